Source: an optimization exercise on an open RTL-to-GDS flow (aim: small area, a short achievable clock period and few clock cycles). Production flows keep margins and buffers that such runs may drop. At most, simulation tests tie the RTL to the original design; equivalence was not proved. Order is by start time. A run may have started before the one above it ended, and the first run may already hold edits. Not every run is shown, and edits may drop behaviour that the tests do not exercise. For runs 2 and 3, only the layout was checked, not whether the RTL still works. No activity file was given, so power comes from the tool's default toggle rates.

[flow/run.sh]
#!/bin/bash
# synth_recipe.tcl (not shown) runs the flow's synth.tcl, then flattens the netlist and writes it again
# the make line also repeats each setting of config.mk as NAME=value (left out here)
make -C /OpenROAD-flow-scripts/flow DESIGN_CONFIG=/design/flow/config.mk WORK_HOME=/design/flow/orfs CLKGATE_MAP_FILE= SYNTH_SCRIPT=/design/flow/synth_recipe.tcl finish
[flow/config.mk]
export PLATFORM = sky130hd
export DESIGN_NAME = cpu
export DESIGN_NICKNAME = cpu
export VERILOG_FILES = /design/flow/design.v
export SDC_FILE = /design/flow/constraint.sdc
export NUM_CORES = 8
export LEC_CHECK = 0
export CAP_MARGIN = 20
export CORE_MARGIN = 2
export CORE_UTILIZATION = 40
export SETUP_SLACK_MARGIN = 5
export SLEW_MARGIN = 20
export TNS_END_PERCENT = 0
[flow/constraint.sdc]
create_clock -name core_clock -period 10.0 [get_ports {clk}]
set_input_delay 2.0000 -clock core_clock [delete_from_list [all_inputs] [get_ports {clk}]]
set_output_delay 2.0000 -clock core_clock [all_outputs]
set_load 0.01 [all_outputs]
[flow/design.v]
module regfile ( input [4:0] rs1,      
                 input [4:0] rs2,      
                 input [4:0] rd,       
                 input we,             
                 input [31:0] wdata,   
                 output [31:0] rv1,    
                 output [31:0] rv2,    
                 input clk              
            );
    reg [31:0] internalRegisters [0:31];
    reg [31:0] rv1_r, rv2_r;
    always @(posedge clk) begin
        if (we == 1'b1) begin
            if(rd == 5'd0)
                internalRegisters[rd] <= 32'd0;
            else
                internalRegisters[rd] <= wdata;
        end
    end
    always @(*) begin
        rv1_r = (rs1 == 5'd0) ? 32'd0 : internalRegisters[rs1];
        rv2_r = (rs2 == 5'd0) ? 32'd0 : internalRegisters[rs2];
    end
    assign rv1 = rv1_r;
    assign rv2 = rv2_r;
endmodule
module cpu (
    input clk, 
    input reset,
    output reg [31:0] iaddr,
    input [31:0] idata,
    output reg [31:0] daddr,
    input [31:0] drdata,
    output reg [31:0] dwdata,
    output reg [3:0] dwe
);
    parameter load= 7'b0000011,                                                     
    store= 7'b0100011,
    ALU= 7'b0110011,
    ALUI= 7'b0010011,
    LUI= 7'b0110111,
    AUIPC= 7'b0010111,
    JAL= 7'b1101111,
    JALR= 7'b1100111,
    BRANCH= 7'b1100011;
    reg [31:0] new_iaddr;
    reg [31:0] wdata;
    reg [6:0] opcode;
    reg [2:0] funct3;
    reg [4:0] rd, rs1, rs2;
    reg [0:0] we;
    reg [6:0] imm;
    reg [0:0] flag;
    wire [31:0] rv1, rv2;
    regfile rf(
        .clk(clk),
        .rs1(rs1),
        .rs2(rs2),
        .rd(rd),
        .we(we),
        .wdata(wdata),
        .rv1(rv1),
        .rv2(rv2)
    );
    always @(posedge clk) begin
        if (reset) begin
            iaddr <= 0;
        end else begin 
            if(flag==1) begin
                iaddr <= new_iaddr;
            end
            else begin
                iaddr <= iaddr + 32'd4;
            end
        end
    end
            always @(*) begin
                opcode=idata[6:0];
                rd=idata[11:7];
                funct3=idata[14:12];
                rs1=idata[19:15];
                rs2=idata[24:20];
                imm=idata[31:25];
                if(reset) begin
                    daddr = 0;
                    dwdata = 0;
                    dwe = 0;
                    we=0;
                    new_iaddr=0;
                    flag= 1'b0;
                    wdata=0;
                end else begin
                        case(opcode)
                            load: begin
                                new_iaddr=iaddr;
                                flag= 1'b0;
                                dwdata = 0;
                                dwe = 0;
                                daddr= rv1+{{20{imm[6]}}, imm, rs2};
                                we =1;
                                wdata=0;
                                case(funct3)
                                    3'b000: begin
                                        case(daddr[1:0])
                                            2'b00: wdata= {{24{drdata[7]}}, drdata[7:0]} ;
                                            2'b01: wdata= {{24{drdata[15]}}, drdata[15:8]} ;
                                            2'b10: wdata=  {{24{drdata[23]}}, drdata[23:16]} ;
                                            2'b11: wdata= {{24{drdata[31]}}, drdata[31:24]} ;
                                            default: begin
                                                wdata = 32'b0;
                                                dwdata=0;
                                                dwe = 4'b0;
                                                we =0;
                                                end
                                        endcase
                                    end
                                    3'b001: begin
                                        case(daddr[1:0])
                                            2'b00: wdata= {{16{drdata[15]}}, drdata[15:0]} ;
                                            2'b10: wdata= {{16{drdata[31]}}, drdata[31:16]} ;
                                            default: begin
                                                wdata = 0;
                                                dwe = 4'b0;
                                                we =0;
                                                end
                                        endcase
                                    end
                                    3'b010:wdata=drdata ;
                                    3'b100: begin
                                         case(daddr[1:0])
                                            2'b00: wdata= {24'b0,drdata[7:0]};
                                            2'b01: wdata= {24'b0,drdata[15:8]} ;
                                            2'b10: wdata= {24'b0,drdata[23:16]} ;
                                            2'b11: wdata= {24'b0,drdata[31:24]} ;
                                            default: begin
                                                wdata = 0;
                                                dwe = 0;
                                                we =0;
                                            end
                                        endcase
                                    end
                                    3'b101: begin
                                        case(daddr[1:0])
                                            2'b00: wdata= {16'b0, drdata[15:0]} ;
                                            2'b10: wdata= {16'b0, drdata[31:16]} ;
                                            default: begin
                                                wdata = 0;
                                                dwe = 0;
                                                we =0;
                                                end
                                        endcase
                                    end
                                    default: begin
                                            dwe =0;
                                            we =0;
                                            wdata =0;
                                    end
                                endcase
                            end
                            store: begin
                                new_iaddr=iaddr;
                                flag= 1'b0;
                                daddr= rv1+{{20{imm[6]}}, imm, rd};
                                we = 0;
                                wdata = 0;
                                dwdata=0;
                                case(funct3)
                                    3'b000: begin
                                    dwdata={4{rv2[7:0]}};
                                    case(daddr[1:0])
                                            2'b00: dwe= 4'b0001 ;
                                            2'b01: dwe= 4'b0010 ;
                                            2'b10: dwe= 4'b0100 ;
                                            2'b11: dwe= 4'b1000 ;
                                            default: begin
                                                dwdata = 0;
                                                dwe = 0;
                                                we =0;
                                            end
                                        endcase
                                    end
                                    3'b001: begin
                                        dwdata={2{rv2[15:0]}};
                                        case(daddr[1:0])
                                                2'b00: dwe= 4'b0011 ;
                                                2'b10: dwe= 4'b1100 ;
                                                default: begin
                                                    dwdata = 0;
                                                    dwe = 0;
                                                    we =0;
                                                end
                                            endcase
                                    end
                                    3'b010: begin
                                        dwdata=rv2;
                                        case(daddr[1:0])
                                                2'b00: dwe= 4'b1111 ;
                                                default: begin
                                                    dwdata = 0;
                                                    dwe = 0;
                                                    we =0;
                                                end
                                            endcase
                                    end
                                    default: begin
                                        dwdata = 0;
                                        dwe = 0;
                                        we =0;
                                    end
                                endcase                        
                            end
                            ALU: begin
                                new_iaddr=iaddr;
                                flag= 1'b0;
                                daddr = 0;
                                dwdata = 0;
                                dwe = 0;
                                we=1;
                                case(funct3)
                                3'b000:begin
                                    case(imm)
                                        7'b0000000: wdata= rv1+rv2;
                                        7'b0100000: wdata= rv1-rv2;
                                        default: begin
                                            wdata = 32'b0;                                   
                                            dwe = 0;
                                            we =0;
                                        end
                                    endcase
                                end 
                                3'b001: wdata= rv1<<rv2[4:0];
                                3'b010: begin
                                    if($signed(rv1)<$signed(rv2)) wdata=32'd1;
                                    else wdata=0;
                                end
                                3'b011: begin
                                    if($unsigned(rv1)<$unsigned(rv2)) wdata=32'd1;
                                    else wdata=0;
                                end
                                3'b100: wdata= rv1^rv2;
                                3'b101:begin
                                    case(imm)
                                        7'b0000000: wdata= rv1>>rv2[4:0];
                                        7'b0100000: wdata= $signed(rv1)>>>rv2[4:0];
                                        default: begin
                                            wdata = 0;
                                            dwe = 0;
                                            we =0;
                                        end
                                    endcase
                                end
                                3'b110: wdata= rv1 | rv2;
                                3'b111: wdata= rv1 & rv2;
                                default: begin
                                        wdata = 0;
                                        dwe = 0;
                                        we =0;         
                                end
                                endcase
                            end
                            ALUI: begin
                                daddr = 0;
                                dwdata = 0;
                                dwe = 0;
                                we= 1;
                                new_iaddr=iaddr;
                                flag= 1'b0;
                                case(funct3)
                                    3'b000: wdata= rv1+{{20{idata[31]}}, idata[31:20]};  
                                    3'b001: wdata= rv1<<rs2;
                                    3'b010: begin
                                        if($signed(rv1)<$signed({{20{idata[31]}}, idata[31:20]})) wdata=32'd1;
                                        else wdata=0;
                                    end
                                    3'b011: begin
                                        if($unsigned(rv1)<$unsigned({{20{idata[31]}}, idata[31:20]})) wdata=32'd1;
                                        else wdata=0;
                                    end
                                    3'b100: wdata= rv1^{{20{idata[31]}}, idata[31:20]};
                                    3'b101:begin
                                        case(imm[6:1])
                                            6'b000000: wdata= rv1>>rs2;
                                            6'b010000: wdata= $signed(rv1)>>>rs2;
                                            default: begin
                                                wdata = 0;
                                                dwe = 0;
                                                we =0;
                                            end
                                        endcase
                                    end
                                    3'b110: wdata= rv1 | {{20{idata[31]}}, idata[31:20]};
                                    3'b111: wdata= rv1 & {{20{idata[31]}}, idata[31:20]};
                                    default: begin
                                        wdata = 0;
                                        dwe = 0;
                                        we =0;
                                    end
                                endcase
                            end
                            LUI: begin
                                dwdata = 0;
                                dwe = 0;
                                daddr= 0;
                                we =1;
                                wdata= {idata[31:12], 12'b0};
                                new_iaddr=iaddr;
                                flag= 1'b0;
                            end
                            AUIPC: begin
                                dwdata = 0;
                                dwe = 0;
                                daddr= 0;
                                we =1;
                                wdata= iaddr+{idata[31:12], 12'b0};
                                new_iaddr=iaddr;
                                flag= 1'b0;
                            end
                            JAL: begin
                                dwdata = 0;
                                dwe = 0;
                                daddr= 0;
                                we =1;
                                wdata= iaddr+32'd4;
                                new_iaddr=iaddr+{{12{imm[6]}}, rs1, funct3, rs2[0], imm[5:0], rs2[4:1], 1'b0};
                                flag= 1'b1;
                            end
                            JALR: begin
                                case(funct3)
                                    3'b000: begin
                                        dwdata = 0;
                                        dwe = 0;
                                        daddr= 0;
                                        we =1;
                                        wdata= iaddr+32'd4;
                                        new_iaddr = (rv1+ {{20{imm[6]}}, imm, rs2}) & 32'b11111111111111111111111111111110;
                                        flag= 1'b1;
                                    end
                                    default: begin
                                        dwdata = 0;
                                        dwe = 0;
                                        daddr= 0;
                                        we =0;
                                        wdata= 0;
                                        new_iaddr = iaddr+32'd4;
                                        flag= 1'b0;
                                    end
                                endcase
                            end
                            BRANCH: begin
                                dwdata = 0;
                                dwe = 0;
                                daddr= 0;
                                we =0;
                                wdata=0;
                                flag= 1'b1;
                                case(funct3)
                                    3'b000: begin
                                        if(rv1==rv2) new_iaddr=iaddr+ {{20{imm[6]}}, rd[0], imm[5:0], rd[4:1], 1'b0};
                                        else new_iaddr= iaddr+32'd4;
                                    end
                                    3'b001: begin
                                        if(rv1!=rv2) new_iaddr=iaddr+ {{20{imm[6]}}, rd[0], imm[5:0], rd[4:1], 1'b0};
                                        else new_iaddr= iaddr+32'd4;
                                    end
                                    3'b100: begin
                                        if($signed(rv1)<$signed(rv2)) new_iaddr=iaddr+ {{20{imm[6]}}, rd[0], imm[5:0], rd[4:1], 1'b0};
                                        else new_iaddr= iaddr+32'd4;
                                    end
                                    3'b101: begin
                                        if($signed(rv1)>=$signed(rv2)) new_iaddr=iaddr+ {{20{imm[6]}}, rd[0], imm[5:0], rd[4:1], 1'b0};
                                        else new_iaddr= iaddr+32'd4;
                                    end
                                    3'b110: begin
                                        if($unsigned(rv1)<$unsigned(rv2)) new_iaddr=iaddr+ {{20{imm[6]}}, rd[0], imm[5:0], rd[4:1], 1'b0};
                                        else new_iaddr= iaddr+32'd4;
                                    end
                                    3'b111:  begin
                                        if($unsigned(rv1)>=$unsigned(rv2)) new_iaddr=iaddr+ {{20{imm[6]}}, rd[0], imm[5:0], rd[4:1], 1'b0};
                                        else new_iaddr= iaddr+32'd4;
                                    end
                                    default: new_iaddr= iaddr+32'd4;
                                endcase
                            end
                            default: begin
                                dwdata = 0;
                                dwe = 0;
                                daddr= 0;
                                we =0;
                                wdata=0;
                                flag= 1'b0;
                                new_iaddr= iaddr;
                            end
                        endcase
                end
            end
endmodule
==> results of run 1 <==
## critical path, stage by stage
cell             delay [ns]
buf_8                  0.37
inv_2                  0.37
nand2_4                0.49
buf_4                  0.39
o22ai_1                0.18
o311ai_0               1.01
o21ai_0                0.24
buf_4                  0.25
a22oi_1                0.16
a21oi_1                0.12
clkdlybuf4s50_1        0.53
## per-layer routing
layer	track usage, %	part of all wire [%]	vias to the layer above
met4	32.9	8.8	16
li1	-	-	28300
met5	0	0.026	-
met2	67.4	43	5544
met1	56.6	37	36300
met3	12.2	12	1311
## final timing paths
| path | from | endpoint | slack (ns) |
|---|---|---|---|
| worst max register to register | rf.internalRegisters[3][0] | rf.internalRegisters[13][19] | 3.24 |
| worst max-delay path | idata[21] | dwdata[31] | 1.69 |
| worst min-delay path | iaddr[1] | iaddr[1] | 0.65 |
| worst min register to register | iaddr[1] | iaddr[1] | 0.65 |
## placed cells by master, fill, tap and decap left out, drive strengths merged, types with 133 or more instances in the layout
master,synthesis,final
a21oi,535,535
a22oi,133,133
buf,217,722
edfxtp,1024,1024
ha,255,255
inv,175,183
mux2i,378,378
mux4,361,361
nand2,540,540
nand3,177,177
nor2,516,516
nor3,138,138
o21ai,404,404
o221ai,172,172
## layout make-up
cell class                 instances  area share, %
antenna                           12         0.0334
clock inverter                    80           1.10
inverter                         179          0.768
clock buffer                     126           3.15
sequential                      1055           34.9
multi-input combinational       5122           47.0
tap                             2480           3.45
timing repair buffer             879           9.60
## sequential cells by signal (all words and copies together), names as in the netlist
register and flops:
rf.internalRegisters 1024, iaddr 31
## through the flow
step	hold slack [ns]	util, %	total power, W
after floorplan	0.572	-	0.00612
after global placement	0.630	44.4	0.00723
after detailed placement	0.624	44.4	0.00721
after CTS	0.629	48.1	0.0117
after global routing	0.715	48.4	0.0121
final	0.650	48.5	0.0119
## cell families after synthesis
group / count (synthesis)
adders and majority gates: 262
buffers and inverters: 733
DFF: 1055
xor gates and xnor gates: 160
AOI/OAI and AO/OA: 2130
muxes: 822
other: 1
and+or+nand+nor: 1744
## power by group through the flow
stage	logic, W	registers, W	clock network, W
3_3_place_gp	0.00235	0.00488	0
3_5_place_dp	0.00233	0.00488	0
2_1_floorplan	0.00124	0.00488	0
4_1_cts	0.00251	0.00479	0.00441
6_report	0.00267	0.00479	0.00440
5_1_grt	0.00270	0.00479	0.00458
## what timing repair did
action	CTS	global route
pin swaps	95	66
gates cloned	23	1
setup endpoints to repair	2147	2147
hold buffers	0	0
resized for setup	368	85
setup buffers	111	32
==> impl_metrics.toml, run 1 <==
[drt]
drc = 0
wl_per_cell_microns = 44.8
drtIter0Drc = 10700
drt-vias-per-instance = 7.20
vias = 71500
ant_nets = 0
dr.pass1.iters = 6
finalWirelength_mm = 445

[setup_path]
arrival_ns = 6.31
crit_required_ns = 8.00
path_class = "input port to output pin"
cp_max_fo = 45
worst_setup_path_start_kind = "input port"
rr_worst_depth = 18
crit_path_end_kind = "output pin"

[yosys]
synth.area.top_cells = "edfxtp_1, mux4_2, mux2i_1"
synth_compound_area_share_pct = 19.2
avgSynthCellArea_sq_um = 10.8
ys_ff_latch = 1055
yosys_warnings = 2
synth_cell_types = 110
synthTopCellsByCount = "edfxtp_1, nand2_1, a21oi_1"
synth.most_common_cell = "edfxtp_1"
synth-simple-area-share_pct = 10.8
synth_top_family_by_area = "compound AO/OA/AOI/OAI gates"
synth_top_area_share_pct = 41.1
synth_edf_count = 1024
syn-cell-area_sq_mm = 0.0748
synth_top_area_cell = "edfxtp_1"
synth_ff_type = "edfxtp_1"
synthAdderAreaFrac_pct = 4.45
synthesis.nets = 7235
ys_seq_area_share_pct = 41.9
synthArstFlopShare_pct = 0
syn_inst = 6907
synth_xor_area_share_pct = 1.87
synthMuxAreaShare_pct = 17.3

[global_routing]
first_global_vias = 67800
grtUsageTotal_pct = 45.2
gr-total-overflow = 0
antenna_found_initial = 28
grt_max_degree = 75
grt_pass1_wl_mm = 595

[sta]
grt_setup_unrepaired = "yes"
relSlewSlack_pct = 7.17
setup_violations = 0
max_clock_freq_mhz = 120
min_period_over_period_pct = 83.1
worst_pin_slew_ns = 1.39
hold_viol_final = 0
layout_min_cycle_time_ns = 8.31
fin_skew_ns = 0.0790
worst_slack_ns = 1.69
maxSlewViolCount = 0
setup_tns_ns = 0

[run_status]
outcome = "finished clean"

[min_path]
holdPathStages = 2
hp-class = "flop to flop"

[power_and_ir_drop]
power.share.clock_pct = 37.1
leakage_nw = 33.7
power_switching_w = 0.00371
seqPwrFrac_pct = 40.4
p_sw_share_pct = 31.3
internal-power_w = 0.00815
ir_drop_v = 0.000181
powerDensity_mw_per_mm2 = 132
combPwrFrac_pct = 22.5

[place]
port_buffers = 164
place_congestion = 1.10
preCtsSetupSlack_ns = 0.0732
dp_hpwl_mm = 319
placedCellCount = 9546
dpl_cell_area_sq_mm = 0.0825

[die]
die_height_microns = 436
start_util_pct = 40.3
die-area_sq_mm = 0.190
row_count = 158
die_w_microns = 436
core_area_sq_mm = 0.186
ios = 166

[cts]
ctsLongestPathBuffers = 3
cts_buffers = 111
htreeDepth = 3
clkTransAtPathRegs_ns = 0.07
clock_sinks = 1055
insertion_delay_ns = 0.81
cts_root_buffer = "clkbuf_16"
cts_tree = "done"

[finish]
instances_no_fill = 9933
final_nets = 7676
fillCellCount = 16800
ff_latch_area_sq_mm = 0.0314
area_growth_syn_to_layout_pct = 20.2
drive_gt1_share_pct = 23.5
multi_input_area_sq_mm = 0.0423
postLayoutCellArea_sq_mm = 0.0900

[flow_run]
cap_violations = 0
Testbench counts, summed over its fixed seeds: cycles 81,405.
==> run 2: changes to the inputs <==
==> flow/design.v (replaced) <==
module cpu (
    input clk,
    input reset,
    output reg [31:0] iaddr,
    input [31:0] idata,
    output reg [31:0] daddr,
    input [31:0] drdata,
    output reg [31:0] dwdata,
    output reg [3:0] dwe
);
    reg [31:0] pc;
    reg [31:0] rf [1:31];
    reg        xv;           
    reg [31:0] xa, xb;       
    reg [11:0] ximm;         
    reg [31:0] xtgt;         
    reg [31:0] xlink;        
    reg [4:0]  xrd;
    reg        xwen;         
    reg [2:0]  xf3;
    reg        xalt;         
    reg        xload, xstore, xbr, xjalr, xjal, xpred;
    wire [12:0] alo = {1'b0, xa[11:0]} + {1'b0, ximm};
    wire [19:0] ahi_p = xa[31:12] + 20'd1;
    wire [19:0] ahi_m = xa[31:12] - 20'd1;
    wire [19:0] ahi = (alo[12] == ximm[11]) ? xa[31:12] : (alo[12] ? ahi_p : ahi_m);
    wire [31:0] addr = {ahi, alo[11:0]};
    wire [31:0] sum = xalt ? (xa - xb) : (xa + xb);
    wire        lts = $signed(xa) < $signed(xb);
    wire        ltu = xa < xb;
    wire [4:0]  sh = xb[4:0];
    wire [31:0] sra = $signed(xa) >>> sh;
    reg  [31:0] alu;
    always @(*) begin
        case (xf3)
            3'b000: alu = sum;
            3'b001: alu = xa << sh;
            3'b010: alu = {31'd0, lts};
            3'b011: alu = {31'd0, ltu};
            3'b100: alu = xa ^ xb;
            3'b101: alu = xalt ? sra : (xa >> sh);
            3'b110: alu = xa | xb;
            default: alu = xa & xb;
        endcase
    end
    reg [31:0] ld;
    always @(*) begin
        case (xf3[1:0])
            2'b00: begin
                case (addr[1:0])
                    2'b00: ld[7:0] = drdata[7:0];
                    2'b01: ld[7:0] = drdata[15:8];
                    2'b10: ld[7:0] = drdata[23:16];
                    default: ld[7:0] = drdata[31:24];
                endcase
                ld[31:8] = {24{ld[7] & ~xf3[2]}};
            end
            2'b01: begin
                ld[15:0] = addr[1] ? drdata[31:16] : drdata[15:0];
                ld[31:16] = {16{ld[15] & ~xf3[2]}};
            end
            default: ld = drdata;
        endcase
    end
    wire [31:0] xres = xload ? ld : ((xjal | xjalr) ? xlink : alu);
    wire        xwe = xv & xwen & ~(xload & (xf3[1:0] == 2'b01) & addr[0]);
    reg cond;
    always @(*) begin
        case (xf3)
            3'b000: cond = (xa == xb);
            3'b001: cond = (xa != xb);
            3'b100: cond = lts;
            3'b101: cond = ~lts;
            3'b110: cond = ltu;
            3'b111: cond = ~ltu;
            default: cond = 1'b0;
        endcase
    end
    wire        taken = xbr & cond;
    wire        redir = xv & (xjalr | (xbr & (taken != xpred)));
    wire [31:0] rtgt = xjalr ? {addr[31:1], 1'b0} : (taken ? xtgt : xlink);
    always @(*) begin
        daddr = addr;
        dwdata = xb;
        dwe = 4'd0;
        if (xv & xstore & ~reset) begin
            case (xf3[1:0])
                2'b00: dwe = 4'b0001 << addr[1:0];
                2'b01: dwe = addr[0] ? 4'b0000 : (addr[1] ? 4'b1100 : 4'b0011);
                2'b10: dwe = (addr[1:0] == 2'b00) ? 4'b1111 : 4'b0000;
                default: dwe = 4'b0000;
            endcase
        end
    end
    always @(posedge clk) begin
        if (xwe) rf[xrd] <= xres;
    end
    always @(*) iaddr = pc;
    wire [6:0] op  = idata[6:0];
    wire [4:0] rd  = idata[11:7];
    wire [2:0] f3  = idata[14:12];
    wire [4:0] rs1 = idata[19:15];
    wire [4:0] rs2 = idata[24:20];
    wire [6:0] f7  = idata[31:25];
    wire is_load  = (op == 7'b0000011) & (f3 != 3'b011) & (f3[2:1] != 2'b11);
    wire is_store = (op == 7'b0100011) & ~f3[2] & (f3[1:0] != 2'b11);
    wire is_alu   = (op == 7'b0110011) &
                    ~(((f3 == 3'b000) | (f3 == 3'b101)) & ((f7 != 7'b0000000) & (f7 != 7'b0100000)));
    wire is_alui  = (op == 7'b0010011) &
                    ~((f3 == 3'b101) & (idata[31:26] != 6'b000000) & (idata[31:26] != 6'b010000));
    wire is_lui   = (op == 7'b0110111);
    wire is_auipc = (op == 7'b0010111);
    wire is_jal   = (op == 7'b1101111);
    wire is_jalr  = (op == 7'b1100111) & (f3 == 3'b000);
    wire is_br    = (op == 7'b1100011);
    wire [31:0] imm_i = {{20{idata[31]}}, idata[31:20]};
    wire [31:0] imm_u = {idata[31:12], 12'd0};
    wire [31:0] imm_b = {{20{idata[31]}}, idata[7], idata[30:25], idata[11:8], 1'b0};
    wire [31:0] imm_j = {{12{idata[31]}}, idata[19:12], idata[20], idata[30:21], 1'b0};
    wire [31:0] ftgt  = pc + (is_jal ? imm_j : imm_b);
    wire [31:0] flink = pc + 32'd4;
    wire        fpred = is_jal | (is_br & idata[31]);
    wire [31:0] r1 = (rs1 == 5'd0) ? 32'd0 : ((xwe & (xrd == rs1)) ? xres : rf[rs1]);
    wire [31:0] r2 = (rs2 == 5'd0) ? 32'd0 : ((xwe & (xrd == rs2)) ? xres : rf[rs2]);
    always @(posedge clk) begin
        if (reset) begin
            pc <= 32'd0;
            xv <= 1'b0;
        end else begin
            pc <= redir ? rtgt : (fpred ? ftgt : flink);
            xv <= ~redir;
        end
        xa <= is_lui ? 32'd0 : (is_auipc ? pc : r1);
        xb <= is_store ? (f3[1] ? r2 : (f3[0] ? {2{r2[15:0]}} : {4{r2[7:0]}})) :
              is_alui ? imm_i :
              (is_lui | is_auipc) ? imm_u : r2;
        ximm <= is_store ? {idata[31:25], idata[11:7]} : idata[31:20];
        xtgt <= ftgt;
        xlink <= flink;
        xrd <= rd;
        xwen <= (rd != 5'd0) & (is_load | is_alu | is_alui | is_lui | is_auipc | is_jal | is_jalr);
        xf3 <= (is_lui | is_auipc) ? 3'b000 : f3;
        xalt <= (is_alu | (is_alui & (f3 == 3'b101))) & idata[30];
        xload <= is_load;
        xstore <= is_store;
        xbr <= is_br;
        xjalr <= is_jalr;
        xjal <= is_jal;
        xpred <= fpred;
    end
endmodule
==> impl_metrics.toml, run 2 <==
[die]
ios = 166
core_area_sq_mm = 0.170
start_util_pct = 40.4
die-area_sq_mm = 0.175
die_w_microns = 418
row_count = 151
die_height_microns = 418

[global_routing]
grtUsageMet2_pct = 50.9
grt_max_degree = 103
busiest_layer = "met2"
gr-total-overflow = 0
grtUsageTotal_pct = 32.4
use_met1_pct = 41.0
first_global_vias = 49500
globalRouteMet3Util_pct = 5.97
grt_pass1_wl_mm = 397
antenna_found_initial = 16

[setup_path]
crit_path_end_kind = "output pin"
r2r_slack_ns = 3.70
cp_max_fo = 15
worstReg2RegStart = "xa[23]"
startpoint = "xa[4]"
reg2reg_to = "pc[2]"
crit_required_ns = 8.00
path_class = "flop to output pin"
worst_setup_path_start_kind = "flop"
rr_worst_depth = 15
arrival_ns = 5.02

[cts]
ctsLongestPathBuffers = 3
cts_tree = "done"
cts_buffers = 120
clock_sinks = 1180
clkTransAtPathRegs_ns = 0.07
cts_root_buffer = "clkbuf_16"
postCtsHoldBufs = 0
htreeDepth = 3
insertion_delay_ns = 0.78

[sta]
setup_violations = 0
setup_tns_ns = 0
min_period_over_period_pct = 70.2
worst_pin_slew_ns = 1.25
relSlewSlack_pct = 15.9
max_clock_freq_mhz = 142
maxSlewViolCount = 0
hold_viol_final = 0
worst_slack_ns = 2.98
layout_min_cycle_time_ns = 7.02
grt_setup_unrepaired = "yes"
fin_skew_ns = 0.0602

[yosys]
synth_edf_count = 992
syn-cell-area_sq_mm = 0.0686
yosys_warnings = 1
syn_inst = 5176
synth_top_area_cell = "edfxtp_1"
synth_top_area_share_pct = 43.4
ys_ff_latch = 1180
synthesis.nets = 5405
avgSynthCellArea_sq_um = 13.2
synthArstFlopShare_pct = 0
synth.most_common_cell = "edfxtp_1"
synth_cell_types = 94
synth.area.top_cells = "edfxtp_1, mux4_2, dfxtp_1"
synth_ff_type = "edfxtp_1"
synthTopCellsByCount = "edfxtp_1, mux4_2, nor2_1"
ys_seq_area_share_pct = 48.9

[flow_run]
cap_violations = 0

[drt]
ant_nets = 0
drtIter0Drc = 7479
vias = 51400
drc = 0
wl_per_cell_microns = 37.9
finalWirelength_mm = 287
dr.pass1.iters = 8
drt-vias-per-instance = 6.78

[min_path]
min_from = "pc[0]"
hp-class = "flop to flop"
holdPathEnd = "xlink[0]"
holdPathStages = 0

[finish]
final_nets = 5491
max_flop_register = "rf"
final_cell_mix = "edfxtp_1, mux4_2, nor2_1"
largest_register_ffs = 992
area_growth_syn_to_layout_pct = 13.1
layout_commonest_cell = "edfxtp_1"
drive_gt1_share_pct = 23.6

[power_and_ir_drop]
report.power.total_w = 0.0142
ir_drop_v = 0.000146
leakage_nw = 26.5
powerDensity_mw_per_mm2 = 183

[place]
preCtsSetupSlack_ns = 2.77
dp_hpwl_mm = 196
place_congestion = 1.06
port_buffers = 165

[run_status]
outcome = "finished clean"
-- run 2: final cells by class --
class | instances | area, sq um
Clock buffer | 150 | 3240
Antenna cell | 6 | 15.0
Tap cell | 2218 | 2780
Fill cell | 15100 | 92300
Inverter | 136 | 518
Timing Repair Buffer | 375 | 3270
Clock inverter | 75 | 831
Sequential cell | 1180 | 33600
Multi-Input combinational cell | 3449 | 33400
-- run 2: logic make-up after synthesis --
kind of cell               Yosys count  share of synthesized area [%]
DFF                               1180                           48.9
and+or+nand+nor                   1112                           7.36
buffers and inverters              547                           3.35
muxes                              884                           24.7
adders and majority gates          163                           3.03
AOI/OAI and AO/OA                 1177                           11.1
xor gates and xnor gates           113                           1.44
-- run 2: worst max-delay path by stage --
stage	to	slack [ns]
after floorplan	daddr[31]	3.65
after global placement	pc[29]	2.78
after detailed placement	pc[29]	2.77
after CTS	daddr[31]	2.99
after global routing	daddr[31]	2.81
final	daddr[30]	2.98
-- run 2: metrics by stage --
step                hold slack, ns  instances  instance area, sq um  utilization (%)
floorplan                    0.364       5176                 68600                -
global placement             0.436       7340                 73100             43.0
detailed placement           0.438       7340                 73100             43.0
CTS                          0.447       7581                 77500             45.6
global route                 0.453       7586                 77600             45.7
finish                       0.466       7589                 77600             45.7
-- run 2: worst max-delay path: stages, from the launching register on --
cell and delay, ns:
dfxtp_1 0.30, buf_4 0.20, ha_1 0.36, o21a_1 0.12, o31a_1 0.14, o41ai_4 0.28, o21ai_2 0.13, o41ai_4 0.39
buf_6 0.18, buf_4 0.11, ha_1 0.27, o21ai_2 0.20, a21oi_4 0.06, o311a_1 0.35, nor2_2 0.17, a31oi_2 0.12
a21o_1 0.20, a21o_1 0.18, xnor2_1 0.12, mux2i_1 0.21, buf_2 0.19
-- run 2: power by group --
group | internal (W) | switching, W | leakage, nW
registers | 0.00561 | 0.000108 | 10.6
clock network | 0.00268 | 0.00198 | 1.99
logic | 0.00131 | 0.00247 | 13.9
total | 0.00961 | 0.00456 | 26.5
-- run 2: what timing repair did --
action / CTS / global route
resized for setup: 58 / 12
pin swaps: 17 / 15
endpoints found under the setup margin: 472 / 580
cloned: 1 / 0
buffers inserted: 15 / 2
-- run 2: metal layers --
metal	up-vias	share of wire, %
met4	6	8.0
met3	829	9.3
met5	-	0.014
met2	3214	46
met1	26600	37
li1	20800	-
==> run 3: changes to the inputs <==
==> flow/design.v (replaced) <==
module cpu (
    input clk,
    input reset,
    output reg [31:0] iaddr,
    input [31:0] idata,
    output reg [31:0] daddr,
    input [31:0] drdata,
    output reg [31:0] dwdata,
    output reg [3:0] dwe
);
    reg [31:0] pc;
    reg [31:0] rf [1:31];
    reg        xv;
    reg [31:0] xa, xb;
    reg [11:0] ximm;
    reg [31:0] xtgt;         
    reg [31:0] xlink;        
    reg [4:0]  xrd;
    reg        xfw1, xfw2;   
    reg        xstl;         
    reg        xwen;
    reg [2:0]  xf3;
    reg        xalt, xload, xstore, xbr, xjalr, xjal, xut, xpred;
    reg [31:0] mres;         
    reg [31:0] mdw;
    reg [3:0]  mdwe;
    reg [4:0]  mrd;
    reg        mwe, mload;
    reg [2:0]  mf3;
    reg [31:0] ld;
    always @(*) begin
        case (mf3[1:0])
            2'b00: begin
                case (mres[1:0])
                    2'b00: ld[7:0] = drdata[7:0];
                    2'b01: ld[7:0] = drdata[15:8];
                    2'b10: ld[7:0] = drdata[23:16];
                    default: ld[7:0] = drdata[31:24];
                endcase
                ld[31:8] = {24{ld[7] & ~mf3[2]}};
            end
            2'b01: begin
                ld[15:0] = mres[1] ? drdata[31:16] : drdata[15:0];
                ld[31:16] = {16{ld[15] & ~mf3[2]}};
            end
            default: ld = drdata;
        endcase
    end
    wire [31:0] mwdata = mload ? ld : mres;
    always @(*) begin
        daddr = mres;
        dwdata = mdw;
        dwe = mdwe & {4{~reset}};
    end
    always @(posedge clk) begin
        if (mwe) rf[mrd] <= mwdata;
    end
    wire stall = xv & xstl;
    wire [31:0] a = xfw1 ? mres : xa;
    wire [31:0] b = xfw2 ? mres : xb;
    wire [31:0] addr = a + {{20{ximm[11]}}, ximm};
    wire [31:0] sum = xalt ? (a - b) : (a + b);
    reg [31:0] lt_t, eq_t;
    reg [15:0] lt1, eq1;
    reg [7:0]  lt2, eq2;
    reg [3:0]  lt3, eq3;
    reg [1:0]  lt4, eq4;
    integer k;
    always @(*) begin
        lt_t = ~a & b;
        eq_t = ~(a ^ b);
        for (k = 0; k < 16; k = k + 1) begin
            lt1[k] = lt_t[2*k+1] | (eq_t[2*k+1] & lt_t[2*k]);
            eq1[k] = eq_t[2*k+1] & eq_t[2*k];
        end
        for (k = 0; k < 8; k = k + 1) begin
            lt2[k] = lt1[2*k+1] | (eq1[2*k+1] & lt1[2*k]);
            eq2[k] = eq1[2*k+1] & eq1[2*k];
        end
        for (k = 0; k < 4; k = k + 1) begin
            lt3[k] = lt2[2*k+1] | (eq2[2*k+1] & lt2[2*k]);
            eq3[k] = eq2[2*k+1] & eq2[2*k];
        end
        for (k = 0; k < 2; k = k + 1) begin
            lt4[k] = lt3[2*k+1] | (eq3[2*k+1] & lt3[2*k]);
            eq4[k] = eq3[2*k+1] & eq3[2*k];
        end
    end
    wire ltu = lt4[1] | (eq4[1] & lt4[0]);
    wire eq  = eq4[1] & eq4[0];
    wire lts = ltu ^ a[31] ^ b[31];
    wire [4:0]  sh = b[4:0];
    wire [31:0] sra = $signed(a) >>> sh;
    reg  [31:0] alu;
    always @(*) begin
        case (xf3)
            3'b000: alu = sum;
            3'b001: alu = a << sh;
            3'b010: alu = {31'd0, lts};
            3'b011: alu = {31'd0, ltu};
            3'b100: alu = a ^ b;
            3'b101: alu = xalt ? sra : (a >> sh);
            3'b110: alu = a | b;
            default: alu = a & b;
        endcase
    end
    wire        cmp   = xf3[2] ? (xf3[1] ? ltu : lts) : eq;
    wire        cond  = (cmp ^ xf3[0]) & (xf3[2:1] != 2'b01);
    wire        xgo   = xv & ~xstl;
    wire        redir = xgo & ((xjalr & ~xpred) | (xbr & (cond ^ xpred)));
    wire [31:0] rtgt  = xjalr ? {addr[31:1], 1'b0} : (xpred ? xlink : xtgt);
    reg [3:0] sdwe;
    always @(*) begin
        case (xf3[1:0])
            2'b00: sdwe = 4'b0001 << addr[1:0];
            2'b01: sdwe = addr[0] ? 4'b0000 : (addr[1] ? 4'b1100 : 4'b0011);
            2'b10: sdwe = (addr[1:0] == 2'b00) ? 4'b1111 : 4'b0000;
            default: sdwe = 4'b0000;
        endcase
    end
    wire xwe = xgo & xwen & ~(xload & (xf3[1:0] == 2'b01) & addr[0]);
    always @(posedge clk) begin
        if (reset) begin
            mwe <= 1'b0;
            mdwe <= 4'd0;
        end else begin
            mwe <= xwe;
            mdwe <= (xgo & xstore) ? sdwe : 4'd0;
        end
        mres <= (xload | xstore) ? addr : ((xjal | xjalr) ? xlink : (xut ? xtgt : alu));
        mdw <= xf3[1] ? b : (xf3[0] ? {2{b[15:0]}} : {4{b[7:0]}});
        mrd <= xrd;
        mload <= xload;
        mf3 <= xf3;
    end
    always @(*) iaddr = pc;
    wire [6:0] op  = idata[6:0];
    wire [4:0] rd  = idata[11:7];
    wire [2:0] f3  = idata[14:12];
    wire [4:0] rs1 = idata[19:15];
    wire [4:0] rs2 = idata[24:20];
    wire [6:0] f7  = idata[31:25];
    wire is_load  = (op == 7'b0000011) & (f3 != 3'b011) & (f3[2:1] != 2'b11);
    wire is_store = (op == 7'b0100011) & ~f3[2] & (f3[1:0] != 2'b11);
    wire is_alu   = (op == 7'b0110011) &
                    ~(((f3 == 3'b000) | (f3 == 3'b101)) & ((f7 != 7'b0000000) & (f7 != 7'b0100000)));
    wire is_alui  = (op == 7'b0010011) &
                    ~((f3 == 3'b101) & (idata[31:26] != 6'b000000) & (idata[31:26] != 6'b010000));
    wire is_lui   = (op == 7'b0110111);
    wire is_auipc = (op == 7'b0010111);
    wire is_jal   = (op == 7'b1101111);
    wire is_jalr  = (op == 7'b1100111) & (f3 == 3'b000);
    wire is_br    = (op == 7'b1100011);
    wire use1 = is_load | is_store | is_alu | is_alui | is_jalr | is_br;
    wire use2 = is_store | is_alu | is_br;
    wire wen  = (rd != 5'd0) & (is_load | is_alu | is_alui | is_lui | is_auipc | is_jal | is_jalr);
    wire [31:0] imm_i = {{20{idata[31]}}, idata[31:20]};
    wire [20:0] imm_jb = is_jal ? {idata[31], idata[19:12], idata[20], idata[30:21], 1'b0}
                                : {{9{idata[31]}}, idata[7], idata[30:25], idata[11:8], 1'b0};
    wire [21:0] tlo    = {1'b0, pc[20:0]} + {1'b0, imm_jb};
    wire [10:0] pch_p  = pc[31:21] + 11'd1;
    wire [10:0] pch_m  = pc[31:21] - 11'd1;
    wire [10:0] thi    = (tlo[21] == idata[31]) ? pc[31:21] : (tlo[21] ? pch_p : pch_m);
    wire [31:0] ftgt   = {thi, tlo[20:0]};
    wire [31:0] flink  = pc + 32'd4;
    wire [19:0] ahi    = pc[31:12] + idata[31:12];
    wire [31:0] fut    = is_lui ? {idata[31:12], 12'd0} : {ahi, pc[11:0]};
    wire        x1busy = (xv & xwen & (xrd == 5'd1)) | (mwe & (mrd == 5'd1));
    wire        xut_w  = xv & xwen & xut;
    wire        jx     = xut_w & (xrd == rs1);
    wire        j0     = (rs1 == 5'd0);
    wire        jr1    = (rs1 == 5'd1) & (idata[31:20] == 12'd0) & ~x1busy;
    wire        jf     = j0 | jx | jr1;
    wire [12:0] jlo    = {1'b0, xtgt[11:0]} + {1'b0, idata[31:20]};
    wire [19:0] xth_p  = xtgt[31:12] + 20'd1;
    wire [19:0] xth_m  = xtgt[31:12] - 20'd1;
    wire [19:0] jhi    = (jlo[12] == idata[31]) ? xtgt[31:12] : (jlo[12] ? xth_p : xth_m);
    wire [31:0] jtgt   = j0 ? {imm_i[31:1], 1'b0} : (jx ? {jhi, jlo[11:1], 1'b0} : {rf[1][31:1], 1'b0});
    wire        fjmp  = is_jal | (is_br & idata[31]) | (is_jalr & jf);
    wire [31:0] fnext = is_jalr ? jtgt : ftgt;
    wire [31:0] r1 = (rs1 == 5'd0) ? 32'd0 : ((mwe & (mrd == rs1)) ? mwdata : rf[rs1]);
    wire [31:0] r2 = (rs2 == 5'd0) ? 32'd0 : ((mwe & (mrd == rs2)) ? mwdata : rf[rs2]);
    wire        xnw = xv & xwen;
    wire        fw1 = xnw & use1 & (xrd == rs1);
    wire        fw2 = xnw & use2 & (xrd == rs2);
    wire [31:0] pc_f = stall ? pc : (fjmp ? fnext : flink);
    always @(posedge clk) begin
        if (reset) begin
            pc <= 32'd0;
            xv <= 1'b0;
        end else begin
            pc <= redir ? rtgt : pc_f;
            if (~stall) xv <= ~redir;
        end
        if (stall) begin
            if (mwe & (mrd == xrd_rs1)) xa <= mwdata;
            if (mwe & (mrd == xrd_rs2)) xb <= mwdata;
            xfw1 <= 1'b0;
            xfw2 <= 1'b0;
            xstl <= 1'b0;
        end else begin
            xa <= r1;
            xb <= is_alui ? imm_i : r2;
            xfw1 <= fw1;
            xfw2 <= fw2;
            xstl <= (fw1 | fw2) & xload;
            ximm <= is_store ? {idata[31:25], idata[11:7]} : idata[31:20];
            xtgt <= (is_lui | is_auipc) ? fut : ftgt;
            xlink <= flink;
            xrd <= rd;
            xrd_rs1 <= use1 ? rs1 : 5'd0;
            xrd_rs2 <= use2 ? rs2 : 5'd0;
            xwen <= wen;
            xf3 <= f3;
            xalt <= (is_alu | (is_alui & (f3 == 3'b101))) & idata[30];
            xload <= is_load;
            xstore <= is_store;
            xbr <= is_br;
            xjalr <= is_jalr;
            xjal <= is_jal;
            xut <= is_lui | is_auipc;
            xpred <= fjmp;
        end
    end
    reg [4:0] xrd_rs1, xrd_rs2;
endmodule
==> impl_metrics.toml, run 3 <==
[yosys]
synth-simple-area-share_pct = 7.50
synth_xor_area_share_pct = 2.35
synth_top_area_share_pct = 46.2
synth_compound_area_share_pct = 13.4
syn-cell-area_sq_mm = 0.0753
avgSynthCellArea_sq_um = 12.3
syn_inst = 6118
synth_edf_count = 1159
synth.most_common_cell = "edfxtp_1"
synth.area.top_cells = "edfxtp_1, mux4_2, mux2i_1"
yosys_warnings = 1
ys_seq_area_share_pct = 49.2
synth_top_area_cell = "edfxtp_1"
synthMuxAreaShare_pct = 20.3
synth_cell_types = 95
synthesis.nets = 6429
ys_ff_latch = 1273
synthArstFlopShare_pct = 0
synthTopCellsByCount = "edfxtp_1, mux2i_1, nor2_1"
synthAdderAreaFrac_pct = 4.14
synth_ff_type = "edfxtp_1"
synth_top_family_by_area = "multiplexers"

[finish]
largest_register_ffs = 992
layout_commonest_cell = "edfxtp_1"
max_flop_register = "rf"
final_cell_mix = "edfxtp_1, mux2i_1, a21oi_1"
drive_gt1_share_pct = 16.7
instances_no_fill = 8834
final_core_utilization_pct = 45.7
postLayoutCellArea_sq_mm = 0.0856
area_growth_syn_to_layout_pct = 13.6
final_nets = 6534

[setup_path]
reg2reg_to = "pc[19]"
path_class = "input port to flop"
cp_slowest_cell = "or4_1"
rr_worst_depth = 14
path_buf_inv = 22
startpoint = "idata[4]"
r2r_slack_ns = 3.82
critPathMaxStageDelay_ns = 0.52
worst_setup_path_start_kind = "input port"
crit_path_frequent_cell = "buf_4"
crit_path_end_kind = "flop"
crit_required_ns = 10.66
worstReg2RegStart = "mres[29]"
arrival_ns = 6.87
cp_max_fo = 26
path_delay_family = "buffers and inverters"

[sta]
max_clock_freq_mhz = 161
fin_skew_ns = 0.0474
min_period_over_period_pct = 62.1
whs_ns = 0.470
maxSlewViolCount = 0
setup_tns_ns = 0
layout_min_cycle_time_ns = 6.21
setup_violations = 0
worst_pin_slew_ns = 1.26
grt_setup_unrepaired = "yes"
relSlewSlack_pct = 15.3
hold_viol_final = 0

[drt]
wl_met2_mm = 145
wl_met3_mm = 29.1
top_layer = "met5"
vias = 58100
drtIter0Drc = 7577
drc = 0
finalWirelength_mm = 317
drt-vias-per-instance = 6.57
wl_per_cell_microns = 35.9
ant_nets = 0
met1_length_mm = 119
dr.pass1.iters = 6

[min_path]
hp-class = "flop to flop"
holdPathStages = 0
holdPathEnd = "mrd[3]"
min_from = "xrd[3]"

[die]
die-area_sq_mm = 0.192
die_height_microns = 438
ios = 166
die_w_microns = 438
start_util_pct = 40.2
core_area_sq_mm = 0.187
row_count = 159

[power_and_ir_drop]
ir_drop_v = 0.000131
leakage_nw = 30.1
powerDensity_mw_per_mm2 = 175

[cts]
insertion_delay_ns = 0.84
clock_sinks = 1273
cts_root_buffer = "clkbuf_16"
clkTransAtPathRegs_ns = 0.07
cts_tree = "done"
cts_buffers = 141
ctsLongestPathBuffers = 3
postCtsHoldBufs = 0
htreeDepth = 4

[global_routing]
grt_pass1_wl_mm = 439
grt_max_degree = 145
first_global_vias = 55900
grtUsageTotal_pct = 32.3
antenna_found_initial = 13
gr-total-overflow = 0

[place]
port_buffers = 165
dp_hpwl_mm = 218
place_congestion = 1.04
placedCellCount = 8523
dpl_cell_area_sq_mm = 0.0803

[flow_run]
cap_violations = 0

[run_status]
outcome = "finished clean"
==> run 3: cell count changes in the layout (fill, tap and decap cells not counted), moves of 70 or more <==
cell	delta
mux4_2	-200
edfxtp_1	+167
mux2i_1	+284
a221oi_1	+91
a21oi_1	+114
nor2_1	+74
ha_1	+84
o22ai_1	+70
==> run 3: worst max path at each step <==
stage | to | slack, ns | cells after the start
final | pc[5] | 3.79 | 28
after global routing | pc[28] | 3.71 | 21
after CTS | pc[31] | 3.99 | 26
after detailed placement | pc[31] | 1.74 | 25
after global placement | pc[31] | 1.77 | 25
after floorplan | pc[31] | 3.35 | 25
==> run 3: metrics by stage <==
| step | power (W) | setup slack [ns] |
|---|---|---|
| floorplan | 0.00829 | 3.35 |
| global placement | 0.00969 | 1.77 |
| detailed placement | 0.00968 | 1.74 |
| CTS | 0.0149 | 3.99 |
| global route | 0.0154 | 3.71 |
| finish | 0.0149 | 3.79 |
==> run 3: report_power, final <==
| part | total (W) | internal [W] | switching [W] |
|---|---|---|---|
| combinational | 0.00335 | 0.00114 | 0.00221 |
| sequential | 0.00636 | 0.00614 | 0.000217 |
| clock | 0.00523 | 0.00293 | 0.00231 |
==> run 3: kinds of logic after synthesis <==
| kind of cell | after synthesis |
|---|---|
| adders and majority gates | 245 |
| AOI/OAI and AO/OA | 1579 |
| muxes | 963 |
| DFF | 1273 |
| buffers and inverters | 612 |
| xor gates and xnor gates | 202 |
| and+or+nand+nor | 1244 |
==> run 3: what timing repair did <==
| action | CTS | global route |
|---|---|---|
| pin swaps | 16 | 17 |
| endpoints found under the setup margin | 363 | 549 |
| resized for setup | 48 | 16 |
| buffers inserted | 40 | 6 |
| gates cloned | 3 | 1 |
==> run 3: per-layer routing <==
| layer | track usage (%) | vias to the layer above |
|---|---|---|
| met1 | 40.8 | 29600 |
| met3 | 6.83 | 817 |
| met2 | 50.5 | 3298 |
| met4 | 20.9 | 14 |
| met5 | 0 | - |
| li1 | - | 24300 |
==> run 3: cell type report <==
type	instances	area [sq um]
multi-input cells	4233	36500
flip-flops and latches	1273	37100
clock buffers	180	3720
well taps	2495	3120
diodes	5	12.5
fillers	16900	102000
inverters	180	691
repair buffers	394	3610
clock inverters	74	820
==> run 4: changes to the inputs <==
==> flow/design.v (replaced) <==
module pfx_add #(parameter W = 32) (
    input  [W-1:0] a,
    input  [W-1:0] b,
    input          ci,
    output [W-1:0] s,
    output         co
);
    reg [W-1:0] g, p, gg, pp;
    integer i, l;
    always @(*) begin
        g = a & b;
        p = a ^ b;
        g[0] = g[0] | (p[0] & ci);
        gg = g;
        pp = p;
        for (l = 0; (1 << l) < W; l = l + 1)
            for (i = 0; i < W; i = i + 1)
                if ((i >> l) & 1) begin
                    gg[i] = gg[i] | (pp[i] & gg[((i >> l) << l) - 1]);
                    pp[i] = pp[i] & pp[((i >> l) << l) - 1];
                end
    end
    assign s  = p ^ {gg[W-2:0], ci};
    assign co = gg[W-1];
endmodule
module imm_add #(parameter W = 12) (
    input  [31:0]  x,
    input  [W-1:0] imm,
    output [31:0]  s
);
    wire [W-1:0] lo;
    wire         c;
    pfx_add #(W) u_lo (.a(x[W-1:0]), .b(imm), .ci(1'b0), .s(lo), .co(c));
    wire [31-W:0] hp = x[31:W] + 1'b1;
    wire [31-W:0] hm = x[31:W] - 1'b1;
    assign s = {(c == imm[W-1]) ? x[31:W] : (c ? hp : hm), lo};
endmodule
module cpu (
    input clk,
    input reset,
    output reg [31:0] iaddr,
    input [31:0] idata,
    output reg [31:0] daddr,
    input [31:0] drdata,
    output reg [31:0] dwdata,
    output reg [3:0] dwe
);
    reg [31:1] pc_r;         
    wire [31:0] pc = {pc_r, 1'b0};
    reg [31:0] rf [1:31];
    reg        xv;
    reg [31:0] xa, xb;       
    reg [11:0] ximm;
    reg [31:1] xtgt_r;       
    wire [31:0] xtgt = {xtgt_r, 1'b0};
    reg [4:0]  xrd;
    reg        xwen;
    reg [2:0]  xf3;
    reg        xsub, xsra, xload, xstore, xbr, xjalr, xpred;
    reg        s_add, s_sll, s_slt, s_sltu, s_xor, s_sr, s_or, s_and, s_link, s_tgt;
    reg [31:0] mres;         
    reg [31:0] mdw;
    reg [3:0]  mdwe;
    reg [4:0]  mrd;
    reg        mwe, mload;
    reg [2:0]  mf3;
    reg [31:0] ld;
    always @(*) begin
        case (mf3[1:0])
            2'b00: begin
                case (mres[1:0])
                    2'b00: ld[7:0] = drdata[7:0];
                    2'b01: ld[7:0] = drdata[15:8];
                    2'b10: ld[7:0] = drdata[23:16];
                    default: ld[7:0] = drdata[31:24];
                endcase
                ld[31:8] = {24{ld[7] & ~mf3[2]}};
            end
            2'b01: begin
                ld[15:0] = mres[1] ? drdata[31:16] : drdata[15:0];
                ld[31:16] = {16{ld[15] & ~mf3[2]}};
            end
            default: ld = drdata;
        endcase
    end
    wire [31:0] mwdata = mload ? ld : mres;
    always @(*) begin
        daddr = mres;
        dwdata = mdw;
        dwe = mdwe & {4{~reset}};
    end
    always @(posedge clk) begin
        if (mwe) rf[mrd] <= mwdata;
    end
    wire [31:0] a = xa;
    wire [31:0] b = xb;
    wire [31:0] addr;
    imm_add #(12) u_addr (.x(a), .imm(ximm), .s(addr));
    wire [31:0] sum;
    pfx_add #(32) u_sum (.a(a), .b(b), .ci(xsub), .s(sum), .co());
    reg [31:0] lt_t, eq_t;
    reg [15:0] lt1, eq1;
    reg [7:0]  lt2, eq2;
    reg [3:0]  lt3, eq3;
    reg [1:0]  lt4, eq4;
    integer k;
    always @(*) begin
        lt_t = ~a & b;
        eq_t = ~(a ^ b);
        for (k = 0; k < 16; k = k + 1) begin
            lt1[k] = lt_t[2*k+1] | (eq_t[2*k+1] & lt_t[2*k]);
            eq1[k] = eq_t[2*k+1] & eq_t[2*k];
        end
        for (k = 0; k < 8; k = k + 1) begin
            lt2[k] = lt1[2*k+1] | (eq1[2*k+1] & lt1[2*k]);
            eq2[k] = eq1[2*k+1] & eq1[2*k];
        end
        for (k = 0; k < 4; k = k + 1) begin
            lt3[k] = lt2[2*k+1] | (eq2[2*k+1] & lt2[2*k]);
            eq3[k] = eq2[2*k+1] & eq2[2*k];
        end
        for (k = 0; k < 2; k = k + 1) begin
            lt4[k] = lt3[2*k+1] | (eq3[2*k+1] & lt3[2*k]);
            eq4[k] = eq3[2*k+1] & eq3[2*k];
        end
    end
    wire ltu = lt4[1] | (eq4[1] & lt4[0]);
    wire eq  = eq4[1] & eq4[0];
    wire lts = ltu ^ a[31] ^ b[31];
    reg  [31:0] a_rev, sh_out_rev;
    integer m;
    always @(*) for (m = 0; m < 32; m = m + 1) a_rev[m] = a[31-m];
    wire [31:0] sh_in   = s_sll ? a_rev : a;
    wire        sh_fill = xsra & a[31];
    wire [31:0] sh_out  = $signed({sh_fill, sh_in}) >>> b[4:0];
    always @(*) for (m = 0; m < 32; m = m + 1) sh_out_rev[m] = sh_out[31-m];
    wire [31:0] xres = ({32{s_add}}  & sum)
                     | ({32{s_sll}}  & sh_out_rev)
                     | ({32{s_sr}}   & sh_out)
                     | ({32{s_xor}}  & (a ^ b))
                     | ({32{s_or}}   & (a | b))
                     | ({32{s_and}}  & (a & b))
                     | ({32{s_link}} & b)
                     | ({32{s_tgt}}  & xtgt)
                     | {31'd0, (s_slt & lts) | (s_sltu & ltu)};
    wire        cmp   = xf3[2] ? (xf3[1] ? ltu : lts) : eq;
    wire        cond  = (cmp ^ xf3[0]) & (xf3[2:1] != 2'b01);
    wire        redir = xv & ((xjalr & ~xpred) | (xbr & (cond ^ xpred)));
    wire [31:0] rtgt  = xjalr ? {addr[31:1], 1'b0} : xtgt;
    reg [3:0] sdwe;
    always @(*) begin
        case (xf3[1:0])
            2'b00: sdwe = 4'b0001 << addr[1:0];
            2'b01: sdwe = addr[0] ? 4'b0000 : (addr[1] ? 4'b1100 : 4'b0011);
            2'b10: sdwe = (addr[1:0] == 2'b00) ? 4'b1111 : 4'b0000;
            default: sdwe = 4'b0000;
        endcase
    end
    wire xwe = xv & xwen & ~(xload & (xf3[1:0] == 2'b01) & addr[0]);
    always @(posedge clk) begin
        if (reset) begin
            mwe <= 1'b0;
            mdwe <= 4'd0;
        end else begin
            mwe <= xwe;
            mdwe <= (xv & xstore) ? sdwe : 4'd0;
        end
        mres <= (xload | xstore) ? addr : xres;
        mdw <= xf3[1] ? b : (xf3[0] ? {2{b[15:0]}} : {4{b[7:0]}});
        mrd <= xrd;
        mload <= xload;
        mf3 <= xf3;
    end
    always @(*) iaddr = pc;
    wire [6:0] op  = idata[6:0];
    wire [4:0] rd  = idata[11:7];
    wire [2:0] f3  = idata[14:12];
    wire [4:0] rs1 = idata[19:15];
    wire [4:0] rs2 = idata[24:20];
    wire [6:0] f7  = idata[31:25];
    wire is_load  = (op == 7'b0000011) & (f3 != 3'b011) & (f3[2:1] != 2'b11);
    wire is_store = (op == 7'b0100011) & ~f3[2] & (f3[1:0] != 2'b11);
    wire alu_ok   = ~(((f3 == 3'b000) | (f3 == 3'b101)) & ((f7 != 7'b0000000) & (f7 != 7'b0100000)));
    wire is_alu   = (op == 7'b0110011) & alu_ok;
    wire alui_ok  = ~((f3 == 3'b101) & (idata[31:26] != 6'b000000) & (idata[31:26] != 6'b010000));
    wire is_alui  = (op == 7'b0010011) & alui_ok;
    wire is_lui   = (op == 7'b0110111);
    wire is_auipc = (op == 7'b0010111);
    wire is_jal   = (op == 7'b1101111);
    wire is_jalr  = (op == 7'b1100111) & (f3 == 3'b000);
    wire is_br    = (op == 7'b1100011);
    wire is_op    = is_alu | is_alui;
    wire is_sub   = is_alu & (f3 == 3'b000) & idata[30];
    wire use1 = is_load | is_store | is_op | is_jalr | is_br;
    wire use2 = is_store | is_alu | is_br;
    wire wen  = (rd != 5'd0) & (is_load | is_op | is_lui | is_auipc | is_jal | is_jalr);
    wire [31:0] imm_i = {{20{idata[31]}}, idata[31:20]};
    wire        sgn   = idata[31];
    wire [31:0] tgt_b, tgt_j;
    imm_add #(13) u_tb (.x(pc), .imm({sgn, idata[7], idata[30:25], idata[11:8], 1'b0}), .s(tgt_b));
    imm_add #(21) u_tj (.x(pc), .imm({sgn, idata[19:12], idata[20], idata[30:21], 1'b0}), .s(tgt_j));
    wire [31:0] flink = pc + 32'd4;
    wire [19:0] ahi;
    pfx_add #(20) u_ahi (.a(pc[31:12]), .b(idata[31:12]), .ci(1'b0), .s(ahi), .co());
    wire [31:0] fut   = is_lui ? {idata[31:12], 12'd0} : {ahi, pc[11:0]};
    wire        x1busy = (xv & xwen & (xrd == 5'd1)) | (mwe & (mrd == 5'd1));
    wire        jx     = xv & xwen & s_tgt & (xrd == rs1);
    wire        j0     = (rs1 == 5'd0);
    wire        jr1    = (rs1 == 5'd1) & (idata[31:20] == 12'd0) & ~x1busy;
    wire        jf     = j0 | jx | jr1;
    wire [31:0] jsum;
    imm_add #(12) u_jsum (.x(xtgt), .imm(idata[31:20]), .s(jsum));
    wire [31:0] jtgt   = j0 ? {imm_i[31:1], 1'b0} : (jx ? {jsum[31:1], 1'b0} : {rf[1][31:1], 1'b0});
    reg  [31:0] rf1, rf2;
    integer n;
    always @(*) begin
        rf1 = 32'd0;
        rf2 = 32'd0;
        for (n = 1; n < 32; n = n + 1) begin
            rf1 = rf1 | (rf[n] & {32{rs1 == n}});
            rf2 = rf2 | (rf[n] & {32{rs2 == n}});
        end
    end
    wire        mb1 = mwe & (mrd == rs1);
    wire        mb2 = mwe & (mrd == rs2);
    wire [31:0] r1  = mb1 ? mwdata : rf1;
    wire [31:0] r2  = mb2 ? mwdata : rf2;
    wire        xnw  = xv & xwen;
    wire        fw1  = xnw & (xrd == rs1);
    wire        fw2  = xnw & (xrd == rs2);
    wire        fstall = xload & ((fw1 & use1) | (fw2 & use2));
    wire        fjmp  = is_jal | (is_br & sgn) | (is_jalr & jf);
    wire [31:0] fnext = is_jalr ? jtgt : (is_jal ? tgt_j : tgt_b);
    wire [31:0] pc_f  = fstall ? pc : (fjmp ? fnext : flink);
    wire [31:0] opa = fw1 ? xres : r1;
    wire [31:0] opb = fw2 ? xres : r2;
    always @(posedge clk) begin
        if (reset) begin
            pc_r <= 31'd0;
            xv <= 1'b0;
        end else begin
            pc_r <= redir ? rtgt[31:1] : pc_f[31:1];
            xv <= ~redir & ~fstall;
        end
        xa <= opa;
        xb <= is_alui ? imm_i : ((is_jal | is_jalr) ? flink : (is_sub ? ~opb : opb));
        ximm <= is_store ? {idata[31:25], idata[11:7]} : idata[31:20];
        xtgt_r <= (is_lui | is_auipc) ? fut[31:1] : (sgn ? flink[31:1] : tgt_b[31:1]);
        xrd <= rd;
        xwen <= wen;
        xf3 <= f3;
        xsub <= is_sub;
        xsra <= idata[30] & (f3 == 3'b101);
        xload <= is_load;
        xstore <= is_store;
        xbr <= is_br;
        xjalr <= is_jalr;
        xpred <= fjmp;
        s_add  <= is_op & (f3 == 3'b000);
        s_sll  <= is_op & (f3 == 3'b001);
        s_slt  <= is_op & (f3 == 3'b010);
        s_sltu <= is_op & (f3 == 3'b011);
        s_xor  <= is_op & (f3 == 3'b100);
        s_sr   <= is_op & (f3 == 3'b101);
        s_or   <= is_op & (f3 == 3'b110);
        s_and  <= is_op & (f3 == 3'b111);
        s_link <= is_jal | is_jalr;
        s_tgt  <= is_lui | is_auipc;
    end
endmodule
==> flow/flow/run.sh (new file) <==
#!/bin/bash
# Layout flow: the standard ORFS flow (standard.sh) with these changes:
#  - synthesis keeps adders as plain logic for ABC (no full/half-adder cell
#    extraction), so ABC can restructure carry logic for delay;
#  - port buffers are buf_4 cells instead of the default delay-type buffer;
set -euo pipefail
bash standard.sh \
    ADDER_MAP_FILE= \
    "BUFFER_PORTS_ARGS=-buffer_cell sky130_fd_sc_hd__buf_4" \
    SETUP_SLACK_MARGIN=5.7 \
    TNS_END_PERCENT=100 \
    finish > orfs_make.log 2>&1
==> flow/standard.sh (new file) <==
#!/bin/bash
# synth_recipe.tcl (not shown) runs the flow's synth.tcl, then flattens the netlist and writes it again
# the make line also repeats each setting of config.mk as NAME=value (left out here)
make -C /OpenROAD-flow-scripts/flow DESIGN_CONFIG=/design/flow/config.mk WORK_HOME=/design/flow/orfs CLKGATE_MAP_FILE= SYNTH_SCRIPT=/design/flow/synth_recipe.tcl "${@:-finish}"
removed: flow/run.sh
==> impl_metrics.toml, run 4 <==
[run_status]
outcome = "finished clean"

[power_and_ir_drop]
seqPwrFrac_pct = 44.7
powerDensity_mw_per_mm2 = 172
ir_drop_v = 0.000202
power.share.clock_pct = 39.1
p_sw_share_pct = 29.7
leakage_nw = 26.2
power_switching_w = 0.00394
combPwrFrac_pct = 16.2
internal-power_w = 0.00931

[min_path]
holdPathStages = 0
min_from = "xrd[1]"
holdPathEnd = "mrd[1]"
hp-class = "flop to flop"

[yosys]
synthTopCellsByCount = "edfxtp_1, a22oi_1, nor2_1"
synth_top_area_share_pct = 45.7
synth_top_area_cell = "edfxtp_1"
synth_cell_types = 90
synth.most_common_cell = "edfxtp_1"
yosys_warnings = 6
synth_ff_type = "edfxtp_1"
synth_xor_area_share_pct = 4.21
ys_seq_area_share_pct = 53.2
synthMuxAreaShare_pct = 3.87
synthesis.nets = 6156
synthAdderAreaFrac_pct = 0.972
synth.area.top_cells = "edfxtp_1, a22oi_1, dfxtp_1"
ys_ff_latch = 1235
synthArstFlopShare_pct = 0
synth_top_family_by_area = "compound AO/OA/AOI/OAI gates"
synth-simple-area-share_pct = 11.3
syn-cell-area_sq_mm = 0.0651
synth_compound_area_share_pct = 22.7
synth_edf_count = 992
syn_inst = 6090
avgSynthCellArea_sq_um = 10.7

[place]
preCtsSetupSlack_ns = 3.76
dpl_cell_area_sq_mm = 0.0697
port_buffers = 164
place_congestion = 1.03
placedCellCount = 8071
dp_hpwl_mm = 215

[cts]
cts_tree = "done"
postCtsHoldBufs = 0
clkTransAtPathRegs_ns = 0.06
cts_root_buffer = "clkbuf_16"
insertion_delay_ns = 0.83
cts_buffers = 134
ctsLongestPathBuffers = 3
htreeDepth = 4
clock_sinks = 1235

[drt]
drt-vias-per-instance = 7.61
dr.pass1.iters = 17
drtIter0Drc = 15600
wl_per_cell_microns = 42.1
ant_nets = 0
finalWirelength_mm = 357
drc = 0
vias = 64500

[sta]
maxSlewViolCount = 0
grt_setup_unrepaired = "yes"
worst_pin_slew_ns = 1.15
hold_viol_final = 0
layout_min_cycle_time_ns = 4.58
max_clock_freq_mhz = 218
worst_slack_ns = 5.42
setup_tns_ns = 0
fin_skew_ns = 0.0526
relSlewSlack_pct = 23.5
setup_violations = 0
min_period_over_period_pct = 45.8

[setup_path]
crit_cells = 14
cp_cell_sequence = "buf_12 > or2_4 > buf_4 > nor2_4 > buf_6 > a221oi_1 > nand3_1 > nor4_4 > a21oi_2 > nand2_1 > o21ai_0 > a211oi_1 > o41ai_1 > o221ai_1"
crit_path_end_kind = "flop"
path_buf_inv = 3
cp_slowest_cell = "nor4_4"
arrival_ns = 5.30
worstReg2RegStart = "xb[13]"
cp_max_fo = 32
r2r_slack_ns = 5.61
startpoint = "idata[23]"
path_delay_family = "compound AO/OA/AOI/OAI gates"
path_class = "input port to flop"
worst_setup_path_start_kind = "input port"
rr_worst_depth = 13
critPathMaxStageDelay_ns = 0.70
reg2reg_to = "pc_r[19]"
crit_required_ns = 10.72

[global_routing]
gr-total-overflow = 0
globalRouteMet3Util_pct = 18.9
grtUsageMet2_pct = 57.0
use_met1_pct = 49.2
first_global_vias = 57900
antenna_found_initial = 24
grt_max_degree = 54
grtUsageTotal_pct = 40.8
busiest_layer = "met2"
grt_pass1_wl_mm = 476

[die]
die-area_sq_mm = 0.166
die_w_microns = 408
start_util_pct = 40.1
die_height_microns = 408
ios = 166
row_count = 148
core_area_sq_mm = 0.162

[finish]
layout_commonest_cell = "edfxtp_1"
final_cell_mix = "edfxtp_1, a22oi_1, nand2_1"
drive_gt1_share_pct = 19.5
largest_register_ffs = 992
instances_no_fill = 8478
final_nets = 6245
postLayoutCellArea_sq_mm = 0.0770
area_growth_syn_to_layout_pct = 18.2
max_flop_register = "rf"
fillCellCount = 14800

[flow_run]
cap_violations = 0
==> run 4: changes by cell type after synthesis, moves of 141 or more <==
cell / before / now
a22oi_1: 35 / 703
mux4_2: 444 / 39
mux2i_1: 480 / 109
ha_1: 238 / 0
edfxtp_1: 1159 / 992
a21oi_1: 454 / 309
clkbuf_1: 324 / 465
==> run 4: worst max-delay path by stage <==
stage	to	slack [ns]
after floorplan	pc_r[19]	5.31
after global placement	xb[26]	3.34
after detailed placement	xb[26]	3.76
after CTS	xb[26]	5.55
after global routing	xb[26]	5.49
final	xb[26]	5.42
==> run 4: what timing repair did <==
action	in CTS	in global routing
hold endpoints to repair	0	0
gates resized for setup	167	192
pin swaps	47	64
buffers inserted	74	68
setup endpoints to repair	108	93
gates cloned	1	3
==> run 4: per-stage QoR <==
step,hold WS (ns),util (%),power [W]
3_3_place_gp,0.459,42.9,0.00790
5_1_grt,0.475,47.4,0.0135
3_5_place_dp,0.451,43.0,0.00791
2_1_floorplan,0.329,-,0.00710
4_1_cts,0.470,46.6,0.0130
6_report,0.467,47.5,0.0132
==> run 4: final cells by class <==
type | instances | area [sq um] | share of cell area [%]
Antenna cell | 18 | 45.0 | 0.0585
Clock buffer | 157 | 3540 | 4.60
Clock inverter | 85 | 952 | 1.24
Inverter | 73 | 288 | 0.374
Multi-Input combinational cell | 4225 | 30400 | 39.4
Sequential cell | 1235 | 34700 | 45.0
Tap cell | 2175 | 2720 | 3.53
Timing Repair Buffer | 510 | 4410 | 5.73
==> run 4: cells by family (layout without fill, tap and decap cells) <==
logic type	count (synthesis)	count (layout)
other cells	1	19
fa+ha+maj	62	62
xor+xnor	313	313
mux	197	197
flops	1235	1235
buf+inv	631	825
compound gates	2072	2072
simple gates	1579	1580
==> run 4: worst register-to-register path, delay by kind of cell (launching register included) <==
family	cells	cell delay [ns]
AOI/OAI and AO/OA	5	1.08
xor gates and xnor gates	1	0.29
buffers and inverters	1	0.20
DFF	1	0.82
and+or+nand+nor	6	1.88
==> run 4: power by group through the flow <==
stage          Combinational, W  Clock (W)  Sequential, W
2_1_floorplan           0.00130          0        0.00580
3_3_place_gp            0.00190          0        0.00600
3_5_place_dp            0.00191          0        0.00600
4_1_cts                 0.00197    0.00515        0.00590
5_1_grt                 0.00220    0.00536        0.00591
6_report                0.00214    0.00518        0.00592
==> run 4: per-layer routing <==
layer	vias up	part of all wire [%]
met5	-	0.15
met4	32	10
met3	2308	17
met2	7184	39
met1	30800	33
li1	24200	-
Testbench counts for the RTL of run 4, summed over its fixed seeds: cycles 86,738.
==> run 5: changes to the inputs <==
--- a/flow/design.v
+++ b/flow/design.v
@@ -57,5 +57,7 @@
     reg        xwen;
     reg [2:0]  xf3;
-    reg        xsub, xsra, xload, xstore, xbr, xjalr, xpred;
+    reg        xsub, xsra, xload, xstore;
+    reg        xb_eq, xb_lt, xb_ltu, xb_inv, xb_never;
+    reg        xj_unres;     
     reg        s_add, s_sll, s_slt, s_sltu, s_xor, s_sr, s_or, s_and, s_link, s_tgt;
     reg [31:0] mres;         
@@ -144,8 +146,7 @@
                      | ({32{s_tgt}}  & xtgt)
                      | {31'd0, (s_slt & lts) | (s_sltu & ltu)};
-    wire        cmp   = xf3[2] ? (xf3[1] ? ltu : lts) : eq;
-    wire        cond  = (cmp ^ xf3[0]) & (xf3[2:1] != 2'b01);
-    wire        redir = xv & ((xjalr & ~xpred) | (xbr & (cond ^ xpred)));
-    wire [31:0] rtgt  = xjalr ? {addr[31:1], 1'b0} : xtgt;
+    wire        redir = xv & (xj_unres | xb_never | (xb_eq & (eq ^ xb_inv))
+                              | (xb_lt & (lts ^ xb_inv)) | (xb_ltu & (ltu ^ xb_inv)));
+    wire [31:0] rtgt  = xj_unres ? {addr[31:1], 1'b0} : xtgt;
     reg [3:0] sdwe;
     always @(*) begin
@@ -230,5 +231,20 @@
     wire        fw2  = xnw & (xrd == rs2);
     wire        fstall = xload & ((fw1 & use1) | (fw2 & use2));
-    wire        fjmp  = is_jal | (is_br & sgn) | (is_jalr & jf);
+    reg  [31:0] zt;
+    integer q;
+    always @(*) for (q = 0; q < 32; q = q + 1)
+        zt[q] = (xa[q] ^ xb[q]) ^ ((q == 0) ? 1'b0 : (xa[q-1] | xb[q-1]));
+    wire        z_x   = ~|zt;
+    wire        s_x   = sum[31];
+    wire        xadd  = xnw & s_add & ~xsub;
+    wire        lp1   = xadd & fw1 & (rs2 == 5'd0);     
+    wire        lp2   = xadd & fw2 & (rs1 == 5'd0);     
+    wire        l_eq  = z_x;
+    wire        l_lts = lp1 ? s_x : (~s_x & ~z_x);
+    wire        l_ltu = lp2 & ~z_x;
+    wire        l_cmp = f3[2] ? (f3[1] ? l_ltu : l_lts) : l_eq;
+    wire        l_tk  = (l_cmp ^ f3[0]) & (f3[2:1] != 2'b01);
+    wire        bpred = (lp1 | lp2) ? l_tk : sgn;
+    wire        fjmp  = is_jal | (is_br & bpred) | (is_jalr & jf);
     wire [31:0] fnext = is_jalr ? jtgt : (is_jal ? tgt_j : tgt_b);
     wire [31:0] pc_f  = fstall ? pc : (fjmp ? fnext : flink);
@@ -246,5 +262,5 @@
         xb <= is_alui ? imm_i : ((is_jal | is_jalr) ? flink : (is_sub ? ~opb : opb));
         ximm <= is_store ? {idata[31:25], idata[11:7]} : idata[31:20];
-        xtgt_r <= (is_lui | is_auipc) ? fut[31:1] : (sgn ? flink[31:1] : tgt_b[31:1]);
+        xtgt_r <= (is_lui | is_auipc) ? fut[31:1] : (bpred ? flink[31:1] : tgt_b[31:1]);
         xrd <= rd;
         xwen <= wen;
@@ -254,7 +270,10 @@
         xload <= is_load;
         xstore <= is_store;
-        xbr <= is_br;
-        xjalr <= is_jalr;
-        xpred <= fjmp;
+        xb_eq  <= is_br & (f3[2:1] == 2'b00);
+        xb_lt  <= is_br & (f3[2:1] == 2'b10);
+        xb_ltu <= is_br & (f3[2:1] == 2'b11);
+        xb_inv <= bpred ^ f3[0];
+        xb_never <= is_br & (f3[2:1] == 2'b01) & bpred;
+        xj_unres <= is_jalr & ~jf;
         s_add  <= is_op & (f3 == 3'b000);
         s_sll  <= is_op & (f3 == 3'b001);
--- a/flow/flow/run.sh
+++ b/flow/flow/run.sh
@@ -4,9 +4,11 @@
 #    extraction), so ABC can restructure carry logic for delay;
 #  - port buffers are buf_4 cells instead of the default delay-type buffer;
+#  - timing repair works on all endpoints and aims past the clock period;
 set -euo pipefail
 bash standard.sh \
     ADDER_MAP_FILE= \
     "BUFFER_PORTS_ARGS=-buffer_cell sky130_fd_sc_hd__buf_4" \
-    SETUP_SLACK_MARGIN=5.7 \
+    SETUP_SLACK_MARGIN=5.5 \
     TNS_END_PERCENT=100 \
+    "CTS_ARGS=-sink_clustering_enable -repair_clock_nets -dont_use_dummy_load -buf_list sky130_fd_sc_hd__clkbuf_8 -sink_clustering_size 50" \
     finish > orfs_make.log 2>&1
==> impl_metrics.toml, run 5 <==
[drt]
finalWirelength_mm = 373
dr.pass1.iters = 14
vias = 65300
drt-vias-per-instance = 7.75
drc = 0
ant_nets = 0
drtIter0Drc = 16200
wl_per_cell_microns = 44.2

[finish]
postLayoutCellArea_sq_mm = 0.0765
drive_gt1_share_pct = 21.0
fillCellCount = 14900
layout_commonest_cell = "edfxtp_1"
instances_no_fill = 8426
largest_register_ffs = 992
max_flop_register = "rf"
final_nets = 6295
area_growth_syn_to_layout_pct = 17.2
final_cell_mix = "edfxtp_1, a22oi_1, buf_4"

[power_and_ir_drop]
ir_drop_v = 0.000146
powerDensity_mw_per_mm2 = 167
leakage_nw = 25.8

[setup_path]
path_buf_inv = 2
path_delay_family = "simple AND/OR/NAND/NOR gates"
path_class = "input port to flop"
startpoint = "idata[19]"
cp_cell_sequence = "buf_4 > xor2_1 > nor4_1 > nand3_4 > buf_4 > o22ai_1 > mux2i_1"
arrival_ns = 5.42
worst_setup_path_start_kind = "input port"
crit_required_ns = 10.75
crit_path_end_kind = "flop"
critPathMaxStageDelay_ns = 0.83
crit_path_frequent_cell = "buf_4"
cp_slowest_cell = "nand3_4"
worstReg2RegStart = "xa[1]"
cp_max_fo = 38

[cts]
htreeDepth = 4
cts_tree = "done"
clkTransAtPathRegs_ns = 0.05
ctsLongestPathBuffers = 3
cts_root_buffer = "clkbuf_8"
insertion_delay_ns = 1.03
clock_sinks = 1238
cts_buffers = 203

[yosys]
synthTopCellsByCount = "edfxtp_1, a22oi_1, nor2_1"
synth_ff_type = "edfxtp_1"
synth_top_area_cell = "edfxtp_1"
yosys_warnings = 6
synth.most_common_cell = "edfxtp_1"
synthArstFlopShare_pct = 0
syn-cell-area_sq_mm = 0.0653
syn_inst = 6047
avgSynthCellArea_sq_um = 10.8
synth_edf_count = 992
synth.area.top_cells = "edfxtp_1, dfxtp_1, a22oi_1"
ys_seq_area_share_pct = 53.2
synthesis.nets = 6113
ys_ff_latch = 1238
synth_top_area_share_pct = 45.6
synth_cell_types = 88

[place]
place_congestion = 1.06
placedCellCount = 8063
dp_hpwl_mm = 220
dpl_cell_area_sq_mm = 0.0701
preCtsSetupSlack_ns = 3.68
port_buffers = 164

[die]
core_area_sq_mm = 0.162
row_count = 148
die_height_microns = 408
die-area_sq_mm = 0.166
start_util_pct = 40.2
die_w_microns = 408
ios = 166

[sta]
maxSlewViolCount = 0
worst_pin_slew_ns = 1.30
grt_setup_unrepaired = "yes"
setup_tns_ns = 0
min_period_over_period_pct = 46.7
layout_min_cycle_time_ns = 4.67
whs_ns = 0.455
setup_violations = 0
worst_slack_ns = 5.33
fin_skew_ns = 0.127
max_clock_freq_mhz = 214
hold_viol_final = 0
relSlewSlack_pct = 13.5

[global_routing]
grt_pass1_wl_mm = 492
grt_max_degree = 60
antenna_found_initial = 33
grtUsageTotal_pct = 42.3
gr-total-overflow = 0
first_global_vias = 58700

[min_path]
min_from = "xb[7]"
hp-class = "flop to flop"

[flow_run]
cap_violations = 0

[run_status]
outcome = "finished clean"
## run 5: cell types whose count changed in the layout (fill, tap and decap cells not counted), moves of 22 or more
cell,change
a211oi_2,+22
dfxtp_1,-22
a22o_1,+103
o22ai_1,+31
clkbuf_8,+200
a22oi_1,-205
nand4_1,+26
nand2_1,-73
a221oi_1,+101
clkbuf_16,-128
clkinv_2,-28
## run 5: logic make-up (layout without fill, tap and decap cells)
kind of cell | count (synthesis) | in the layout | synth area share [%]
AO/OA/AOI/OAI | 2061 | 2061 | 22.8
AND/OR/NAND/NOR | 1518 | 1520 | 11.0
flip-flops | 1238 | 1238 | 53.2
buffers and inverters | 631 | 809 | 3.74
XOR/XNOR | 345 | 345 | 4.64
multiplexers | 196 | 196 | 3.77
adder cells (fa/ha/maj) | 57 | 57 | 0.874
other | 1 | 25 | 0.00574
## run 5: per-layer routing
layer	track usage (%)	vias up	part of all wire, %
met5	0.0287	-	0.11
met4	32.4	34	11
met3	19.9	2383	17
met2	58.6	7584	39
met1	50.6	31100	33
li1	-	24100	-
## run 5: final cells by class
class | instances | area, sq um | area share (%)
tap | 2175 | 2720 | 3.56
clock buffer | 203 | 2790 | 3.65
inverter | 71 | 279 | 0.365
multi-input combinational | 4180 | 30900 | 40.4
sequential | 1238 | 34800 | 45.5
antenna | 24 | 60.1 | 0.0785
timing repair inverter | 1 | 5.00 | 0.00654
timing repair buffer | 534 | 4920 | 6.43
## run 5: where the power goes
group	internal [W]	switching [W]	total (W)
clock	0.00177	0.00197	0.00374
sequential	0.00570	0.000341	0.00604
combinational	0.00108	0.00194	0.00302
## run 5: through the flow
stage                     total power [W]  utilization (%)
final                              0.0128             47.1
after global routing               0.0130             47.1
after CTS                          0.0124             45.8
after detailed placement          0.00863             43.2
after global placement            0.00863             43.2
after floorplan                   0.00754                -
## run 5: timing repair
action / in CTS / in global routing
setup buffers: 44 / 69
gates cloned: 9 / 14
endpoints found under the hold margin: 0 / 0
gates resized for setup: 195 / 259
endpoints found under the setup margin: 122 / 114
pin swaps: 25 / 79
hold buffers: 0 / 0
## run 5: path summary, 6_finish.rpt
kind / to / slack (ns) / depth (start not counted)
worst max-delay path: xa[4] / 5.33 / 7
worst min-delay path: mdw[7] / 0.45 / 0
worst max register to register: pc_r[13] / 5.41 / 13
worst min register to register: mdw[7] / 0.45 / 0
Testbench counts for the RTL of run 5, summed over its fixed seeds: cycles 85,301.
==> run 6: changes to the inputs <==
--- a/flow/design.v
+++ b/flow/design.v
@@ -27,10 +27,11 @@
     input  [31:0]  x,
     input  [W-1:0] imm,
-    output [31:0]  s
+    output [31:0]  s,
+    output [31-W:0] hp       
 );
     wire [W-1:0] lo;
     wire         c;
     pfx_add #(W) u_lo (.a(x[W-1:0]), .b(imm), .ci(1'b0), .s(lo), .co(c));
-    wire [31-W:0] hp = x[31:W] + 1'b1;
+    assign hp = x[31:W] + 1'b1;
     wire [31-W:0] hm = x[31:W] - 1'b1;
     assign s = {(c == imm[W-1]) ? x[31:W] : (c ? hp : hm), lo};
@@ -59,4 +60,7 @@
     reg        xsub, xsra, xload, xstore;
     reg        xb_eq, xb_lt, xb_ltu, xb_inv, xb_never;
+    reg        xbf, xbp;     
+    reg [3:0]  xbi;          
+    reg [15:0] bht;
     reg        xj_unres;     
     reg        s_add, s_sll, s_slt, s_sltu, s_xor, s_sr, s_or, s_and, s_link, s_tgt;
@@ -98,5 +102,5 @@
     wire [31:0] b = xb;
     wire [31:0] addr;
-    imm_add #(12) u_addr (.x(a), .imm(ximm), .s(addr));
+    imm_add #(12) u_addr (.x(a), .imm(ximm), .s(addr), .hp());
     wire [31:0] sum;
     pfx_add #(32) u_sum (.a(a), .b(b), .ci(xsub), .s(sum), .co());
@@ -149,4 +153,8 @@
                               | (xb_lt & (lts ^ xb_inv)) | (xb_ltu & (ltu ^ xb_inv)));
     wire [31:0] rtgt  = xj_unres ? {addr[31:1], 1'b0} : xtgt;
+    always @(posedge clk) begin
+        if (reset) bht <= 0;
+        else if (xv & xbf) bht[xbi] <= xbp ^ redir;
+    end
     reg [3:0] sdwe;
     always @(*) begin
@@ -199,7 +207,9 @@
     wire        sgn   = idata[31];
     wire [31:0] tgt_b, tgt_j;
-    imm_add #(13) u_tb (.x(pc), .imm({sgn, idata[7], idata[30:25], idata[11:8], 1'b0}), .s(tgt_b));
-    imm_add #(21) u_tj (.x(pc), .imm({sgn, idata[19:12], idata[20], idata[30:21], 1'b0}), .s(tgt_j));
-    wire [31:0] flink = pc + 32'd4;
+    wire [31:13] pch1;
+    imm_add #(13) u_tb (.x(pc), .imm({sgn, idata[7], idata[30:25], idata[11:8], 1'b0}), .s(tgt_b), .hp(pch1));
+    imm_add #(21) u_tj (.x(pc), .imm({sgn, idata[19:12], idata[20], idata[30:21], 1'b0}), .s(tgt_j), .hp());
+    wire [11:0] fl_lo = {1'b0, pc[12:2]} + 12'd1;
+    wire [31:0] flink = {fl_lo[11] ? pch1 : pc[31:13], fl_lo[10:0], 2'b00};
     wire [19:0] ahi;
     pfx_add #(20) u_ahi (.a(pc[31:12]), .b(idata[31:12]), .ci(1'b0), .s(ahi), .co());
@@ -211,6 +221,5 @@
     wire        jf     = j0 | jx | jr1;
     wire [31:0] jsum;
-    imm_add #(12) u_jsum (.x(xtgt), .imm(idata[31:20]), .s(jsum));
-    wire [31:0] jtgt   = j0 ? {imm_i[31:1], 1'b0} : (jx ? {jsum[31:1], 1'b0} : {rf[1][31:1], 1'b0});
+    imm_add #(12) u_jsum (.x(xtgt), .imm(idata[31:20]), .s(jsum), .hp());
     reg  [31:0] rf1, rf2;
     integer n;
@@ -245,8 +254,16 @@
     wire        l_cmp = f3[2] ? (f3[1] ? l_ltu : l_lts) : l_eq;
     wire        l_tk  = (l_cmp ^ f3[0]) & (f3[2:1] != 2'b01);
-    wire        bpred = (lp1 | lp2) ? l_tk : sgn;
+    wire        bpred = (lp1 | lp2) ? l_tk : (sgn | bht[pc[5:2]]);
     wire        fjmp  = is_jal | (is_br & bpred) | (is_jalr & jf);
-    wire [31:0] fnext = is_jalr ? jtgt : (is_jal ? tgt_j : tgt_b);
-    wire [31:0] pc_f  = fstall ? pc : (fjmp ? fnext : flink);
+    wire        ps_st = fstall;
+    wire        ps_j  = ~fstall & is_jal;
+    wire        ps_b  = ~fstall & is_br & bpred;
+    wire        ps_r0 = ~fstall & is_jalr & j0;
+    wire        ps_rx = ~fstall & is_jalr & ~j0 & jx;
+    wire        ps_r1 = ~fstall & is_jalr & ~j0 & ~jx & jr1;
+    wire        ps_l  = ~fstall & ~fjmp;
+    wire [31:0] pc_f  = ({32{ps_st}} & pc) | ({32{ps_j}} & tgt_j) | ({32{ps_b}} & tgt_b)
+                      | ({32{ps_r0}} & imm_i) | ({32{ps_rx}} & jsum) | ({32{ps_r1}} & rf[1])
+                      | ({32{ps_l}} & flink);
     wire [31:0] opa = fw1 ? xres : r1;
     wire [31:0] opb = fw2 ? xres : r2;
@@ -274,4 +291,7 @@
         xb_ltu <= is_br & (f3[2:1] == 2'b11);
         xb_inv <= bpred ^ f3[0];
+        xbf <= is_br & ~sgn;
+        xbp <= bpred;
+        xbi <= pc[5:2];
         xb_never <= is_br & (f3[2:1] == 2'b01) & bpred;
         xj_unres <= is_jalr & ~jf;
--- a/flow/flow/run.sh
+++ b/flow/flow/run.sh
@@ -9,5 +9,5 @@
     ADDER_MAP_FILE= \
     "BUFFER_PORTS_ARGS=-buffer_cell sky130_fd_sc_hd__buf_4" \
-    SETUP_SLACK_MARGIN=5.5 \
+    SETUP_SLACK_MARGIN=5.7 \
     TNS_END_PERCENT=100 \
     "CTS_ARGS=-sink_clustering_enable -repair_clock_nets -dont_use_dummy_load -buf_list sky130_fd_sc_hd__clkbuf_8 -sink_clustering_size 50" \
==> impl_metrics.toml, run 6 <==
[yosys]
syn_inst = 6153
synth_edf_count = 992
synth_top_area_cell = "edfxtp_1"
synth_ff_type = "edfxtp_1"
synth.area.top_cells = "edfxtp_1, dfxtp_1, a22oi_1"
synthesis.nets = 6219
synthMuxAreaShare_pct = 4.12
ys_ff_latch = 1260
avgSynthCellArea_sq_um = 10.7
synth_top_family_by_area = "compound AO/OA/AOI/OAI gates"
synth_compound_area_share_pct = 21.7
synthAdderAreaFrac_pct = 0.719
synth_cell_types = 102
synth.most_common_cell = "edfxtp_1"
synth-simple-area-share_pct = 11.9
syn-cell-area_sq_mm = 0.0661
synthTopCellsByCount = "edfxtp_1, a22oi_1, nor2_1"
ys_seq_area_share_pct = 53.2
synth_xor_area_share_pct = 4.61
yosys_warnings = 6
synthArstFlopShare_pct = 0
synth_top_area_share_pct = 45.1

[setup_path]
worst_setup_path_start_kind = "input port"
critPathMaxStageDelay_ns = 0.61
crit_required_ns = 10.76
cp_slowest_cell = "a222oi_1"
cp_max_fo = 5
crit_path_end_kind = "flop"
cp_cell_sequence = "buf_16 > o211ai_1 > a222oi_1 > o21ai_2 > o221ai_1 > nand4_1 > buf_6 > a31o_4 > a222oi_1 > buf_4 > o22ai_4 > a311oi_2 > buf_4 > o21a_1 > nor3_1 > xnor2_1 > a21oi_1"
path_class = "input port to flop"
arrival_ns = 5.22

[die]
die-area_sq_mm = 0.169
row_count = 149
die_w_microns = 410
ios = 166
die_height_microns = 410
core_area_sq_mm = 0.165
start_util_pct = 40.2

[cts]
cts_buffers = 205
postCtsHoldBufs = 0
clock_sinks = 1260
ctsLongestPathBuffers = 3
clkTransAtPathRegs_ns = 0.06
insertion_delay_ns = 1.05
htreeDepth = 4
cts_root_buffer = "clkbuf_8"
cts_tree = "done"

[power_and_ir_drop]
leakage_nw = 26.3
ir_drop_v = 0.000155
powerDensity_mw_per_mm2 = 165

[sta]
relSlewSlack_pct = 13.7
layout_min_cycle_time_ns = 4.46
min_period_over_period_pct = 44.6
maxSlewViolCount = 0
hold_viol_final = 0
max_clock_freq_mhz = 224
setup_tns_ns = 0
setup_violations = 0
grt_setup_unrepaired = "yes"
worst_slack_ns = 5.54
fin_skew_ns = 0.168
worst_pin_slew_ns = 1.28

[global_routing]
grt_pass1_wl_mm = 497
grt_max_degree = 60
first_global_vias = 59400
gr-total-overflow = 0
antenna_found_initial = 38
grtUsageTotal_pct = 42.6

[finish]
largest_register_ffs = 992
final_cell_mix = "edfxtp_1, a22oi_1, buf_4"
max_flop_register = "rf"
area_growth_syn_to_layout_pct = 17.7
drive_gt1_share_pct = 21.0
layout_commonest_cell = "edfxtp_1"
final_nets = 6481
instances_no_fill = 8632

[min_path]
hp-class = "flop to flop"

[run_status]
outcome = "finished clean"

[place]
dp_hpwl_mm = 225
port_buffers = 164
placedCellCount = 8203
place_congestion = 1.04
preCtsSetupSlack_ns = 3.50

[drt]
drt-vias-per-instance = 7.62
drc = 0
wl_per_cell_microns = 43.8
ant_nets = 0
vias = 65800
dr.pass1.iters = 17
finalWirelength_mm = 378
drtIter0Drc = 15500

[flow_run]
cap_violations = 0
-- run 6: cell count changes in the layout (fill, tap and decap cells not counted), moves of 17 or more --
cell and delta:
a22oi_1 +208, a22o_1 -100, nand2_1 +84, a221oi_1 -83, buf_4 +48, xor2_1 -40
xnor2_1 +38, nor3_1 +36, o22ai_1 -33, a21oi_1 -23, dfxtp_1 +22, a211oi_2 -21
o21ai_0 +17
-- run 6: path summary, 6_finish.rpt --
path / slack [ns] / to / from / depth (start not counted)
worst max-delay path: 5.54 / xtgt_r[30] / idata[13] / 17
worst min-delay path: 0.44 / mf3[2] / xf3[2] / 0
worst max register to register: 5.56 / pc_r[31] / xa[1] / 13
worst min register to register: 0.44 / mf3[2] / xf3[2] / 0
-- run 6: area by class of cell --
class	instances	area (sq um)
clock buffer	205	2820
tap	2189	2740
fill	15100	86800
timing repair inverter	1	7.51
sequential	1260	35200
multi-input combinational	4267	31000
timing repair buffer	592	5510
inverter	88	353
antenna	30	75.1
-- run 6: worst max-delay path: cells and delay by family --
kind | cells | cell delay (ns)
compound gates | 10 | 2.25
xor+xnor | 1 | 0.16
simple gates | 2 | 0.18
buf+inv | 4 | 0.62
-- run 6: logic make-up (layout without fill, tap and decap cells) --
kind of cell | count (synthesis) | after routing
compound gates | 1994 | 1997
xor+xnor | 346 | 346
fa+ha+maj | 47 | 47
buf+inv | 633 | 886
flops | 1260 | 1260
mux | 215 | 215
other cells | 1 | 31
simple gates | 1657 | 1661
-- run 6: power breakdown --
| group | internal [W] | switching [W] | total, W |
|---|---|---|---|
| Combinational | 0.00104 | 0.00189 | 0.00293 |
| Clock | 0.00179 | 0.00199 | 0.00378 |
| Sequential | 0.00578 | 0.000354 | 0.00613 |
-- run 6: metrics by stage --
stage / total power (W) / hold slack (ns) / area (sq um) / utilization [%]
3_3_place_gp: 0.00873 / 0.471 / 71000 / 43.1
6_report: 0.0128 / 0.437 / 77800 / 47.2
5_1_grt: 0.0131 / 0.401 / 77700 / 47.2
4_1_cts: 0.0126 / 0.412 / 76200 / 46.3
3_5_place_dp: 0.00872 / 0.474 / 71000 / 43.1
2_1_floorplan: 0.00764 / 0.310 / 66900 / -
-- run 6: repair_timing --
action                                  in CTS  in global routing
gates resized for setup                    275                168
setup buffers                               97                 74
pin swaps                                   60                 37
endpoints found under the setup margin     146                117
gates cloned                                14                  9
-- run 6: routing by layer --
metal	part of all wire [%]	vias to the layer above	wire, microns	GRT usage (%)
met4	9.8	42	37200	30.9
met3	17	2226	64500	19.2
li1	-	24600	-	-
met1	33	31500	125000	51.1
met2	40	7414	151000	60.1
met5	0.12	-	463	0.259
Testbench counts for the RTL of run 6, summed over its fixed seeds: cycles 83,982.
==> run 7: changes to the inputs <==
--- a/flow/design.v
+++ b/flow/design.v
@@ -52,7 +52,5 @@
     reg        xv;
     reg [31:0] xa, xb;       
-    reg [11:0] ximm;
-    reg [31:1] xtgt_r;       
-    wire [31:0] xtgt = {xtgt_r, 1'b0};
+    reg [31:0] xtgt;         
     reg [4:0]  xrd;
     reg        xwen;
@@ -64,5 +62,5 @@
     reg [15:0] bht;
     reg        xj_unres;     
-    reg        s_add, s_sll, s_slt, s_sltu, s_xor, s_sr, s_or, s_and, s_link, s_tgt;
+    reg        s_add, s_sll, s_slt, s_sltu, s_xor, s_sr, s_or, s_and, s_tgt;
     reg [31:0] mres;         
     reg [31:0] mdw;
@@ -101,6 +99,4 @@
     wire [31:0] a = xa;
     wire [31:0] b = xb;
-    wire [31:0] addr;
-    imm_add #(12) u_addr (.x(a), .imm(ximm), .s(addr), .hp());
     wire [31:0] sum;
     pfx_add #(32) u_sum (.a(a), .b(b), .ci(xsub), .s(sum), .co());
@@ -147,9 +143,9 @@
                      | ({32{s_or}}   & (a | b))
                      | ({32{s_and}}  & (a & b))
-                     | ({32{s_link}} & b)
                      | ({32{s_tgt}}  & xtgt)
                      | {31'd0, (s_slt & lts) | (s_sltu & ltu)};
     wire        redir = xv & (xj_unres | xb_never | (xb_eq & (eq ^ xb_inv))
                               | (xb_lt & (lts ^ xb_inv)) | (xb_ltu & (ltu ^ xb_inv)));
+    wire [31:0] addr  = sum;        
     wire [31:0] rtgt  = xj_unres ? {addr[31:1], 1'b0} : xtgt;
     always @(posedge clk) begin
@@ -175,6 +171,6 @@
             mdwe <= (xv & xstore) ? sdwe : 4'd0;
         end
-        mres <= (xload | xstore) ? addr : xres;
-        mdw <= xf3[1] ? b : (xf3[0] ? {2{b[15:0]}} : {4{b[7:0]}});
+        mres <= xres;
+        mdw <= xf3[1] ? xtgt : (xf3[0] ? {2{xtgt[15:0]}} : {4{xtgt[7:0]}});
         mrd <= xrd;
         mload <= xload;
@@ -246,5 +242,5 @@
     wire        z_x   = ~|zt;
     wire        s_x   = sum[31];
-    wire        xadd  = xnw & s_add & ~xsub;
+    wire        xadd  = xnw & s_add & ~xsub & ~xload;
     wire        lp1   = xadd & fw1 & (rs2 == 5'd0);     
     wire        lp2   = xadd & fw2 & (rs1 == 5'd0);     
@@ -277,7 +273,8 @@
         end
         xa <= opa;
-        xb <= is_alui ? imm_i : ((is_jal | is_jalr) ? flink : (is_sub ? ~opb : opb));
-        ximm <= is_store ? {idata[31:25], idata[11:7]} : idata[31:20];
-        xtgt_r <= (is_lui | is_auipc) ? fut[31:1] : (bpred ? flink[31:1] : tgt_b[31:1]);
+        xb <= (is_alui | is_load | is_jalr) ? imm_i :
+              (is_store ? {{20{idata[31]}}, idata[31:25], idata[11:7]} : (is_sub ? ~opb : opb));
+        xtgt <= is_store ? opb : ((is_lui | is_auipc) ? fut :
+                ((is_jal | is_jalr | bpred) ? flink : tgt_b));
         xrd <= rd;
         xwen <= wen;
@@ -296,5 +293,5 @@
         xb_never <= is_br & (f3[2:1] == 2'b01) & bpred;
         xj_unres <= is_jalr & ~jf;
-        s_add  <= is_op & (f3 == 3'b000);
+        s_add  <= (is_op & (f3 == 3'b000)) | is_load | is_store;
         s_sll  <= is_op & (f3 == 3'b001);
         s_slt  <= is_op & (f3 == 3'b010);
@@ -304,6 +301,5 @@
         s_or   <= is_op & (f3 == 3'b110);
         s_and  <= is_op & (f3 == 3'b111);
-        s_link <= is_jal | is_jalr;
-        s_tgt  <= is_lui | is_auipc;
+        s_tgt  <= is_lui | is_auipc | is_jal | is_jalr;
     end
 endmodule
--- a/flow/flow/run.sh
+++ b/flow/flow/run.sh
@@ -5,4 +5,6 @@
 #  - port buffers are buf_4 cells instead of the default delay-type buffer;
 #  - timing repair works on all endpoints and aims past the clock period;
+#  - slew and capacitance repair keep a wider margin, so antenna diodes
+#    added after repair do not push a net over its limit;
 set -euo pipefail
 bash standard.sh \
@@ -11,4 +13,6 @@
     SETUP_SLACK_MARGIN=5.7 \
     TNS_END_PERCENT=100 \
+    CAP_MARGIN=35 \
+    SLEW_MARGIN=35 \
     "CTS_ARGS=-sink_clustering_enable -repair_clock_nets -dont_use_dummy_load -buf_list sky130_fd_sc_hd__clkbuf_8 -sink_clustering_size 50" \
     finish > orfs_make.log 2>&1
==> impl_metrics.toml, run 7 <==
[yosys]
ys_seq_area_share_pct = 53.8
synthesis.nets = 6084
synth.area.top_cells = "edfxtp_1, a22oi_1, dfxtp_1"
syn_inst = 6018
yosys_warnings = 6
synth.most_common_cell = "edfxtp_1"
synth_ff_type = "edfxtp_1"
synthArstFlopShare_pct = 0
synth_top_area_share_pct = 45.9
syn-cell-area_sq_mm = 0.0649
synth_top_area_cell = "edfxtp_1"
avgSynthCellArea_sq_um = 10.8
ys_ff_latch = 1248
synthTopCellsByCount = "edfxtp_1, a22oi_1, nand2_1"
synth_edf_count = 992
synth_cell_types = 96

[finish]
max_flop_register = "rf"
instances_no_fill = 8448
fillCellCount = 14600
multi_input_area_sq_mm = 0.0305
final_cell_mix = "edfxtp_1, a22oi_1, buf_4"
area_growth_syn_to_layout_pct = 18.8
postLayoutCellArea_sq_mm = 0.0771
layout_commonest_cell = "edfxtp_1"
final_nets = 6337
largest_register_ffs = 992
ff_latch_area_sq_mm = 0.0350
drive_gt1_share_pct = 21.5

[setup_path]
crit_required_ns = 10.76
arrival_ns = 5.31
cp_max_fo = 20
crit_path_end_kind = "flop"
worst_setup_path_start_kind = "input port"
path_class = "input port to flop"

[flow_run]
cap_violations = 0

[global_routing]
grt_pass1_wl_mm = 483
grtUsageTotal_pct = 42.4
gr-total-overflow = 0
grt_max_degree = 51
antenna_found_initial = 26
first_global_vias = 58600

[cts]
htreeDepth = 4
clkTransAtPathRegs_ns = 0.06
clock_sinks = 1248
ctsLongestPathBuffers = 3
insertion_delay_ns = 1.02
postCtsHoldBufs = 0
cts_buffers = 207
cts_root_buffer = "clkbuf_8"
cts_tree = "done"

[place]
dp_hpwl_mm = 219
dpl_cell_area_sq_mm = 0.0700
port_buffers = 164
preCtsSetupSlack_ns = 3.73
place_congestion = 1.02
placedCellCount = 8034

[drt]
dr.pass1.iters = 13
ant_nets = 0
vias = 64100
drt-vias-per-instance = 7.59
drtIter0Drc = 14600
finalWirelength_mm = 364
drc = 0
wl_per_cell_microns = 43.1

[die]
row_count = 147
die_height_microns = 407
ios = 166
die_w_microns = 407
core_area_sq_mm = 0.161
start_util_pct = 40.4
die-area_sq_mm = 0.165

[sta]
setup_tns_ns = 0
hold_viol_final = 0
fin_skew_ns = 0.158
maxSlewViolCount = 0
relSlewSlack_pct = 26.3
layout_min_cycle_time_ns = 4.56
max_clock_freq_mhz = 219
worst_slack_ns = 5.44
min_period_over_period_pct = 45.6
worst_pin_slew_ns = 1.11
setup_violations = 0
grt_setup_unrepaired = "yes"

[power_and_ir_drop]
ir_drop_v = 0.000163
powerDensity_mw_per_mm2 = 163
report.power.total_w = 0.0126
leakage_nw = 26.1

[min_path]
hp-class = "flop to flop"

[run_status]
outcome = "finished clean"
## run 7: worst max-delay path, stage by stage
cell,delay (ns)
buf_12,0.12
buf_4,0.14
buf_4,0.13
nor2_1,0.08
nand2_1,0.27
nor2_4,0.83
buf_4,0.61
a221oi_1,0.17
nand4_1,0.15
o22ai_1,0.28
a21oi_2,0.53
## run 7: power breakdown
part	internal, W	leakage (nW)	switching, W
clock	0.00180	1.49	0.00197
sequential	0.00583	11.2	0.000287
combinational	0.000902	13.4	0.00178
total	0.00854	26.1	0.00403
## run 7: worst paths after layout
kind	end	slack (ns)	start	cells past startpoint
worst min register to register	bht[14]	0.48	bht[14]	2
worst max register to register	pc_r[13]	5.58	xb[3]	15
worst min-delay path	bht[14]	0.48	bht[14]	2
worst max-delay path	xa[2]	5.44	idata[19]	11
## run 7: kinds of logic after synthesis
family | share of synthesized area, %
AO/OA/AOI/OAI | 22.2
AND/OR/NAND/NOR | 11.7
flip-flops | 53.8
buffers and inverters | 3.80
XOR/XNOR | 3.97
multiplexers | 3.92
adder cells (fa/ha/maj) | 0.609
other | 0.00578
## run 7: final cells by class
cell class,instances,share of cell area [%]
well taps,2160,3.51
repair buffers,579,7.26
diodes,19,0.0617
flip-flops and latches,1248,45.3
multi-input cells,4130,39.6
clock buffers,207,3.70
inverters,105,0.531
## run 7: repair_timing
item | CTS | global route
buffers inserted | 102 | 63
setup endpoints to repair | 136 | 129
resized for setup | 244 | 222
cloned | 11 | 5
pin swaps | 69 | 95
## run 7: per-stage QoR
step,util [%],hold slack [ns]
after floorplan,-,0.310
after global placement,43.4,0.458
after detailed placement,43.5,0.458
after CTS,46.7,0.453
after global routing,47.9,0.437
final,48.0,0.477
## run 7: metal layers
| layer | wire (microns) | share of wire (%) | GRT usage, % | vias to the layer above |
|---|---|---|---|---|
| met4 | 39400 | 11 | 34.2 | 45 |
| met3 | 62400 | 17 | 19.6 | 2301 |
| li1 | - | - | - | 24100 |
| met5 | 606 | 0.17 | 1.64 | - |
| met1 | 116000 | 32 | 49.4 | 30500 |
| met2 | 146000 | 40 | 59.6 | 7148 |
Testbench counts for the RTL of run 7, summed over its fixed seeds: cycles 83,982.
==> run 8: changes to the inputs <==
--- a/flow/design.v
+++ b/flow/design.v
@@ -52,5 +52,7 @@
     reg        xv;
     reg [31:0] xa, xb;       
-    reg [31:0] xtgt;         
+    reg [11:0] ximm;
+    reg [31:1] xtgt_r;       
+    wire [31:0] xtgt = {xtgt_r, 1'b0};
     reg [4:0]  xrd;
     reg        xwen;
@@ -62,5 +64,5 @@
     reg [15:0] bht;
     reg        xj_unres;     
-    reg        s_add, s_sll, s_slt, s_sltu, s_xor, s_sr, s_or, s_and, s_tgt;
+    reg        s_add, s_sll, s_slt, s_sltu, s_xor, s_sr, s_or, s_and, s_link, s_tgt;
     reg [31:0] mres;         
     reg [31:0] mdw;
@@ -99,4 +101,6 @@
     wire [31:0] a = xa;
     wire [31:0] b = xb;
+    wire [31:0] addr;
+    imm_add #(12) u_addr (.x(a), .imm(ximm), .s(addr), .hp());
     wire [31:0] sum;
     pfx_add #(32) u_sum (.a(a), .b(b), .ci(xsub), .s(sum), .co());
@@ -143,9 +147,9 @@
                      | ({32{s_or}}   & (a | b))
                      | ({32{s_and}}  & (a & b))
+                     | ({32{s_link}} & b)
                      | ({32{s_tgt}}  & xtgt)
                      | {31'd0, (s_slt & lts) | (s_sltu & ltu)};
     wire        redir = xv & (xj_unres | xb_never | (xb_eq & (eq ^ xb_inv))
                               | (xb_lt & (lts ^ xb_inv)) | (xb_ltu & (ltu ^ xb_inv)));
-    wire [31:0] addr  = sum;        
     wire [31:0] rtgt  = xj_unres ? {addr[31:1], 1'b0} : xtgt;
     always @(posedge clk) begin
@@ -171,6 +175,6 @@
             mdwe <= (xv & xstore) ? sdwe : 4'd0;
         end
-        mres <= xres;
-        mdw <= xf3[1] ? xtgt : (xf3[0] ? {2{xtgt[15:0]}} : {4{xtgt[7:0]}});
+        mres <= (xload | xstore) ? addr : xres;
+        mdw <= xf3[1] ? b : (xf3[0] ? {2{b[15:0]}} : {4{b[7:0]}});
         mrd <= xrd;
         mload <= xload;
@@ -207,5 +211,5 @@
     imm_add #(21) u_tj (.x(pc), .imm({sgn, idata[19:12], idata[20], idata[30:21], 1'b0}), .s(tgt_j), .hp());
     wire [11:0] fl_lo = {1'b0, pc[12:2]} + 12'd1;
-    wire [31:0] flink = {fl_lo[11] ? pch1 : pc[31:13], fl_lo[10:0], 2'b00};
+    wire [31:0] flink = {fl_lo[11] ? pch1 : pc[31:13], fl_lo[10:0], pc[1:0]};
     wire [19:0] ahi;
     pfx_add #(20) u_ahi (.a(pc[31:12]), .b(idata[31:12]), .ci(1'b0), .s(ahi), .co());
@@ -242,5 +246,5 @@
     wire        z_x   = ~|zt;
     wire        s_x   = sum[31];
-    wire        xadd  = xnw & s_add & ~xsub & ~xload;
+    wire        xadd  = xnw & s_add & ~xsub;
     wire        lp1   = xadd & fw1 & (rs2 == 5'd0);     
     wire        lp2   = xadd & fw2 & (rs1 == 5'd0);     
@@ -273,8 +277,7 @@
         end
         xa <= opa;
-        xb <= (is_alui | is_load | is_jalr) ? imm_i :
-              (is_store ? {{20{idata[31]}}, idata[31:25], idata[11:7]} : (is_sub ? ~opb : opb));
-        xtgt <= is_store ? opb : ((is_lui | is_auipc) ? fut :
-                ((is_jal | is_jalr | bpred) ? flink : tgt_b));
+        xb <= is_alui ? imm_i : ((is_jal | is_jalr) ? flink : (is_sub ? ~opb : opb));
+        ximm <= is_store ? {idata[31:25], idata[11:7]} : idata[31:20];
+        xtgt_r <= (is_lui | is_auipc) ? fut[31:1] : (bpred ? flink[31:1] : tgt_b[31:1]);
         xrd <= rd;
         xwen <= wen;
@@ -293,5 +296,5 @@
         xb_never <= is_br & (f3[2:1] == 2'b01) & bpred;
         xj_unres <= is_jalr & ~jf;
-        s_add  <= (is_op & (f3 == 3'b000)) | is_load | is_store;
+        s_add  <= is_op & (f3 == 3'b000);
         s_sll  <= is_op & (f3 == 3'b001);
         s_slt  <= is_op & (f3 == 3'b010);
@@ -301,5 +304,6 @@
         s_or   <= is_op & (f3 == 3'b110);
         s_and  <= is_op & (f3 == 3'b111);
-        s_tgt  <= is_lui | is_auipc | is_jal | is_jalr;
+        s_link <= is_jal | is_jalr;
+        s_tgt  <= is_lui | is_auipc;
     end
 endmodule
--- a/flow/flow/run.sh
+++ b/flow/flow/run.sh
@@ -5,6 +5,4 @@
 #  - port buffers are buf_4 cells instead of the default delay-type buffer;
 #  - timing repair works on all endpoints and aims past the clock period;
-#  - slew and capacitance repair keep a wider margin, so antenna diodes
-#    added after repair do not push a net over its limit;
 set -euo pipefail
 bash standard.sh \
@@ -13,6 +11,4 @@
     SETUP_SLACK_MARGIN=5.7 \
     TNS_END_PERCENT=100 \
-    CAP_MARGIN=35 \
-    SLEW_MARGIN=35 \
     "CTS_ARGS=-sink_clustering_enable -repair_clock_nets -dont_use_dummy_load -buf_list sky130_fd_sc_hd__clkbuf_8 -sink_clustering_size 50" \
     finish > orfs_make.log 2>&1
==> impl_metrics.toml, run 8 <==
[run_status]
outcome = "finished clean"

[sta]
worst_pin_slew_ns = 1.24
max_clock_freq_mhz = 220
setup_violations = 0
hold_viol_final = 0
worst_slack_ns = 5.45
setup_tns_ns = 0
grt_setup_unrepaired = "yes"
min_period_over_period_pct = 45.5
fin_skew_ns = 0.152
maxSlewViolCount = 0
relSlewSlack_pct = 17.1
layout_min_cycle_time_ns = 4.55

[place]
port_buffers = 164
dpl_cell_area_sq_mm = 0.0709
place_congestion = 1.04
dp_hpwl_mm = 223
preCtsSetupSlack_ns = 3.70

[finish]
layout_commonest_cell = "edfxtp_1"
postLayoutCellArea_sq_mm = 0.0784
final_cell_mix = "edfxtp_1, a22oi_1, nand2_1"
largest_register_ffs = 992
final_nets = 6549
final_core_utilization_pct = 47.6
max_flop_register = "rf"
area_growth_syn_to_layout_pct = 18.3
drive_gt1_share_pct = 21.5

[drt]
wl_met2_mm = 147
met1_length_mm = 123
finalWirelength_mm = 376
drt-vias-per-instance = 7.58
wl_met3_mm = 66.7
drc = 0
drtIter0Drc = 16100
top_layer = "met5"
ant_nets = 0
dr.pass1.iters = 17
vias = 65800
wl_per_cell_microns = 43.4

[setup_path]
path_class = "input port to flop"
rr_worst_depth = 19
cp_max_fo = 7
crit_required_ns = 10.81
arrival_ns = 5.36
worst_setup_path_start_kind = "input port"
crit_path_end_kind = "flop"

[global_routing]
gr-total-overflow = 0
first_global_vias = 59800
grt_pass1_wl_mm = 496
grt_max_degree = 59
antenna_found_initial = 26
grtUsageTotal_pct = 42.5

[die]
die-area_sq_mm = 0.169
ios = 166
die_height_microns = 411
core_area_sq_mm = 0.165
row_count = 149
die_w_microns = 411
start_util_pct = 40.2

[cts]
cts_buffers = 206
cts_tree = "done"
cts_root_buffer = "clkbuf_8"
clock_sinks = 1260
ctsLongestPathBuffers = 3
clkTransAtPathRegs_ns = 0.05
insertion_delay_ns = 1.03
htreeDepth = 4
postCtsHoldBufs = 0

[yosys]
syn-cell-area_sq_mm = 0.0662
ys_seq_area_share_pct = 53.1
yosys_warnings = 6
avgSynthCellArea_sq_um = 10.6
synth_top_area_cell = "edfxtp_1"
synth_top_area_share_pct = 45.0
synthTopCellsByCount = "edfxtp_1, a22oi_1, nand2_1"
ys_ff_latch = 1260
synth.area.top_cells = "edfxtp_1, dfxtp_1, a22oi_1"
syn_inst = 6220
synth_cell_types = 94
synthesis.nets = 6286
synth_ff_type = "edfxtp_1"
synthArstFlopShare_pct = 0
synth.most_common_cell = "edfxtp_1"
synth_edf_count = 992

[min_path]
hp-class = "flop to flop"
holdPathStages = 0

[power_and_ir_drop]
leakage_nw = 27.0
powerDensity_mw_per_mm2 = 167
ir_drop_v = 0.000160

[flow_run]
cap_violations = 0
[run 8: cell count changes after synthesis, sizes merged, moves of 18 or more]
cell	previous run	this run
nand2	450	526
o21ai	234	269
nor2	433	466
o22ai	84	55
inv	105	81
a21oi	256	279
xnor2	194	217
o221ai	11	29
[run 8: critical path, stage by stage]
cell	delay [ns]
buf_16	0.12
buf_6	0.11
a22oi_2	0.06
o21ai_2	0.22
a22oi_2	0.09
o31ai_2	0.37
a221o_1	0.36
maj3_2	0.37
o2111ai_4	0.24
buf_4	0.24
a211oi_2	0.27
o2bb2a_4	0.21
nor2_2	0.09
a41oi_2	0.04
mux2_4	0.30
a221oi_2	0.23
[run 8: layout make-up]
| class | count | area, sq um |
|---|---|---|
| Multi-Input combinational cell | 4331 | 31500 |
| Sequential cell | 1260 | 35200 |
| Tap cell | 2189 | 2740 |
| Timing Repair Buffer | 598 | 5700 |
| Inverter | 86 | 369 |
| Clock buffer | 206 | 2840 |
| Antenna cell | 14 | 35.0 |
| Fill cell | 15000 | 86200 |
[run 8: routing by layer]
metal / GRT usage (%) / vias to the layer above
met3: 20.5 / 2273
met4: 32.2 / 34
met5: 0.509 / -
met1: 50.6 / 31200
met2: 58.7 / 7509
li1: - / 24700
[run 8: repair_timing]
action	in CTS	in global routing
resized for setup	272	294
buffers inserted	118	83
cloned	17	7
pin swaps	90	111
endpoints found under the setup margin	154	138
endpoints found under the hold margin	0	0
[run 8: logic make-up after synthesis]
group | Yosys count | share of synthesized area, %
mux | 220 | 4.17
buf+inv | 637 | 3.68
other cells | 1 | 0.00566
xor+xnor | 328 | 4.34
flops | 1260 | 53.1
fa+ha+maj | 54 | 0.827
compound gates | 2010 | 21.8
simple gates | 1710 | 12.1
[run 8: final timing paths]
kind / from / endpoint / slack (ns)
worst min-delay path: xf3[2] / mf3[2] / 0.38
worst max register to register: xa[0] / xtgt_r[31] / 5.63
worst min register to register: xf3[2] / mf3[2] / 0.38
worst max-delay path: idata[22] / pc_r[29] / 5.45
[run 8: report_power, final]
part           switching (W)  total [W]  internal, W  leakage [nW]
combinational        0.00199    0.00313      0.00115          13.8
clock                0.00199    0.00378      0.00180          1.48
sequential          0.000409    0.00619      0.00578          11.7
total                0.00438     0.0131      0.00872          27.0
[run 8: stage by stage]
step | instances | power (W) | hold slack (ns)
after floorplan | 6220 | 0.00773 | 0.310
after global placement | 8237 | 0.00883 | 0.381
after detailed placement | 8238 | 0.00884 | 0.360
after CTS | 8579 | 0.0127 | 0.374
after global routing | 8671 | 0.0133 | 0.386
final | 8684 | 0.0131 | 0.382
Testbench counts for the RTL of run 8, summed over its fixed seeds: cycles 83,982.
==> run 9: changes to the inputs <==
--- a/flow/design.v
+++ b/flow/design.v
@@ -52,7 +52,5 @@
     reg        xv;
     reg [31:0] xa, xb;       
-    reg [11:0] ximm;
-    reg [31:1] xtgt_r;       
-    wire [31:0] xtgt = {xtgt_r, 1'b0};
+    reg [31:0] xtgt;         
     reg [4:0]  xrd;
     reg        xwen;
@@ -64,5 +62,5 @@
     reg [15:0] bht;
     reg        xj_unres;     
-    reg        s_add, s_sll, s_slt, s_sltu, s_xor, s_sr, s_or, s_and, s_link, s_tgt;
+    reg        s_add, s_sll, s_slt, s_sltu, s_xor, s_sr, s_or, s_and, s_tgt;
     reg [31:0] mres;         
     reg [31:0] mdw;
@@ -101,6 +99,4 @@
     wire [31:0] a = xa;
     wire [31:0] b = xb;
-    wire [31:0] addr;
-    imm_add #(12) u_addr (.x(a), .imm(ximm), .s(addr), .hp());
     wire [31:0] sum;
     pfx_add #(32) u_sum (.a(a), .b(b), .ci(xsub), .s(sum), .co());
@@ -147,9 +143,9 @@
                      | ({32{s_or}}   & (a | b))
                      | ({32{s_and}}  & (a & b))
-                     | ({32{s_link}} & b)
                      | ({32{s_tgt}}  & xtgt)
                      | {31'd0, (s_slt & lts) | (s_sltu & ltu)};
     wire        redir = xv & (xj_unres | xb_never | (xb_eq & (eq ^ xb_inv))
                               | (xb_lt & (lts ^ xb_inv)) | (xb_ltu & (ltu ^ xb_inv)));
+    wire [31:0] addr  = sum;        
     wire [31:0] rtgt  = xj_unres ? {addr[31:1], 1'b0} : xtgt;
     always @(posedge clk) begin
@@ -175,6 +171,6 @@
             mdwe <= (xv & xstore) ? sdwe : 4'd0;
         end
-        mres <= (xload | xstore) ? addr : xres;
-        mdw <= xf3[1] ? b : (xf3[0] ? {2{b[15:0]}} : {4{b[7:0]}});
+        mres <= xres;
+        mdw <= xf3[1] ? xtgt : (xf3[0] ? {2{xtgt[15:0]}} : {4{xtgt[7:0]}});
         mrd <= xrd;
         mload <= xload;
@@ -246,5 +242,5 @@
     wire        z_x   = ~|zt;
     wire        s_x   = sum[31];
-    wire        xadd  = xnw & s_add & ~xsub;
+    wire        xadd  = xnw & s_add & ~xsub & ~xload;
     wire        lp1   = xadd & fw1 & (rs2 == 5'd0);     
     wire        lp2   = xadd & fw2 & (rs1 == 5'd0);     
@@ -277,7 +273,8 @@
         end
         xa <= opa;
-        xb <= is_alui ? imm_i : ((is_jal | is_jalr) ? flink : (is_sub ? ~opb : opb));
-        ximm <= is_store ? {idata[31:25], idata[11:7]} : idata[31:20];
-        xtgt_r <= (is_lui | is_auipc) ? fut[31:1] : (bpred ? flink[31:1] : tgt_b[31:1]);
+        xb <= (is_alui | is_load | is_jalr) ? imm_i :
+              (is_store ? {{20{idata[31]}}, idata[31:25], idata[11:7]} : (is_sub ? ~opb : opb));
+        xtgt <= is_store ? opb : ((is_lui | is_auipc) ? fut :
+                ((is_jal | is_jalr | bpred) ? flink : tgt_b));
         xrd <= rd;
         xwen <= wen;
@@ -296,5 +293,5 @@
         xb_never <= is_br & (f3[2:1] == 2'b01) & bpred;
         xj_unres <= is_jalr & ~jf;
-        s_add  <= is_op & (f3 == 3'b000);
+        s_add  <= (is_op & (f3 == 3'b000)) | is_load | is_store;
         s_sll  <= is_op & (f3 == 3'b001);
         s_slt  <= is_op & (f3 == 3'b010);
@@ -304,6 +301,5 @@
         s_or   <= is_op & (f3 == 3'b110);
         s_and  <= is_op & (f3 == 3'b111);
-        s_link <= is_jal | is_jalr;
-        s_tgt  <= is_lui | is_auipc;
+        s_tgt  <= is_lui | is_auipc | is_jal | is_jalr;
     end
 endmodule
--- a/flow/flow/run.sh
+++ b/flow/flow/run.sh
@@ -5,4 +5,6 @@
 #  - port buffers are buf_4 cells instead of the default delay-type buffer;
 #  - timing repair works on all endpoints and aims past the clock period;
+#  - slew and capacitance repair keep a wider margin, so antenna diodes
+#    added after repair do not push a net over its limit;
 set -euo pipefail
 bash standard.sh \
@@ -11,4 +13,6 @@
     SETUP_SLACK_MARGIN=5.7 \
     TNS_END_PERCENT=100 \
+    CAP_MARGIN=35 \
+    SLEW_MARGIN=35 \
     "CTS_ARGS=-sink_clustering_enable -repair_clock_nets -dont_use_dummy_load -buf_list sky130_fd_sc_hd__clkbuf_8 -sink_clustering_size 50" \
     finish > orfs_make.log 2>&1
==> impl_metrics.toml, run 9 <==
[min_path]
hp-class = "flop to flop"
holdPathStages = 0

[setup_path]
critPathMaxStageDelay_ns = 0.66
cp_slowest_cell = "dfxtp_1"
path_delay_family = "compound AO/OA/AOI/OAI gates"
cp_cell_sequence = "xnor2_1 > or4_4 > a21oi_1 > o21ai_0 > a31oi_1 > nor3_4 > a2111oi_4 > nor4b_4 > buf_4 > nor3_4 > buf_12 > buf_12 > mux2i_2 > nor3_1 > a21oi_1 > mux2i_1"
startpoint = "xa[23]"
path_buf_inv = 3
endpoint = "xtgt[11]"
arrival_ns = 5.48
crit_cells = 16
reg2reg_to = "xtgt[11]"
path_class = "flop to flop"
rr_worst_depth = 16
worstReg2RegStart = "xa[23]"
crit_path_end_kind = "flop"
worst_setup_path_start_kind = "flop"
crit_required_ns = 10.78
cp_max_fo = 10
r2r_slack_ns = 5.30

[yosys]
ys_seq_area_share_pct = 54.0
synth_top_area_cell = "edfxtp_1"
avgSynthCellArea_sq_um = 11.0
yosys_warnings = 6
ys_ff_latch = 1248
synthTopCellsByCount = "edfxtp_1, a22oi_1, nor2_1"
synthesis.nets = 5928
syn_inst = 5862
synth_top_area_share_pct = 46.1
synth.most_common_cell = "edfxtp_1"
synth_cell_types = 109
synthArstFlopShare_pct = 0
synth_ff_type = "edfxtp_1"
synth.area.top_cells = "edfxtp_1, dfxtp_1, a22oi_1"
syn-cell-area_sq_mm = 0.0647
synth_edf_count = 992

[cts]
clkTransAtPathRegs_ns = 0.06
clock_sinks = 1248
cts_root_buffer = "clkbuf_8"
insertion_delay_ns = 0.98
htreeDepth = 4
ctsLongestPathBuffers = 3
cts_buffers = 203
postCtsHoldBufs = 0
cts_tree = "done"

[sta]
max_clock_freq_mhz = 213
fin_skew_ns = 0.115
grt_setup_unrepaired = "yes"
maxSlewViolCount = 0
worst_pin_slew_ns = 1.09
setup_tns_ns = 0
hold_viol_final = 0
layout_min_cycle_time_ns = 4.70
relSlewSlack_pct = 26.9
min_period_over_period_pct = 47.0
setup_violations = 0
whs_ns = 0.463

[global_routing]
grt_pass1_wl_mm = 478
first_global_vias = 57500
grtUsageTotal_pct = 42.1
gr-total-overflow = 0
antenna_found_initial = 27
grt_max_degree = 61

[die]
die_w_microns = 406
core_area_sq_mm = 0.161
die-area_sq_mm = 0.165
die_height_microns = 406
ios = 166
start_util_pct = 40.3
row_count = 147

[finish]
final_nets = 6206
area_growth_syn_to_layout_pct = 18.6
layout_commonest_cell = "edfxtp_1"
final_cell_mix = "edfxtp_1, a22oi_1, buf_4"
max_flop_register = "rf"
postLayoutCellArea_sq_mm = 0.0767
final_core_utilization_pct = 47.8
drive_gt1_share_pct = 23.0
largest_register_ffs = 992
fillCellCount = 14400

[drt]
wl_per_cell_microns = 43.5
drtIter0Drc = 15100
drt-vias-per-instance = 7.65
finalWirelength_mm = 362
drc = 0
ant_nets = 0
vias = 63600
dr.pass1.iters = 13

[power_and_ir_drop]
power_switching_w = 0.00406
combPwrFrac_pct = 21.5
report.power.total_w = 0.0126
ir_drop_v = 0.000150
seqPwrFrac_pct = 48.7
leakage_nw = 25.6
powerDensity_mw_per_mm2 = 164
p_sw_share_pct = 32.3
power.share.clock_pct = 29.8
internal-power_w = 0.00851

[flow_run]
cap_violations = 0

[place]
port_buffers = 164
dpl_cell_area_sq_mm = 0.0696
dp_hpwl_mm = 213
place_congestion = 1.05

[run_status]
outcome = "finished clean"
[run 9: cell count changes in the layout (fill, tap and decap cells not counted), moves of 39 or more]
cell      change
a221oi_1    +102
a22oi_1     -174
a22o_1       +85
a21oi_1      -39
nand2_1     -233
o21ai_0      -52
[run 9: layout make-up]
type	count	area, sq um	area share (%)
Multi-Input combinational cell	3997	30400	39.6
Tap cell	2160	2700	3.52
Clock buffer	203	2790	3.64
Timing Repair Buffer	586	5410	7.05
Inverter	104	413	0.538
Sequential cell	1248	35000	45.6
Antenna cell	15	37.5	0.0489
[run 9: per-layer routing]
metal	GRT usage [%]	wire, microns	up-vias
met5	2.32	804	-
met4	32.5	38600	42
met3	21.7	65000	2284
met2	58.2	142000	7225
met1	48.7	115000	30300
li1	-	-	23700
[run 9: worst min path at each step]
stage,startpoint,end,slack (ns)
after global routing,xf3[2],mf3[2],0.47
after CTS,xrd[0],mrd[0],0.46
after global placement,xrd[1],mrd[1],0.40
after detailed placement,xrd[1],mrd[1],0.39
after floorplan,xf3[2],mf3[2],0.31
final,xrd[1],mrd[1],0.46
[run 9: metrics by stage]
step	worst slack [ns]	std cells
after global routing	5.25	8303
after CTS	5.43	8230
after global placement	3.14	7888
final	5.30	8313
after detailed placement	3.19	7892
after floorplan	4.97	5862
[run 9: kinds of logic (layout without fill, tap and decap cells)]
| kind of cell | count (synthesis) | in the layout | synth area share [%] |
|---|---|---|---|
| xor gates and xnor gates | 301 | 301 | 4.09 |
| muxes | 215 | 215 | 4.12 |
| buffers and inverters | 628 | 893 | 3.94 |
| other | 1 | 16 | 0.00580 |
| DFF | 1248 | 1248 | 54.0 |
| and+or+nand+nor | 1451 | 1456 | 10.9 |
| adders and majority gates | 42 | 42 | 0.650 |
| AOI/OAI and AO/OA | 1976 | 1982 | 22.4 |
[run 9: power groups by stage]
| stage | sequential, W | combinational, W | clock (W) |
|---|---|---|---|
| floorplan | 0.00602 | 0.00145 | 0 |
| global placement | 0.00619 | 0.00230 | 0 |
| detailed placement | 0.00619 | 0.00230 | 0 |
| CTS | 0.00610 | 0.00247 | 0.00370 |
| global route | 0.00612 | 0.00276 | 0.00390 |
| finish | 0.00612 | 0.00270 | 0.00374 |
[run 9: timing repair]
action	CTS	global route
cloned	16	4
pin swaps	88	63
buffers inserted	119	59
setup endpoints to repair	137	137
gates resized for setup	320	193
Testbench counts for the RTL of run 9, summed over its fixed seeds: cycles 83,982.
==> run 10: changes to the inputs <==
--- a/flow/design.v
+++ b/flow/design.v
@@ -250,5 +250,6 @@
     wire        l_cmp = f3[2] ? (f3[1] ? l_ltu : l_lts) : l_eq;
     wire        l_tk  = (l_cmp ^ f3[0]) & (f3[2:1] != 2'b01);
-    wire        bpred = (lp1 | lp2) ? l_tk : (sgn | bht[pc[5:2]]);
+    wire        bpred_h = sgn | bht[pc[5:2]];
+    wire        bpred = (lp1 | lp2) ? l_tk : bpred_h;
     wire        fjmp  = is_jal | (is_br & bpred) | (is_jalr & jf);
     wire        ps_st = fstall;
@@ -276,5 +277,5 @@
               (is_store ? {{20{idata[31]}}, idata[31:25], idata[11:7]} : (is_sub ? ~opb : opb));
         xtgt <= is_store ? opb : ((is_lui | is_auipc) ? fut :
-                ((is_jal | is_jalr | bpred) ? flink : tgt_b));
+                ((is_jal | is_jalr | bpred_h) ? flink : tgt_b));
         xrd <= rd;
         xwen <= wen;
==> impl_metrics.toml, run 10 <==
[finish]
final_cell_mix = "edfxtp_1, a22oi_1, buf_4"
final_nets = 6174
max_flop_register = "rf"
drive_gt1_share_pct = 21.1
layout_commonest_cell = "edfxtp_1"
fillCellCount = 14200
area_growth_syn_to_layout_pct = 17.4
largest_register_ffs = 992

[yosys]
syn-cell-area_sq_mm = 0.0640
synth_top_area_cell = "edfxtp_1"
synth.area.top_cells = "edfxtp_1, dfxtp_1, a22oi_1"
syn_inst = 5865
synth.most_common_cell = "edfxtp_1"
synth_cell_types = 90
synth_top_area_share_pct = 46.5
synth_ff_type = "edfxtp_1"
avgSynthCellArea_sq_um = 10.9
synthTopCellsByCount = "edfxtp_1, a22oi_1, nor2_1"
ys_seq_area_share_pct = 54.5
synthesis.nets = 5931
ys_ff_latch = 1248
synthArstFlopShare_pct = 0
synth_edf_count = 992
yosys_warnings = 6

[sta]
setup_tns_ns = 0
setup_violations = 0
maxSlewViolCount = 0
worst_pin_slew_ns = 1.11
grt_setup_unrepaired = "yes"
fin_skew_ns = 0.126
hold_viol_final = 0
max_clock_freq_mhz = 220
min_period_over_period_pct = 45.5
layout_min_cycle_time_ns = 4.55
relSlewSlack_pct = 25.7

[global_routing]
grt_pass1_wl_mm = 474
grt_max_degree = 58
first_global_vias = 57100
grtUsageTotal_pct = 41.9
antenna_found_initial = 30
gr-total-overflow = 0

[power_and_ir_drop]
internal-power_w = 0.00871
combPwrFrac_pct = 23.7
power.share.clock_pct = 28.7
leakage_nw = 25.2
seqPwrFrac_pct = 47.6
ir_drop_v = 0.000164
report.power.total_w = 0.0131
power_switching_w = 0.00440
powerDensity_mw_per_mm2 = 174
p_sw_share_pct = 33.5

[drt]
drtIter0Drc = 15100
vias = 63000
dr.pass1.iters = 19
drt-vias-per-instance = 7.69
finalWirelength_mm = 356
wl_per_cell_microns = 43.4
drc = 0
ant_nets = 0

[setup_path]
path_class = "input port to flop"
cp_max_fo = 25
arrival_ns = 5.32
critPathMaxStageDelay_ns = 0.73
cp_cell_sequence = "buf_4 > nand3b_1 > nor2_4 > buf_4 > a22oi_1 > nand4_1 > nor2_1 > nand4_1 > o22ai_1 > a21oi_1"
path_buf_inv = 2
worst_setup_path_start_kind = "input port"
path_delay_family = "simple AND/OR/NAND/NOR gates"
crit_required_ns = 10.77
cp_slowest_cell = "buf_4"
crit_path_end_kind = "flop"

[die]
start_util_pct = 40.3
ios = 166
core_area_sq_mm = 0.159
row_count = 146
die_height_microns = 404
die-area_sq_mm = 0.163
die_w_microns = 404

[place]
dp_hpwl_mm = 215
port_buffers = 164
place_congestion = 1.03

[cts]
clock_sinks = 1248
cts_root_buffer = "clkbuf_8"
cts_tree = "done"
ctsLongestPathBuffers = 3
postCtsHoldBufs = 0
htreeDepth = 4
insertion_delay_ns = 1.02
clkTransAtPathRegs_ns = 0.06
cts_buffers = 206

[flow_run]
cap_violations = 0

[run_status]
outcome = "finished clean"

[min_path]
hp-class = "flop to flop"
## run 10: changes by cell type after synthesis, sizes merged, moves of 19 or more
cell   delta
nand2    +84
a22oi    +24
mux2i    -22
o22ai    -20
nand3    -19
## run 10: cells by family after synthesis
| logic type | share of synthesized area (%) |
|---|---|
| buf+inv | 3.65 |
| other cells | 0.00586 |
| flops | 54.5 |
| simple gates | 11.4 |
| fa+ha+maj | 0.834 |
| compound gates | 22.1 |
| mux | 3.36 |
| xor+xnor | 4.06 |
## run 10: final timing paths
path | end | from | cells past startpoint | slack [ns]
max | xa[27] | idata[16] | 10 | 5.45
min | bht[10] | bht[10] | 2 | 0.49
max reg2reg | pc_r[13] | xb[0] | 18 | 5.50
min reg2reg | bht[10] | bht[10] | 2 | 0.49
## run 10: worst reg2reg max path: stages, from the launching register on
cell,delay (ns)
dfxtp_4,0.36
buf_12,0.14
maj3_2,0.31
maj3_2,0.35
o221ai_4,0.24
a211oi_4,0.12
o211a_1,0.28
o211a_1,0.25
o31ai_2,0.50
a211o_1,0.26
buf_6,0.11
a31oi_4,0.07
o31a_4,0.40
inv_8,0.07
a21oi_4,0.05
buf_8,0.16
buf_12,0.14
a2111oi_4,0.38
a221oi_2,0.13
## run 10: timing repair
item	4_1_cts	5_1_grt
cloned	3	2
endpoints found under the setup margin	141	121
gates resized for setup	208	168
pin swaps	59	72
setup buffers	100	54
## run 10: metal layers
layer  vias to the layer above  global-route usage [%]  routed length [microns]
met4                        31                    31.2                    38500
li1                      23600                       -                        -
met5                         -                    1.43                      764
met1                     29700                    49.5                   116000
met3                      2441                    20.3                    61100
met2                      7251                    58.3                   139000
## run 10: final cells by class
| type | instances | area (sq um) | share of cell area (%) |
|---|---|---|---|
| Sequential cell | 1248 | 35000 | 46.5 |
| Multi-Input combinational cell | 4010 | 29400 | 39.1 |
| Timing Repair Buffer | 548 | 4930 | 6.56 |
| Clock buffer | 206 | 2840 | 3.77 |
| Tap cell | 2072 | 2590 | 3.45 |
| Inverter | 94 | 380 | 0.506 |
| Antenna cell | 23 | 57.6 | 0.0766 |
## run 10: per-stage QoR
step	utilization (%)	setup slack (ns)	instance area, sq um	std cells	hold WS, ns
after global placement	43.3	3.49	68800	7802	0.471
after CTS	46.4	5.57	73700	8118	0.495
after detailed placement	43.4	3.84	69000	7809	0.467
after global routing	47.3	5.46	75100	8184	0.508
final	47.3	5.45	75100	8201	0.493
after floorplan	-	5.37	64800	5865	0.310
## run 10: power groups by stage
stage / clock network [W] / registers, W / logic (W)
after detailed placement: 0 / 0.00631 / 0.00275
after global routing: 0.00394 / 0.00624 / 0.00319
final: 0.00376 / 0.00624 / 0.00310
after CTS: 0.00373 / 0.00621 / 0.00287
after floorplan: 0 / 0.00608 / 0.00173
after global placement: 0 / 0.00631 / 0.00274
Testbench counts for the RTL of run 10, summed over its fixed seeds: cycles 83,982.
==> run 11: changes to the inputs <==
--- a/flow/design.v
+++ b/flow/design.v
@@ -52,5 +52,7 @@
     reg        xv;
     reg [31:0] xa, xb;       
-    reg [31:0] xtgt;         
+    reg [11:0] ximm;
+    reg [31:1] xtgt_r;       
+    wire [31:0] xtgt = {xtgt_r, 1'b0};
     reg [4:0]  xrd;
     reg        xwen;
@@ -62,5 +64,5 @@
     reg [15:0] bht;
     reg        xj_unres;     
-    reg        s_add, s_sll, s_slt, s_sltu, s_xor, s_sr, s_or, s_and, s_tgt;
+    reg        s_add, s_sll, s_slt, s_sltu, s_xor, s_sr, s_or, s_and, s_link, s_tgt;
     reg [31:0] mres;         
     reg [31:0] mdw;
@@ -99,4 +101,6 @@
     wire [31:0] a = xa;
     wire [31:0] b = xb;
+    wire [31:0] addr;
+    imm_add #(12) u_addr (.x(a), .imm(ximm), .s(addr), .hp());
     wire [31:0] sum;
     pfx_add #(32) u_sum (.a(a), .b(b), .ci(xsub), .s(sum), .co());
@@ -143,9 +147,9 @@
                      | ({32{s_or}}   & (a | b))
                      | ({32{s_and}}  & (a & b))
+                     | ({32{s_link}} & b)
                      | ({32{s_tgt}}  & xtgt)
                      | {31'd0, (s_slt & lts) | (s_sltu & ltu)};
     wire        redir = xv & (xj_unres | xb_never | (xb_eq & (eq ^ xb_inv))
                               | (xb_lt & (lts ^ xb_inv)) | (xb_ltu & (ltu ^ xb_inv)));
-    wire [31:0] addr  = sum;        
     wire [31:0] rtgt  = xj_unres ? {addr[31:1], 1'b0} : xtgt;
     always @(posedge clk) begin
@@ -171,6 +175,6 @@
             mdwe <= (xv & xstore) ? sdwe : 4'd0;
         end
-        mres <= xres;
-        mdw <= xf3[1] ? xtgt : (xf3[0] ? {2{xtgt[15:0]}} : {4{xtgt[7:0]}});
+        mres <= (xload | xstore) ? addr : xres;
+        mdw <= xf3[1] ? b : (xf3[0] ? {2{b[15:0]}} : {4{b[7:0]}});
         mrd <= xrd;
         mload <= xload;
@@ -242,5 +246,5 @@
     wire        z_x   = ~|zt;
     wire        s_x   = sum[31];
-    wire        xadd  = xnw & s_add & ~xsub & ~xload;
+    wire        xadd  = xnw & s_add & ~xsub;
     wire        lp1   = xadd & fw1 & (rs2 == 5'd0);     
     wire        lp2   = xadd & fw2 & (rs1 == 5'd0);     
@@ -274,8 +278,7 @@
         end
         xa <= opa;
-        xb <= (is_alui | is_load | is_jalr) ? imm_i :
-              (is_store ? {{20{idata[31]}}, idata[31:25], idata[11:7]} : (is_sub ? ~opb : opb));
-        xtgt <= is_store ? opb : ((is_lui | is_auipc) ? fut :
-                ((is_jal | is_jalr | bpred_h) ? flink : tgt_b));
+        xb <= is_alui ? imm_i : ((is_jal | is_jalr) ? flink : (is_sub ? ~opb : opb));
+        ximm <= is_store ? {idata[31:25], idata[11:7]} : idata[31:20];
+        xtgt_r <= (is_lui | is_auipc) ? fut[31:1] : (bpred_h ? flink[31:1] : tgt_b[31:1]);
         xrd <= rd;
         xwen <= wen;
@@ -294,5 +297,5 @@
         xb_never <= is_br & (f3[2:1] == 2'b01) & bpred;
         xj_unres <= is_jalr & ~jf;
-        s_add  <= (is_op & (f3 == 3'b000)) | is_load | is_store;
+        s_add  <= is_op & (f3 == 3'b000);
         s_sll  <= is_op & (f3 == 3'b001);
         s_slt  <= is_op & (f3 == 3'b010);
@@ -302,5 +305,6 @@
         s_or   <= is_op & (f3 == 3'b110);
         s_and  <= is_op & (f3 == 3'b111);
-        s_tgt  <= is_lui | is_auipc | is_jal | is_jalr;
+        s_link <= is_jal | is_jalr;
+        s_tgt  <= is_lui | is_auipc;
     end
 endmodule
--- a/flow/flow/run.sh
+++ b/flow/flow/run.sh
@@ -5,6 +5,4 @@
 #  - port buffers are buf_4 cells instead of the default delay-type buffer;
 #  - timing repair works on all endpoints and aims past the clock period;
-#  - slew and capacitance repair keep a wider margin, so antenna diodes
-#    added after repair do not push a net over its limit;
 set -euo pipefail
 bash standard.sh \
@@ -13,6 +11,4 @@
     SETUP_SLACK_MARGIN=5.7 \
     TNS_END_PERCENT=100 \
-    CAP_MARGIN=35 \
-    SLEW_MARGIN=35 \
     "CTS_ARGS=-sink_clustering_enable -repair_clock_nets -dont_use_dummy_load -buf_list sky130_fd_sc_hd__clkbuf_8 -sink_clustering_size 50" \
     finish > orfs_make.log 2>&1
==> impl_metrics.toml, run 11 <==
[sta]
min_period_over_period_pct = 46.1
worst_pin_slew_ns = 1.21
layout_min_cycle_time_ns = 4.61
setup_tns_ns = 0
worst_slack_ns = 5.39
relSlewSlack_pct = 18.2
hold_viol_final = 0
fin_skew_ns = 0.146
maxSlewViolCount = 0
grt_setup_unrepaired = "yes"
setup_violations = 0
max_clock_freq_mhz = 217

[die]
row_count = 149
start_util_pct = 40.3
die-area_sq_mm = 0.169
die_height_microns = 411
die_w_microns = 411
ios = 166
core_area_sq_mm = 0.165

[setup_path]
critPathMaxStageDelay_ns = 0.77
path_class = "input port to flop"
crit_required_ns = 10.86
worst_setup_path_start_kind = "input port"
crit_cells = 11
r2r_slack_ns = 5.60
reg2reg_to = "pc_r[26]"
crit_path_frequent_cell = "nand3_1"
rr_worst_depth = 14
path_buf_inv = 2
cp_slowest_cell = "buf_4"
cp_cell_sequence = "buf_6 > nand3_1 > nor2_4 > buf_4 > a22o_1 > a221oi_1 > nand3_1 > nor2_1 > nand4_1 > o22ai_1 > mux2i_1"
arrival_ns = 5.46
path_delay_family = "simple AND/OR/NAND/NOR gates"
worstReg2RegStart = "xa[0]"
cp_max_fo = 23
crit_path_end_kind = "flop"

[min_path]
min_from = "xrd[0]"
holdPathStages = 0
holdPathEnd = "mrd[0]"
hp-class = "flop to flop"

[global_routing]
grt_max_degree = 60
grtUsageTotal_pct = 41.5
antenna_found_initial = 38
gr-total-overflow = 0
grt_pass1_wl_mm = 488
first_global_vias = 59500

[finish]
final_cell_mix = "edfxtp_1, a22oi_1, buf_4"
layout_commonest_cell = "edfxtp_1"
drive_gt1_share_pct = 22.3
area_growth_syn_to_layout_pct = 17.6
largest_register_ffs = 992
final_nets = 6404
instances_no_fill = 8552
max_flop_register = "rf"
postLayoutCellArea_sq_mm = 0.0781

[drt]
drc = 0
drtIter0Drc = 16700
dr.pass1.iters = 30
ant_nets = 0
vias = 66200
drt-vias-per-instance = 7.74
finalWirelength_mm = 370
wl_per_cell_microns = 43.3

[place]
place_congestion = 1.05
placedCellCount = 8134
preCtsSetupSlack_ns = 3.65
dpl_cell_area_sq_mm = 0.0712
port_buffers = 164
dp_hpwl_mm = 218

[cts]
cts_tree = "done"
ctsLongestPathBuffers = 3
clkTransAtPathRegs_ns = 0.06
cts_buffers = 201
insertion_delay_ns = 1.02
postCtsHoldBufs = 0
htreeDepth = 4
clock_sinks = 1260
cts_root_buffer = "clkbuf_8"

[run_status]
outcome = "finished clean"

[yosys]
synth.area.top_cells = "edfxtp_1, dfxtp_1, a22oi_1"
syn-cell-area_sq_mm = 0.0664
synth.most_common_cell = "edfxtp_1"
avgSynthCellArea_sq_um = 10.9
synth_cell_types = 107
ys_ff_latch = 1260
synth_top_area_cell = "edfxtp_1"
yosys_warnings = 6
synthArstFlopShare_pct = 0
synth_edf_count = 992
ys_seq_area_share_pct = 52.9
synth_ff_type = "edfxtp_1"
synthesis.nets = 6179
synth_top_area_share_pct = 44.9
synthTopCellsByCount = "edfxtp_1, nor2_1, a22oi_1"
syn_inst = 6113

[power_and_ir_drop]
leakage_nw = 26.3
report.power.total_w = 0.0129
ir_drop_v = 0.000157
powerDensity_mw_per_mm2 = 166

[flow_run]
cap_violations = 0
-- run 11: where the power goes --
group / switching (W) / internal [W]
clock network: 0.00196 / 0.00175
logic: 0.00194 / 0.00109
registers: 0.000375 / 0.00581
total: 0.00428 / 0.00865
-- run 11: cell families (layout without fill, tap and decap cells) --
| logic type | after synthesis | count (layout) | share of synthesized area (%) |
|---|---|---|---|
| AND/OR/NAND/NOR | 1609 | 1614 | 11.7 |
| adder cells (fa/ha/maj) | 56 | 56 | 0.859 |
| multiplexers | 217 | 217 | 4.10 |
| flip-flops | 1260 | 1260 | 52.9 |
| XOR/XNOR | 333 | 333 | 4.47 |
| buffers and inverters | 634 | 851 | 3.88 |
| AO/OA/AOI/OAI | 2003 | 2004 | 22.1 |
| other | 1 | 28 | 0.00565 |
-- run 11: worst max-delay path by stage --
stage / startpoint / to / slack, ns
6_report: idata[15] / xa[1] / 5.39
5_1_grt: idata[21] / xb[15] / 5.49
4_1_cts: idata[18] / xa[21] / 5.59
3_5_place_dp: idata[16] / pc_r[2] / 3.65
3_3_place_gp: idata[23] / pc_r[18] / 3.61
2_1_floorplan: idata[15] / pc_r[18] / 5.29
-- run 11: per-layer routing --
layer	vias to the layer above	GRT usage [%]	routed length, microns
met5	-	0.509	205
met4	20	32.5	41100
met3	2659	21.0	68100
met2	7827	56.9	142000
met1	31100	48.7	118000
li1	24500	-	-
-- run 11: repair_timing --
action,CTS,global route
buffers inserted,67,101
gates cloned,11,10
setup endpoints to repair,130,114
pin swaps,48,94
gates resized for setup,256,232
-- run 11: layout make-up --
class | instances | area (sq um)
antenna | 27 | 67.6
clock buffer | 201 | 2770
fill | 14900 | 86900
inverter | 79 | 309
multi-input combinational | 4225 | 31700
sequential | 1260 | 35200
tap | 2189 | 2740
timing repair buffer | 570 | 5260
timing repair inverter | 1 | 5.00
-- run 11: metrics by stage --
| step | hold WS (ns) | utilization, % |
|---|---|---|
| 2_1_floorplan | 0.310 | - |
| 3_3_place_gp | 0.429 | 43.1 |
| 3_5_place_dp | 0.431 | 43.1 |
| 4_1_cts | 0.451 | 46.0 |
| 5_1_grt | 0.455 | 47.3 |
| 6_report | 0.455 | 47.3 |
Testbench counts for the RTL of run 11, summed over its fixed seeds: cycles 83,982.
==> run 12: changes to the inputs <==
==> flow/design.v: back to that of run 10 <==
--- a/flow/flow/run.sh
+++ b/flow/flow/run.sh
@@ -5,4 +5,6 @@
 #  - port buffers are buf_4 cells instead of the default delay-type buffer;
 #  - timing repair works on all endpoints and aims past the clock period;
+#  - slew and capacitance repair keep a wider margin, so antenna diodes
+#    added after repair do not push a net over its limit;
 set -euo pipefail
 bash standard.sh \
@@ -11,4 +13,6 @@
     SETUP_SLACK_MARGIN=5.7 \
     TNS_END_PERCENT=100 \
-    "CTS_ARGS=-sink_clustering_enable -repair_clock_nets -dont_use_dummy_load -buf_list sky130_fd_sc_hd__clkbuf_8 -sink_clustering_size 50" \
+    CAP_MARGIN=35 \
+    SLEW_MARGIN=35 \
+    "CTS_ARGS=-sink_clustering_enable -repair_clock_nets -dont_use_dummy_load -buf_list sky130_fd_sc_hd__clkbuf_16 -sink_clustering_size 20 -sink_clustering_max_diameter 80" \
     finish > orfs_make.log 2>&1
==> impl_metrics.toml, run 12 <==
[finish]
max_flop_register = "rf"
drive_gt1_share_pct = 21.4
fillCellCount = 14200
postLayoutCellArea_sq_mm = 0.0758
final_nets = 6120
final_cell_mix = "edfxtp_1, a22oi_1, buf_4"
final_core_utilization_pct = 47.7
largest_register_ffs = 992
layout_commonest_cell = "edfxtp_1"
area_growth_syn_to_layout_pct = 18.4

[drt]
drt-vias-per-instance = 7.74
finalWirelength_mm = 358
vias = 63100
drc = 0
drtIter0Drc = 15400
dr.pass1.iters = 19
wl_per_cell_microns = 43.9
ant_nets = 0

[global_routing]
busiest_layer = "met2"
use_met1_pct = 49.1
grt_pass1_wl_mm = 473
globalRouteMet3Util_pct = 20.1
first_global_vias = 56600
antenna_found_initial = 33
grt_max_degree = 58
grtUsageMet2_pct = 58.7
gr-total-overflow = 0
grtUsageTotal_pct = 41.8

[setup_path]
crit_required_ns = 10.61
path_class = "input port to flop"
crit_path_end_kind = "flop"
r2r_slack_ns = 5.50
cp_max_fo = 18
worst_setup_path_start_kind = "input port"
arrival_ns = 5.21

[cts]
cts_root_buffer = "clkbuf_16"
insertion_delay_ns = 0.78
clock_sinks = 1248
cts_buffers = 84
ctsLongestPathBuffers = 3
clkTransAtPathRegs_ns = 0.08
cts_tree = "done"
htreeDepth = 3

[yosys]
yosys_warnings = 6
synth_top_area_cell = "edfxtp_1"
synth.area.top_cells = "edfxtp_1, dfxtp_1, a22oi_1"
ys_ff_latch = 1248
synth_cell_types = 90
synthTopCellsByCount = "edfxtp_1, a22oi_1, nor2_1"
synth.most_common_cell = "edfxtp_1"
synthesis.nets = 5931
syn_inst = 5865
syn-cell-area_sq_mm = 0.0640
ys_seq_area_share_pct = 54.5
synthArstFlopShare_pct = 0
synth_edf_count = 992
avgSynthCellArea_sq_um = 10.9
synth_top_area_share_pct = 46.5
synth_ff_type = "edfxtp_1"

[sta]
fin_skew_ns = 0.123
setup_tns_ns = 0
min_period_over_period_pct = 46.0
grt_setup_unrepaired = "yes"
hold_viol_final = 0
relSlewSlack_pct = 25.8
max_clock_freq_mhz = 217
maxSlewViolCount = 0
whs_ns = 0.492
layout_min_cycle_time_ns = 4.60
worst_pin_slew_ns = 1.11
setup_violations = 0

[place]
place_congestion = 1.03
dpl_cell_area_sq_mm = 0.0690
port_buffers = 164
dp_hpwl_mm = 215

[power_and_ir_drop]
combPwrFrac_pct = 25.1
ir_drop_v = 0.000147
seqPwrFrac_pct = 49.1
p_sw_share_pct = 33.6
leakage_nw = 25.3
power_switching_w = 0.00426
internal-power_w = 0.00843
power.share.clock_pct = 25.8
powerDensity_mw_per_mm2 = 168

[die]
die_height_microns = 404
ios = 166
row_count = 146
core_area_sq_mm = 0.159
start_util_pct = 40.3
die-area_sq_mm = 0.163
die_w_microns = 404

[min_path]
hp-class = "flop to flop"

[flow_run]
cap_violations = 0

[run_status]
outcome = "finished clean"
## run 12: cell count changes after synthesis, sizes merged, moves of 32 or more
cell	before	now
xnor2	224	192
nand2	324	382
nor2	495	457
nand3	188	153
a22oi	485	549
a21oi	305	266
buf	147	87
## run 12: what timing repair did
item                                    4_1_cts  5_1_grt
endpoints found under the setup margin      152      127
hold buffers                                  0        0
pin swaps                                    94       80
resized for setup                           321      214
hold endpoints to repair                      0        0
buffers inserted                            146       72
cloned                                        7        4
## run 12: worst max-delay path, stage by stage
cell,delay (ns)
buf_6,0.16
nand3b_1,0.47
nor2_4,0.04
buf_4,0.28
buf_4,0.37
a22o_1,0.30
a221oi_1,0.33
nand4_1,0.18
nor3_2,0.52
o21ai_0,0.33
o21a_1,0.18
## run 12: final timing paths
check,startpoint,end,cells past startpoint
max,idata[15],xa[22],11
min reg2reg,bht[10],bht[10],2
max reg2reg,xb[0],pc_r[13],17
min,bht[10],bht[10],2
## run 12: final cells by class
type	instances	area, sq um	area share, %
multi-input combinational	4010	29800	39.3
tap	2072	2590	3.42
inverter	94	383	0.505
antenna	19	47.5	0.0627
clock buffer	84	2100	2.77
sequential	1248	35000	46.2
timing repair buffer	616	5890	7.77
## run 12: kinds of logic after synthesis
family | synth area share, %
XOR/XNOR | 4.06
AND/OR/NAND/NOR | 11.4
buffers and inverters | 3.65
AO/OA/AOI/OAI | 22.1
multiplexers | 3.36
other | 0.00586
adder cells (fa/ha/maj) | 0.834
flip-flops | 54.5
## run 12: metrics by stage
step,power (W),cells,setup slack [ns]
floorplan,0.00781,5865,5.37
global placement,0.00905,7802,3.49
detailed placement,0.00906,7809,3.84
CTS,0.0124,8046,5.60
global route,0.0129,8128,5.44
finish,0.0127,8143,5.40
## run 12: layer usage
layer | vias to the layer above | wire, microns | part of all wire [%]
li1 | 23500 | - | -
met1 | 30100 | 116000 | 32
met2 | 7134 | 141000 | 39
met3 | 2353 | 61900 | 17
met4 | 40 | 38000 | 11
met5 | - | 822 | 0.23
## run 12: power groups by stage
stage	clock, W	combinational, W	sequential [W]
6_report	0.00328	0.00319	0.00623
3_5_place_dp	0	0.00275	0.00631
3_3_place_gp	0	0.00274	0.00631
2_1_floorplan	0	0.00173	0.00608
4_1_cts	0.00324	0.00292	0.00620
5_1_grt	0.00340	0.00328	0.00623
Testbench counts for the RTL of run 12, summed over its fixed seeds: cycles 83,982.

[re-timing with driven ports]
The flow's constraints put no driver on any port. The routed layouts listed below were extracted and timed again, unchanged, in two steps.
Step 1 (the two cells are an assumption about what drives the block):
set clk [get_ports {clk}]
set_driving_cell -lib_cell sky130_fd_sc_hd__clkbuf_16 $clk
set_driving_cell -lib_cell sky130_fd_sc_hd__buf_2 [delete_from_list [all_inputs] $clk]
Step 2 moves the port delays by t, midway between the first and last clock arrival at a register: inputs arrive t later, outputs are due t later. That takes back most of the time a late clock gives input paths.
Slacks: no drivers / after step 1 / after step 2; pairs: no drivers / after step 1.
| run | shift t [ns] | setup slack, ns | clock arrival spread, ns |
|---|---|---|---|
| run 1 | 0.859 | 1.692 / 1.167 / 0.564 | 0.079 / 0.079 |
| run 2 | 0.832 | 2.981 / 2.901 / 2.686 | 0.062 / 0.063 |
| run 3 | 0.905 | 3.788 / 3.695 / 2.790 | 0.048 / 0.048 |
| run 4 | 0.896 | 5.418 / 5.413 / 4.517 | 0.053 / 0.054 |
| run 5 | 1.050 | 5.327 / 5.376 / 4.327 | 0.130 / 0.131 |
| run 6 | 1.057 | 5.540 / 5.425 / 4.368 | 0.172 / 0.172 |
| run 7 | 1.015 | 5.443 / 5.371 / 4.356 | 0.165 / 0.164 |
| run 8 | 1.022 | 5.451 / 5.329 / 4.307 | 0.165 / 0.165 |
| run 9 | 0.990 | 5.300 / 5.244 / 4.254 | 0.133 / 0.133 |
| run 10 | 1.033 | 5.453 / 5.487 / 4.454 | 0.134 / 0.134 |
| run 11 | 1.028 | 5.392 / 5.346 / 4.318 | 0.155 / 0.155 |
| run 12 | 0.803 | 5.400 / 5.439 / 4.636 | 0.124 / 0.124 |
After both steps setup and hold are still met in every run listed. The setup slack of run 6, which loses most, moves by -0.115 ns with the drivers and by -1.172 ns with both steps.
